Background: an optimization exercise with open tools, aiming at small area. Do not read the settings as production practice.
The RTL was checked by simulation tests, not by an equivalence proof against the original design.
The runs stand in the order in which they began. Some may have run side by side, so a run need not build on the results above it, and the first need not be the original design.
Not every run is shown, and edits may drop behaviour that the tests do not exercise.

==> design.v <==
module clk_divider(
    input clk,
    input rst,                   
    input [32:0] d_val, 
    output d_clk,
    output d_rise                
    );
        reg [32:1] cnt;
        reg x;
        assign d_clk=x; 
        assign d_rise=(cnt==((d_val/2)-1)) && !x;
        always @(posedge clk)
        begin 
            if(rst)
                begin
                    cnt<=0;
                    x<=1'b0;
                end
            else if(cnt==((d_val/2)-1))
                begin
                    cnt<=0;
                    x<=~x;
                end
            else 
                cnt<=cnt+1;
        end
endmodule
module seg_decoder(
        input [3:0] val, 
        output [7:0] out 
);
reg [7:0] code;
assign out=code; 
always@(val)
begin
        case(val)
        4'd0:code=8'b0111_1110;
        4'd1:code=8'b0011_0000;
        4'd2:code=8'b0110_1101;
        4'd3:code=8'b0111_1001;
        4'd4:code=8'b0011_0011;
        4'd5:code=8'b0101_1011;
        4'd6:code=8'b0101_1111;
        4'd7:code=8'b0111_0000;
        4'd8:code=8'b0111_1111;
        4'd9:code=8'b0111_1011;
        default:code=8'b01111111;
        endcase
end
endmodule
module disp(
        input [31:0] val,
        input clk,
        input rst,
        output [3:0] digit_sel,
        output [7:0] seg
  );
  wire r_clk;
  wire r_rise;
  localparam integer clk_1khz=1000;
  reg [31:0] register;
  reg [3:0] bit4; 
  reg [3:0] bit3; 
  reg [3:0] bit2; 
  reg [3:0] bit1; 
  wire [3:0] bit0=0;
  reg [3:0] num_select;
  wire [7:0] seg_1;
  clk_divider refresh_clk(
        .clk(clk),
        .rst(rst),
        .d_val(clk_1khz),
        .d_clk(r_clk),
        .d_rise(r_rise)
  ); 
  always@(*)
    begin
      register=val;
      bit4=register/1000;
      bit3=register%1000/100;
      bit2=register%100/10;
      bit1=register%10;
    end
  reg[3:0] bit_ctrl;
  always@(posedge clk)
    begin
        if(rst)
            bit_ctrl<=4'b0001;
        else if(r_rise)
            bit_ctrl<={bit_ctrl[2:0],bit_ctrl[3]};
    end  
    assign digit_sel=bit_ctrl;
    always @(*)
      begin
       case(bit_ctrl)
        4'b0001:num_select=bit1;
        4'b0010:num_select=bit2;
        4'b0100:num_select=bit3;
        4'b1000:num_select=bit4;
        default:num_select=bit0;
        endcase
      end
    seg_decoder p1(
            .val(num_select),
            .out(seg)
    );
endmodule
==> run.sh <==
#!/bin/bash
# synth_recipe.tcl (not shown) runs the flow's synth.tcl, then flattens the netlist and writes it again
# the make line also repeats each setting of config.mk as NAME=value (left out here)
make -C /OpenROAD-flow-scripts/flow DESIGN_CONFIG=/design/flow/config.mk WORK_HOME=/design/flow/orfs CLKGATE_MAP_FILE= SYNTH_SCRIPT=/design/flow/synth_recipe.tcl finish
==> config.mk <==
export PLATFORM = sky130hd
export DESIGN_NAME = disp
export DESIGN_NICKNAME = disp
export VERILOG_FILES = /design/flow/design.v
export SDC_FILE = /design/flow/constraint.sdc
export NUM_CORES = 4
export LEC_CHECK = 0
export CAP_MARGIN = 20
export CORE_MARGIN = 2
export CORE_UTILIZATION = 40
export SLEW_MARGIN = 20
==> constraint.sdc <==
create_clock -name core_clock -period 250.0 [get_ports {clk}]
set_input_delay 50.0000 -clock core_clock [delete_from_list [all_inputs] [get_ports {clk}]]
set_output_delay 50.0000 -clock core_clock [all_outputs]
set_load 0.01 [all_outputs]
==> metrics.yaml, run 1 <==
synth_edf_count: 0
grt_pass1_wl_um: 93900
critPathKind: "in2out"
synthSimpleGateAreaFrac: 0.282
cts-root-buf: "clkbuf_16"
rows: 77
ant_nets: 0
r2r_slack_ns: 247.47
ys_ff_latch: 37
cts_setup_buffers: 0
antenna_found_initial: 0
clkSinkCount: 37
vias: 21100
ctsHoldBuffers: 0
synth_commonest_cells: "263 x nor2_1, 215 x nand2_1, 157 x a21oi_1"
synthFlopType: "dfxtp_1"
synth_compound_area_frac: 0.451
cp-start-kind: "primary input"
cp.required_ns: 200.00
grt_max_degree: 54
initial_core_util: 0.407
status: "complete, no violations"
place_area_mm2: 0.0187
avgRoutedWirePerCell_um: 17.3
stdcell_area_mm2: 0.0189
setup_tns_ns: 0
maxCapViolations: 0
async_flop_share: 0
fin_util: 0.424
antenna_cells: 0
cts.htree.levels: 2
synth_cells: 2687
cts_tree: "yes"
grt_pass1_vias: 19500
end_kind: "output port"
synth_area_mm2: 0.0181
drt_iter0_drc: 1921
pin_count: 46
grt.total_usage: 0.225
setup_viol: 0
stdcell_count: 3178
crit_top_cell: "a211oi_2"
fmax_mhz: 8.13
crit_fanout: 22
ys_seq_area_frac: 0.0409
synth_area_leaders: "xnor2_1 6.2%, nor2_1 5.4%, nand2_1 4.5%"
slowest_stage: "clkdlybuf4s50_1"
vias_per_cell: 6.63
gp_congestion: 0.947
core_mm2: 0.0445
port_buffers: 44
die_h_um: 217
drv_slew: 0
synthXorXnorAreaFrac: 0.0908
synthMuxAreaShare: 0.0558
dieArea_mm2: 0.0470
min-delay-path-class: "reg2reg"
dp_hpwl_um: 41200
r2r_cells: 10
hold_viol_final: 0
synth_top_area_cell: "xnor2_1"
area_growth_pct: 4.04
fill_cells: 4631
die_w_um: 217
cts-buffers-inserted: 5
synth.most_common_cell: "nor2_1"
drive_gt1_frac: 0.0828
tightest_slew_ns: 1.02
synth.top_cell.area_share: 0.0623
period_share: 0.492
drtPass1Iterations: 9
final_nets: 2628
cts_resized: 0
ys_types: 140
slew_headroom: 0.312
clkTransAtPathRegs_ns: 0.05
rsz0062_at_grt: "no"
clock_latency_ns: 0.28
yosysWarnings: 4
overflow: 0
synth_top_family_by_area: "compound AO/OA/AOI/OAI gates"
synthAdderAreaFrac: 0.0200
cts_max_path_buffers: 2
wirelength_um: 55100
clock_skew_ns: 0.00347
cp_slowest_stage_delay_ns: 0.86
drc: 0
hold_depth: 1
min_period_ns: 122.99
worstPathArrival_ns: 72.99
dp.cells: 3170
syn_avg_cell_area_um2: 6.75
-- through the flow --
stage                     worst slack [ns]  hold WS [ns]
after CTS                           127.27         0.464
after global placement              127.50         0.439
final                               127.01         0.462
after detailed placement            127.29         0.451
after global routing                125.27         0.500
after floorplan                     132.81         0.426
-- flip-flops by register name (all words and copies together), names as in the netlist --
signal / flops
refresh_clk.cnt: 32
bit_ctrl: 4
refresh_clk.x: 1
-- metal layers --
metal  share of wire  global-route usage
met4           0.022              0.0630
met5               0                   0
met3           0.045             0.00964
met2            0.48               0.395
met1            0.45               0.299
-- logic make-up after synthesis --
group                    Yosys count
AO/OA/AOI/OAI                   1072
AND/OR/NAND/NOR                 1019
buffers and inverters            251
XOR/XNOR                         179
multiplexers                      94
flip-flops                        37
adder cells (fa/ha/maj)           34
other                              1
-- critical path: cells and delay by family --
kind | cells | cell delay (ns)
buffers and inverters | 3 | 1.97
AND/OR/NAND/NOR | 10 | 2.88
AO/OA/AOI/OAI | 45 | 15.34
adder cells (fa/ha/maj) | 1 | 0.34
multiplexers | 3 | 1.65
XOR/XNOR | 3 | 0.74
-- final timing paths --
kind	to	startpoint
worst max-delay path	seg[5]	val[24]
worst min-delay path	refresh_clk.cnt[1]$_SDFF_PP0_	refresh_clk.cnt[1]$_SDFF_PP0_
worst max register to register	refresh_clk.cnt[32]$_SDFF_PP0_	refresh_clk.cnt[11]$_SDFF_PP0_
worst min register to register	refresh_clk.cnt[1]$_SDFF_PP0_	refresh_clk.cnt[1]$_SDFF_PP0_
-- cells in the final DEF (no fill, tap or decap), types with 54 or more instances in the layout --
master | netlist | final
nor2_1 | 263 | 263
nand2_1 | 215 | 215
a21oi_1 | 157 | 157
o21ai_0 | 137 | 137
xnor2_1 | 129 | 129
nor3_1 | 106 | 106
nand3_1 | 96 | 96
a211oi_1 | 65 | 65
inv_1 | 62 | 62
mux2i_1 | 62 | 61
o211ai_1 | 55 | 55
a31oi_1 | 54 | 54
-- final cells by class --
class,instances,area (µm²),area share
well taps,592,741,0.0393
clock buffers,7,143,0.00756
flip-flops and latches,37,741,0.0393
multi-input cells,2399,16300,0.866
inverters,72,270,0.0143
repair buffers,71,641,0.0340
Power of run 1 is not shown: default switching activity piles up to over one toggle a cycle in this logic, so the estimate is an artifact.
==> run 2: changes to the inputs <==
==> design.v (replaced) <==
module clk_divider(
    input clk,
    input rst,
    output reg [1:0] sel
    );
    reg [9:0] c;
    wire wrap = &c;
    always @(posedge clk) begin
        if (rst) begin
            c <= 10'd524;
            sel <= 2'd0;
        end else begin
            c <= wrap ? 10'd24 : c + 10'd1;
            if (wrap) sel <= sel + 2'd1;
        end
    end
endmodule
module segdec(input th, input [3:0] x, output reg [7:0] seg);
  always @(*) begin
    case ({th, x})
      5'b00000: seg = 8'b01111111;
      5'b00001: seg = 8'b01111011;
      5'b00010: seg = 8'b00110011;
      5'b00011: seg = 8'b01011011;
      5'b01000: seg = 8'b01011111;
      5'b01001: seg = 8'b01110000;
      5'b01010: seg = 8'b01101101;
      5'b01011: seg = 8'b01111001;
      5'b01110: seg = 8'b01111110;
      5'b01111: seg = 8'b00110000;
      5'b10000: seg = 8'b01111110;
      5'b10001: seg = 8'b00110000;
      5'b10010: seg = 8'b01101101;
      5'b10011: seg = 8'b01111001;
      5'b10100: seg = 8'b00110011;
      5'b10101: seg = 8'b01011011;
      5'b10110: seg = 8'b01011111;
      5'b10111: seg = 8'b01110000;
      5'b11000: seg = 8'b01111111;
      5'b11001: seg = 8'b01111011;
      5'b11010: seg = 8'b01111111;
      5'b11011: seg = 8'b01111111;
      5'b11100: seg = 8'b01111111;
      5'b11101: seg = 8'b01111111;
      5'b11110: seg = 8'b01111111;
      5'b11111: seg = 8'b01111111;
      default: seg = 8'b0111_1111;
    endcase
  end
endmodule
module disp(
        input [31:0] val,
        input clk,
        input rst,
        output [3:0] digit_sel,
        output [7:0] seg
  );
  wire [1:0] s;
  wire [7:0] S;
  wire [3:0] dun, dte, dhu, dth;
  reg [3:0] num;
  clk_divider refresh(.clk(clk), .rst(rst), .sel(s));
  assign digit_sel = {s == 2'd3, s == 2'd2, s == 2'd1, s == 2'd0};
  sumtree u_sum(.y(val[31:7]), .S(S));
  dabble u_dab(.r({S, val[6:0]}), .dun(dun), .dte(dte), .dhu(dhu), .dth(dth));
  always @(*) begin
    case (s)
      2'd0: num = dun;
      2'd1: num = dte;
      2'd2: num = dhu;
      default: num = dth;
    endcase
  end
  segdec p1(.th(s == 2'd3), .x(num), .seg(seg));
endmodule
module sumtree(input [24:0] y, output [7:0] S);
  wire t1, t2;
  fadd at1(.a(y[0]), .b(y[7]), .c(y[13]), .s(t1), .co(t2));
  wire t3, t4;
  fadd at3(.a(y[14]), .b(y[18]), .c(y[21]), .s(t3), .co(t4));
  wire t5, t6;
  fadd at5(.a(y[24]), .b(t1), .c(t3), .s(t5), .co(t6));
  wire t7, t8;
  fadd at7(.a(y[1]), .b(y[7]), .c(y[8]), .s(t7), .co(t8));
  wire t9, t10;
  fadd at9(.a(y[13]), .b(y[15]), .c(y[18]), .s(t9), .co(t10));
  wire t11, t12;
  fadd at11(.a(y[19]), .b(y[21]), .c(y[22]), .s(t11), .co(t12));
  wire t13, t14;
  fadd at13(.a(y[24]), .b(t2), .c(t4), .s(t13), .co(t14));
  wire t15, t16;
  fadd at15(.a(t6), .b(t7), .c(t9), .s(t15), .co(t16));
  wire t17, t18;
  fadd at17(.a(t11), .b(t13), .c(t15), .s(t17), .co(t18));
  wire t19, t20;
  fadd at19(.a(y[2]), .b(y[8]), .c(y[9]), .s(t19), .co(t20));
  wire t21, t22;
  fadd at21(.a(y[16]), .b(y[19]), .c(y[20]), .s(t21), .co(t22));
  wire t23, t24;
  fadd at23(.a(y[22]), .b(y[23]), .c(t8), .s(t23), .co(t24));
  wire t25, t26;
  fadd at25(.a(t10), .b(t12), .c(t14), .s(t25), .co(t26));
  wire t27, t28;
  fadd at27(.a(t16), .b(t18), .c(t19), .s(t27), .co(t28));
  wire t29, t30;
  fadd at29(.a(t21), .b(t23), .c(t25), .s(t29), .co(t30));
  wire t31, t32;
  fadd at31(.a(y[3]), .b(y[9]), .c(y[10]), .s(t31), .co(t32));
  wire t33, t34;
  fadd at33(.a(y[14]), .b(y[17]), .c(y[20]), .s(t33), .co(t34));
  wire t35, t36;
  fadd at35(.a(y[21]), .b(y[23]), .c(y[24]), .s(t35), .co(t36));
  wire t37, t38;
  fadd at37(.a(t20), .b(t22), .c(t24), .s(t37), .co(t38));
  wire t39, t40;
  fadd at39(.a(t26), .b(t28), .c(t30), .s(t39), .co(t40));
  wire t41, t42;
  fadd at41(.a(t31), .b(t33), .c(t35), .s(t41), .co(t42));
  wire t43, t44;
  fadd at43(.a(t37), .b(t39), .c(t41), .s(t43), .co(t44));
  wire t45, t46;
  fadd at45(.a(y[4]), .b(y[10]), .c(y[11]), .s(t45), .co(t46));
  wire t47, t48;
  fadd at47(.a(y[15]), .b(y[18]), .c(y[21]), .s(t47), .co(t48));
  wire t49, t50;
  fadd at49(.a(y[22]), .b(y[24]), .c(t32), .s(t49), .co(t50));
  wire t51, t52;
  fadd at51(.a(t34), .b(t36), .c(t38), .s(t51), .co(t52));
  wire t53, t54;
  fadd at53(.a(t40), .b(t42), .c(t44), .s(t53), .co(t54));
  wire t55, t56;
  fadd at55(.a(t45), .b(t47), .c(t49), .s(t55), .co(t56));
  wire t57, t58;
  fadd at57(.a(t51), .b(t53), .c(t55), .s(t57), .co(t58));
  wire t59, t60;
  fadd at59(.a(y[5]), .b(y[11]), .c(y[12]), .s(t59), .co(t60));
  wire t61, t62;
  fadd at61(.a(y[16]), .b(y[19]), .c(y[22]), .s(t61), .co(t62));
  wire t63, t64;
  fadd at63(.a(y[23]), .b(t46), .c(t48), .s(t63), .co(t64));
  wire t65, t66;
  fadd at65(.a(t50), .b(t52), .c(t54), .s(t65), .co(t66));
  wire t67, t68;
  fadd at67(.a(t56), .b(t58), .c(t59), .s(t67), .co(t68));
  wire t69, t70;
  fadd at69(.a(t61), .b(t63), .c(t65), .s(t69), .co(t70));
  wire t71, t72;
  fadd at71(.a(y[6]), .b(y[12]), .c(y[13]), .s(t71), .co(t72));
  wire t73, t74;
  fadd at73(.a(y[17]), .b(y[20]), .c(y[23]), .s(t73), .co(t74));
  wire t75, t76;
  fadd at75(.a(y[24]), .b(t60), .c(t62), .s(t75), .co(t76));
  wire t77, t78;
  fadd at77(.a(t64), .b(t66), .c(t68), .s(t77), .co(t78));
  wire t79, t80;
  fadd at79(.a(t70), .b(t71), .c(t73), .s(t79), .co(t80));
  wire t81, t82;
  fadd at81(.a(t75), .b(t77), .c(t79), .s(t81), .co(t82));
  wire t83, t84;
  fadd at83(.a(t5), .b(t72), .c(t74), .s(t83), .co(t84));
  wire t85, t86;
  fadd at85(.a(t76), .b(t78), .c(t80), .s(t85), .co(t86));
  wire t87, t88;
  fadd at87(.a(t82), .b(t83), .c(t85), .s(t87), .co(t88));
  wire t89, t90;
  fadd at89(.a(t17), .b(t72), .c(t74), .s(t89), .co(t90));
  wire t91, t92;
  fadd at91(.a(t76), .b(t78), .c(t80), .s(t91), .co(t92));
  wire t93, t94;
  fadd at93(.a(t82), .b(t84), .c(t86), .s(t93), .co(t94));
  wire t95, t96;
  fadd at95(.a(t88), .b(t89), .c(t91), .s(t95), .co(t96));
  wire t97, t98;
  fadd at97(.a(t27), .b(t29), .c(t90), .s(t97), .co(t98));
  wire t99, t100;
  fadd at99(.a(t92), .b(t94), .c(t96), .s(t99), .co(t100));
  wire t101, t102;
  fadd at101(.a(t43), .b(t98), .c(t100), .s(t101), .co(t102));
  wire t103, t104;
  hadd at103(.a(t93), .b(t95), .s(t103), .co(t104));
  wire t105, t106;
  fadd at105(.a(t97), .b(t99), .c(t104), .s(t105), .co(t106));
  wire t107, t108;
  hadd at107(.a(t101), .b(t106), .s(t107), .co(t108));
  wire t109, t110;
  fadd at109(.a(t57), .b(t102), .c(t108), .s(t109), .co(t110));
  wire t111, t112;
  fadd at111(.a(t67), .b(t69), .c(t110), .s(t111), .co(t112));
  wire t113, t114;
  hadd at113(.a(t81), .b(t112), .s(t113), .co(t114));
  assign S = {t114, t113, t111, t109, t107, t105, t103, t87};
endmodule
module dabble(input [14:0] r, output [3:0] dun, output [3:0] dte, output [3:0] dhu, output [3:0] dth);
  wire [39:1] q;
  wire [2:0] g1, g2, g3, g4, g5, g6, g7, g8, g9, g10, g11, g12, g13, g14, g15, g16, g17, g18, g19, g20, g21, g22, g23, g24, g25, g26, g27, g28, g29, g30, g31, g32, g33, g34, g35, g36, g37, g38, g39;
  assign q[1] = 1'b0;
  assign g1 = {1'b1, ~r[14], 1'b1};
  dstep u2 (.b(r[13]), .g(g1), .q(q[2]), .gn(g2));
  dstep u3 (.b(r[12]), .g(g2), .q(q[3]), .gn(g3));
  dstep u4 (.b(r[11]), .g(g3), .q(q[4]), .gn(g4));
  dstep u5 (.b(r[10]), .g(g4), .q(q[5]), .gn(g5));
  dstep u6 (.b(r[9]), .g(g5), .q(q[6]), .gn(g6));
  dstep u7 (.b(r[8]), .g(g6), .q(q[7]), .gn(g7));
  dstep u8 (.b(r[7]), .g(g7), .q(q[8]), .gn(g8));
  dstep u9 (.b(r[6]), .g(g8), .q(q[9]), .gn(g9));
  dstep u10 (.b(r[5]), .g(g9), .q(q[10]), .gn(g10));
  dstep u11 (.b(r[4]), .g(g10), .q(q[11]), .gn(g11));
  dstep u12 (.b(r[3]), .g(g11), .q(q[12]), .gn(g12));
  dstep u13 (.b(r[2]), .g(g12), .q(q[13]), .gn(g13));
  dstep u14 (.b(r[1]), .g(g13), .q(q[14]), .gn(g14));
  assign q[15] = 1'b0;
  assign g15 = {1'b1, ~q[1], 1'b1};
  dstep u16 (.b(q[2]), .g(g15), .q(q[16]), .gn(g16));
  dstep u17 (.b(q[3]), .g(g16), .q(q[17]), .gn(g17));
  dstep u18 (.b(q[4]), .g(g17), .q(q[18]), .gn(g18));
  dstep u19 (.b(q[5]), .g(g18), .q(q[19]), .gn(g19));
  dstep u20 (.b(q[6]), .g(g19), .q(q[20]), .gn(g20));
  dstep u21 (.b(q[7]), .g(g20), .q(q[21]), .gn(g21));
  dstep u22 (.b(q[8]), .g(g21), .q(q[22]), .gn(g22));
  dstep u23 (.b(q[9]), .g(g22), .q(q[23]), .gn(g23));
  dstep u24 (.b(q[10]), .g(g23), .q(q[24]), .gn(g24));
  dstep u25 (.b(q[11]), .g(g24), .q(q[25]), .gn(g25));
  dstep u26 (.b(q[12]), .g(g25), .q(q[26]), .gn(g26));
  dstep u27 (.b(q[13]), .g(g26), .q(q[27]), .gn(g27));
  assign q[28] = 1'b0;
  assign g28 = {1'b1, ~q[15], 1'b1};
  dstep u29 (.b(q[16]), .g(g28), .q(q[29]), .gn(g29));
  dstep u30 (.b(q[17]), .g(g29), .q(q[30]), .gn(g30));
  dstep u31 (.b(q[18]), .g(g30), .q(q[31]), .gn(g31));
  dstep u32 (.b(q[19]), .g(g31), .q(q[32]), .gn(g32));
  dstep u33 (.b(q[20]), .g(g32), .q(q[33]), .gn(g33));
  dstep u34 (.b(q[21]), .g(g33), .q(q[34]), .gn(g34));
  dstep u35 (.b(q[22]), .g(g34), .q(q[35]), .gn(g35));
  dstep u36 (.b(q[23]), .g(g35), .q(q[36]), .gn(g36));
  dstep u37 (.b(q[24]), .g(g36), .q(q[37]), .gn(g37));
  dstep u38 (.b(q[25]), .g(g37), .q(q[38]), .gn(g38));
  dstep u39 (.b(q[26]), .g(g38), .q(q[39]), .gn(g39));
  assign dun = {g14, r[0]};
  assign dte = {g27, q[14]};
  assign dhu = {g39, q[27]};
  assign dth = {q[36], q[37], q[38], q[39]};
endmodule
module dstep(input b, input [2:0] g, output q, output [2:0] gn);
  assign q = (~b & ~g[0] & ~g[1] & ~g[2]) | (b & ~g[0] & ~g[1] & ~g[2]) | (b & g[0] & ~g[1] & ~g[2]) | (~b & ~g[0] & g[1] & ~g[2]) | (b & ~g[0] & g[1] & ~g[2]) | (b & g[0] & g[1] & ~g[2]) | (~b & ~g[0] & ~g[1] & g[2]) | (b & ~g[0] & ~g[1] & g[2]) | (~b & ~g[0] & g[1] & g[2]) | (b & ~g[0] & g[1] & g[2]);
  assign gn[0] = (b & g[0] & ~g[1] & ~g[2]) | (~b & ~g[0] & g[1] & ~g[2]) | (b & ~g[0] & g[1] & ~g[2]) | (~b & g[0] & g[1] & ~g[2]) | (b & g[0] & g[1] & ~g[2]) | (~b & ~g[0] & ~g[1] & g[2]) | (b & ~g[0] & ~g[1] & g[2]) | (~b & g[0] & ~g[1] & g[2]) | (~b & ~g[0] & g[1] & g[2]) | (b & ~g[0] & g[1] & g[2]) | (~b & g[0] & g[1] & g[2]) | (b & g[0] & g[1] & g[2]);
  assign gn[1] = (b & g[0] & ~g[1] & ~g[2]) | (~b & ~g[0] & g[1] & ~g[2]) | (b & ~g[0] & g[1] & ~g[2]) | (~b & g[0] & g[1] & ~g[2]) | (b & g[0] & g[1] & ~g[2]) | (~b & ~g[0] & g[1] & g[2]) | (~b & g[0] & g[1] & g[2]);
  assign gn[2] = (~b & ~g[0] & ~g[1] & ~g[2]) | (b & g[0] & ~g[1] & ~g[2]) | (~b & ~g[0] & g[1] & ~g[2]) | (b & ~g[0] & g[1] & ~g[2]) | (~b & g[0] & g[1] & ~g[2]) | (b & g[0] & g[1] & ~g[2]) | (~b & ~g[0] & ~g[1] & g[2]) | (b & g[0] & ~g[1] & g[2]) | (~b & ~g[0] & g[1] & g[2]) | (b & ~g[0] & g[1] & g[2]) | (~b & g[0] & g[1] & g[2]) | (b & g[0] & g[1] & g[2]);
endmodule
module fadd(input a, input b, input c, output s, output co);
  assign s = a ^ b ^ c;
  assign co = (a & (b | c)) | (b & c);
endmodule
module hadd(input a, input b, output s, output co);
  assign s = a ^ b;
  assign co = a & b;
endmodule
--- a/config.mk
+++ b/config.mk
@@ -6,6 +6,9 @@
 export NUM_CORES = 4
 export LEC_CHECK = 0
+export ABC_AREA = 0
 export CAP_MARGIN = 20
 export CORE_MARGIN = 2
 export CORE_UTILIZATION = 40
 export SLEW_MARGIN = 20
+export SYNTH_HIERARCHICAL = 1
+export SYNTH_MINIMUM_KEEP_SIZE = 0
==> metrics.yaml, run 2 <==
status: "complete, no violations"
cp.required_ns: 200.00
final_common_cell: "a21oi_1"
min-delay-path-class: "reg2reg"
die_w_um: 107
cts-root-buf: "clkbuf_8"
cts_tree: "yes"
r2r_cells: 4
avgRoutedWirePerCell_um: 11.8
r2r_slack_ns: 248.32
wirelength_um: 8150
drt_iter0_drc: 92
worstPathArrival_ns: 66.05
synth_area_mm2: 0.00423
cts_resized: 0
grt_max_degree: 16
cts_setup_buffers: 0
grt.total_usage: 0.148
regMostFlops: "refresh.c"
end_kind: "output port"
cts.htree.levels: 1
rsz0062_at_grt: "no"
hold_depth: 1
min_period_ns: 116.04
initial_core_util: 0.412
r2r_end: "refresh.sel[0]$_SDFFE_PP0P_"
drv_slew: 0
fmax_mhz: 8.62
area_growth_pct: 14.2
final_cell_mix: "113 x a21oi_1, 54 x fa_1, 44 x clkdlybuf4s50_1"
top_regs: "refresh.c (10), refresh.sel (2)"
syn_avg_cell_area_um2: 8.53
die_h_um: 107
ctsHoldBuffers: 0
port_buffers: 44
crit_top_cell: "fa_1"
yosysWarnings: 9
critPathTopFamily: "adder cells"
hold_start: "refresh.c[0]$_SDFF_PP0_"
clkSinkCount: 12
drive_gt1_frac: 0.0978
dp_hpwl_um: 7140
dieArea_mm2: 0.0114
antenna_cells: 0
period_share: 0.464
hold_viol_final: 0
ant_nets: 0
clock_latency_ns: 0.24
cp-start-kind: "primary input"
hold_end: "refresh.c[0]$_SDFF_PP0_"
cp_slowest_stage_delay_ns: 0.61
reg2reg_from: "refresh.c[0]$_SDFF_PP0_"
cp_num_buf_inv: 4
final_nets: 652
setup_tns_ns: 0
crit_fanout: 6
pin_count: 46
slowest_stage: "clkdlybuf4s50_1"
grt_pass1_vias: 3457
clkTransAtPathRegs_ns: 0.05
cts_max_path_buffers: 2
overflow: 0
drtPass1Iterations: 4
core_mm2: 0.0103
rows: 37
slew_headroom: 0.551
gp_congestion: 0.809
largest_register_ffs: 10
synth_cells: 496
clock_skew_ns: 0.000819
critPathKind: "in2out"
maxCapViolations: 0
vias: 3576
grt_pass1_wl_um: 14400
cts-buffers-inserted: 3
antenna_found_initial: 0
setup_viol: 0
tightest_slew_ns: 0.667
vias_per_cell: 5.20
drc: 0
run 2: worst max path at each step:
stage	depth (start not counted)	to	slack, ns	startpoint
final	52	seg[3]	133.96	val[28]
after floorplan	52	seg[3]	135.85	val[7]
after CTS	53	seg[3]	133.86	val[20]
after global placement	53	seg[3]	134.28	val[28]
after detailed placement	53	seg[3]	133.85	val[20]
after global routing	52	seg[3]	132.73	val[20]
run 2: routing by layer:
layer,wire length [µm],track usage,up-vias
li1,-,-,1829
met1,3600,0.177,1694
met2,4320,0.295,47
met3,190,0.00851,6
met4,43,0.0223,0
met5,0,0,-
run 2: area by class of cell:
class | instances | area, µm²
sequential | 12 | 240
inverter | 36 | 135
tap | 136 | 170
clock buffer | 3 | 41.3
timing repair buffer | 44 | 440
fill | 1033 | 5450
multi-input combinational | 457 | 3800
run 2: through the flow:
| step | cell area, µm² | std cells | worst slack, ns | utilization | hold WS [ns] |
|---|---|---|---|---|---|
| 6_report | 4830 | 688 | 133.96 | 0.470 | 0.473 |
| 5_1_grt | 4830 | 688 | 132.73 | 0.470 | 0.483 |
| 4_1_cts | 4830 | 688 | 133.86 | 0.470 | 0.476 |
| 3_5_place_dp | 4790 | 685 | 133.85 | 0.466 | 0.466 |
| 3_3_place_gp | 4790 | 685 | 134.28 | 0.466 | 0.456 |
| 2_1_floorplan | 4340 | 526 | 135.85 | - | 0.433 |
Power of run 2 is left out for the same reason.
==> run 3: changes to the inputs <==
==> design.v (replaced) <==
module clk_divider(
    input clk,
    input rst,
    output reg [1:0] sel,
    output [3:0] digit_sel
    );
    localparam [9:0] POL = 10'h2d5;
    localparam [9:0] W = 10'h387;
    localparam [9:0] R = 10'h27c;
    reg [9:0] p;
    wire [9:0] l = p ^ POL;
    wire wrap = (l == W);
    wire [9:0] ln = {l[8:0], l[9] ^ l[2]} ^ {2'b00, wrap, 7'b0000000};
    always @(posedge clk) begin
        if (rst) begin
            p <= R ^ POL;
            sel <= 2'd0;
        end else begin
            p <= ln ^ POL;
            if (wrap) sel <= {sel[0], ~sel[1]};
        end
    end
    assign digit_sel = {sel == 2'b10, sel == 2'b11, sel == 2'b01, sel == 2'b00};
endmodule
module seg_decoder(input [1:0] s, input [3:0] digit_sel, input [2:0] gu, input bu, input [2:0] gt, input bt,
                   input [2:0] gh, input bh, input [3:0] th, output [7:0] seg);
  reg [3:0] tc; reg [3:0] x; reg [6:0] c;
  always @(*) begin
    case (th)
      4'd0: tc = 4'b0110;
      4'd1: tc = 4'b0111;
      4'd2: tc = 4'b1110;
      4'd3: tc = 4'b1111;
      4'd4: tc = 4'b0100;
      4'd5: tc = 4'b0101;
      4'd6: tc = 4'b1010;
      4'd7: tc = 4'b1011;
      4'd8: tc = 4'b0010;
      4'd9: tc = 4'b0011;
      4'd10: tc = 4'b0010;
      4'd11: tc = 4'b0010;
      4'd12: tc = 4'b0010;
      4'd13: tc = 4'b0010;
      4'd14: tc = 4'b0010;
      4'd15: tc = 4'b0010;
      default: tc = 4'b0000;
    endcase
  end
  always @(*) begin
    case (s)
      2'b00: x = {gu, bu};
      2'b01: x = {gt, bt};
      2'b11: x = {gh, bh};
      default: x = tc;
    endcase
  end
  always @(*) begin
    case (x)
      4'b0010: c = 7'b1111111;
      4'b0011: c = 7'b1111011;
      4'b0100: c = 7'b0110011;
      4'b0101: c = 7'b1011011;
      4'b0110: c = 7'b1111110;
      4'b0111: c = 7'b0110000;
      4'b1010: c = 7'b1011111;
      4'b1011: c = 7'b1110000;
      4'b1110: c = 7'b1101101;
      4'b1111: c = 7'b1111001;
      default: c = 7'b1111111;
    endcase
  end
  assign seg = {1'b0, c};
endmodule
module disp(
        input [31:0] val,
        input clk,
        input rst,
        output [3:0] digit_sel,
        output [7:0] seg
  );
  wire [1:0] s;
  wire [7:0] sm;
  wire [2:0] gu, gt, gh;
  wire bt, bh;
  wire [3:0] th;
  clk_divider refresh(.clk(clk), .rst(rst), .sel(s), .digit_sel(digit_sel));
  sumtree u_sum(.y(val[31:7]), .S(sm));
  dabble u_dab(.S(sm), .v(val[6:1]), .gu(gu), .gt(gt), .bt(bt), .gh(gh), .bh(bh), .th(th));
  seg_decoder p1(.s(s), .digit_sel(digit_sel), .gu(gu), .bu(val[0]), .gt(gt), .bt(bt), .gh(gh), .bh(bh), .th(th), .seg(seg));
endmodule
module sumtree(input [24:0] y, output [7:0] S);
  wire t1, t2;
  fadd at1(.a(y[0]), .b(y[7]), .c(y[13]), .s(t1), .co(t2));
  wire t3, t4;
  fadd at3(.a(y[14]), .b(y[18]), .c(y[21]), .s(t3), .co(t4));
  wire t5, t6;
  fadd at5(.a(y[24]), .b(t1), .c(t3), .s(t5), .co(t6));
  wire t7, t8;
  fadd at7(.a(y[1]), .b(y[7]), .c(y[8]), .s(t7), .co(t8));
  wire t9, t10;
  fadd at9(.a(y[13]), .b(y[15]), .c(y[18]), .s(t9), .co(t10));
  wire t11, t12;
  fadd at11(.a(y[19]), .b(y[21]), .c(y[22]), .s(t11), .co(t12));
  wire t13, t14;
  fadd at13(.a(y[24]), .b(t2), .c(t4), .s(t13), .co(t14));
  wire t15, t16;
  fadd at15(.a(t6), .b(t7), .c(t9), .s(t15), .co(t16));
  wire t17, t18;
  fadd at17(.a(t11), .b(t13), .c(t15), .s(t17), .co(t18));
  wire t19, t20;
  fadd at19(.a(y[2]), .b(y[8]), .c(y[9]), .s(t19), .co(t20));
  wire t21, t22;
  fadd at21(.a(y[16]), .b(y[19]), .c(y[20]), .s(t21), .co(t22));
  wire t23, t24;
  fadd at23(.a(y[22]), .b(y[23]), .c(t8), .s(t23), .co(t24));
  wire t25, t26;
  fadd at25(.a(t10), .b(t12), .c(t14), .s(t25), .co(t26));
  wire t27, t28;
  fadd at27(.a(t16), .b(t18), .c(t19), .s(t27), .co(t28));
  wire t29, t30;
  fadd at29(.a(t21), .b(t23), .c(t25), .s(t29), .co(t30));
  wire t31, t32;
  fadd at31(.a(y[3]), .b(y[9]), .c(y[10]), .s(t31), .co(t32));
  wire t33, t34;
  fadd at33(.a(y[14]), .b(y[17]), .c(y[20]), .s(t33), .co(t34));
  wire t35, t36;
  fadd at35(.a(y[21]), .b(y[23]), .c(y[24]), .s(t35), .co(t36));
  wire t37, t38;
  fadd at37(.a(t20), .b(t22), .c(t24), .s(t37), .co(t38));
  wire t39, t40;
  fadd at39(.a(t26), .b(t28), .c(t30), .s(t39), .co(t40));
  wire t41, t42;
  fadd at41(.a(t31), .b(t33), .c(t35), .s(t41), .co(t42));
  wire t43, t44;
  fadd at43(.a(t37), .b(t39), .c(t41), .s(t43), .co(t44));
  wire t45, t46;
  fadd at45(.a(y[4]), .b(y[10]), .c(y[11]), .s(t45), .co(t46));
  wire t47, t48;
  fadd at47(.a(y[15]), .b(y[18]), .c(y[21]), .s(t47), .co(t48));
  wire t49, t50;
  fadd at49(.a(y[22]), .b(y[24]), .c(t32), .s(t49), .co(t50));
  wire t51, t52;
  fadd at51(.a(t34), .b(t36), .c(t38), .s(t51), .co(t52));
  wire t53, t54;
  fadd at53(.a(t40), .b(t42), .c(t44), .s(t53), .co(t54));
  wire t55, t56;
  fadd at55(.a(t45), .b(t47), .c(t49), .s(t55), .co(t56));
  wire t57, t58;
  fadd at57(.a(t51), .b(t53), .c(t55), .s(t57), .co(t58));
  wire t59, t60;
  fadd at59(.a(y[5]), .b(y[11]), .c(y[12]), .s(t59), .co(t60));
  wire t61, t62;
  fadd at61(.a(y[16]), .b(y[19]), .c(y[22]), .s(t61), .co(t62));
  wire t63, t64;
  fadd at63(.a(y[23]), .b(t46), .c(t48), .s(t63), .co(t64));
  wire t65, t66;
  fadd at65(.a(t50), .b(t52), .c(t54), .s(t65), .co(t66));
  wire t67, t68;
  fadd at67(.a(t56), .b(t58), .c(t59), .s(t67), .co(t68));
  wire t69, t70;
  fadd at69(.a(t61), .b(t63), .c(t65), .s(t69), .co(t70));
  wire t71, t72;
  fadd at71(.a(y[6]), .b(y[12]), .c(y[13]), .s(t71), .co(t72));
  wire t73, t74;
  fadd at73(.a(y[17]), .b(y[20]), .c(y[23]), .s(t73), .co(t74));
  wire t75, t76;
  fadd at75(.a(y[24]), .b(t60), .c(t62), .s(t75), .co(t76));
  wire t77, t78;
  fadd at77(.a(t64), .b(t66), .c(t68), .s(t77), .co(t78));
  wire t79, t80;
  fadd at79(.a(t70), .b(t71), .c(t73), .s(t79), .co(t80));
  wire t81, t82;
  fadd at81(.a(t75), .b(t77), .c(t79), .s(t81), .co(t82));
  wire t83, t84;
  fadd at83(.a(t5), .b(t72), .c(t74), .s(t83), .co(t84));
  wire t85, t86;
  fadd at85(.a(t76), .b(t78), .c(t80), .s(t85), .co(t86));
  wire t87, t88;
  fadd at87(.a(t82), .b(t83), .c(t85), .s(t87), .co(t88));
  wire t89, t90;
  fadd at89(.a(t17), .b(t72), .c(t74), .s(t89), .co(t90));
  wire t91, t92;
  fadd at91(.a(t76), .b(t78), .c(t80), .s(t91), .co(t92));
  wire t93, t94;
  fadd at93(.a(t82), .b(t84), .c(t86), .s(t93), .co(t94));
  wire t95, t96;
  fadd at95(.a(t88), .b(t89), .c(t91), .s(t95), .co(t96));
  wire t97, t98;
  fadd at97(.a(t27), .b(t29), .c(t90), .s(t97), .co(t98));
  wire t99, t100;
  fadd at99(.a(t92), .b(t94), .c(t96), .s(t99), .co(t100));
  wire t101, t102;
  fadd at101(.a(t43), .b(t98), .c(t100), .s(t101), .co(t102));
  wire t103, t104;
  hadd at103(.a(t93), .b(t95), .s(t103), .co(t104));
  wire t105, t106;
  fadd at105(.a(t97), .b(t99), .c(t104), .s(t105), .co(t106));
  wire t107, t108;
  hadd at107(.a(t101), .b(t106), .s(t107), .co(t108));
  wire t109, t110;
  fadd at109(.a(t57), .b(t102), .c(t108), .s(t109), .co(t110));
  wire t111, t112;
  fadd at111(.a(t67), .b(t69), .c(t110), .s(t111), .co(t112));
  wire t113, t114;
  hadd at113(.a(t81), .b(t112), .s(t113), .co(t114));
  assign S = {t114, t113, t111, t109, t107, t105, t103, t87};
endmodule
module dabble(input [7:0] S, input [6:1] v, output [2:0] gu, output [2:0] gt, output bt, output [2:0] gh, output bh, output [3:0] th);
  wire d1;
  assign d1 = (~S[6] & ~S[7]) | (S[6] & ~S[7]) | (S[6] & S[7]);
  wire d2;
  assign d2 = (~S[6] & ~S[7]) | (S[6] & ~S[7]) | (~S[6] & S[7]);
  wire d3;
  assign d3 = (S[5] & ~d1 & ~d2 & ~S[6]) | (~S[5] & d1 & ~d2 & ~S[6]) | (S[5] & d1 & ~d2 & ~S[6]) | (S[5] & ~d1 & d2 & ~S[6]) | (S[5] & ~d1 & ~d2 & S[6]) | (~S[5] & d1 & ~d2 & S[6]) | (S[5] & d1 & ~d2 & S[6]) | (S[5] & ~d1 & d2 & S[6]);
  wire d4;
  assign d4 = (~S[5] & ~d1 & ~d2 & ~S[6]) | (S[5] & ~d1 & ~d2 & ~S[6]) | (~S[5] & d1 & ~d2 & ~S[6]) | (S[5] & d1 & ~d2 & ~S[6]) | (~S[5] & ~d1 & d2 & ~S[6]) | (S[5] & ~d1 & d2 & ~S[6]) | (~S[5] & d1 & d2 & ~S[6]) | (S[5] & d1 & d2 & ~S[6]) | (~S[5] & ~d1 & ~d2 & S[6]) | (~S[5] & d1 & ~d2 & S[6]) | (S[5] & d1 & d2 & S[6]);
  wire d5;
  assign d5 = (S[5] & ~d1 & ~d2 & ~S[6]) | (~S[5] & d1 & ~d2 & ~S[6]) | (S[5] & d1 & ~d2 & ~S[6]) | (S[5] & ~d1 & d2 & ~S[6]) | (~S[5] & d1 & d2 & ~S[6]) | (S[5] & d1 & d2 & ~S[6]) | (S[5] & ~d1 & ~d2 & S[6]) | (~S[5] & d1 & ~d2 & S[6]) | (S[5] & d1 & ~d2 & S[6]) | (~S[5] & d1 & d2 & S[6]);
  wire d6;
  assign d6 = (~S[5] & ~d1 & ~d2 & ~S[6]) | (~S[5] & d1 & ~d2 & ~S[6]) | (S[5] & d1 & d2 & ~S[6]) | (~S[5] & ~d1 & ~d2 & S[6]) | (~S[5] & d1 & ~d2 & S[6]) | (S[5] & d1 & d2 & S[6]);
  wire d7;
  wire [2:0] d8;
  dstep u8(.b(S[4]), .g({d6, d5, d4}), .q(d7), .gn(d8));
  wire d9;
  wire [2:0] d10;
  dstep u10(.b(S[3]), .g({d8[2], d8[1], d8[0]}), .q(d9), .gn(d10));
  wire d11;
  wire [2:0] d12;
  dstep u12(.b(S[2]), .g({d10[2], d10[1], d10[0]}), .q(d11), .gn(d12));
  wire d13;
  wire [2:0] d14;
  dstep u14(.b(S[1]), .g({d12[2], d12[1], d12[0]}), .q(d13), .gn(d14));
  wire d15;
  wire [2:0] d16;
  dstep u16(.b(S[0]), .g({d14[2], d14[1], d14[0]}), .q(d15), .gn(d16));
  wire d17;
  wire [2:0] d18;
  dstep u18(.b(v[6]), .g({d16[2], d16[1], d16[0]}), .q(d17), .gn(d18));
  wire d19;
  wire [2:0] d20;
  dstep u20(.b(v[5]), .g({d18[2], d18[1], d18[0]}), .q(d19), .gn(d20));
  wire d21;
  wire [2:0] d22;
  dstep u22(.b(v[4]), .g({d20[2], d20[1], d20[0]}), .q(d21), .gn(d22));
  wire d23;
  wire [2:0] d24;
  dstep u24(.b(v[3]), .g({d22[2], d22[1], d22[0]}), .q(d23), .gn(d24));
  wire d25;
  wire [2:0] d26;
  dstep u26(.b(v[2]), .g({d24[2], d24[1], d24[0]}), .q(d25), .gn(d26));
  wire d27;
  wire [2:0] d28;
  dstep u28(.b(v[1]), .g({d26[2], d26[1], d26[0]}), .q(d27), .gn(d28));
  wire d29;
  assign d29 = (~d7 & ~d3) | (d7 & ~d3) | (d7 & d3);
  wire d30;
  assign d30 = (~d7 & ~d3) | (d7 & ~d3) | (~d7 & d3);
  wire d31;
  assign d31 = (d9 & ~d29 & ~d30 & ~d7) | (~d9 & d29 & ~d30 & ~d7) | (d9 & d29 & ~d30 & ~d7) | (d9 & ~d29 & d30 & ~d7) | (d9 & ~d29 & ~d30 & d7) | (~d9 & d29 & ~d30 & d7) | (d9 & d29 & ~d30 & d7) | (d9 & ~d29 & d30 & d7);
  wire d32;
  assign d32 = (~d9 & ~d29 & ~d30 & ~d7) | (d9 & ~d29 & ~d30 & ~d7) | (~d9 & d29 & ~d30 & ~d7) | (d9 & d29 & ~d30 & ~d7) | (~d9 & ~d29 & d30 & ~d7) | (d9 & ~d29 & d30 & ~d7) | (~d9 & d29 & d30 & ~d7) | (d9 & d29 & d30 & ~d7) | (~d9 & ~d29 & ~d30 & d7) | (~d9 & d29 & ~d30 & d7) | (d9 & d29 & d30 & d7);
  wire d33;
  assign d33 = (d9 & ~d29 & ~d30 & ~d7) | (~d9 & d29 & ~d30 & ~d7) | (d9 & d29 & ~d30 & ~d7) | (d9 & ~d29 & d30 & ~d7) | (~d9 & d29 & d30 & ~d7) | (d9 & d29 & d30 & ~d7) | (d9 & ~d29 & ~d30 & d7) | (~d9 & d29 & ~d30 & d7) | (d9 & d29 & ~d30 & d7) | (~d9 & d29 & d30 & d7);
  wire d34;
  assign d34 = (~d9 & ~d29 & ~d30 & ~d7) | (~d9 & d29 & ~d30 & ~d7) | (d9 & d29 & d30 & ~d7) | (~d9 & ~d29 & ~d30 & d7) | (~d9 & d29 & ~d30 & d7) | (d9 & d29 & d30 & d7);
  wire d35;
  wire [2:0] d36;
  dstep u36(.b(d11), .g({d34, d33, d32}), .q(d35), .gn(d36));
  wire d37;
  wire [2:0] d38;
  dstep u38(.b(d13), .g({d36[2], d36[1], d36[0]}), .q(d37), .gn(d38));
  wire d39;
  wire [2:0] d40;
  dstep u40(.b(d15), .g({d38[2], d38[1], d38[0]}), .q(d39), .gn(d40));
  wire d41;
  wire [2:0] d42;
  dstep u42(.b(d17), .g({d40[2], d40[1], d40[0]}), .q(d41), .gn(d42));
  wire d43;
  wire [2:0] d44;
  dstep u44(.b(d19), .g({d42[2], d42[1], d42[0]}), .q(d43), .gn(d44));
  wire d45;
  wire [2:0] d46;
  dstep u46(.b(d21), .g({d44[2], d44[1], d44[0]}), .q(d45), .gn(d46));
  wire d47;
  wire [2:0] d48;
  dstep u48(.b(d23), .g({d46[2], d46[1], d46[0]}), .q(d47), .gn(d48));
  wire d49;
  wire [2:0] d50;
  dstep u50(.b(d25), .g({d48[2], d48[1], d48[0]}), .q(d49), .gn(d50));
  wire d51;
  assign d51 = (~d35 & ~d31) | (d35 & ~d31) | (d35 & d31);
  wire d52;
  assign d52 = (~d35 & ~d31) | (d35 & ~d31) | (~d35 & d31);
  wire d53;
  assign d53 = (d37 & ~d51 & ~d52 & ~d35) | (~d37 & d51 & ~d52 & ~d35) | (d37 & d51 & ~d52 & ~d35) | (d37 & ~d51 & d52 & ~d35) | (d37 & ~d51 & ~d52 & d35) | (~d37 & d51 & ~d52 & d35) | (d37 & d51 & ~d52 & d35) | (d37 & ~d51 & d52 & d35);
  wire d54;
  assign d54 = (~d37 & ~d51 & ~d52 & ~d35) | (d37 & ~d51 & ~d52 & ~d35) | (~d37 & d51 & ~d52 & ~d35) | (d37 & d51 & ~d52 & ~d35) | (~d37 & ~d51 & d52 & ~d35) | (d37 & ~d51 & d52 & ~d35) | (~d37 & d51 & d52 & ~d35) | (d37 & d51 & d52 & ~d35) | (~d37 & ~d51 & ~d52 & d35) | (~d37 & d51 & ~d52 & d35) | (d37 & d51 & d52 & d35);
  wire d55;
  assign d55 = (d37 & ~d51 & ~d52 & ~d35) | (~d37 & d51 & ~d52 & ~d35) | (d37 & d51 & ~d52 & ~d35) | (d37 & ~d51 & d52 & ~d35) | (~d37 & d51 & d52 & ~d35) | (d37 & d51 & d52 & ~d35) | (d37 & ~d51 & ~d52 & d35) | (~d37 & d51 & ~d52 & d35) | (d37 & d51 & ~d52 & d35) | (~d37 & d51 & d52 & d35);
  wire d56;
  assign d56 = (~d37 & ~d51 & ~d52 & ~d35) | (~d37 & d51 & ~d52 & ~d35) | (d37 & d51 & d52 & ~d35) | (~d37 & ~d51 & ~d52 & d35) | (~d37 & d51 & ~d52 & d35) | (d37 & d51 & d52 & d35);
  wire d57;
  wire [2:0] d58;
  dstep u58(.b(d39), .g({d56, d55, d54}), .q(d57), .gn(d58));
  wire d59;
  wire [2:0] d60;
  dstep u60(.b(d41), .g({d58[2], d58[1], d58[0]}), .q(d59), .gn(d60));
  wire d61;
  wire [2:0] d62;
  dstep u62(.b(d43), .g({d60[2], d60[1], d60[0]}), .q(d61), .gn(d62));
  wire d63;
  wire [2:0] d64;
  dstep u64(.b(d45), .g({d62[2], d62[1], d62[0]}), .q(d63), .gn(d64));
  wire d65;
  wire [2:0] d66;
  dstep u66(.b(d47), .g({d64[2], d64[1], d64[0]}), .q(d65), .gn(d66));
  assign gu = {d28[2], d28[1], d28[0]};
  assign gt = {d50[2], d50[1], d50[0]};
  assign gh = {d66[2], d66[1], d66[0]};
  assign bt = d27;
  assign bh = d49;
  assign th = {d59, d61, d63, d65};
endmodule
module dstep(input b, input [2:0] g, output q, output [2:0] gn);
  assign q = (b & ~g[0] & ~g[1] & ~g[2]) | (~b & g[0] & ~g[1] & ~g[2]) | (b & g[0] & ~g[1] & ~g[2]) | (b & ~g[0] & g[1] & ~g[2]) | (b & ~g[0] & ~g[1] & g[2]) | (~b & g[0] & ~g[1] & g[2]) | (b & g[0] & ~g[1] & g[2]) | (b & ~g[0] & g[1] & g[2]);
  assign gn[0] = (~b & ~g[0] & ~g[1] & ~g[2]) | (b & ~g[0] & ~g[1] & ~g[2]) | (~b & g[0] & ~g[1] & ~g[2]) | (b & g[0] & ~g[1] & ~g[2]) | (~b & ~g[0] & g[1] & ~g[2]) | (b & ~g[0] & g[1] & ~g[2]) | (~b & g[0] & g[1] & ~g[2]) | (b & g[0] & g[1] & ~g[2]) | (~b & ~g[0] & ~g[1] & g[2]) | (~b & g[0] & ~g[1] & g[2]) | (b & g[0] & g[1] & g[2]);
  assign gn[1] = (b & ~g[0] & g[1] & ~g[2]) | (~b & g[0] & g[1] & ~g[2]) | (b & g[0] & g[1] & ~g[2]) | (b & ~g[0] & ~g[1] & g[2]) | (~b & g[0] & ~g[1] & g[2]) | (b & g[0] & ~g[1] & g[2]) | (~b & g[0] & g[1] & g[2]);
  assign gn[2] = (~b & ~g[0] & ~g[1] & ~g[2]) | (~b & g[0] & ~g[1] & ~g[2]) | (b & g[0] & g[1] & ~g[2]) | (~b & ~g[0] & ~g[1] & g[2]) | (~b & g[0] & ~g[1] & g[2]) | (b & g[0] & g[1] & g[2]);
endmodule
module fadd(input a, input b, input c, output s, output co);
  assign s = a ^ b ^ c;
  assign co = (a & (b | c)) | (b & c);
endmodule
module hadd(input a, input b, output s, output co);
  assign s = a ^ b;
  assign co = a & b;
endmodule
==> metrics.yaml, run 3 <==
final_nets: 466
antenna_cells: 0
slew_headroom: 0.630
cp_slowest_stage_delay_ns: 0.63
slowest_stage: "clkdlybuf4s50_1"
drive_gt1_frac: 0.0405
setup_viol: 0
r2r_slack_ns: 248.85
maxCapViolations: 0
period_share: 0.466
ant_nets: 0
worstPathArrival_ns: 66.44
final_cell_mix: "54 x fa_1, 44 x clkdlybuf4s50_1, 28 x inv_1"
hold_end: "refresh.p[5]$_SDFF_PP1_"
min-delay-path-class: "reg2reg"
cp.required_ns: 200.00
dp_hpwl_um: 5230
crit_fanout: 6
cts-buffers-inserted: 3
grt_pass1_vias: 2526
clock_latency_ns: 0.24
gp_congestion: 0.781
min_period_ns: 116.44
initial_core_util: 0.408
fill_cells: 725
cts-root-buf: "clkbuf_8"
largest_register_ffs: 10
end_kind: "output port"
cts_resized: 0
die_h_um: 92.3
fmax_mhz: 8.59
overflow: 0
regMostFlops: "refresh.p"
status: "complete, no violations"
clkTransAtPathRegs_ns: 0.05
cts.htree.levels: 1
grt.total_usage: 0.154
clkSinkCount: 12
syn_avg_cell_area_um2: 9.22
tightest_slew_ns: 0.555
critPathKind: "in2out"
die_w_um: 92.3
wirelength_um: 5880
core_mm2: 0.00765
synth_cells: 338
drv_slew: 0
drc: 0
vias: 2548
ctsHoldBuffers: 0
antenna_found_initial: 0
final_common_cell: "fa_1"
cts_tree: "yes"
avgRoutedWirePerCell_um: 12.5
dieArea_mm2: 0.00852
top_regs: "refresh.p (10), refresh.sel (2)"
yosysWarnings: 8
setup_tns_ns: 0
cp-start-kind: "primary input"
crit_top_cell: "fa_1"
hold_depth: 1
r2r_end: "refresh.sel[1]$_SDFFE_PP0N_"
reg2reg_from: "refresh.p[4]$_SDFF_PP0_"
r2r_cells: 3
area_growth_pct: 16.1
vias_per_cell: 5.40
hold_viol_final: 0
rows: 32
drt_iter0_drc: 104
cts_setup_buffers: 0
hold_start: "refresh.p[4]$_SDFF_PP0_"
synth_area_mm2: 0.00312
pin_count: 46
clock_skew_ns: 0.00286
grt_pass1_wl_um: 11000
grt_max_degree: 19
port_buffers: 44
rsz0062_at_grt: "no"
drtPass1Iterations: 4
cts_max_path_buffers: 2
==> run 3: how the worst max path moves through the flow <==
stage	from	end	slack (ns)
final	val[20]	seg[5]	133.56
after global routing	val[20]	seg[5]	132.15
after CTS	val[20]	seg[5]	133.49
after detailed placement	val[20]	seg[5]	133.48
after global placement	val[20]	seg[5]	133.90
after floorplan	val[7]	seg[5]	135.76
==> run 3: through the flow <==
step / utilization / cell area, µm² / setup WS [ns] / instances / hold slack, ns
2_1_floorplan: - / 3120 / 135.76 / 338 / 0.366
3_3_place_gp: 0.468 / 3580 / 133.90 / 469 / 0.377
3_5_place_dp: 0.468 / 3580 / 133.48 / 469 / 0.377
4_1_cts: 0.473 / 3620 / 133.49 / 472 / 0.390
5_1_grt: 0.473 / 3620 / 132.15 / 472 / 0.404
6_report: 0.473 / 3620 / 133.56 / 472 / 0.386
==> run 3: layout make-up <==
class | instances | area [µm²] | area share
Multi-Input combinational cell | 283 | 2670 | 0.736
Tap cell | 102 | 128 | 0.0352
Inverter | 28 | 105 | 0.0290
Sequential cell | 12 | 240 | 0.0663
Clock buffer | 3 | 41.3 | 0.0114
Timing Repair Buffer | 44 | 440 | 0.122
==> run 3: worst max-delay path, delay by kind of cell <==
kind	cells	cell delay [ns]
AO/OA/AOI/OAI	23	5.59
adder cells (fa/ha/maj)	21	8.77
buffers and inverters	3	1.27
multiplexers	1	0.10
AND/OR/NAND/NOR	4	0.69
==> run 3: metal layers <==
metal	part of all wire	vias to the layer above	track usage
met5	0	-	0
met1	0.49	1176	0.210
met3	0.017	3	0.0146
li1	-	1340	-
met4	0.0017	0	0.0149
met2	0.49	29	0.275
Power of run 3 is left out for the same reason.
==> run 4: changes to the inputs <==
==> flow/run.sh (new file) <==
#!/bin/bash
# Layout flow: the standard flow (standard.sh), except that synthesis maps the logic
# with an area-oriented ABC script (flow/abc_map.script: strash; dch; map -a) in place of
# ORFS's delay-oriented abc_speed.script.  Everything else, registers included, is the
# standard synthesis and layout.
set -euo pipefail
W=$(pwd)
rm -rf "$W/scripts_area"
cp -r "$FLOW_HOME/scripts" "$W/scripts_area"
cp "$W/flow/abc_map.script" "$W/scripts_area/abc_speed.script"
bash standard.sh SCRIPTS_DIR="$W/scripts_area" synth > "$W/synth.log" 2>&1
bash standard.sh BUFFER_PORTS_ARGS="-buffer_cell sky130_fd_sc_hd__buf_1" > "$W/layout.log" 2>&1
==> flow/abc_map.script (new file) <==
strash
dch
map -a
topo
==> standard.sh (new file) <==
#!/bin/bash
# synth_recipe.tcl (not shown) runs the flow's synth.tcl, then flattens the netlist and writes it again
# the make line also repeats each setting of config.mk as NAME=value (left out here)
make -C /OpenROAD-flow-scripts/flow DESIGN_CONFIG=/design/flow/config.mk WORK_HOME=/design/flow/orfs CLKGATE_MAP_FILE= SYNTH_SCRIPT=/design/flow/synth_recipe.tcl "${@:-finish}"
removed: run.sh
==> metrics.yaml, run 4 <==
hold_viol_final: 0
cts_tree: "yes"
stdcell_area_mm2: 0.00313
worstPathArrival_ns: 65.61
critPathKind: "in2out"
grt_pass1_vias: 2507
area_growth_pct: 8.04
critPathTopFamily: "adder cells"
busiest_layer: "met2"
synth_cells: 363
gr-usage-met1: 0.206
final_cell_mix: "54 x fa_1, 44 x buf_1, 43 x nor2_1"
overflow: 0
cp.required_ns: 200.00
wirelength_um: 5820
cts-root-buf: "clkbuf_8"
setup_viol: 0
crit_fanout: 6
syn_avg_cell_area_um2: 7.97
gp_congestion: 0.788
clock_latency_ns: 0.24
stdcell_count: 496
drv_slew: 0
timing.hold.ws_ns: 0.387
yosysWarnings: 8
grt.total_usage: 0.163
avgRoutedWirePerCell_um: 11.7
min_period_ns: 115.62
final_nets: 493
drc: 0
cts_resized: 0
crit_top_cell: "fa_1"
drt_iter0_drc: 69
min-delay-path-class: "reg2reg"
final_common_cell: "fa_1"
place_area_mm2: 0.00309
synth_area_mm2: 0.00289
ctsHoldBuffers: 0
status: "complete, no violations"
drive_gt1_frac: 0.00756
ant_nets: 0
setup_tns_ns: 0
dieArea_mm2: 0.00793
cp-start-kind: "primary input"
die_h_um: 89.1
vias: 2666
rows: 31
port_buffers: 44
cts.htree.levels: 1
fmax_mhz: 8.65
drtPass1Iterations: 4
cp_slowest_stage_delay_ns: 0.50
cp_num_buf_inv: 4
die_w_um: 89.1
maxCapViolations: 0
fill_cells: 750
antenna_found_initial: 0
clkTransAtPathRegs_ns: 0.05
grtUsageMet3: 0.0157
dp.cells: 493
cts_setup_buffers: 0
clkSinkCount: 12
vias_per_cell: 5.38
slowest_stage: "fa_1"
cts-buffers-inserted: 3
grt_pass1_wl_um: 10500
largest_register_ffs: 10
antenna_cells: 0
regMostFlops: "refresh.p"
top_regs: "refresh.p (10), refresh.sel (2)"
core_mm2: 0.00714
clock_skew_ns: 0.00519
grt_use_met2: 0.318
grt_max_degree: 11
pin_count: 46
rsz0062_at_grt: "no"
period_share: 0.462
initial_core_util: 0.406
end_kind: "output port"
dp_hpwl_um: 5210
cts_max_path_buffers: 2
[run 4: layer usage]
layer	vias to the layer above	wire length [µm]
met2	22	3080
met3	0	94
li1	1406	-
met5	-	0
met4	0	0
met1	1238	2640
[run 4: final timing paths]
check,startpoint,endpoint,slack (ns),cells after the start
worst max-delay path,val[28],seg[2],134.39,52
worst max register to register,refresh.p[0]$_SDFF_PP1_,refresh.sel[0]$_SDFFE_PP0N_,248.69,6
worst min-delay path,refresh.p[4]$_SDFF_PP0_,refresh.p[5]$_SDFF_PP1_,0.39,1
worst min register to register,refresh.p[4]$_SDFF_PP0_,refresh.p[5]$_SDFF_PP1_,0.39,1
[run 4: stage by stage]
step	util	setup WS, ns
global placement	0.432	134.67
global route	0.438	133.03
CTS	0.438	134.33
detailed placement	0.432	134.37
finish	0.438	134.39
floorplan	-	135.81
[run 4: final cells by class]
cell class	count	area [µm²]	area share
clock buffers	3	41.3	0.0132
inverters	17	63.8	0.0204
multi-input cells	321	2490	0.797
flip-flops and latches	12	240	0.0768
well taps	99	124	0.0396
repair buffers	44	165	0.0528
Power of run 4 is left out for the same reason.
==> run 5: changes to the inputs <==
--- a/flow/run.sh
+++ b/flow/run.sh
@@ -10,3 +10,3 @@
 cp "$W/flow/abc_map.script" "$W/scripts_area/abc_speed.script"
 bash standard.sh SCRIPTS_DIR="$W/scripts_area" synth > "$W/synth.log" 2>&1
-bash standard.sh BUFFER_PORTS_ARGS="-buffer_cell sky130_fd_sc_hd__buf_1" > "$W/layout.log" 2>&1
+bash standard.sh > "$W/layout.log" 2>&1
==> metrics.yaml, run 5 <==
status: "complete, no violations"
cp_num_buf_inv: 4
gp_congestion: 0.807
hold_viol_final: 0
cp_slowest_stage_delay_ns: 0.63
antenna_found_initial: 0
r2r_slack_ns: 248.64
cts_setup_buffers: 0
setup_viol: 0
initial_core_util: 0.406
final_cell_mix: "54 x fa_1, 44 x clkdlybuf4s50_1, 43 x nor2_1"
drive_gt1_frac: 0.0101
clkTransAtPathRegs_ns: 0.05
overflow: 0
pin_count: 46
avgRoutedWirePerCell_um: 11.6
cts.htree.levels: 1
worstPathArrival_ns: 66.39
drv_slew: 0
grt_pass1_wl_um: 10100
crit_path_start: "val[28]"
maxCapViolations: 0
final_common_cell: "fa_1"
r2r_end: "refresh.sel[0]$_SDFFE_PP0N_"
yosysWarnings: 8
period_share: 0.466
crit_top_cell: "fa_1"
final_nets: 493
crit_fanout: 6
hold_end: "refresh.p[5]$_SDFF_PP1_"
cts_resized: 0
ant_nets: 0
dieArea_mm2: 0.00793
cts-buffers-inserted: 3
min_period_ns: 116.40
reg2reg_from: "refresh.p[0]$_SDFF_PP1_"
syn_avg_cell_area_um2: 7.97
clock_latency_ns: 0.24
setup_tns_ns: 0
slowest_stage: "clkdlybuf4s50_1"
largest_register_ffs: 10
die_h_um: 89.1
hold_depth: 1
synth_cells: 363
grt.total_usage: 0.157
grt_max_degree: 11
cp-start-kind: "primary input"
rows: 31
core_mm2: 0.00714
critPathKind: "in2out"
grt_pass1_vias: 2415
top_regs: "refresh.p (10), refresh.sel (2)"
cts_max_path_buffers: 2
ctsHoldBuffers: 0
rsz0062_at_grt: "no"
vias: 2651
antenna_cells: 0
fmax_mhz: 8.59
area_growth_pct: 18.0
clock_skew_ns: 0.00543
dp_hpwl_um: 5170
end_kind: "output port"
cts-root-buf: "clkbuf_8"
regMostFlops: "refresh.p"
drc: 0
vias_per_cell: 5.33
port_buffers: 44
critPathTopFamily: "adder cells"
hold_start: "refresh.p[4]$_SDFF_PP0_"
cts_tree: "yes"
cp.required_ns: 200.00
drtPass1Iterations: 4
synth_area_mm2: 0.00289
min-delay-path-class: "reg2reg"
drt_iter0_drc: 49
clkSinkCount: 12
die_w_um: 89.1
r2r_cells: 6
wirelength_um: 5780
[run 5: cell type report]
cell class	count	area, µm²
clock buffers	4	55.1
fillers	754	3720
multi-input cells	321	2490
well taps	99	124
repair buffers	44	440
inverters	17	63.8
flip-flops and latches	12	240
[run 5: per-stage QoR]
| stage | hold WS [ns] | std cells | setup WS (ns) | util | area [µm²] |
|---|---|---|---|---|---|
| floorplan | 0.367 | 363 | 135.81 | - | 2890 |
| CTS | 0.387 | 497 | 133.62 | 0.479 | 3420 |
| detailed placement | 0.375 | 493 | 133.64 | 0.471 | 3360 |
| global route | 0.398 | 497 | 132.30 | 0.479 | 3420 |
| global placement | 0.374 | 493 | 133.97 | 0.471 | 3360 |
| finish | 0.384 | 497 | 133.61 | 0.479 | 3420 |
[run 5: worst max-delay path by stage]
stage	endpoint	slack, ns	cells after the start
4_1_cts	seg[2]	133.62	52
5_1_grt	seg[2]	132.30	52
3_3_place_gp	seg[2]	133.97	52
2_1_floorplan	seg[2]	135.81	51
3_5_place_dp	seg[2]	133.64	52
6_report	seg[2]	133.61	52
[run 5: routing by layer]
metal	global-route usage	up-vias	share of wire
met1	0.202	1218	0.46
met4	0.00407	0	0
li1	-	1411	-
met2	0.301	22	0.52
met5	0	-	0
met3	0.0166	0	0.017
Power of run 5 is left out for the same reason.
==> run 6: changes to the inputs <==
--- a/design.v
+++ b/design.v
@@ -23,52 +23,60 @@
     assign digit_sel = {sel == 2'b10, sel == 2'b11, sel == 2'b01, sel == 2'b00};
 endmodule
-module seg_decoder(input [1:0] s, input [3:0] digit_sel, input [2:0] gu, input bu, input [2:0] gt, input bt,
+module seg_decoder(input [3:0] digit_sel, input [2:0] gu, input bu, input [2:0] gt, input bt,
                    input [2:0] gh, input bh, input [3:0] th, output [7:0] seg);
-  reg [3:0] tc; reg [3:0] x; reg [6:0] c;
-  always @(*) begin
-    case (th)
-      4'd0: tc = 4'b0110;
-      4'd1: tc = 4'b0111;
-      4'd2: tc = 4'b1110;
-      4'd3: tc = 4'b1111;
-      4'd4: tc = 4'b0100;
-      4'd5: tc = 4'b0101;
-      4'd6: tc = 4'b1010;
-      4'd7: tc = 4'b1011;
-      4'd8: tc = 4'b0010;
-      4'd9: tc = 4'b0011;
-      4'd10: tc = 4'b0010;
-      4'd11: tc = 4'b0010;
-      4'd12: tc = 4'b0010;
-      4'd13: tc = 4'b0010;
-      4'd14: tc = 4'b0010;
-      4'd15: tc = 4'b0010;
-      default: tc = 4'b0000;
-    endcase
-  end
-  always @(*) begin
-    case (s)
-      2'b00: x = {gu, bu};
-      2'b01: x = {gt, bt};
-      2'b11: x = {gh, bh};
-      default: x = tc;
-    endcase
-  end
-  always @(*) begin
-    case (x)
-      4'b0010: c = 7'b1111111;
-      4'b0011: c = 7'b1111011;
-      4'b0100: c = 7'b0110011;
-      4'b0101: c = 7'b1011011;
-      4'b0110: c = 7'b1111110;
-      4'b0111: c = 7'b0110000;
-      4'b1010: c = 7'b1011111;
-      4'b1011: c = 7'b1110000;
-      4'b1110: c = 7'b1101101;
-      4'b1111: c = 7'b1111001;
-      default: c = 7'b1111111;
-    endcase
-  end
-  assign seg = {1'b0, c};
+  wire [3:0] tc, x;
+  tconv u_tc(.t(th), .c(tc));
+  omux m0(.e(digit_sel), .a(bu), .b(bt), .c(bh), .d(tc[0]), .x(x[0]));
+  omux m1(.e(digit_sel), .a(gu[0]), .b(gt[0]), .c(gh[0]), .d(tc[1]), .x(x[1]));
+  omux m2(.e(digit_sel), .a(gu[1]), .b(gt[1]), .c(gh[1]), .d(tc[2]), .x(x[2]));
+  omux m3(.e(digit_sel), .a(gu[2]), .b(gt[2]), .c(gh[2]), .d(tc[3]), .x(x[3]));
+  sdec u_dec(.x(x), .seg(seg[6:0]));
+  assign seg[7] = 1'b0;
+endmodule
+module omux(input [3:0] e, input a, input b, input c, input d, output x);
+  assign x = (e[0] & a) | (e[1] & b) | (e[2] & c) | (e[3] & d);
+endmodule
+module tconv(input [3:0] t, output [3:0] c);
+  wire n1;
+  wire n2;
+  wire n3;
+  assign n1 = ~t[3];
+  assign n2 = ~(t[1] | t[2]);
+  assign c[0] = (n1 | n2) & t[0];
+  assign c[1] = ~((t[1] & t[2]) | t[3]);
+  assign n3 = ~t[1];
+  assign c[2] = ~(n3 & n1 & t[2]);
+  assign c[3] = ~(t[3] | n3);
+endmodule
+module sdec(input [3:0] x, output [6:0] seg);
+  wire n1;
+  wire n2;
+  wire n3;
+  wire n4;
+  wire n5;
+  wire n6;
+  wire n7;
+  wire n8;
+  wire n9;
+  wire n10;
+  wire n11;
+  assign n1 = ~(x[1] | x[3]);
+  assign n2 = ~x[1];
+  assign n3 = ~x[3];
+  assign n4 = ~(n2 | n3);
+  assign n5 = ~(n1 | n4);
+  assign n6 = ~((x[0] | x[1]) & x[2]);
+  assign n7 = ~n6;
+  assign seg[0] = ~(n5 & n7);
+  assign n8 = ~x[0];
+  assign n9 = ~x[2];
+  assign n10 = ~(n8 | n2 | n9);
+  assign seg[1] = ~((x[0] & x[3]) | n4 | n10);
+  assign seg[2] = ~(x[0] | n9);
+  assign n11 = ~((x[0] & x[1]) | x[2]);
+  assign seg[3] = ~((n5 & x[0] & x[2]) | n11);
+  assign seg[4] = ~(n4 & n8);
+  assign seg[5] = ~((x[0] | x[3]) & n6);
+  assign seg[6] = ~((n11 | n10) & n3);
 endmodule
 module disp(
@@ -87,5 +95,5 @@
   sumtree u_sum(.y(val[31:7]), .S(sm));
   dabble u_dab(.S(sm), .v(val[6:1]), .gu(gu), .gt(gt), .bt(bt), .gh(gh), .bh(bh), .th(th));
-  seg_decoder p1(.s(s), .digit_sel(digit_sel), .gu(gu), .bu(val[0]), .gt(gt), .bt(bt), .gh(gh), .bh(bh), .th(th), .seg(seg));
+  seg_decoder p1(.digit_sel(digit_sel), .gu(gu), .bu(val[0]), .gt(gt), .bt(bt), .gh(gh), .bh(bh), .th(th), .seg(seg));
 endmodule
 module sumtree(input [24:0] y, output [7:0] S);
@@ -208,15 +216,25 @@
 module dabble(input [7:0] S, input [6:1] v, output [2:0] gu, output [2:0] gt, output bt, output [2:0] gh, output bh, output [3:0] th);
   wire d1;
-  assign d1 = (~S[6] & ~S[7]) | (S[6] & ~S[7]) | (S[6] & S[7]);
+  assign d1 = ~(S[6] & S[7]);
   wire d2;
-  assign d2 = (~S[6] & ~S[7]) | (S[6] & ~S[7]) | (~S[6] & S[7]);
+  wire d2_1;
+  assign d2_1 = ~(S[6] & S[7]);
+  assign d2 = ~(d2_1 & S[7]);
   wire d3;
-  assign d3 = (S[5] & ~d1 & ~d2 & ~S[6]) | (~S[5] & d1 & ~d2 & ~S[6]) | (S[5] & d1 & ~d2 & ~S[6]) | (S[5] & ~d1 & d2 & ~S[6]) | (S[5] & ~d1 & ~d2 & S[6]) | (~S[5] & d1 & ~d2 & S[6]) | (S[5] & d1 & ~d2 & S[6]) | (S[5] & ~d1 & d2 & S[6]);
+  wire d3_1;
+  assign d3_1 = ~(S[5] | d2);
+  assign d3 = ~((d1 & d2) | d3_1);
   wire d4;
-  assign d4 = (~S[5] & ~d1 & ~d2 & ~S[6]) | (S[5] & ~d1 & ~d2 & ~S[6]) | (~S[5] & d1 & ~d2 & ~S[6]) | (S[5] & d1 & ~d2 & ~S[6]) | (~S[5] & ~d1 & d2 & ~S[6]) | (S[5] & ~d1 & d2 & ~S[6]) | (~S[5] & d1 & d2 & ~S[6]) | (S[5] & d1 & d2 & ~S[6]) | (~S[5] & ~d1 & ~d2 & S[6]) | (~S[5] & d1 & ~d2 & S[6]) | (S[5] & d1 & d2 & S[6]);
+  wire d4_1;
+  assign d4_1 = ~(S[5] | d2);
+  assign d4 = ~((S[5] & d1 & S[6]) | d4_1);
   wire d5;
-  assign d5 = (S[5] & ~d1 & ~d2 & ~S[6]) | (~S[5] & d1 & ~d2 & ~S[6]) | (S[5] & d1 & ~d2 & ~S[6]) | (S[5] & ~d1 & d2 & ~S[6]) | (~S[5] & d1 & d2 & ~S[6]) | (S[5] & d1 & d2 & ~S[6]) | (S[5] & ~d1 & ~d2 & S[6]) | (~S[5] & d1 & ~d2 & S[6]) | (S[5] & d1 & ~d2 & S[6]) | (~S[5] & d1 & d2 & S[6]);
+  wire d5_1;
+  assign d5_1 = ~(S[5] & d1 & d2);
+  assign d5 = ~((S[5] | d1) & S[6] & d5_1);
   wire d6;
-  assign d6 = (~S[5] & ~d1 & ~d2 & ~S[6]) | (~S[5] & d1 & ~d2 & ~S[6]) | (S[5] & d1 & d2 & ~S[6]) | (~S[5] & ~d1 & ~d2 & S[6]) | (~S[5] & d1 & ~d2 & S[6]) | (S[5] & d1 & d2 & S[6]);
+  wire d6_1;
+  assign d6_1 = ~(S[5] & d1 & d2);
+  assign d6 = ~((S[5] | d1) & d6_1);
   wire d7;
   wire [2:0] d8;
@@ -253,15 +271,25 @@
   dstep u28(.b(v[1]), .g({d26[2], d26[1], d26[0]}), .q(d27), .gn(d28));
   wire d29;
-  assign d29 = (~d7 & ~d3) | (d7 & ~d3) | (d7 & d3);
+  assign d29 = ~(d7 & d3);
   wire d30;
-  assign d30 = (~d7 & ~d3) | (d7 & ~d3) | (~d7 & d3);
+  wire d30_1;
+  assign d30_1 = ~(d7 & d3);
+  assign d30 = ~(d30_1 & d3);
   wire d31;
-  assign d31 = (d9 & ~d29 & ~d30 & ~d7) | (~d9 & d29 & ~d30 & ~d7) | (d9 & d29 & ~d30 & ~d7) | (d9 & ~d29 & d30 & ~d7) | (d9 & ~d29 & ~d30 & d7) | (~d9 & d29 & ~d30 & d7) | (d9 & d29 & ~d30 & d7) | (d9 & ~d29 & d30 & d7);
+  wire d31_1;
+  assign d31_1 = ~(d9 | d30);
+  assign d31 = ~((d29 & d30) | d31_1);
   wire d32;
-  assign d32 = (~d9 & ~d29 & ~d30 & ~d7) | (d9 & ~d29 & ~d30 & ~d7) | (~d9 & d29 & ~d30 & ~d7) | (d9 & d29 & ~d30 & ~d7) | (~d9 & ~d29 & d30 & ~d7) | (d9 & ~d29 & d30 & ~d7) | (~d9 & d29 & d30 & ~d7) | (d9 & d29 & d30 & ~d7) | (~d9 & ~d29 & ~d30 & d7) | (~d9 & d29 & ~d30 & d7) | (d9 & d29 & d30 & d7);
+  wire d32_1;
+  assign d32_1 = ~(d9 | d30);
+  assign d32 = ~((d9 & d29 & d7) | d32_1);
   wire d33;
-  assign d33 = (d9 & ~d29 & ~d30 & ~d7) | (~d9 & d29 & ~d30 & ~d7) | (d9 & d29 & ~d30 & ~d7) | (d9 & ~d29 & d30 & ~d7) | (~d9 & d29 & d30 & ~d7) | (d9 & d29 & d30 & ~d7) | (d9 & ~d29 & ~d30 & d7) | (~d9 & d29 & ~d30 & d7) | (d9 & d29 & ~d30 & d7) | (~d9 & d29 & d30 & d7);
+  wire d33_1;
+  assign d33_1 = ~(d9 & d29 & d30);
+  assign d33 = ~((d9 | d29) & d7 & d33_1);
   wire d34;
-  assign d34 = (~d9 & ~d29 & ~d30 & ~d7) | (~d9 & d29 & ~d30 & ~d7) | (d9 & d29 & d30 & ~d7) | (~d9 & ~d29 & ~d30 & d7) | (~d9 & d29 & ~d30 & d7) | (d9 & d29 & d30 & d7);
+  wire d34_1;
+  assign d34_1 = ~(d9 & d29 & d30);
+  assign d34 = ~((d9 | d29) & d34_1);
   wire d35;
   wire [2:0] d36;
@@ -289,15 +317,25 @@
   dstep u50(.b(d25), .g({d48[2], d48[1], d48[0]}), .q(d49), .gn(d50));
   wire d51;
-  assign d51 = (~d35 & ~d31) | (d35 & ~d31) | (d35 & d31);
+  assign d51 = ~(d35 & d31);
   wire d52;
-  assign d52 = (~d35 & ~d31) | (d35 & ~d31) | (~d35 & d31);
+  wire d52_1;
+  assign d52_1 = ~(d35 & d31);
+  assign d52 = ~(d52_1 & d31);
   wire d53;
-  assign d53 = (d37 & ~d51 & ~d52 & ~d35) | (~d37 & d51 & ~d52 & ~d35) | (d37 & d51 & ~d52 & ~d35) | (d37 & ~d51 & d52 & ~d35) | (d37 & ~d51 & ~d52 & d35) | (~d37 & d51 & ~d52 & d35) | (d37 & d51 & ~d52 & d35) | (d37 & ~d51 & d52 & d35);
+  wire d53_1;
+  assign d53_1 = ~(d37 | d52);
+  assign d53 = ~((d51 & d52) | d53_1);
   wire d54;
-  assign d54 = (~d37 & ~d51 & ~d52 & ~d35) | (d37 & ~d51 & ~d52 & ~d35) | (~d37 & d51 & ~d52 & ~d35) | (d37 & d51 & ~d52 & ~d35) | (~d37 & ~d51 & d52 & ~d35) | (d37 & ~d51 & d52 & ~d35) | (~d37 & d51 & d52 & ~d35) | (d37 & d51 & d52 & ~d35) | (~d37 & ~d51 & ~d52 & d35) | (~d37 & d51 & ~d52 & d35) | (d37 & d51 & d52 & d35);
+  wire d54_1;
+  assign d54_1 = ~(d37 | d52);
+  assign d54 = ~((d37 & d51 & d35) | d54_1);
   wire d55;
-  assign d55 = (d37 & ~d51 & ~d52 & ~d35) | (~d37 & d51 & ~d52 & ~d35) | (d37 & d51 & ~d52 & ~d35) | (d37 & ~d51 & d52 & ~d35) | (~d37 & d51 & d52 & ~d35) | (d37 & d51 & d52 & ~d35) | (d37 & ~d51 & ~d52 & d35) | (~d37 & d51 & ~d52 & d35) | (d37 & d51 & ~d52 & d35) | (~d37 & d51 & d52 & d35);
+  wire d55_1;
+  assign d55_1 = ~(d37 & d51 & d52);
+  assign d55 = ~((d37 | d51) & d35 & d55_1);
   wire d56;
-  assign d56 = (~d37 & ~d51 & ~d52 & ~d35) | (~d37 & d51 & ~d52 & ~d35) | (d37 & d51 & d52 & ~d35) | (~d37 & ~d51 & ~d52 & d35) | (~d37 & d51 & ~d52 & d35) | (d37 & d51 & d52 & d35);
+  wire d56_1;
+  assign d56_1 = ~(d37 & d51 & d52);
+  assign d56 = ~((d37 | d51) & d56_1);
   wire d57;
   wire [2:0] d58;
@@ -323,8 +361,14 @@
 endmodule
 module dstep(input b, input [2:0] g, output q, output [2:0] gn);
-  assign q = (b & ~g[0] & ~g[1] & ~g[2]) | (~b & g[0] & ~g[1] & ~g[2]) | (b & g[0] & ~g[1] & ~g[2]) | (b & ~g[0] & g[1] & ~g[2]) | (b & ~g[0] & ~g[1] & g[2]) | (~b & g[0] & ~g[1] & g[2]) | (b & g[0] & ~g[1] & g[2]) | (b & ~g[0] & g[1] & g[2]);
-  assign gn[0] = (~b & ~g[0] & ~g[1] & ~g[2]) | (b & ~g[0] & ~g[1] & ~g[2]) | (~b & g[0] & ~g[1] & ~g[2]) | (b & g[0] & ~g[1] & ~g[2]) | (~b & ~g[0] & g[1] & ~g[2]) | (b & ~g[0] & g[1] & ~g[2]) | (~b & g[0] & g[1] & ~g[2]) | (b & g[0] & g[1] & ~g[2]) | (~b & ~g[0] & ~g[1] & g[2]) | (~b & g[0] & ~g[1] & g[2]) | (b & g[0] & g[1] & g[2]);
-  assign gn[1] = (b & ~g[0] & g[1] & ~g[2]) | (~b & g[0] & g[1] & ~g[2]) | (b & g[0] & g[1] & ~g[2]) | (b & ~g[0] & ~g[1] & g[2]) | (~b & g[0] & ~g[1] & g[2]) | (b & g[0] & ~g[1] & g[2]) | (~b & g[0] & g[1] & g[2]);
-  assign gn[2] = (~b & ~g[0] & ~g[1] & ~g[2]) | (~b & g[0] & ~g[1] & ~g[2]) | (b & g[0] & g[1] & ~g[2]) | (~b & ~g[0] & ~g[1] & g[2]) | (~b & g[0] & ~g[1] & g[2]) | (b & g[0] & g[1] & g[2]);
+  wire n1;
+  wire n2;
+  wire n3;
+  assign n1 = ~(b | g[1]);
+  assign q = ~((g[0] & g[1]) | n1);
+  assign n2 = ~((b | g[1]) & (g[0] | g[2]));
+  assign gn[0] = ~((b & g[0] & g[2]) | n2);
+  assign n3 = ~(b & g[0] & g[1]);
+  assign gn[1] = ~((b | g[0]) & g[2] & n3);
+  assign gn[2] = ~((b | g[0]) & n3);
 endmodule
 module fadd(input a, input b, input c, output s, output co);
--- a/flow/run.sh
+++ b/flow/run.sh
@@ -10,3 +10,3 @@
 cp "$W/flow/abc_map.script" "$W/scripts_area/abc_speed.script"
 bash standard.sh SCRIPTS_DIR="$W/scripts_area" synth > "$W/synth.log" 2>&1
-bash standard.sh > "$W/layout.log" 2>&1
+bash standard.sh BUFFER_PORTS_ARGS="-buffer_cell sky130_fd_sc_hd__buf_1" > "$W/layout.log" 2>&1
--- a/config.mk
+++ b/config.mk
@@ -10,4 +10,5 @@
 export CORE_MARGIN = 2
 export CORE_UTILIZATION = 40
+export CTS_BUF_LIST = sky130_fd_sc_hd__clkbuf_4
 export SLEW_MARGIN = 20
 export SYNTH_HIERARCHICAL = 1
==> metrics.yaml, run 6 <==
setup_tns_ns: 0
worstPathArrival_ns: 65.86
area_growth_pct: 7.54
cts.htree.levels: 1
crit_path_start: "val[28]"
clock_latency_ns: 0.28
core_mm2: 0.00683
overflow: 0
gp_congestion: 0.805
initial_core_util: 0.415
cts_max_path_buffers: 2
drv_slew: 0
cts_resized: 0
final_nets: 471
yosysWarnings: 7
fmax_mhz: 8.63
port_buffers: 44
dieArea_mm2: 0.00778
clkTransAtPathRegs_ns: 0.08
cp.required_ns: 200.00
hold_start: "refresh.p[4]$_SDFF_PP0_"
drive_gt1_frac: 0.0212
fill_cells: 730
synth_area_mm2: 0.00284
dp_hpwl_um: 4950
wirelength_um: 5500
clock_skew_ns: 0.00891
avgRoutedWirePerCell_um: 11.6
min_period_ns: 115.86
maxCapViolations: 0
setup_viol: 0
antenna_found_initial: 0
multi_input_area_mm2: 0.00244
timing.hold.ws_ns: 0.392
fin_ws_ns: 134.14
die_w_um: 88.2
grt_pass1_wl_um: 9600
crit_fanout: 6
cts-buffers-inserted: 3
grt.total_usage: 0.152
cts-root-buf: "clkbuf_4"
ctsHoldBuffers: 0
seqCellArea_um2: 240
vias: 2535
die_h_um: 88.2
critPathKind: "in2out"
reg2reg_from: "refresh.p[0]$_SDFF_PP1_"
drc: 0
drt_iter0_drc: 107
period_share: 0.463
grt_max_degree: 9
crit_top_cell: "fa_1"
cp_slowest_stage_delay_ns: 0.50
pin_count: 46
dp.cells: 469
largest_register_ffs: 10
rows: 30
cts_setup_buffers: 0
end_kind: "output port"
clkSinkCount: 12
antenna_cells: 0
final_common_cell: "fa_1"
vias_per_cell: 5.36
stdcell_count: 473
regMostFlops: "refresh.p"
cts_tree: "yes"
synth_cells: 342
min-delay-path-class: "reg2reg"
drtPass1Iterations: 4
final_cell_mix: "54 x fa_1, 45 x nor2_1, 44 x buf_1"
ant_nets: 0
pre_cts_ws_ns: 134.10
top_regs: "refresh.p (10), refresh.sel (2)"
slowest_stage: "fa_1"
cp-start-kind: "primary input"
rsz0062_at_grt: "no"
hold_viol_final: 0
syn_avg_cell_area_um2: 8.29
status: "complete, no violations"
grt_pass1_vias: 2258
[run 6: cell types whose count changed in the layout (fill, tap and decap cells not counted), sizes merged, moves of 2 or more]
cell	previous run	this run
nand2	35	14
or2	0	3
o21ai	37	31
nor2	43	45
a21oi	30	34
nand3	38	28
buf	0	44
a22oi	0	8
clkdlybuf4s50	44	0
[run 6: path summary, 6_finish.rpt]
check                                      to  slack (ns)  depth (start not counted)
setup / recovery                       seg[6]      134.14                         52
hold / removal        refresh.p[5]$_SDFF_PP1_        0.39                          1
setup reg to reg  refresh.sel[0]$_SDFFE_PP0N_      248.67                          6
hold reg to reg       refresh.p[5]$_SDFF_PP1_        0.39                          1
[run 6: layout make-up]
type,count,area share
clock inverters,1,0.00123
well taps,96,0.0394
repair buffers,44,0.0541
clock buffers,3,0.00738
multi-input cells,302,0.801
inverters,15,0.0185
flip-flops and latches,12,0.0788
[run 6: worst max-delay path, delay by kind of cell]
family	cells	cell delay (ns)
buf+inv	3	0.49
simple gates	3	0.49
compound gates	25	6.11
fa+ha+maj	21	8.76
[run 6: stage by stage]
stage	util	area [µm²]
after floorplan	-	2840
after global placement	0.443	3020
after detailed placement	0.443	3020
after CTS	0.447	3050
after global routing	0.447	3050
final	0.447	3050
[run 6: per-layer routing]
metal	vias to the layer above	global-route usage	routed length, µm
met3	0	0.0140	159
met2	35	0.259	2550
li1	1357	-	-
met1	1143	0.220	2800
met5	-	0	0
met4	0	0.0124	0
Power of run 6 is left out for the same reason.
==> run 7: changes to the inputs <==
--- a/design.v
+++ b/design.v
@@ -99,118 +99,102 @@
 module sumtree(input [24:0] y, output [7:0] S);
   wire t1, t2;
-  fadd at1(.a(y[0]), .b(y[7]), .c(y[13]), .s(t1), .co(t2));
+  fadd at1(.a(y[0]), .b(y[7]), .c(y[14]), .s(t1), .co(t2));
   wire t3, t4;
-  fadd at3(.a(y[14]), .b(y[18]), .c(y[21]), .s(t3), .co(t4));
+  fadd at3(.a(y[1]), .b(y[7]), .c(y[8]), .s(t3), .co(t4));
   wire t5, t6;
-  fadd at5(.a(y[24]), .b(t1), .c(t3), .s(t5), .co(t6));
+  fadd at5(.a(y[15]), .b(t2), .c(t3), .s(t5), .co(t6));
   wire t7, t8;
-  fadd at7(.a(y[1]), .b(y[7]), .c(y[8]), .s(t7), .co(t8));
+  fadd at7(.a(y[2]), .b(y[8]), .c(y[9]), .s(t7), .co(t8));
   wire t9, t10;
-  fadd at9(.a(y[13]), .b(y[15]), .c(y[18]), .s(t9), .co(t10));
+  fadd at9(.a(y[16]), .b(t4), .c(t6), .s(t9), .co(t10));
   wire t11, t12;
-  fadd at11(.a(y[19]), .b(y[21]), .c(y[22]), .s(t11), .co(t12));
+  fadd at11(.a(y[3]), .b(y[9]), .c(y[10]), .s(t11), .co(t12));
   wire t13, t14;
-  fadd at13(.a(y[24]), .b(t2), .c(t4), .s(t13), .co(t14));
+  fadd at13(.a(y[14]), .b(y[17]), .c(t8), .s(t13), .co(t14));
   wire t15, t16;
-  fadd at15(.a(t6), .b(t7), .c(t9), .s(t15), .co(t16));
+  fadd at15(.a(t10), .b(t11), .c(t13), .s(t15), .co(t16));
   wire t17, t18;
-  fadd at17(.a(t11), .b(t13), .c(t15), .s(t17), .co(t18));
+  fadd at17(.a(y[4]), .b(y[10]), .c(y[11]), .s(t17), .co(t18));
   wire t19, t20;
-  fadd at19(.a(y[2]), .b(y[8]), .c(y[9]), .s(t19), .co(t20));
+  fadd at19(.a(y[15]), .b(y[18]), .c(t12), .s(t19), .co(t20));
   wire t21, t22;
-  fadd at21(.a(y[16]), .b(y[19]), .c(y[20]), .s(t21), .co(t22));
+  fadd at21(.a(t14), .b(t16), .c(t17), .s(t21), .co(t22));
   wire t23, t24;
-  fadd at23(.a(y[22]), .b(y[23]), .c(t8), .s(t23), .co(t24));
+  fadd at23(.a(y[5]), .b(y[11]), .c(y[12]), .s(t23), .co(t24));
   wire t25, t26;
-  fadd at25(.a(t10), .b(t12), .c(t14), .s(t25), .co(t26));
+  fadd at25(.a(y[16]), .b(y[19]), .c(y[23]), .s(t25), .co(t26));
   wire t27, t28;
-  fadd at27(.a(t16), .b(t18), .c(t19), .s(t27), .co(t28));
+  fadd at27(.a(t18), .b(t20), .c(t22), .s(t27), .co(t28));
   wire t29, t30;
-  fadd at29(.a(t21), .b(t23), .c(t25), .s(t29), .co(t30));
+  fadd at29(.a(t23), .b(t25), .c(t27), .s(t29), .co(t30));
   wire t31, t32;
-  fadd at31(.a(y[3]), .b(y[9]), .c(y[10]), .s(t31), .co(t32));
+  fadd at31(.a(y[6]), .b(y[12]), .c(y[13]), .s(t31), .co(t32));
   wire t33, t34;
-  fadd at33(.a(y[14]), .b(y[17]), .c(y[20]), .s(t33), .co(t34));
+  fadd at33(.a(y[17]), .b(y[20]), .c(y[23]), .s(t33), .co(t34));
   wire t35, t36;
-  fadd at35(.a(y[21]), .b(y[23]), .c(y[24]), .s(t35), .co(t36));
+  fadd at35(.a(y[24]), .b(t24), .c(t26), .s(t35), .co(t36));
   wire t37, t38;
-  fadd at37(.a(t20), .b(t22), .c(t24), .s(t37), .co(t38));
+  fadd at37(.a(t28), .b(t30), .c(t31), .s(t37), .co(t38));
   wire t39, t40;
-  fadd at39(.a(t26), .b(t28), .c(t30), .s(t39), .co(t40));
+  fadd at39(.a(t33), .b(t35), .c(t37), .s(t39), .co(t40));
   wire t41, t42;
-  fadd at41(.a(t31), .b(t33), .c(t35), .s(t41), .co(t42));
+  fadd at41(.a(y[13]), .b(y[18]), .c(y[21]), .s(t41), .co(t42));
   wire t43, t44;
-  fadd at43(.a(t37), .b(t39), .c(t41), .s(t43), .co(t44));
+  fadd at43(.a(y[24]), .b(t32), .c(t34), .s(t43), .co(t44));
   wire t45, t46;
-  fadd at45(.a(y[4]), .b(y[10]), .c(y[11]), .s(t45), .co(t46));
+  fadd at45(.a(t36), .b(t38), .c(t40), .s(t45), .co(t46));
   wire t47, t48;
-  fadd at47(.a(y[15]), .b(y[18]), .c(y[21]), .s(t47), .co(t48));
+  fadd at47(.a(t41), .b(t43), .c(t45), .s(t47), .co(t48));
   wire t49, t50;
-  fadd at49(.a(y[22]), .b(y[24]), .c(t32), .s(t49), .co(t50));
+  fadd at49(.a(y[19]), .b(y[22]), .c(t42), .s(t49), .co(t50));
   wire t51, t52;
-  fadd at51(.a(t34), .b(t36), .c(t38), .s(t51), .co(t52));
+  fadd at51(.a(t44), .b(t46), .c(t48), .s(t51), .co(t52));
   wire t53, t54;
-  fadd at53(.a(t40), .b(t42), .c(t44), .s(t53), .co(t54));
+  fadd at53(.a(y[20]), .b(y[23]), .c(t50), .s(t53), .co(t54));
   wire t55, t56;
-  fadd at55(.a(t45), .b(t47), .c(t49), .s(t55), .co(t56));
+  fadd at55(.a(y[21]), .b(y[24]), .c(t54), .s(t55), .co(t56));
   wire t57, t58;
-  fadd at57(.a(t51), .b(t53), .c(t55), .s(t57), .co(t58));
+  fadd at57(.a(t5), .b(t47), .c(t49), .s(t57), .co(t58));
   wire t59, t60;
-  fadd at59(.a(y[5]), .b(y[11]), .c(y[12]), .s(t59), .co(t60));
+  fadd at59(.a(t7), .b(t9), .c(t49), .s(t59), .co(t60));
   wire t61, t62;
-  fadd at61(.a(y[16]), .b(y[19]), .c(y[22]), .s(t61), .co(t62));
+  fadd at61(.a(t51), .b(t52), .c(t53), .s(t61), .co(t62));
   wire t63, t64;
-  fadd at63(.a(y[23]), .b(t46), .c(t48), .s(t63), .co(t64));
+  fadd at63(.a(t58), .b(t59), .c(t61), .s(t63), .co(t64));
   wire t65, t66;
-  fadd at65(.a(t50), .b(t52), .c(t54), .s(t65), .co(t66));
+  fadd at65(.a(t15), .b(t52), .c(t53), .s(t65), .co(t66));
   wire t67, t68;
-  fadd at67(.a(t56), .b(t58), .c(t59), .s(t67), .co(t68));
+  fadd at67(.a(t55), .b(t60), .c(t62), .s(t67), .co(t68));
   wire t69, t70;
-  fadd at69(.a(t61), .b(t63), .c(t65), .s(t69), .co(t70));
+  fadd at69(.a(t64), .b(t65), .c(t67), .s(t69), .co(t70));
   wire t71, t72;
-  fadd at71(.a(y[6]), .b(y[12]), .c(y[13]), .s(t71), .co(t72));
+  fadd at71(.a(t19), .b(t21), .c(t55), .s(t71), .co(t72));
   wire t73, t74;
-  fadd at73(.a(y[17]), .b(y[20]), .c(y[23]), .s(t73), .co(t74));
+  fadd at73(.a(y[22]), .b(t56), .c(t66), .s(t73), .co(t74));
   wire t75, t76;
-  fadd at75(.a(y[24]), .b(t60), .c(t62), .s(t75), .co(t76));
+  fadd at75(.a(t68), .b(t70), .c(t71), .s(t75), .co(t76));
   wire t77, t78;
-  fadd at77(.a(t64), .b(t66), .c(t68), .s(t77), .co(t78));
+  fadd at77(.a(t29), .b(y[22]), .c(t56), .s(t77), .co(t78));
   wire t79, t80;
-  fadd at79(.a(t70), .b(t71), .c(t73), .s(t79), .co(t80));
+  fadd at79(.a(t72), .b(t74), .c(t76), .s(t79), .co(t80));
   wire t81, t82;
-  fadd at81(.a(t75), .b(t77), .c(t79), .s(t81), .co(t82));
+  fadd at81(.a(t39), .b(t78), .c(t80), .s(t81), .co(t82));
   wire t83, t84;
-  fadd at83(.a(t5), .b(t72), .c(t74), .s(t83), .co(t84));
+  fadd at83(.a(t1), .b(t47), .c(t82), .s(t83), .co(t84));
   wire t85, t86;
-  fadd at85(.a(t76), .b(t78), .c(t80), .s(t85), .co(t86));
+  fadd at85(.a(t51), .b(t57), .c(t82), .s(t85), .co(t86));
   wire t87, t88;
-  fadd at87(.a(t82), .b(t83), .c(t85), .s(t87), .co(t88));
+  hadd at87(.a(t84), .b(t85), .s(t87), .co(t88));
   wire t89, t90;
-  fadd at89(.a(t17), .b(t72), .c(t74), .s(t89), .co(t90));
+  fadd at89(.a(t63), .b(t86), .c(t88), .s(t89), .co(t90));
   wire t91, t92;
-  fadd at91(.a(t76), .b(t78), .c(t80), .s(t91), .co(t92));
+  hadd at91(.a(t69), .b(t90), .s(t91), .co(t92));
   wire t93, t94;
-  fadd at93(.a(t82), .b(t84), .c(t86), .s(t93), .co(t94));
+  fadd at93(.a(t73), .b(t75), .c(t92), .s(t93), .co(t94));
   wire t95, t96;
-  fadd at95(.a(t88), .b(t89), .c(t91), .s(t95), .co(t96));
+  fadd at95(.a(t77), .b(t79), .c(t94), .s(t95), .co(t96));
   wire t97, t98;
-  fadd at97(.a(t27), .b(t29), .c(t90), .s(t97), .co(t98));
-  wire t99, t100;
-  fadd at99(.a(t92), .b(t94), .c(t96), .s(t99), .co(t100));
-  wire t101, t102;
-  fadd at101(.a(t43), .b(t98), .c(t100), .s(t101), .co(t102));
-  wire t103, t104;
-  hadd at103(.a(t93), .b(t95), .s(t103), .co(t104));
-  wire t105, t106;
-  fadd at105(.a(t97), .b(t99), .c(t104), .s(t105), .co(t106));
-  wire t107, t108;
-  hadd at107(.a(t101), .b(t106), .s(t107), .co(t108));
-  wire t109, t110;
-  fadd at109(.a(t57), .b(t102), .c(t108), .s(t109), .co(t110));
-  wire t111, t112;
-  fadd at111(.a(t67), .b(t69), .c(t110), .s(t111), .co(t112));
-  wire t113, t114;
-  hadd at113(.a(t81), .b(t112), .s(t113), .co(t114));
-  assign S = {t114, t113, t111, t109, t107, t105, t103, t87};
+  hadd at97(.a(t81), .b(t96), .s(t97), .co(t98));
+  assign S = {t98, t97, t95, t93, t91, t89, t87, t83};
 endmodule
 module dabble(input [7:0] S, input [6:1] v, output [2:0] gu, output [2:0] gt, output bt, output [2:0] gh, output bh, output [3:0] th);
==> metrics.yaml, run 7 <==
ctsHoldBuffers: 0
setup_tns_ns: 0
cts.htree.levels: 1
antenna_cells: 0
vias: 2473
top_regs: "refresh.p (10), refresh.sel (2)"
cts_resized: 0
hold_end: "refresh.p[5]$_SDFF_PP1_"
cts_max_path_buffers: 2
rsz0062_at_grt: "no"
fin_util: 0.446
crit_top_cell: "fa_1"
final_cell_mix: "46 x fa_1, 45 x nor2_1, 44 x buf_1"
die_h_um: 85.8
grt_max_degree: 9
cts-root-buf: "clkbuf_4"
crit_fanout: 6
cts_setup_buffers: 0
clock_skew_ns: 0.00687
grt_pass1_vias: 2304
setup_viol: 0
hold_viol_final: 0
core_mm2: 0.00642
cp_slowest_stage_delay_ns: 0.54
port_buffers: 44
vias_per_cell: 5.54
overflow: 0
dieArea_mm2: 0.00736
clkTransAtPathRegs_ns: 0.06
syn_avg_cell_area_um2: 8.01
avgRoutedWirePerCell_um: 11.6
clkSinkCount: 12
synth_area_mm2: 0.00268
largest_register_ffs: 10
r2r_cells: 6
grt.total_usage: 0.153
rows: 29
reg2reg_from: "refresh.p[0]$_SDFF_PP1_"
drtPass1Iterations: 16
final_common_cell: "fa_1"
final_nets: 455
antenna_found_initial: 0
clock_latency_ns: 0.27
hold_start: "refresh.p[4]$_SDFF_PP0_"
r2r_end: "refresh.sel[0]$_SDFFE_PP0N_"
yosysWarnings: 7
pin_count: 46
synth_cells: 334
pre_cts_ws_ns: 132.64
fin_ws_ns: 132.58
dp_hpwl_um: 4690
cts_tree: "yes"
wirelength_um: 5160
cts-buffers-inserted: 3
drv_slew: 0
worstPathArrival_ns: 67.42
die_w_um: 85.8
initial_core_util: 0.417
cp.required_ns: 200.00
min-delay-path-class: "reg2reg"
drive_gt1_frac: 0.0217
hold_depth: 1
drt_iter0_drc: 83
r2r_slack_ns: 248.69
regMostFlops: "refresh.p"
gp_congestion: 0.817
critPathKind: "in2out"
slowest_stage: "fa_1"
area_growth_pct: 7.11
fmax_mhz: 8.52
ant_nets: 0
min_period_ns: 117.42
cp-start-kind: "primary input"
grt_pass1_wl_um: 9540
period_share: 0.470
status: "complete, no violations"
drc: 0
end_kind: "output port"
maxCapViolations: 0
run 7: through the flow:
stage	std cells	instance area [µm²]	hold slack [ns]
floorplan	334	2680	0.367
global placement	442	2840	0.377
detailed placement	442	2840	0.378
CTS	446	2870	0.394
global route	446	2870	0.398
finish	446	2870	0.388
run 7: how the worst max path moves through the flow:
stage	from	to	slack, ns	depth (start not counted)
4_1_cts	val[15]	seg[6]	132.58	57
3_5_place_dp	val[15]	seg[6]	132.64	57
3_3_place_gp	val[14]	seg[6]	132.96	57
6_report	val[15]	seg[6]	132.58	57
2_1_floorplan	val[8]	seg[6]	134.04	56
5_1_grt	val[15]	seg[6]	131.17	57
run 7: layer usage:
layer | vias to the layer above | wire length [µm] | track usage
li1 | 1327 | - | -
met1 | 1125 | 2760 | 0.228
met2 | 21 | 2340 | 0.255
met3 | 0 | 66 | 0.0144
met4 | 0 | 0 | 0.00866
met5 | - | 0 | 0
run 7: critical path: cells and delay by family:
family / cells / cell delay (ns)
compound gates: 25 / 6.09
simple gates: 3 / 0.48
fa+ha+maj: 26 / 10.44
buf+inv: 3 / 0.38
run 7: layout make-up:
| cell class | instances | area, µm² |
|---|---|---|
| clock buffer | 3 | 22.5 |
| clock inverter | 1 | 3.75 |
| fill | 679 | 3560 |
| inverter | 15 | 56.3 |
| multi-input combinational | 294 | 2280 |
| sequential | 12 | 240 |
| tap | 77 | 96.3 |
| timing repair buffer | 44 | 165 |
Power of run 7 is left out for the same reason.
==> run 8: changes to the inputs <==
--- a/config.mk
+++ b/config.mk
@@ -10,5 +10,7 @@
 export CORE_MARGIN = 2
 export CORE_UTILIZATION = 40
-export CTS_BUF_LIST = sky130_fd_sc_hd__clkbuf_4
+export CTS_BUF_LIST = sky130_fd_sc_hd__clkbuf_2 sky130_fd_sc_hd__clkbuf_4
+export CTS_CLUSTER_DIAMETER = 200
+export CTS_CLUSTER_SIZE = 30
 export SLEW_MARGIN = 20
 export SYNTH_HIERARCHICAL = 1
==> metrics.yaml, run 8 <==
status: "complete, no violations"
setup_viol: 0
drv_slew: 0
initial_core_util: 0.417
grt_pass1_vias: 2304
slowest_stage: "fa_1"
fill_cells: 679
final_cell_mix: "46 x fa_1, 45 x nor2_1, 44 x buf_1"
synth_cells: 334
top_regs: "refresh.p (10), refresh.sel (2)"
grt.total_usage: 0.153
hold_end: "refresh.p[5]$_SDFF_PP1_"
clkTransAtPathRegs_ns: 0.06
end_kind: "output port"
pin_count: 46
cts_max_path_buffers: 2
ctsHoldBuffers: 0
seqCellArea_um2: 240
area_growth_pct: 7.11
cts-buffers-inserted: 3
drtPass1Iterations: 16
regMostFlops: "refresh.p"
hold_depth: 1
vias: 2473
multi_input_area_mm2: 0.00228
crit_top_cell: "fa_1"
vias_per_cell: 5.54
hold_start: "refresh.p[4]$_SDFF_PP0_"
r2r_cells: 6
rows: 29
final_nets: 455
drt_iter0_drc: 83
ant_nets: 0
dp_hpwl_um: 4690
cp_num_buf_inv: 3
maxCapViolations: 0
reg2reg_from: "refresh.p[0]$_SDFF_PP1_"
cts.htree.levels: 1
cts-root-buf: "clkbuf_4"
clock_latency_ns: 0.27
grt_pass1_wl_um: 9540
critPathKind: "in2out"
min-delay-path-class: "reg2reg"
avgRoutedWirePerCell_um: 11.6
cts_tree: "yes"
cp.required_ns: 200.00
crit_fanout: 6
drive_gt1_frac: 0.0217
r2r_slack_ns: 248.69
antenna_found_initial: 0
setup_tns_ns: 0
syn_avg_cell_area_um2: 8.01
cp_slowest_stage_delay_ns: 0.54
die_h_um: 85.8
cp_num_cells: 57
antenna_cells: 0
synth_area_mm2: 0.00268
largest_register_ffs: 10
final_common_cell: "fa_1"
hold_viol_final: 0
worstPathArrival_ns: 67.42
clock_skew_ns: 0.00687
cp-start-kind: "primary input"
fmax_mhz: 8.52
die_w_um: 85.8
core_mm2: 0.00642
dieArea_mm2: 0.00736
overflow: 0
drc: 0
min_period_ns: 117.42
rsz0062_at_grt: "no"
cts_setup_buffers: 0
period_share: 0.470
clkSinkCount: 12
yosysWarnings: 7
grt_max_degree: 9
r2r_end: "refresh.sel[0]$_SDFFE_PP0N_"
wirelength_um: 5160
cts_resized: 0
gp_congestion: 0.817
critPathTopFamily: "adder cells"
port_buffers: 44
-- run 8: final cells by class --
cell class | instances | area share
sequential | 12 | 0.0838
inverter | 15 | 0.0196
clock buffer | 3 | 0.00786
multi-input combinational | 294 | 0.796
timing repair buffer | 44 | 0.0576
clock inverter | 1 | 0.00131
tap | 77 | 0.0336
-- run 8: metrics by stage --
step	hold slack (ns)	cell area [µm²]	instances	setup slack [ns]	utilization
global route	0.398	2870	446	131.17	0.446
detailed placement	0.378	2840	442	132.64	0.442
finish	0.388	2870	446	132.58	0.446
floorplan	0.367	2680	334	134.04	-
global placement	0.377	2840	442	132.96	0.442
CTS	0.394	2870	446	132.58	0.446
-- run 8: worst max-delay path by stage --
stage                     slack (ns)      to  startpoint
after floorplan               134.04  seg[6]      val[8]
after global placement        132.96  seg[6]     val[14]
after detailed placement      132.64  seg[6]     val[15]
after CTS                     132.58  seg[6]     val[15]
after global routing          131.17  seg[6]     val[15]
final                         132.58  seg[6]     val[15]
-- run 8: per-layer routing --
layer	GRT usage	vias up	wire, µm
li1	-	1327	-
met1	0.228	1125	2760
met2	0.255	21	2340
met3	0.0144	0	66
met4	0.00866	0	0
met5	0	-	0
Power of run 8 is left out for the same reason.
==> run 9: changes to the inputs <==
--- a/config.mk
+++ b/config.mk
@@ -10,5 +10,5 @@
 export CORE_MARGIN = 2
 export CORE_UTILIZATION = 40
-export CTS_BUF_LIST = sky130_fd_sc_hd__clkbuf_2 sky130_fd_sc_hd__clkbuf_4
+export CTS_BUF_LIST = sky130_fd_sc_hd__clkbuf_4
 export CTS_CLUSTER_DIAMETER = 200
 export CTS_CLUSTER_SIZE = 30
==> metrics.yaml, run 9 <==
antenna_cells: 0
grt_pass1_wl_um: 9540
r2r_slack_ns: 248.69
final_nets: 455
avgRoutedWirePerCell_um: 11.6
maxCapViolations: 0
r2r_end: "refresh.sel[0]$_SDFFE_PP0N_"
crit_top_cell: "fa_1"
core_mm2: 0.00642
cts_resized: 0
hold_start: "refresh.p[4]$_SDFF_PP0_"
synth_area_mm2: 0.00268
worstPathArrival_ns: 67.42
initial_core_util: 0.417
cts_setup_buffers: 0
cp.required_ns: 200.00
grt_max_degree: 9
final_cell_mix: "46 x fa_1, 45 x nor2_1, 44 x buf_1"
hold_viol_final: 0
end_kind: "output port"
pin_count: 46
grt_pass1_vias: 2304
clock_skew_ns: 0.00687
port_buffers: 44
cp-start-kind: "primary input"
status: "complete, no violations"
rsz0062_at_grt: "no"
min_period_ns: 117.42
gp_congestion: 0.817
drc: 0
period_share: 0.470
die_h_um: 85.8
cts_tree: "yes"
vias: 2473
crit_fanout: 6
grt.total_usage: 0.153
drv_slew: 0
final_common_cell: "fa_1"
stdcell_count: 446
dieArea_mm2: 0.00736
hold_depth: 1
synth_cells: 334
clkSinkCount: 12
ctsHoldBuffers: 0
area_growth_pct: 7.11
cts_max_path_buffers: 2
drtPass1Iterations: 16
min-delay-path-class: "reg2reg"
hold_end: "refresh.p[5]$_SDFF_PP1_"
dp_hpwl_um: 4690
largest_register_ffs: 10
wirelength_um: 5160
setup_tns_ns: 0
clkTransAtPathRegs_ns: 0.06
rows: 29
yosysWarnings: 7
cts-root-buf: "clkbuf_4"
r2r_cells: 6
setup_viol: 0
antenna_found_initial: 0
critPathKind: "in2out"
top_regs: "refresh.p (10), refresh.sel (2)"
reg2reg_from: "refresh.p[0]$_SDFF_PP1_"
dp.cells: 442
drive_gt1_frac: 0.0217
clock_latency_ns: 0.27
vias_per_cell: 5.54
cp_slowest_stage_delay_ns: 0.54
cts-buffers-inserted: 3
ant_nets: 0
cts.htree.levels: 1
die_w_um: 85.8
fmax_mhz: 8.52
overflow: 0
slowest_stage: "fa_1"
drt_iter0_drc: 83
regMostFlops: "refresh.p"
syn_avg_cell_area_um2: 8.01
==> run 9: layer usage <==
metal | vias up | wire length (µm) | track usage
met5 | - | 0 | 0
met4 | 0 | 0 | 0.00866
met3 | 0 | 66 | 0.0144
met2 | 21 | 2340 | 0.255
met1 | 1125 | 2760 | 0.228
li1 | 1327 | - | -
==> run 9: per-stage QoR <==
step	area [µm²]	util	setup slack, ns	hold slack [ns]
after global routing	2870	0.446	131.17	0.398
final	2870	0.446	132.58	0.388
after floorplan	2680	-	134.04	0.367
after global placement	2840	0.442	132.96	0.377
after detailed placement	2840	0.442	132.64	0.378
after CTS	2870	0.446	132.58	0.394
==> run 9: worst max-delay path: cells and delay by family <==
| kind | cells | cell delay (ns) |
|---|---|---|
| fa+ha+maj | 26 | 10.44 |
| compound gates | 25 | 6.09 |
| buf+inv | 3 | 0.38 |
| simple gates | 3 | 0.48 |
==> run 9: layout make-up <==
| cell class | instances | area (µm²) |
|---|---|---|
| fillers | 679 | 3560 |
| multi-input cells | 294 | 2280 |
| flip-flops and latches | 12 | 240 |
| repair buffers | 44 | 165 |
| well taps | 77 | 96.3 |
| inverters | 15 | 56.3 |
| clock buffers | 3 | 22.5 |
| clock inverters | 1 | 3.75 |
==> run 9: how the worst max path moves through the flow <==
stage	startpoint	end	slack, ns	cells past startpoint
after floorplan	val[8]	seg[6]	134.04	56
after detailed placement	val[15]	seg[6]	132.64	57
after CTS	val[15]	seg[6]	132.58	57
final	val[15]	seg[6]	132.58	57
after global placement	val[14]	seg[6]	132.96	57
after global routing	val[15]	seg[6]	131.17	57
Power of run 9 is left out for the same reason.
==> run 10: changes to the inputs <==
--- a/design.v
+++ b/design.v
@@ -5,11 +5,11 @@
     output [3:0] digit_sel
     );
-    localparam [9:0] POL = 10'h2d5;
-    localparam [9:0] W = 10'h387;
-    localparam [9:0] R = 10'h27c;
+    localparam [9:0] POL = 10'h2aa;
+    localparam [9:0] W = 10'h1f8;
+    localparam [9:0] R = 10'h0e7;
     reg [9:0] p;
     wire [9:0] l = p ^ POL;
     wire wrap = (l == W);
-    wire [9:0] ln = {l[8:0], l[9] ^ l[2]} ^ {2'b00, wrap, 7'b0000000};
+    wire [9:0] ln = {l[8:0], l[9] ^ l[2]} ^ {6'b000000, wrap, 3'b000};
     always @(posedge clk) begin
         if (rst) begin
@@ -88,5 +88,5 @@
   );
   wire [1:0] s;
-  wire [7:0] sm;
+  wire [6:0] sm;
   wire [2:0] gu, gt, gh;
   wire bt, bh;
@@ -97,5 +97,5 @@
   seg_decoder p1(.digit_sel(digit_sel), .gu(gu), .bu(val[0]), .gt(gt), .bt(bt), .gh(gh), .bh(bh), .th(th), .seg(seg));
 endmodule
-module sumtree(input [24:0] y, output [7:0] S);
+module sumtree(input [24:0] y, output [6:0] S);
   wire t1, t2;
   fadd at1(.a(y[0]), .b(y[7]), .c(y[14]), .s(t1), .co(t2));
@@ -196,151 +196,156 @@
   wire t97, t98;
   hadd at97(.a(t81), .b(t96), .s(t97), .co(t98));
-  assign S = {t98, t97, t95, t93, t91, t89, t87, t83};
+  wire t99, t100;
+  hadd at99(.a(t83), .b(t98), .s(t99), .co(t100));
+  wire t101, t102;
+  fadd at101(.a(t87), .b(t98), .c(t100), .s(t101), .co(t102));
+  wire t103, t104;
+  hadd at103(.a(t89), .b(t102), .s(t103), .co(t104));
+  wire t105, t106;
+  hadd at105(.a(t91), .b(t104), .s(t105), .co(t106));
+  wire t107, t108;
+  hadd at107(.a(t93), .b(t106), .s(t107), .co(t108));
+  wire t109, t110;
+  hadd at109(.a(t95), .b(t108), .s(t109), .co(t110));
+  wire t111, t112;
+  hadd at111(.a(t97), .b(t110), .s(t111), .co(t112));
+  assign S = {t111, t109, t107, t105, t103, t101, t99};
 endmodule
-module dabble(input [7:0] S, input [6:1] v, output [2:0] gu, output [2:0] gt, output bt, output [2:0] gh, output bh, output [3:0] th);
+module dabble(input [6:0] S, input [6:1] v, output [2:0] gu, output [2:0] gt, output bt, output [2:0] gh, output bh, output [3:0] th);
   wire d1;
-  assign d1 = ~(S[6] & S[7]);
+  assign d1 = ~(S[5] & S[6]);
   wire d2;
   wire d2_1;
-  assign d2_1 = ~(S[6] & S[7]);
-  assign d2 = ~(d2_1 & S[7]);
+  assign d2_1 = ~(S[5] & S[6]);
+  assign d2 = ~(d2_1 & S[6]);
   wire d3;
   wire d3_1;
-  assign d3_1 = ~(S[5] | d2);
+  assign d3_1 = ~(S[4] | d2);
   assign d3 = ~((d1 & d2) | d3_1);
   wire d4;
   wire d4_1;
-  assign d4_1 = ~(S[5] | d2);
-  assign d4 = ~((S[5] & d1 & S[6]) | d4_1);
+  assign d4_1 = ~(S[4] | d2);
+  assign d4 = ~((S[4] & d1 & S[5]) | d4_1);
   wire d5;
   wire d5_1;
-  assign d5_1 = ~(S[5] & d1 & d2);
-  assign d5 = ~((S[5] | d1) & S[6] & d5_1);
+  assign d5_1 = ~(S[4] & d1 & d2);
+  assign d5 = ~((S[4] | d1) & S[5] & d5_1);
   wire d6;
   wire d6_1;
-  assign d6_1 = ~(S[5] & d1 & d2);
-  assign d6 = ~((S[5] | d1) & d6_1);
+  assign d6_1 = ~(S[4] & d1 & d2);
+  assign d6 = ~((S[4] | d1) & d6_1);
   wire d7;
   wire [2:0] d8;
-  dstep u8(.b(S[4]), .g({d6, d5, d4}), .q(d7), .gn(d8));
+  dstep u8(.b(S[3]), .g({d6, d5, d4}), .q(d7), .gn(d8));
   wire d9;
   wire [2:0] d10;
-  dstep u10(.b(S[3]), .g({d8[2], d8[1], d8[0]}), .q(d9), .gn(d10));
+  dstep u10(.b(S[2]), .g({d8[2], d8[1], d8[0]}), .q(d9), .gn(d10));
   wire d11;
   wire [2:0] d12;
-  dstep u12(.b(S[2]), .g({d10[2], d10[1], d10[0]}), .q(d11), .gn(d12));
+  dstep u12(.b(S[1]), .g({d10[2], d10[1], d10[0]}), .q(d11), .gn(d12));
   wire d13;
   wire [2:0] d14;
-  dstep u14(.b(S[1]), .g({d12[2], d12[1], d12[0]}), .q(d13), .gn(d14));
+  dstep u14(.b(S[0]), .g({d12[2], d12[1], d12[0]}), .q(d13), .gn(d14));
   wire d15;
   wire [2:0] d16;
-  dstep u16(.b(S[0]), .g({d14[2], d14[1], d14[0]}), .q(d15), .gn(d16));
+  dstep u16(.b(v[6]), .g({d14[2], d14[1], d14[0]}), .q(d15), .gn(d16));
   wire d17;
   wire [2:0] d18;
-  dstep u18(.b(v[6]), .g({d16[2], d16[1], d16[0]}), .q(d17), .gn(d18));
+  dstep u18(.b(v[5]), .g({d16[2], d16[1], d16[0]}), .q(d17), .gn(d18));
   wire d19;
   wire [2:0] d20;
-  dstep u20(.b(v[5]), .g({d18[2], d18[1], d18[0]}), .q(d19), .gn(d20));
+  dstep u20(.b(v[4]), .g({d18[2], d18[1], d18[0]}), .q(d19), .gn(d20));
   wire d21;
   wire [2:0] d22;
-  dstep u22(.b(v[4]), .g({d20[2], d20[1], d20[0]}), .q(d21), .gn(d22));
+  dstep u22(.b(v[3]), .g({d20[2], d20[1], d20[0]}), .q(d21), .gn(d22));
   wire d23;
   wire [2:0] d24;
-  dstep u24(.b(v[3]), .g({d22[2], d22[1], d22[0]}), .q(d23), .gn(d24));
+  dstep u24(.b(v[2]), .g({d22[2], d22[1], d22[0]}), .q(d23), .gn(d24));
   wire d25;
   wire [2:0] d26;
-  dstep u26(.b(v[2]), .g({d24[2], d24[1], d24[0]}), .q(d25), .gn(d26));
+  dstep u26(.b(v[1]), .g({d24[2], d24[1], d24[0]}), .q(d25), .gn(d26));
   wire d27;
-  wire [2:0] d28;
-  dstep u28(.b(v[1]), .g({d26[2], d26[1], d26[0]}), .q(d27), .gn(d28));
+  assign d27 = ~(d7 & d3);
+  wire d28;
+  wire d28_1;
+  assign d28_1 = ~(d7 & d3);
+  assign d28 = ~(d28_1 & d3);
   wire d29;
-  assign d29 = ~(d7 & d3);
+  wire d29_1;
+  assign d29_1 = ~(d9 | d28);
+  assign d29 = ~((d27 & d28) | d29_1);
   wire d30;
   wire d30_1;
-  assign d30_1 = ~(d7 & d3);
-  assign d30 = ~(d30_1 & d3);
+  assign d30_1 = ~(d9 | d28);
+  assign d30 = ~((d9 & d27 & d7) | d30_1);
   wire d31;
   wire d31_1;
-  assign d31_1 = ~(d9 | d30);
-  assign d31 = ~((d29 & d30) | d31_1);
+  assign d31_1 = ~(d9 & d27 & d28);
+  assign d31 = ~((d9 | d27) & d7 & d31_1);
   wire d32;
   wire d32_1;
-  assign d32_1 = ~(d9 | d30);
-  assign d32 = ~((d9 & d29 & d7) | d32_1);
+  assign d32_1 = ~(d9 & d27 & d28);
+  assign d32 = ~((d9 | d27) & d32_1);
   wire d33;
-  wire d33_1;
-  assign d33_1 = ~(d9 & d29 & d30);
-  assign d33 = ~((d9 | d29) & d7 & d33_1);
-  wire d34;
-  wire d34_1;
-  assign d34_1 = ~(d9 & d29 & d30);
-  assign d34 = ~((d9 | d29) & d34_1);
+  wire [2:0] d34;
+  dstep u34(.b(d11), .g({d32, d31, d30}), .q(d33), .gn(d34));
   wire d35;
   wire [2:0] d36;
-  dstep u36(.b(d11), .g({d34, d33, d32}), .q(d35), .gn(d36));
+  dstep u36(.b(d13), .g({d34[2], d34[1], d34[0]}), .q(d35), .gn(d36));
   wire d37;
   wire [2:0] d38;
-  dstep u38(.b(d13), .g({d36[2], d36[1], d36[0]}), .q(d37), .gn(d38));
+  dstep u38(.b(d15), .g({d36[2], d36[1], d36[0]}), .q(d37), .gn(d38));
   wire d39;
   wire [2:0] d40;
-  dstep u40(.b(d15), .g({d38[2], d38[1], d38[0]}), .q(d39), .gn(d40));
+  dstep u40(.b(d17), .g({d38[2], d38[1], d38[0]}), .q(d39), .gn(d40));
   wire d41;
   wire [2:0] d42;
-  dstep u42(.b(d17), .g({d40[2], d40[1], d40[0]}), .q(d41), .gn(d42));
+  dstep u42(.b(d19), .g({d40[2], d40[1], d40[0]}), .q(d41), .gn(d42));
   wire d43;
   wire [2:0] d44;
-  dstep u44(.b(d19), .g({d42[2], d42[1], d42[0]}), .q(d43), .gn(d44));
+  dstep u44(.b(d21), .g({d42[2], d42[1], d42[0]}), .q(d43), .gn(d44));
   wire d45;
   wire [2:0] d46;
-  dstep u46(.b(d21), .g({d44[2], d44[1], d44[0]}), .q(d45), .gn(d46));
+  dstep u46(.b(d23), .g({d44[2], d44[1], d44[0]}), .q(d45), .gn(d46));
   wire d47;
-  wire [2:0] d48;
-  dstep u48(.b(d23), .g({d46[2], d46[1], d46[0]}), .q(d47), .gn(d48));
+  assign d47 = ~(d33 & d29);
+  wire d48;
+  wire d48_1;
+  assign d48_1 = ~(d33 & d29);
+  assign d48 = ~(d48_1 & d29);
   wire d49;
-  wire [2:0] d50;
-  dstep u50(.b(d25), .g({d48[2], d48[1], d48[0]}), .q(d49), .gn(d50));
+  wire d49_1;
+  assign d49_1 = ~(d35 | d48);
+  assign d49 = ~((d47 & d48) | d49_1);
+  wire d50;
+  wire d50_1;
+  assign d50_1 = ~(d35 | d48);
+  assign d50 = ~((d35 & d47 & d33) | d50_1);
   wire d51;
-  assign d51 = ~(d35 & d31);
+  wire d51_1;
+  assign d51_1 = ~(d35 & d47 & d48);
+  assign d51 = ~((d35 | d47) & d33 & d51_1);
   wire d52;
   wire d52_1;
-  assign d52_1 = ~(d35 & d31);
-  assign d52 = ~(d52_1 & d31);
+  assign d52_1 = ~(d35 & d47 & d48);
+  assign d52 = ~((d35 | d47) & d52_1);
   wire d53;
-  wire d53_1;
-  assign d53_1 = ~(d37 | d52);
-  assign d53 = ~((d51 & d52) | d53_1);
-  wire d54;
-  wire d54_1;
-  assign d54_1 = ~(d37 | d52);
-  assign d54 = ~((d37 & d51 & d35) | d54_1);
+  wire [2:0] d54;
+  dstep u54(.b(d37), .g({d52, d51, d50}), .q(d53), .gn(d54));
   wire d55;
-  wire d55_1;
-  assign d55_1 = ~(d37 & d51 & d52);
-  assign d55 = ~((d37 | d51) & d35 & d55_1);
-  wire d56;
-  wire d56_1;
-  assign d56_1 = ~(d37 & d51 & d52);
-  assign d56 = ~((d37 | d51) & d56_1);
+  wire [2:0] d56;
+  dstep u56(.b(d39), .g({d54[2], d54[1], d54[0]}), .q(d55), .gn(d56));
   wire d57;
   wire [2:0] d58;
-  dstep u58(.b(d39), .g({d56, d55, d54}), .q(d57), .gn(d58));
+  dstep u58(.b(d41), .g({d56[2], d56[1], d56[0]}), .q(d57), .gn(d58));
   wire d59;
   wire [2:0] d60;
-  dstep u60(.b(d41), .g({d58[2], d58[1], d58[0]}), .q(d59), .gn(d60));
-  wire d61;
-  wire [2:0] d62;
-  dstep u62(.b(d43), .g({d60[2], d60[1], d60[0]}), .q(d61), .gn(d62));
-  wire d63;
-  wire [2:0] d64;
-  dstep u64(.b(d45), .g({d62[2], d62[1], d62[0]}), .q(d63), .gn(d64));
-  wire d65;
-  wire [2:0] d66;
-  dstep u66(.b(d47), .g({d64[2], d64[1], d64[0]}), .q(d65), .gn(d66));
-  assign gu = {d28[2], d28[1], d28[0]};
-  assign gt = {d50[2], d50[1], d50[0]};
-  assign gh = {d66[2], d66[1], d66[0]};
-  assign bt = d27;
-  assign bh = d49;
-  assign th = {d59, d61, d63, d65};
+  dstep u60(.b(d43), .g({d58[2], d58[1], d58[0]}), .q(d59), .gn(d60));
+  assign gu = {d26[2], d26[1], d26[0]};
+  assign gt = {d46[2], d46[1], d46[0]};
+  assign gh = {d60[2], d60[1], d60[0]};
+  assign bt = d25;
+  assign bh = d45;
+  assign th = {d53, d55, d57, d59};
 endmodule
 module dstep(input b, input [2:0] g, output q, output [2:0] gn);
==> flow/run.sh (replaced) <==
#!/bin/bash
# Layout flow: the standard flow (standard.sh) with two changes:
# - synthesis maps the logic with the area-oriented ABC script flow/abc_map.script in place
#   of ORFS's delay-oriented abc_speed.script (registers are mapped as in the standard
#   synthesis);
# - every input and output port is buffered with sky130_fd_sc_hd__buf_1 instead of the
#   default buffer cell that buffer_ports picks.
# Each step's output goes to synth.log and layout.log here, and ORFS's own logs to orfs/logs.
set -euo pipefail
W=$(pwd)
rm -rf "$W/scripts_area"
cp -r "$FLOW_HOME/scripts" "$W/scripts_area"
cp "$W/flow/abc_map.script" "$W/scripts_area/abc_speed.script"
bash standard.sh SCRIPTS_DIR="$W/scripts_area" synth > "$W/synth.log" 2>&1
bash standard.sh BUFFER_PORTS_ARGS="-buffer_cell sky130_fd_sc_hd__buf_1" > "$W/layout.log" 2>&1
==> flow/abc_map.script (replaced) <==
strash
&get -n
&dch -f
&nf -a -R 1000
&put
topo
--- a/config.mk
+++ b/config.mk
@@ -11,6 +11,4 @@
 export CORE_UTILIZATION = 40
 export CTS_BUF_LIST = sky130_fd_sc_hd__clkbuf_4
-export CTS_CLUSTER_DIAMETER = 200
-export CTS_CLUSTER_SIZE = 30
 export SLEW_MARGIN = 20
 export SYNTH_HIERARCHICAL = 1
==> metrics.yaml, run 10 <==
rsz0062_at_grt: "no"
async_flop_share: 0
yosysWarnings: 7
ys_seq_area_frac: 0.0912
clkTransAtPathRegs_ns: 0.07
grt_pass1_wl_um: 8780
status: "complete, no violations"
reg2reg_from: "refresh.p[0]$_SDFF_PP1_"
grt_max_degree: 13
cp_slowest_stage_delay_ns: 0.53
cp.required_ns: 200.00
ys_ff_latch: 12
final_cell_mix: "47 x fa_1, 44 x buf_1, 32 x nor2_1"
cts_resized: 0
drv_slew: 0
timing.hold.ws_ns: 0.389
synth.top_cell.area_share: 0.357
port_buffers: 44
ctsHoldBuffers: 0
synth_commonest_cells: "47 x fa_1, 32 x nor2_1, 29 x o21ai_0"
maxCapViolations: 0
avgRoutedWirePerCell_um: 11.8
antenna_found_initial: 0
hold_end: "refresh.p[2]$_SDFF_PP1_"
busiest_layer: "met2"
grtUsageMet3: 0.0126
cts.htree.levels: 1
pin_count: 46
synth.most_common_cell: "fa_1"
worstPathArrival_ns: 68.78
die_w_um: 85.1
overflow: 0
synth_area_mm2: 0.00263
synth_edf_count: 0
cp-start-kind: "primary input"
ys_types: 27
clock_skew_ns: 0.000917
final_nets: 432
antenna_cells: 0
syn_avg_cell_area_um2: 8.69
die_h_um: 85.1
drtPass1Iterations: 4
end_kind: "output port"
cts_tree: "yes"
largest_register_ffs: 10
ant_nets: 0
synthFlopType: "dfxtp_1"
gp_congestion: 0.790
drive_gt1_frac: 0.00885
clock_latency_ns: 0.27
final_common_cell: "fa_1"
cts_max_path_buffers: 2
critPathKind: "in2out"
drt_iter0_drc: 128
top_regs: "refresh.p (10), refresh.sel (2)"
dp_hpwl_um: 4440
hold_viol_final: 0
crit_top_cell: "fa_1"
vias: 2323
cts_setup_buffers: 0
crit_fanout: 6
fmax_mhz: 8.42
setup_tns_ns: 0
regMostFlops: "refresh.p"
initial_core_util: 0.415
period_share: 0.475
setup_viol: 0
grt_use_met2: 0.238
min_period_ns: 118.78
drc: 0
gr-usage-met1: 0.206
hold_start: "refresh.p[1]$_SDFF_PP0_"
slowest_stage: "fa_1"
synth_top_area_cell: "fa_1"
core_mm2: 0.00635
dieArea_mm2: 0.00725
rows: 29
clkSinkCount: 12
grt_pass1_vias: 2084
synth_cells: 303
cts-root-buf: "clkbuf_4"
min-delay-path-class: "reg2reg"
area_growth_pct: 7.51
r2r_cells: 4
r2r_end: "refresh.sel[0]$_SDFFE_PP0N_"
vias_per_cell: 5.58
hold_depth: 1
cts-buffers-inserted: 3
synth_area_leaders: "fa_1 36%, dfxtp_1 9.1%, o211ai_1 6.6%"
wirelength_um: 4910
grt.total_usage: 0.143
r2r_slack_ns: 248.76
[run 10: worst max path at each step]
stage	start	endpoint	slack (ns)	cells past startpoint
after global placement	val[14]	seg[6]	131.54	60
after CTS	val[14]	seg[6]	131.20	60
after detailed placement	val[14]	seg[6]	131.20	60
final	val[14]	seg[6]	131.22	60
after global routing	val[14]	seg[6]	129.80	60
after floorplan	val[8]	seg[1]	132.79	59
[run 10: stage by stage]
step | cell area (µm²) | utilization | worst slack [ns] | instances
floorplan | 2630 | - | 132.79 | 303
global placement | 2810 | 0.442 | 131.54 | 412
detailed placement | 2810 | 0.442 | 131.20 | 412
CTS | 2830 | 0.446 | 131.20 | 416
global route | 2830 | 0.446 | 129.80 | 416
finish | 2830 | 0.446 | 131.22 | 416
[run 10: per-layer routing]
metal	vias up	routed length, µm	part of all wire
met1	1048	2480	0.50
li1	1235	-	-
met4	0	46	0.0094
met5	-	0	0
met2	34	2280	0.46
met3	6	104	0.021
[run 10: modules after synthesis, one instance, submodules excluded, excerpt]
module | cell area [µm²] | cells inside
clk_divider | 373 | 36
dabble | 144 | 25
sdec | 85.1 | 12
sumtree | 52.6 | 7
dstep | 38.8 | 7
tconv | 30.0 | 6
fadd | 20.0 | 1
omux | 17.5 | 3
hadd | 12.5 | 1
seg_decoder | 11.3 | 2
[run 10: cell families (layout without fill, tap and decap cells)]
| kind of cell | count (synthesis) | after routing | synth area share |
|---|---|---|---|
| AO/OA/AOI/OAI | 130 | 130 | 0.300 |
| adder cells (fa/ha/maj) | 58 | 58 | 0.409 |
| buffers and inverters | 13 | 49 | 0.0356 |
| flip-flops | 12 | 12 | 0.0912 |
| multiplexers | 1 | 1 | 0.00380 |
| other | 1 | 1 | 0.00142 |
| AND/OR/NAND/NOR | 88 | 88 | 0.158 |
[run 10: layout make-up]
| cell class | count | area [µm²] |
|---|---|---|
| Fill cell | 636 | 3520 |
| Sequential cell | 12 | 240 |
| Tap cell | 77 | 96.3 |
| Inverter | 1 | 3.75 |
| Multi-Input combinational cell | 278 | 2300 |
| Timing Repair Buffer | 44 | 165 |
| Clock buffer | 3 | 22.5 |
| Clock inverter | 1 | 3.75 |
[run 10: worst max-delay path, delay by kind of cell]
kind | cells | cell delay, ns
simple gates | 4 | 0.72
compound gates | 21 | 5.74
fa+ha+maj | 33 | 12.01
buf+inv | 2 | 0.27
Power of run 10 is left out for the same reason.
==> run 11: changes to the inputs <==
==> run.sh (new file) <==
#!/bin/bash
# synth_recipe.tcl (not shown) runs the flow's synth.tcl, then flattens the netlist and writes it again
# the make line also repeats each setting of config.mk as NAME=value (left out here)
make -C /OpenROAD-flow-scripts/flow DESIGN_CONFIG=/design/flow/config.mk WORK_HOME=/design/flow/orfs CLKGATE_MAP_FILE= SYNTH_SCRIPT=/design/flow/synth_recipe.tcl finish
removed: flow/run.sh
removed: flow/abc_map.script
removed: standard.sh
==> metrics.yaml, run 11 <==
status: "complete, no violations"
overflow: 0
critPathKind: "in2out"
ys_seq_area_frac: 0.0850
largest_register_ffs: 10
grt.total_usage: 0.139
hold_start: "refresh.p[3]$_SDFF_PP1_"
min_period_ns: 119.17
cts-root-buf: "clkbuf_4"
setup_tns_ns: 0
final_nets: 434
clkSinkCount: 12
period_share: 0.477
ys_ff_latch: 12
clkTransAtPathRegs_ns: 0.07
fill_cells: 671
synth_cells: 306
port_buffers: 44
final_common_cell: "fa_1"
dieArea_mm2: 0.00776
drive_gt1_frac: 0.0440
synth_commonest_cells: "47 x fa_1, 25 x o21ai_0, 24 x mux2i_1"
regMostFlops: "refresh.p"
async_flop_share: 0
slowest_stage: "clkdlybuf4s50_1"
cp-start-kind: "primary input"
cp_slowest_stage_delay_ns: 0.53
synthFlopType: "dfxtp_1"
synth_top_area_cell: "fa_1"
clock_skew_ns: 0.000276
grt_pass1_vias: 2160
yosysWarnings: 7
top_regs: "refresh.p (10), refresh.sel (2)"
grt_max_degree: 14
area_growth_pct: 17.4
r2r_cells: 3
die_h_um: 88.1
multi_input_area_mm2: 0.00241
die_w_um: 88.1
min-delay-path-class: "reg2reg"
syn_avg_cell_area_um2: 9.24
hold_depth: 1
final_cell_mix: "47 x fa_1, 44 x clkdlybuf4s50_1, 25 x o21ai_0"
worstPathArrival_ns: 69.17
antenna_found_initial: 0
antenna_cells: 0
r2r_slack_ns: 248.88
cts-buffers-inserted: 3
synth_edf_count: 0
setup_viol: 0
hold_viol_final: 0
cts_tree: "yes"
cts.htree.levels: 1
drc: 0
grt_pass1_wl_um: 8910
synth.most_common_cell: "fa_1"
hold_end: "refresh.p[4]$_SDFF_PP0_"
rows: 30
vias_per_cell: 5.32
initial_core_util: 0.414
clock_latency_ns: 0.27
maxCapViolations: 0
vias: 2326
core_mm2: 0.00683
r2r_end: "refresh.sel[1]$_SDFFE_PP0N_"
end_kind: "output port"
synth.top_cell.area_share: 0.333
synth_area_leaders: "fa_1 33%, dfxtp_1 8.5%, mux2i_1 8.5%"
pin_count: 46
cp.required_ns: 200.00
seqCellArea_um2: 240
gp_congestion: 0.817
crit_top_cell: "fa_1"
wirelength_um: 5250
reg2reg_from: "refresh.p[9]$_SDFF_PP1_"
drv_slew: 0
cts_resized: 0
ant_nets: 0
crit_fanout: 6
dp_hpwl_um: 4580
synth_area_mm2: 0.00283
avgRoutedWirePerCell_um: 12.0
drt_iter0_drc: 53
cts_setup_buffers: 0
rsz0062_at_grt: "no"
fmax_mhz: 8.39
cts_max_path_buffers: 2
drtPass1Iterations: 5
ys_types: 36
ctsHoldBuffers: 0
[run 11: changes by cell type after synthesis, moves of 5 or more]
cell	change
a22oi_1	+8
a21oi_1	-22
inv_1	+22
mux2i_1	+23
nor2_1	-21
nand2_1	-5
[run 11: per-module statistics from Yosys (local to each module, per instance), a selection]
module	flops+latches	copies in the design	area, µm²	cells
clk_divider	12	1	422	36
fadd	0	47	20.0	1
dstep	0	21	43.8	7
seg_decoder	0	1	11.3	2
sdec	0	1	90.1	12
dabble	0	1	171	28
hadd	0	9	12.5	1
omux	0	4	18.8	3
tconv	0	1	32.5	6
sumtree	0	1	52.6	7
[run 11: how the worst max path moves through the flow]
stage / start / to / slack, ns
after floorplan: val[8] / seg[6] / 133.02
after global placement: val[14] / seg[6] / 131.14
after detailed placement: val[14] / seg[6] / 130.78
after CTS: val[14] / seg[6] / 130.74
after global routing: val[14] / seg[6] / 129.42
final: val[14] / seg[6] / 130.83
[run 11: per-layer routing]
| layer | up-vias | global-route usage | share of wire |
|---|---|---|---|
| met5 | - | 0 | 0 |
| met4 | 0 | 0.0165 | 0.0021 |
| met3 | 2 | 0.0132 | 0.023 |
| met2 | 26 | 0.249 | 0.48 |
| met1 | 1081 | 0.189 | 0.49 |
| li1 | 1217 | - | - |
[run 11: area by class of cell]
| class | instances | area share |
|---|---|---|
| multi-input cells | 259 | 0.726 |
| clock inverters | 1 | 0.00113 |
| well taps | 96 | 0.0362 |
| inverters | 22 | 0.0249 |
| repair buffers | 44 | 0.133 |
| flip-flops and latches | 12 | 0.0723 |
| clock buffers | 3 | 0.00678 |
[run 11: logic make-up (layout without fill, tap and decap cells)]
family | after synthesis | count (layout) | synth area share
AOI/OAI and AO/OA | 107 | 107 | 0.242
and+or+nand+nor | 68 | 68 | 0.140
adders and majority gates | 58 | 58 | 0.381
buffers and inverters | 35 | 70 | 0.0624
muxes | 24 | 24 | 0.0850
DFF | 12 | 12 | 0.0850
other | 1 | 1 | 0.00133
xor gates and xnor gates | 1 | 1 | 0.00310
[run 11: metrics by stage]
stage	hold slack [ns]	util	cells	area (µm²)	setup slack [ns]
floorplan	0.370	-	306	2830	133.02
global placement	0.386	0.482	433	3290	131.14
detailed placement	0.381	0.482	433	3290	130.78
CTS	0.404	0.486	437	3320	130.74
global route	0.429	0.486	437	3320	129.42
finish	0.405	0.486	437	3320	130.83
[run 11: critical path: cells and delay by family]
kind                     cells  cell delay, ns
AO/OA/AOI/OAI               20            4.91
adder cells (fa/ha/maj)     33           12.01
multiplexers                 1            0.28
buffers and inverters        2            1.01
AND/OR/NAND/NOR              5            0.92
Power of run 11 is left out for the same reason.
==> run 12: changes to the inputs <==
--- a/design.v
+++ b/design.v
@@ -208,7 +208,5 @@
   wire t109, t110;
   hadd at109(.a(t95), .b(t108), .s(t109), .co(t110));
-  wire t111, t112;
-  hadd at111(.a(t97), .b(t110), .s(t111), .co(t112));
-  assign S = {t111, t109, t107, t105, t103, t101, t99};
+  assign S = {t97, t109, t107, t105, t103, t101, t99};
 endmodule
 module dabble(input [6:0] S, input [6:1] v, output [2:0] gu, output [2:0] gt, output bt, output [2:0] gh, output bh, output [3:0] th);
==> flow/run.sh (new file) <==
#!/bin/bash
# Layout flow: the standard flow (standard.sh) with two changes:
# - synthesis maps the logic with the area-oriented ABC script flow/abc_map.script in place
#   of ORFS's delay-oriented abc_speed.script (registers are mapped as in the standard
#   synthesis);
# - every input and output port is buffered with sky130_fd_sc_hd__buf_1 instead of the
#   default buffer cell that buffer_ports picks.
# Each step's output goes to synth.log and layout.log here, and ORFS's own logs to orfs/logs.
set -euo pipefail
W=$(pwd)
rm -rf "$W/scripts_area"
cp -r "$FLOW_HOME/scripts" "$W/scripts_area"
cp "$W/flow/abc_map.script" "$W/scripts_area/abc_speed.script"
bash standard.sh SCRIPTS_DIR="$W/scripts_area" synth > "$W/synth.log" 2>&1
bash standard.sh BUFFER_PORTS_ARGS="-buffer_cell sky130_fd_sc_hd__buf_1" > "$W/layout.log" 2>&1
==> flow/abc_map.script (new file) <==
strash
&get -n
&dch -f
&nf -a -R 1000
&put
topo
==> standard.sh (new file) <==
#!/bin/bash
# synth_recipe.tcl (not shown) runs the flow's synth.tcl, then flattens the netlist and writes it again
# the make line also repeats each setting of config.mk as NAME=value (left out here)
make -C /OpenROAD-flow-scripts/flow DESIGN_CONFIG=/design/flow/config.mk WORK_HOME=/design/flow/orfs CLKGATE_MAP_FILE= SYNTH_SCRIPT=/design/flow/synth_recipe.tcl "${@:-finish}"
removed: run.sh
==> metrics.yaml, run 12 <==
status: "complete, no violations"
largest_register_ffs: 10
min_period_ns: 118.36
ant_nets: 0
hold_end: "refresh.p[2]$_SDFF_PP1_"
yosysWarnings: 7
fin_util: 0.444
timing.hold.ws_ns: 0.387
r2r_slack_ns: 248.75
synth_top_area_cell: "fa_1"
final_cell_mix: "47 x fa_1, 44 x buf_1, 32 x nor2_1"
drive_gt1_frac: 0.00888
rows: 29
drt_iter0_drc: 112
hold_depth: 1
synth.most_common_cell: "fa_1"
cp-start-kind: "primary input"
rsz0062_at_grt: "no"
dp_hpwl_um: 4290
clkTransAtPathRegs_ns: 0.07
cts.htree.levels: 1
dieArea_mm2: 0.00722
cts_max_path_buffers: 2
core_mm2: 0.00635
grt.total_usage: 0.137
syn_avg_cell_area_um2: 8.68
hold_start: "refresh.p[1]$_SDFF_PP0_"
drtPass1Iterations: 4
cts_setup_buffers: 0
slowest_stage: "fa_1"
period_share: 0.473
grt_max_degree: 13
antenna_cells: 0
final_nets: 430
initial_core_util: 0.413
synth_cells: 302
worstPathArrival_ns: 68.36
synth_area_leaders: "fa_1 36%, dfxtp_1 9.2%, o211ai_1 6.6%"
crit_top_cell: "fa_1"
min-delay-path-class: "reg2reg"
gp_congestion: 0.782
cp.required_ns: 200.00
r2r_cells: 4
drc: 0
reg2reg_from: "refresh.p[0]$_SDFF_PP1_"
antenna_found_initial: 0
overflow: 0
grt_pass1_wl_um: 8490
clock_skew_ns: 0.00409
synth_area_mm2: 0.00262
vias_per_cell: 5.58
hold_viol_final: 0
grt_pass1_vias: 2102
wirelength_um: 4820
ys_types: 27
crit_path_start: "val[14]"
regMostFlops: "refresh.p"
synth.top_cell.area_share: 0.359
clock_latency_ns: 0.27
top_regs: "refresh.p (10), refresh.sel (2)"
cts-buffers-inserted: 3
area_growth_pct: 7.54
synth_edf_count: 0
ctsHoldBuffers: 0
cts_tree: "yes"
pin_count: 46
fill_cells: 641
die_w_um: 85.0
seqCellArea_um2: 240
synthFlopType: "dfxtp_1"
r2r_end: "refresh.sel[1]$_SDFFE_PP0N_"
multi_input_area_mm2: 0.00229
critPathKind: "in2out"
synth_commonest_cells: "47 x fa_1, 32 x nor2_1, 29 x o21ai_0"
setup_viol: 0
end_kind: "output port"
cts_resized: 0
final_common_cell: "fa_1"
drv_slew: 0
vias: 2316
ys_ff_latch: 12
cts-root-buf: "clkbuf_4"
cp_slowest_stage_delay_ns: 0.52
port_buffers: 44
setup_tns_ns: 0
die_h_um: 85.0
ys_seq_area_frac: 0.0916
async_flop_share: 0
crit_fanout: 6
maxCapViolations: 0
clkSinkCount: 12
fmax_mhz: 8.45
avgRoutedWirePerCell_um: 11.6
==> run 12: worst max-delay path by stage <==
stage	endpoint	cells past startpoint
6_report	seg[6]	60
5_1_grt	seg[6]	60
4_1_cts	seg[6]	60
3_3_place_gp	seg[6]	60
2_1_floorplan	seg[1]	59
3_5_place_dp	seg[6]	60
==> run 12: layer usage <==
metal  GRT usage  up-vias  routed length [µm]
li1            -     1234                   -
met1       0.197     1059                2400
met2       0.234       23                2320
met3     0.00681        0                  94
met4      0.0173        0                   0
met5           0        -                   0
==> run 12: cell families (layout without fill, tap and decap cells) <==
logic type,Yosys count,in the layout,share of synthesized area
other,1,1,0.00143
and+or+nand+nor,88,88,0.159
AOI/OAI and AO/OA,130,130,0.302
DFF,12,12,0.0916
buffers and inverters,13,49,0.0358
adders and majority gates,57,57,0.407
muxes,1,1,0.00382
==> run 12: critical path, delay by kind of cell <==
kind / cells / cell delay [ns]
fa+ha+maj: 32 / 11.84
simple gates: 4 / 0.77
buf+inv: 2 / 0.27
compound gates: 22 / 5.42
==> run 12: layout make-up <==
cell class,count,share of cell area
Clock buffer,3,0.00799
Clock inverter,1,0.00133
Inverter,1,0.00133
Multi-Input combinational cell,277,0.811
Sequential cell,12,0.0852
Tap cell,77,0.0342
Timing Repair Buffer,44,0.0586
==> run 12: per-module statistics from Yosys (local to each module, per instance), a selection <==
module       area (µm²)  times used  flops+latches
sumtree            52.6           1              0
dstep              38.8          21              0
fadd               20.0          47              0
omux               17.5           4              0
sdec               85.1           1              0
hadd               12.5           8              0
clk_divider         373           1             12
seg_decoder        11.3           1              0
tconv              30.0           1              0
dabble              144           1              0
==> run 12: per-stage QoR <==
step	setup WS [ns]	cells	instance area, µm²
finish	131.64	415	2820
CTS	131.61	415	2820
global placement	132.04	411	2790
floorplan	133.05	302	2620
detailed placement	131.59	411	2790
global route	130.15	415	2820
Power of run 12 is left out for the same reason.
==> run 13: changes to the inputs <==
--- a/design.v
+++ b/design.v
@@ -39,13 +39,9 @@
 module tconv(input [3:0] t, output [3:0] c);
   wire n1;
-  wire n2;
-  wire n3;
-  assign n1 = ~t[3];
-  assign n2 = ~(t[1] | t[2]);
-  assign c[0] = (n1 | n2) & t[0];
+  assign n1 = ~((t[1] | t[2]) & t[3]);
+  assign c[0] = t[0] & n1;
   assign c[1] = ~((t[1] & t[2]) | t[3]);
-  assign n3 = ~t[1];
-  assign c[2] = ~(n3 & n1 & t[2]);
-  assign c[3] = ~(t[3] | n3);
+  assign c[2] = t[1] | t[3] | ~t[2];
+  assign c[3] = ~(t[3] | ~t[1]);
 endmodule
 module sdec(input [3:0] x, output [6:0] seg);
@@ -58,25 +54,19 @@
   wire n7;
   wire n8;
-  wire n9;
-  wire n10;
-  wire n11;
-  assign n1 = ~(x[1] | x[3]);
-  assign n2 = ~x[1];
-  assign n3 = ~x[3];
-  assign n4 = ~(n2 | n3);
-  assign n5 = ~(n1 | n4);
-  assign n6 = ~((x[0] | x[1]) & x[2]);
-  assign n7 = ~n6;
-  assign seg[0] = ~(n5 & n7);
-  assign n8 = ~x[0];
-  assign n9 = ~x[2];
-  assign n10 = ~(n8 | n2 | n9);
-  assign seg[1] = ~((x[0] & x[3]) | n4 | n10);
-  assign seg[2] = ~(x[0] | n9);
-  assign n11 = ~((x[0] & x[1]) | x[2]);
-  assign seg[3] = ~((n5 & x[0] & x[2]) | n11);
-  assign seg[4] = ~(n4 & n8);
-  assign seg[5] = ~((x[0] | x[3]) & n6);
-  assign seg[6] = ~((n11 | n10) & n3);
+  assign n1 = ~(x[1] & x[2]);
+  assign n2 = ~(x[3] | n1);
+  assign seg[0] = ~((x[0] & x[3] & n1) | n2);
+  assign n3 = ~(x[1] | x[3]);
+  assign n4 = ~(x[0] & x[2]);
+  assign n5 = ~(n3 | n4);
+  assign seg[1] = ~((x[1] & x[3]) | n5);
+  assign n6 = ~x[2];
+  assign seg[2] = ~(x[0] | n6);
+  assign n7 = ~(x[1] & x[3]);
+  assign n8 = ~((x[0] & x[1]) | x[2]);
+  assign seg[3] = ~((n7 & n5) | n8);
+  assign seg[4] = ~(x[1] & x[3] & n4);
+  assign seg[5] = ~((x[0] | x[3]) & n1 & n4);
+  assign seg[6] = ~((n6 & x[3]) | (n2 & x[0]) | n8);
 endmodule
 module disp(
@@ -212,25 +202,21 @@
 module dabble(input [6:0] S, input [6:1] v, output [2:0] gu, output [2:0] gt, output bt, output [2:0] gh, output bh, output [3:0] th);
   wire d1;
-  assign d1 = ~(S[5] & S[6]);
   wire d2;
-  wire d2_1;
-  assign d2_1 = ~(S[5] & S[6]);
-  assign d2 = ~(d2_1 & S[6]);
+  assign d1 = ~(S[5] & S[6]);
+  assign d2 = ~(~S[5] & S[6]);
   wire d3;
-  wire d3_1;
-  assign d3_1 = ~(S[4] | d2);
-  assign d3 = ~((d1 & d2) | d3_1);
   wire d4;
-  wire d4_1;
-  assign d4_1 = ~(S[4] | d2);
-  assign d4 = ~((S[4] & d1 & S[5]) | d4_1);
   wire d5;
-  wire d5_1;
-  assign d5_1 = ~(S[4] & d1 & d2);
-  assign d5 = ~((S[4] | d1) & S[5] & d5_1);
   wire d6;
-  wire d6_1;
-  assign d6_1 = ~(S[4] & d1 & d2);
-  assign d6 = ~((S[4] | d1) & d6_1);
+  wire d3_1;
+  wire d3_2;
+  wire d3_3;
+  assign d3_1 = ~(S[4] | S[5]);
+  assign d3 = ~((d1 & d2) | d3_1);
+  assign d3_2 = ~(S[4] | d2);
+  assign d4 = ~((S[4] & d1 & S[5]) | d3_2);
+  assign d3_3 = ~(S[4] & d1 & d2);
+  assign d6 = ~((S[4] | d1) & d3_3);
+  assign d5 = ~(~d6 & S[5]);
   wire d7;
   wire [2:0] d8;
@@ -264,25 +250,21 @@
   dstep u26(.b(v[1]), .g({d24[2], d24[1], d24[0]}), .q(d25), .gn(d26));
   wire d27;
-  assign d27 = ~(d7 & d3);
   wire d28;
-  wire d28_1;
-  assign d28_1 = ~(d7 & d3);
-  assign d28 = ~(d28_1 & d3);
+  assign d27 = ~(d7 & d3);
+  assign d28 = ~(~d7 & d3);
   wire d29;
-  wire d29_1;
-  assign d29_1 = ~(d9 | d28);
-  assign d29 = ~((d27 & d28) | d29_1);
   wire d30;
-  wire d30_1;
-  assign d30_1 = ~(d9 | d28);
-  assign d30 = ~((d9 & d27 & d7) | d30_1);
   wire d31;
-  wire d31_1;
-  assign d31_1 = ~(d9 & d27 & d28);
-  assign d31 = ~((d9 | d27) & d7 & d31_1);
   wire d32;
-  wire d32_1;
-  assign d32_1 = ~(d9 & d27 & d28);
-  assign d32 = ~((d9 | d27) & d32_1);
+  wire d29_1;
+  wire d29_2;
+  wire d29_3;
+  assign d29_1 = ~(d9 | d7);
+  assign d29 = ~((d27 & d28) | d29_1);
+  assign d29_2 = ~(d9 | d28);
+  assign d30 = ~((d9 & d27 & d7) | d29_2);
+  assign d29_3 = ~(d9 & d27 & d28);
+  assign d32 = ~((d9 | d27) & d29_3);
+  assign d31 = ~(~d32 & d7);
   wire d33;
   wire [2:0] d34;
@@ -307,25 +289,21 @@
   dstep u46(.b(d23), .g({d44[2], d44[1], d44[0]}), .q(d45), .gn(d46));
   wire d47;
-  assign d47 = ~(d33 & d29);
   wire d48;
-  wire d48_1;
-  assign d48_1 = ~(d33 & d29);
-  assign d48 = ~(d48_1 & d29);
+  assign d47 = ~(d33 & d29);
+  assign d48 = ~(~d33 & d29);
   wire d49;
-  wire d49_1;
-  assign d49_1 = ~(d35 | d48);
-  assign d49 = ~((d47 & d48) | d49_1);
   wire d50;
-  wire d50_1;
-  assign d50_1 = ~(d35 | d48);
-  assign d50 = ~((d35 & d47 & d33) | d50_1);
   wire d51;
-  wire d51_1;
-  assign d51_1 = ~(d35 & d47 & d48);
-  assign d51 = ~((d35 | d47) & d33 & d51_1);
   wire d52;
-  wire d52_1;
-  assign d52_1 = ~(d35 & d47 & d48);
-  assign d52 = ~((d35 | d47) & d52_1);
+  wire d49_1;
+  wire d49_2;
+  wire d49_3;
+  assign d49_1 = ~(d35 | d33);
+  assign d49 = ~((d47 & d48) | d49_1);
+  assign d49_2 = ~(d35 | d48);
+  assign d50 = ~((d35 & d47 & d33) | d49_2);
+  assign d49_3 = ~(d35 & d47 & d48);
+  assign d52 = ~((d35 | d47) & d49_3);
+  assign d51 = ~(~d52 & d33);
   wire d53;
   wire [2:0] d54;
@@ -353,9 +331,9 @@
   assign n1 = ~(b | g[1]);
   assign q = ~((g[0] & g[1]) | n1);
-  assign n2 = ~((b | g[1]) & (g[0] | g[2]));
+  assign n2 = ~((b | g[1]) & (g[2] | g[0]));
   assign gn[0] = ~((b & g[0] & g[2]) | n2);
   assign n3 = ~(b & g[0] & g[1]);
-  assign gn[1] = ~((b | g[0]) & g[2] & n3);
   assign gn[2] = ~((b | g[0]) & n3);
+  assign gn[1] = ~(~gn[2] & g[2]);
 endmodule
 module fadd(input a, input b, input c, output s, output co);
==> flow/abc_map.script (replaced) <==
strash
&get -n
&dch -f
&nf -a -R 1000
&put
strash
&get -n
&dch -f
&nf -a -R 1000
&put
topo
==> metrics.yaml, run 13 <==
stdcell_area_mm2: 0.00277
drv_slew: 0
avgRoutedWirePerCell_um: 11.6
clock_latency_ns: 0.25
setup_viol: 0
grt.total_usage: 0.137
rows: 29
antenna_cells: 0
cp.required_ns: 200.00
grt_pass1_wl_um: 8300
cts.htree.levels: 1
r2r_slack_ns: 248.72
vias_per_cell: 5.39
drt_iter0_drc: 113
syn_avg_cell_area_um2: 8.35
crit_fanout: 5
initial_core_util: 0.410
cts_resized: 0
slowest_stage: "fa_1"
cts-root-buf: "clkbuf_4"
clkSinkCount: 12
ant_nets: 0
grt_pass1_vias: 2039
pin_count: 46
fmax_mhz: 8.45
synth_area_leaders: "fa_1 37%, dfxtp_1 9.3%, nand2b_1 6.3%"
fill_cells: 644
ys_ff_latch: 12
end_kind: "output port"
area_growth_pct: 7.54
drive_gt1_frac: 0.00875
gp_congestion: 0.778
maxCapViolations: 0
synth_cells: 308
largest_register_ffs: 10
async_flop_share: 0
synth_area_mm2: 0.00257
port_buffers: 44
seqCellArea_um2: 240
synth.most_common_cell: "fa_1"
crit_top_cell: "fa_1"
worstPathArrival_ns: 68.32
dp_hpwl_um: 4310
regMostFlops: "refresh.p"
core_mm2: 0.00628
clkTransAtPathRegs_ns: 0.07
place_area_mm2: 0.00274
die_h_um: 84.2
min-delay-path-class: "reg2reg"
die_w_um: 84.2
wirelength_um: 4860
clock_skew_ns: 0.000730
synth.top_cell.area_share: 0.366
cp_slowest_stage_delay_ns: 0.51
grt_max_degree: 13
cts_tree: "yes"
yosysWarnings: 7
drc: 0
cts-buffers-inserted: 3
fin_ws_ns: 131.68
ys_seq_area_frac: 0.0934
final_common_cell: "fa_1"
period_share: 0.473
status: "complete, no violations"
vias: 2264
final_cell_mix: "47 x fa_1, 44 x buf_1, 39 x nor2_1"
pre_cts_ws_ns: 131.73
antenna_found_initial: 0
dieArea_mm2: 0.00709
synth_commonest_cells: "47 x fa_1, 39 x nor2_1, 31 x a21oi_1"
hold_viol_final: 0
ctsHoldBuffers: 0
final_nets: 434
multi_input_area_mm2: 0.00223
cts_setup_buffers: 0
top_regs: "refresh.p (10), refresh.sel (2)"
critPathKind: "in2out"
drtPass1Iterations: 4
synth_top_area_cell: "fa_1"
min_period_ns: 118.32
synthFlopType: "dfxtp_1"
rsz0062_at_grt: "no"
ys_types: 26
synth_edf_count: 0
setup_tns_ns: 0
cts_max_path_buffers: 2
overflow: 0
cp-start-kind: "primary input"
==> run 13: worst max-delay path: cells and delay by family <==
kind,cells,cell delay [ns]
and+or+nand+nor,21,3.54
buffers and inverters,2,0.34
AOI/OAI and AO/OA,15,2.78
adders and majority gates,31,11.63
==> run 13: final timing paths <==
kind / startpoint / end / cells past startpoint
hold / removal: refresh.p[8]$_SDFF_PP0_ / refresh.p[9]$_SDFF_PP1_ / 1
setup / recovery: val[14] / seg[6] / 69
setup reg to reg: refresh.p[0]$_SDFF_PP1_ / refresh.sel[0]$_SDFFE_PP0N_ / 5
hold reg to reg: refresh.p[8]$_SDFF_PP0_ / refresh.p[9]$_SDFF_PP1_ / 1
==> run 13: metrics by stage <==
stage / instances / hold WS (ns) / util
6_report: 420 / 0.392 / 0.441
5_1_grt: 420 / 0.413 / 0.441
4_1_cts: 420 / 0.394 / 0.441
3_5_place_dp: 417 / 0.378 / 0.437
3_3_place_gp: 417 / 0.375 / 0.437
2_1_floorplan: 308 / 0.366 / -
==> run 13: metal layers <==
layer / global-route usage / wire (µm)
met1: 0.190 / 2490
met2: 0.245 / 2260
met3: 0.00295 / 90
met4: 0.0191 / 21
met5: 0 / 0
==> run 13: final cells by class <==
cell class,instances,area share
well taps,77,0.0348
multi-input cells,281,0.806
clock buffers,3,0.00814
repair buffers,44,0.0597
flip-flops and latches,12,0.0869
inverters,3,0.00407
==> run 13: Yosys stat by module (local to each module, per instance), excerpt <==
module	flops+latches	cell area, µm²	times used
dabble	0	131	1
seg_decoder	0	11.3	1
sumtree	0	52.6	1
dstep	0	37.5	21
omux	0	17.5	4
fadd	0	20.0	47
sdec	0	76.3	1
==> run 13: logic make-up after synthesis <==
group,after synthesis,synth area share
AOI/OAI and AO/OA,109,0.247
buffers and inverters,15,0.0394
adders and majority gates,55,0.405
and+or+nand+nor,116,0.214
DFF,12,0.0934
other,1,0.00146
Power of run 13 is left out for the same reason.
==> run 14: changes to the inputs <==
--- a/flow/run.sh
+++ b/flow/run.sh
@@ -13,3 +13,3 @@
 cp "$W/flow/abc_map.script" "$W/scripts_area/abc_speed.script"
 bash standard.sh SCRIPTS_DIR="$W/scripts_area" synth > "$W/synth.log" 2>&1
-bash standard.sh BUFFER_PORTS_ARGS="-buffer_cell sky130_fd_sc_hd__buf_1" > "$W/layout.log" 2>&1
+bash standard.sh BUFFER_PORTS_ARGS="-buffer_cell sky130_fd_sc_hd__buf_1" CTS_ARGS="-buf_list sky130_fd_sc_hd__clkbuf_4 -root_buf sky130_fd_sc_hd__clkbuf_4 -sink_clustering_enable -sink_clustering_size 16 -sink_clustering_max_diameter 500 -repair_clock_nets" > "$W/layout.log" 2>&1
==> metrics.yaml, run 14 <==
status: "complete, no violations"
regMostFlops: "refresh.p"
dieArea_mm2: 0.00709
synth_area_mm2: 0.00257
ys_seq_area_frac: 0.0934
antenna_found_initial: 0
drtPass1Iterations: 4
cp.required_ns: 200.00
stdcell_area_mm2: 0.00277
initial_core_util: 0.410
drv_slew: 0
critPathKind: "in2out"
syn_avg_cell_area_um2: 8.35
port_buffers: 44
ys_ff_latch: 12
maxCapViolations: 0
top_regs: "refresh.p (10), refresh.sel (2)"
cts-buffers-inserted: 3
drt_iter0_drc: 113
r2r_slack_ns: 248.72
period_share: 0.473
endpoint: "seg[6]"
synth_commonest_cells: "47 x fa_1, 39 x nor2_1, 31 x a21oi_1"
r2r_end: "refresh.sel[0]$_SDFFE_PP0N_"
gp_congestion: 0.778
cts-root-buf: "clkbuf_4"
synthFlopType: "dfxtp_1"
synth_top_area_cell: "fa_1"
grt_pass1_vias: 2039
largest_register_ffs: 10
synth.top_cell.area_share: 0.366
vias_per_cell: 5.39
grt_max_degree: 13
drc: 0
core_mm2: 0.00628
synth_cells: 308
die_w_um: 84.2
place_area_mm2: 0.00274
cts.htree.levels: 1
slowest_stage: "fa_1"
setup_tns_ns: 0
vias: 2264
overflow: 0
cts_tree: "yes"
synth.most_common_cell: "fa_1"
crit_top_cell: "fa_1"
wirelength_um: 4860
final_cell_mix: "47 x fa_1, 44 x buf_1, 39 x nor2_1"
dp_hpwl_um: 4310
worstPathArrival_ns: 68.32
cts_setup_buffers: 0
rsz0062_at_grt: "no"
cp_slowest_stage_delay_ns: 0.51
r2r_cells: 5
pin_count: 46
ctsHoldBuffers: 0
avgRoutedWirePerCell_um: 11.6
cts_resized: 0
setup_viol: 0
min-delay-path-class: "reg2reg"
fmax_mhz: 8.45
rows: 29
cts_max_path_buffers: 2
reg2reg_from: "refresh.p[0]$_SDFF_PP1_"
final_nets: 434
clkTransAtPathRegs_ns: 0.07
clock_skew_ns: 0.000730
cp-start-kind: "primary input"
end_kind: "output port"
clock_latency_ns: 0.25
crit_path_start: "val[14]"
ant_nets: 0
min_period_ns: 118.32
yosysWarnings: 7
drive_gt1_frac: 0.00875
async_flop_share: 0
crit_fanout: 5
grt.total_usage: 0.137
antenna_cells: 0
area_growth_pct: 7.54
final_common_cell: "fa_1"
ys_types: 26
hold_viol_final: 0
clkSinkCount: 12
synth_edf_count: 0
synth_area_leaders: "fa_1 37%, dfxtp_1 9.3%, nand2b_1 6.3%"
grt_pass1_wl_um: 8300
die_h_um: 84.2
## run 14: cell counts after synthesis
No cell type changed its count.
## run 14: routing by layer
metal	vias up	global-route usage	share of wire
met5	-	0	0
met4	0	0.0191	0.0043
met3	2	0.00295	0.019
met2	29	0.245	0.46
met1	1037	0.190	0.51
li1	1196	-	-
## run 14: worst max-delay path: cells and delay by family
| family | cells | cell delay, ns |
|---|---|---|
| adders and majority gates | 31 | 11.63 |
| and+or+nand+nor | 21 | 3.54 |
| AOI/OAI and AO/OA | 15 | 2.78 |
| buffers and inverters | 2 | 0.34 |
## run 14: area by class of cell
class | count | area [µm²]
sequential | 12 | 240
multi-input combinational | 281 | 2230
timing repair buffer | 44 | 165
fill | 644 | 3510
clock buffer | 3 | 22.5
inverter | 3 | 11.3
tap | 77 | 96.3
## run 14: per-stage QoR
stage                      util  std cells  setup slack, ns  hold slack, ns
final                     0.441        420           131.68           0.392
after global routing      0.441        420           130.31           0.413
after CTS                 0.441        420           131.68           0.394
after detailed placement  0.437        417           131.73           0.378
after global placement    0.437        417           131.97           0.375
after floorplan               -        308           133.09           0.366
## run 14: worst min path at each step
stage,from,to,cells after the start
floorplan,refresh.p[8]$_SDFF_PP0_,refresh.p[9]$_SDFF_PP1_,1
global placement,refresh.p[8]$_SDFF_PP0_,refresh.p[9]$_SDFF_PP1_,1
detailed placement,refresh.p[8]$_SDFF_PP0_,refresh.p[9]$_SDFF_PP1_,1
CTS,refresh.p[8]$_SDFF_PP0_,refresh.p[9]$_SDFF_PP1_,1
global route,refresh.p[1]$_SDFF_PP0_,refresh.p[2]$_SDFF_PP1_,1
finish,refresh.p[8]$_SDFF_PP0_,refresh.p[9]$_SDFF_PP1_,1
## run 14: Yosys stat by module, one instance, submodules excluded, a selection
module / cell area (µm²) / times used / flops+latches / cells inside
hadd: 12.5 / 8 / 0 / 1
sumtree: 52.6 / 1 / 0 / 7
dabble: 131 / 1 / 0 / 25
sdec: 76.3 / 1 / 0 / 16
fadd: 20.0 / 47 / 0 / 1
omux: 17.5 / 4 / 0 / 3
clk_divider: 370 / 1 / 12 / 38
seg_decoder: 11.3 / 1 / 0 / 2
dstep: 37.5 / 21 / 0 / 7
tconv: 30.0 / 1 / 0 / 6
## run 14: cells by family (layout without fill, tap and decap cells)
group	count (synthesis)	count (layout)	synth area share
simple gates	116	116	0.214
compound gates	109	109	0.247
fa+ha+maj	55	55	0.405
buf+inv	15	50	0.0394
flops	12	12	0.0934
other cells	1	1	0.00146
Power of run 14 is left out for the same reason.
==> run 15: changes to the inputs <==
==> run.sh (new file) <==
#!/bin/bash
# synth_recipe.tcl (not shown) runs the flow's synth.tcl, then flattens the netlist and writes it again
# the make line also repeats each setting of config.mk as NAME=value (left out here)
make -C /OpenROAD-flow-scripts/flow DESIGN_CONFIG=/design/flow/config.mk WORK_HOME=/design/flow/orfs CLKGATE_MAP_FILE= SYNTH_SCRIPT=/design/flow/synth_recipe.tcl finish
removed: flow/run.sh
removed: flow/abc_map.script
removed: standard.sh
==> metrics.yaml, run 15 <==
cts-root-buf: "clkbuf_4"
avgRoutedWirePerCell_um: 11.9
cts.htree.levels: 1
wirelength_um: 5230
top_regs: "refresh.p (10), refresh.sel (2)"
drt_iter0_drc: 94
fill_cells: 687
grt_pass1_vias: 2189
drtPass1Iterations: 4
clock_skew_ns: 0.00125
largest_register_ffs: 10
ys_ff_latch: 12
vias: 2333
stdcell_count: 438
ctsHoldBuffers: 0
crit_top_cell: "fa_1"
clkTransAtPathRegs_ns: 0.07
end_kind: "output port"
dieArea_mm2: 0.00776
cp-start-kind: "primary input"
grt_max_degree: 14
port_buffers: 44
final_common_cell: "fa_1"
critPathKind: "in2out"
overflow: 0
cp.required_ns: 200.00
area_growth_pct: 17.2
yosysWarnings: 7
setup_viol: 0
die_w_um: 88.1
min-delay-path-class: "reg2reg"
final_cell_mix: "47 x fa_1, 44 x clkdlybuf4s50_1, 24 x inv_1, 24 x mux2i_1"
cts_setup_buffers: 0
clock_latency_ns: 0.27
timing.hold.ws_ns: 0.402
synth.top_cell.area_share: 0.332
rows: 30
synthFlopType: "dfxtp_1"
cts-buffers-inserted: 3
drv_slew: 0
worstPathArrival_ns: 68.86
synth_area_mm2: 0.00283
dp.cells: 434
synth_edf_count: 0
synth_top_area_cell: "fa_1"
crit_fanout: 7
rsz0062_at_grt: "no"
initial_core_util: 0.414
clkSinkCount: 12
grt_pass1_wl_um: 9220
syn_avg_cell_area_um2: 9.19
min_period_ns: 118.86
core_mm2: 0.00683
final_nets: 432
r2r_slack_ns: 248.89
die_h_um: 88.1
status: "complete, no violations"
dp_hpwl_um: 4640
synth.most_common_cell: "fa_1"
maxCapViolations: 0
pin_count: 46
cp_slowest_stage_delay_ns: 0.58
synth_area_leaders: "fa_1 33%, dfxtp_1 8.5%, mux2i_1 8.5%"
cts_max_path_buffers: 2
setup_tns_ns: 0
drive_gt1_frac: 0.0351
slowest_stage: "clkdlybuf4s50_1"
vias_per_cell: 5.33
ant_nets: 0
drc: 0
regMostFlops: "refresh.p"
antenna_cells: 0
synth_cells: 308
fmax_mhz: 8.41
cts_resized: 0
grt.total_usage: 0.143
ys_seq_area_frac: 0.0849
antenna_found_initial: 0
cts_tree: "yes"
async_flop_share: 0
hold_viol_final: 0
gp_congestion: 0.830
synth_commonest_cells: "47 x fa_1, 24 x inv_1, 24 x mux2i_1"
period_share: 0.475
ys_types: 40
## run 15: cell count changes after synthesis, moves of 4 or more
cell,change
a222oi_1,-4
o21ai_0,-4
a22oi_1,+8
a21oi_1,-26
nand2b_1,-20
inv_1,+24
nor2_1,-28
o211ai_1,+20
nand2_1,-10
mux2i_1,+24
## run 15: layout make-up
type | count | area (µm²) | area share
clock buffers | 3 | 22.5 | 0.00679
clock inverters | 1 | 3.75 | 0.00113
inverters | 24 | 90.1 | 0.0272
multi-input cells | 258 | 2400 | 0.723
flip-flops and latches | 12 | 240 | 0.0725
well taps | 96 | 120 | 0.0362
repair buffers | 44 | 440 | 0.133
## run 15: worst max-delay path, delay by kind of cell
kind / cells / cell delay, ns
adder cells (fa/ha/maj): 31 / 11.55
AO/OA/AOI/OAI: 21 / 5.18
buffers and inverters: 2 / 1.11
AND/OR/NAND/NOR: 4 / 0.71
multiplexers: 1 / 0.26
## run 15: cells by family (layout without fill, tap and decap cells)
kind of cell,after synthesis,after routing,synth area share
AND/OR/NAND/NOR,68,68,0.140
adder cells (fa/ha/maj),56,56,0.372
XOR/XNOR,2,2,0.00619
flip-flops,12,12,0.0849
multiplexers,25,25,0.0889
AO/OA/AOI/OAI,106,106,0.240
other,1,1,0.00132
buffers and inverters,38,72,0.0676
## run 15: metrics by stage
step / area, µm² / util / setup slack [ns]
2_1_floorplan: 2830 / - / 133.29
3_3_place_gp: 3290 / 0.482 / 131.44
3_5_place_dp: 3290 / 0.482 / 131.13
4_1_cts: 3320 / 0.485 / 131.14
5_1_grt: 3320 / 0.485 / 129.87
6_report: 3320 / 0.485 / 131.14
## run 15: routing by layer
layer	part of all wire	up-vias	GRT usage
met5	0	-	0
met4	0.0029	0	0.0124
met3	0.021	2	0.00848
met2	0.48	29	0.253
met1	0.50	1086	0.202
li1	-	1216	-
## run 15: worst paths after layout
kind	startpoint	to	depth (start not counted)
worst max-delay path	val[15]	seg[3]	59
worst min-delay path	refresh.p[1]$_SDFF_PP0_	refresh.p[2]$_SDFF_PP1_	1
worst max register to register	refresh.p[9]$_SDFF_PP1_	refresh.sel[0]$_SDFFE_PP0N_	3
worst min register to register	refresh.p[1]$_SDFF_PP0_	refresh.p[2]$_SDFF_PP1_	1
## run 15: per-module statistics from Yosys (local to each module, per instance), a selection
module	copies in the design	flip-flops and latches	cells inside	cell area (µm²)
seg_decoder	1	0	2	11.3
hadd	8	0	1	12.5
dstep	21	0	7	43.8
tconv	1	0	6	32.5
sumtree	1	0	7	52.6
dabble	1	0	26	166
clk_divider	1	12	36	422
fadd	47	0	1	20.0
omux	4	0	3	18.8
Power of run 15 is left out for the same reason.

separate check: timing with driven ports:
The results above use ideal ports. As a check the final layouts listed here were re-extracted and re-timed, cells and wires unchanged.
Step 1 sets driving cells, clkbuf_16 on the clock port and buf_2 on the other inputs (assumed; they add their load-dependent delay and slew).
Step 2, shift: input delay + t, output delay - t, t = (earliest + latest rising clock arrival at the registers) / 2. This alone moves slack from input paths to output paths.
Three values: ideal, step 1, step 2; two values: the first two.
run	t (ns)	slack for setup (ns)	worst data-port slew with drivers (ns)	cell pins on the clock port's net
run 1	0.304	127.010 / 126.988 / 126.988	0.04	1
run 2	0.258	133.955 / 133.932 / 133.932	0.03	1
run 3	0.256	133.564 / 133.540 / 133.540	0.03	1
run 4	0.257	134.385 / 134.359 / 134.359	0.03	1
run 5	0.257	133.605 / 133.581 / 133.581	0.03	1
run 6	0.293	134.136 / 134.115 / 134.115	0.04	1
run 7	0.281	132.579 / 132.558 / 132.558	0.03	1
run 8	0.281	132.579 / 132.558 / 132.558	0.03	1
run 9	0.281	132.579 / 132.558 / 132.558	0.03	1
run 10	0.284	131.219 / 131.198 / 131.198	0.03	1
run 11	0.283	130.827 / 130.803 / 130.803	0.04	1
run 12	0.279	131.640 / 131.619 / 131.619	0.03	1
run 13	0.271	131.678 / 131.652 / 131.652	0.04	1
run 14	0.271	131.678 / 131.652 / 131.652	0.04	1
run 15	0.280	131.141 / 131.116 / 131.116	0.04	1
After both steps setup and hold are still met in every run listed.
